What follows belongs to an exercise in optimizing a design on an open flow for small area; a production flow would make more cautious choices. RTL that was checked went through simulation tests only; none was proved equivalent to the original. Order is by start time. A run may have started before the one above it ended, and the first run may already hold edits. Some runs may be left out. An edit can pass the tests and still lose a function that they never use. Function not checked in runs 5 to 9 and 19: the RTL went through the layout flow alone. Power is estimated from default activity; no workload was simulated.

File: flow/design.v
module carrier_mixer (
  input  logic       if_sign,
  input  logic       if_mag,
  input  logic       carrier_sign,
  input  logic       carrier_mag,
  output logic       mix_sign,
  output logic [2:0] mix_mag
);
  assign mix_mag[0] = ~carrier_mag;
  assign mix_mag[1] =  if_mag | carrier_mag;
  assign mix_mag[2] =  if_mag & carrier_mag;
  assign mix_sign = ~(if_sign ^ carrier_sign);
endmodule
module carrier_nco (
  input  logic        clk,
  input  logic        rstn,
  input  logic        tic_enable,
  input  logic [28:0] f_control,
  output logic [31:0] carrier_val,
  output logic        i_sign,
  output logic        i_mag,    
  output logic        q_sign,
  output logic        q_mag     
);
  logic [29:0] accum_reg;
  logic [21:0] cycle_count_reg;
  logic [3:0]  phase_key;
  logic [30:0] accum_sum;
  logic        accum_carry;
  logic [31:0] combined_carr_value;
  always_ff @(posedge clk) begin
    if (!rstn) accum_reg <= '0;
    else       accum_reg <= accum_sum[29:0];
  end
  assign accum_sum   = {1'b0, accum_reg} + {2'b0, f_control};  
  assign accum_carry = accum_sum[30];
  assign phase_key   = accum_sum[29:26];
  assign combined_carr_value[9:0]   = accum_reg[29:20];
  assign combined_carr_value[31:10] = cycle_count_reg;
  always_ff @(posedge clk) begin
    if (!rstn) begin
      cycle_count_reg <= '0;
      carrier_val     <= '0;
    end
    else if (tic_enable) begin
      carrier_val     <= combined_carr_value;  
      cycle_count_reg <= '0;                   
    end
    else if (accum_carry) begin
      cycle_count_reg <= cycle_count_reg + 22'd1;
    end
  end
  always_comb begin
    i_sign = 1'b0;
    i_mag  = 1'b0;
    q_sign = 1'b0;
    q_mag  = 1'b0;
    case (phase_key)
      4'd15, 4'd0: begin
        i_sign = 1'b1; i_mag = 1'b0;
        q_sign = 1'b1; q_mag = 1'b1;
      end
      4'd1, 4'd2: begin
        i_sign = 1'b1; i_mag = 1'b1;
        q_sign = 1'b1; q_mag = 1'b0;
      end
      4'd3, 4'd4: begin
        i_sign = 1'b1; i_mag = 1'b1;
        q_sign = 1'b0; q_mag = 1'b0;
      end
      4'd5, 4'd6: begin
        i_sign = 1'b1; i_mag = 1'b0;
        q_sign = 1'b0; q_mag = 1'b1;
      end
      4'd7, 4'd8: begin
        i_sign = 1'b0; i_mag = 1'b0;
        q_sign = 1'b0; q_mag = 1'b1;
      end
      4'd9, 4'd10: begin
        i_sign = 1'b0; i_mag = 1'b1;
        q_sign = 1'b0; q_mag = 1'b0;
      end
      4'd11, 4'd12: begin
        i_sign = 1'b0; i_mag = 1'b1;
        q_sign = 1'b1; q_mag = 1'b0;
      end
      4'd13, 4'd14: begin
        i_sign = 1'b0; i_mag = 1'b0;
        q_sign = 1'b1; q_mag = 1'b1;
      end
      default: begin
      end
    endcase
  end
endmodule
module code_nco (
  input  logic        clk,
  input  logic        rstn,
  input  logic        tic_enable,
  input  logic [27:0] f_control,
  output logic        hc_enable,
  output logic [9:0]  code_nco_phase
);
  logic [28:0] accum_reg;
  logic [29:0] accum_sum;
  logic        accum_carry;
  always_ff @(posedge clk) begin
    if (!rstn) begin
      accum_reg <= '0;
    end
    else begin
      accum_reg <= accum_sum[28:0];
    end
  end
  assign accum_sum   = accum_reg + {1'b0, f_control};
  assign accum_carry = accum_sum[29];
  always_ff @(posedge clk) begin
    if (!rstn) begin
      code_nco_phase <= '0;
    end
    else if (tic_enable) begin
      code_nco_phase <= accum_reg[28:19];
    end
  end
  always_ff @(posedge clk) begin
    if (!rstn) begin
      hc_enable <= 1'b0;
    end
    else if (accum_carry) begin
      hc_enable <= 1'b1;
    end
    else begin
      hc_enable <= 1'b0;
    end
  end
endmodule
module code_gen (
  input  logic        clk,
  input  logic        rstn,
  input  logic        tic_enable,         
  input  logic        hc_enable,          
  input  logic        prn_key_enable,     
  input  logic [9:0]  prn_key,            
  input  logic [10:0] code_slew,          
  input  logic        slew_enable,        
  output logic        dump_enable,        
  output logic [10:0] code_phase,         
  output logic        fc_enable,          
  output logic        early,
  output logic        prompt,
  output logic        late
);
  logic [9:0] g1, g2;
  logic       g1_q, g2_q;
  logic       ca_code;
  logic [2:0] srq;
  logic [10:0] hc_count1;
  logic [10:0] hc_count3;
  logic [10:0] slew;
  logic [11:0] hc_count2;
  logic [11:0] max_count2;
  logic        slew_flag;
  logic        slew_trigger;
  logic [2:0]  shft_reg;
  always_ff @(posedge clk) begin
    if (prn_key_enable) begin
      g1_q <= 1'b0;
      g1   <= 10'b1111111111;
    end
    else if (fc_enable) begin
      g1_q <= g1[0];
      g1   <= {(g1[7] ^ g1[0]), g1[9:1]};
    end
  end
  always_ff @(posedge clk) begin
    if (prn_key_enable) begin
      g2_q <= 1'b0;
      g2   <= prn_key;
    end
    else if (fc_enable) begin
      g2_q <= g2[0];
      g2   <= {(g2[8] ^ g2[7] ^ g2[4] ^ g2[2] ^ g2[1] ^ g2[0]), g2[9:1]};
    end
  end
  assign ca_code = g1_q ^ g2_q;
  always_ff @(posedge clk) begin
    if (prn_key_enable) begin
      shft_reg <= 3'b000;
    end
    else if (hc_enable) begin
      shft_reg <= {shft_reg[1:0], ca_code};
    end
  end
  assign srq    = shft_reg;
  assign early  = srq[2];
  assign prompt = srq[1];
  assign late   = srq[0];
  always_ff @(posedge clk) begin
    if (prn_key_enable || dump_enable) begin
      hc_count3 <= 11'd0;
    end
    else if (hc_enable) begin
      hc_count3 <= hc_count3 + 11'd1;
    end
  end
  always_ff @(posedge clk) begin
    if (tic_enable) begin
      code_phase <= hc_count3;
    end
  end
  always_ff @(posedge clk) begin
    if (prn_key_enable) begin
      hc_count1 <= 11'd0;
      fc_enable <= 1'b0;
      slew      <= 11'd0;
    end
    else begin
      fc_enable <= 1'b0;
      if (slew_trigger) begin
        slew <= code_slew;
      end
      if (hc_enable) begin
        if (slew == 11'd0) begin
          if (hc_count1 == 11'd1) begin
            hc_count1 <= 11'd0;
            fc_enable <= 1'b1;    
          end
          else begin
            hc_count1 <= hc_count1 + 11'd1;
          end
        end
        else begin
          slew <= slew - 11'd1;
        end
      end
    end
  end
  always_ff @(posedge clk) begin
    if (prn_key_enable) begin
      dump_enable  <= 1'b0;
      hc_count2    <= 12'd0;
      slew_trigger <= 1'b0;
      max_count2   <= 12'd2045;
    end
    else if (hc_enable) begin
      hc_count2 <= hc_count2 + 12'd1;
      if (hc_count2 == 12'd3) begin
        dump_enable <= 1'b1;
      end
      else begin
        dump_enable <= 1'b0;
      end
      if (hc_count2 == max_count2) begin
        hc_count2 <= 12'd0;
      end
      else if (hc_count2 == 12'd1) begin
        if (slew_flag) begin
          slew_trigger <= 1'b1;
          max_count2   <= 12'd2045 + {1'b0, code_slew};  
        end
        else begin
          max_count2 <= 12'd2045;
        end
      end
      else begin
        slew_trigger <= 1'b0;
      end
    end
    else begin
      dump_enable  <= 1'b0;
      slew_trigger <= 1'b0;
    end
  end
  always_ff @(posedge clk) begin
    if (prn_key_enable) begin
      slew_flag <= 1'b0;
    end
    else if (slew_enable) begin
      slew_flag <= 1'b1;
    end
    else if (dump_enable) begin
      slew_flag <= 1'b0;
    end
  end
endmodule
module epoch_counter (
  input  logic        clk,
  input  logic        rstn,
  input  logic        tic_enable,
  input  logic        dump_enable,
  input  logic        epoch_enable,
  input  logic [10:0] epoch_load,
  output logic [10:0] epoch,
  output logic [10:0] epoch_check
);
  logic [4:0] cycle_count;
  logic [5:0] bit_count;
  logic       cycle_count_overflow;
  always_ff @(posedge clk) begin
    if (!rstn) begin
      cycle_count <= 5'd0;
    end
    else if (epoch_enable) begin
      cycle_count <= epoch_load[4:0];
    end
    else if (dump_enable) begin
      if (cycle_count_overflow)
        cycle_count <= 5'd0;
      else
        cycle_count <= cycle_count + 5'd1;
    end
  end
  assign cycle_count_overflow = (cycle_count == 5'd19);
  always_ff @(posedge clk) begin
    if (!rstn) begin
      bit_count <= 6'd0;
    end
    else if (epoch_enable) begin
      bit_count <= epoch_load[10:5];
    end
    else if (cycle_count_overflow && dump_enable) begin
      if (bit_count == 6'd49)
        bit_count <= 6'd0;
      else
        bit_count <= bit_count + 6'd1;
    end
  end
  always_ff @(posedge clk) begin
    if (tic_enable) begin
      epoch[4:0]  <= cycle_count;
      epoch[10:5] <= bit_count;
    end
  end
  always_ff @(posedge clk) begin
    epoch_check[4:0]  <= cycle_count;
    epoch_check[10:5] <= bit_count;
  end
endmodule
module accumulator (
  input  logic        clk,
  input  logic        rstn,
  input  logic        code,
  input  logic        carrier_mix_sign,
  input  logic [2:0]  carrier_mix_mag,
  input  logic        dump_enable,
  output logic signed [15:0] accumulation
);
  logic signed [15:0] accum_i;
  logic signed [15:0] mag_ext;
  assign mag_ext = $signed({13'b0, carrier_mix_mag});
  always_ff @(posedge clk) begin
    if (!rstn) begin
      accumulation <= '0;
      accum_i      <= '0;
    end
    else if (dump_enable) begin
      accumulation <= accum_i;
      if (code == carrier_mix_sign)
        accum_i <= mag_ext;
      else
        accum_i <= -mag_ext;
    end
    else begin
      if (code == carrier_mix_sign)
        accum_i <= accum_i + mag_ext;
      else
        accum_i <= accum_i - mag_ext;
    end
  end
endmodule
module tracking_channel (
  input  logic        clk,
  input  logic        rstn,
  input  logic        if_sign,
  input  logic        if_mag,
  input  logic        pre_tic_enable,
  input  logic        tic_enable,
  input  logic [28:0] carr_nco_fc,
  input  logic [27:0] code_nco_fc,
  input  logic [9:0]  prn_key,
  input  logic        prn_key_enable,
  input  logic [10:0] code_slew,
  input  logic        slew_enable,
  input  logic        epoch_enable,
  input  logic [10:0] epoch_load,
  output logic        dump,
  output logic signed [15:0] i_early,
  output logic signed [15:0] q_early,
  output logic signed [15:0] i_prompt,
  output logic signed [15:0] q_prompt,
  output logic signed [15:0] i_late,
  output logic signed [15:0] q_late,
  output logic [31:0] carrier_val,
  output logic [20:0] code_val,
  output logic [10:0] epoch,
  output logic [10:0] epoch_check,
  output logic        test_point_01,
  output logic        test_point_02,
  output logic        test_point_03
);
  logic        carrier_i_mag,  carrier_q_mag;
  logic        carrier_i_sign, carrier_q_sign;
  logic        hc_enable, fc_enable;
  logic        dump_enable;
  logic        early_code, prompt_code, late_code;
  logic        mix_i_sign, mix_q_sign;
  logic [2:0]  mix_i_mag,  mix_q_mag;
  assign dump = dump_enable;
  carrier_mixer i_cos (
    .if_sign      (if_sign),
    .if_mag       (if_mag),
    .carrier_sign (carrier_i_sign),
    .carrier_mag  (carrier_i_mag),
    .mix_sign     (mix_i_sign),
    .mix_mag      (mix_i_mag)
  );
  carrier_mixer q_sin (
    .if_sign      (if_sign),
    .if_mag       (if_mag),
    .carrier_sign (carrier_q_sign),
    .carrier_mag  (carrier_q_mag),
    .mix_sign     (mix_q_sign),
    .mix_mag      (mix_q_mag)
  );
  carrier_nco carrnco (
    .clk         (clk),
    .rstn        (rstn),
    .tic_enable  (tic_enable),
    .f_control   (carr_nco_fc),
    .carrier_val (carrier_val),
    .i_sign      (carrier_i_sign),
    .i_mag       (carrier_i_mag),
    .q_sign      (carrier_q_sign),
    .q_mag       (carrier_q_mag)
  );
  code_nco codenco (
    .clk           (clk),
    .rstn          (rstn),
    .tic_enable    (pre_tic_enable),
    .f_control     (code_nco_fc),
    .hc_enable     (hc_enable),
    .code_nco_phase(code_val[9:0])
  );
  code_gen codegen (
    .clk            (clk),
    .rstn           (rstn),
    .tic_enable     (tic_enable),
    .hc_enable      (hc_enable),
    .prn_key_enable (prn_key_enable),
    .prn_key        (prn_key),
    .code_slew      (code_slew),
    .slew_enable    (slew_enable),
    .dump_enable    (dump_enable),
    .code_phase     (code_val[20:10]),
    .fc_enable      (fc_enable),
    .early          (early_code),
    .prompt         (prompt_code),
    .late           (late_code)
  );
  epoch_counter epc (
    .clk          (clk),
    .rstn         (rstn),
    .tic_enable   (tic_enable),
    .dump_enable  (dump_enable),
    .epoch_enable (epoch_enable),
    .epoch_load   (epoch_load),
    .epoch        (epoch),
    .epoch_check  (epoch_check)
  );
  accumulator ie (
    .clk             (clk),
    .rstn            (rstn),
    .code            (early_code),
    .carrier_mix_sign(mix_i_sign),
    .carrier_mix_mag (mix_i_mag),
    .dump_enable     (dump_enable),
    .accumulation    (i_early)
  );
  accumulator ip (
    .clk             (clk),
    .rstn            (rstn),
    .code            (prompt_code),
    .carrier_mix_sign(mix_i_sign),
    .carrier_mix_mag (mix_i_mag),
    .dump_enable     (dump_enable),
    .accumulation    (i_prompt)
  );
  accumulator il (
    .clk             (clk),
    .rstn            (rstn),
    .code            (late_code),
    .carrier_mix_sign(mix_i_sign),
    .carrier_mix_mag (mix_i_mag),
    .dump_enable     (dump_enable),
    .accumulation    (i_late)
  );
  accumulator qe (
    .clk             (clk),
    .rstn            (rstn),
    .code            (early_code),
    .carrier_mix_sign(mix_q_sign),
    .carrier_mix_mag (mix_q_mag),
    .dump_enable     (dump_enable),
    .accumulation    (q_early)
  );
  accumulator qp (
    .clk             (clk),
    .rstn            (rstn),
    .code            (prompt_code),
    .carrier_mix_sign(mix_q_sign),
    .carrier_mix_mag (mix_q_mag),
    .dump_enable     (dump_enable),
    .accumulation    (q_prompt)
  );
  accumulator ql (
    .clk             (clk),
    .rstn            (rstn),
    .code            (late_code),
    .carrier_mix_sign(mix_q_sign),
    .carrier_mix_mag (mix_q_mag),
    .dump_enable     (dump_enable),
    .accumulation    (q_late)
  );
  assign test_point_01 = hc_enable;
  assign test_point_02 = fc_enable;
  assign test_point_03 = prompt_code;
endmodule
File: flow/run.sh
#!/bin/bash
# synth_recipe.tcl (not shown) runs the flow's synth.tcl, then flattens the netlist and writes it again
# the make line also repeats each setting of config.mk as NAME=value (left out here)
make -C /OpenROAD-flow-scripts/flow DESIGN_CONFIG=/design/flow/config.mk WORK_HOME=/design/flow/orfs CLKGATE_MAP_FILE= SYNTH_SCRIPT=/design/flow/synth_recipe.tcl finish
File: flow/config.mk
export PLATFORM = sky130hd
export DESIGN_NAME = tracking_channel
export DESIGN_NICKNAME = tracking_channel
export VERILOG_FILES = /design/flow/design.v
export SDC_FILE = /design/flow/constraint.sdc
export NUM_CORES = 4
export LEC_CHECK = 0
export CAP_MARGIN = 20
export CORE_MARGIN = 2
export CORE_UTILIZATION = 40
export SLEW_MARGIN = 20
File: flow/constraint.sdc
create_clock -name core_clock -period 10.0 [get_ports {clk}]
set_input_delay 2.0000 -clock core_clock [delete_from_list [all_inputs] [get_ports {clk}]]
set_output_delay 2.0000 -clock core_clock [all_outputs]
set_load 0.01 [all_outputs]
==> reports/results.tsv, run 1 <==
stage	metric	value	unit
outcome	status	complete, no violations	
floorplan	design.die.area	60100	um2
critical_path	worstPathRequired	10.45	ns
power_and_ir_drop	cell_internal_pwr	6.85	mW
power_and_ir_drop	power_per_cell_area	429	nW/um2
timing	clock-skew-final	0.0134	ns
logic_synthesis	synthCells	2561	
power_and_ir_drop	netSwitchingFraction	43.7	%
timing	setup_viol	0	
floorplan	chipHeight	245	um
critical_path	critical_path.endpoint_type	flip-flop	
floorplan	die_width	245	um
critical_path	cp_max_fo	17	
critical_path	setup.worst_path.start_class	input pin	
critical_path	crit_start	carr_nco_fc[0]	
grt	global_route_wire_length_before_repair	95.6	mm
hold_path	worstHoldPathType	reg2reg	
logic_synthesis	synthArstFlopShare	0	%
power_and_ir_drop	comb_power_share	65.0	%
drt	number_of_optimization_iterations_in_the_first_detailed_route_pass	5	
cts	count_of_instances_resized_after_the_clock_tree_is_built	0	
cts	cts_htree_levels	2	
logic_synthesis	syn-num-nets	2822	
logic_synthesis	post_synth.cell_area_avg	9.09	um2
drt	ant_nets	0	
power_and_ir_drop	share_clk_of_total_power	15.6	%
logic_synthesis	post_synth_main_area_contributors	sky130_fd_sc_hd__dfxtp_1, sky130_fd_sc_hd__ha_1, sky130_fd_sc_hd__mux2i_1	
critical_path	r2r_setup_slack	3.17	ns
floorplan	starting_density	40.4	%
cts	clk-insertion-delay-late	0.59	ns
cts	clk_transition_reported_paths	0.06	ns
power_and_ir_drop	seq_power_share	19.4	%
finish	fin_util	49.2	%
timing	layout_min_cycle_time	8.41	ns
timing	slew_headroom	38.9	%
hold_path	worst_hold_depth	0	
logic_synthesis	synth_enable_flop_cells	32	
timing	max_slew.worst_pin.slew	0.912	ns
floorplan	std_cell_rows	88	
placement	port_buffers	272	
finish	final_net_count	3062	
hold_path	min_delay_worst_endpoint	epc.epoch_check[3]	
floorplan	core-area	57600	um2
drt	drtIter0Drc	1154	
logic_synthesis	yosys.cell_types.count	95	
critical_path	cp_slowest_cell	sky130_fd_sc_hd__a2111oi_0	
timing	final-max-slew-violation-count	0	
placement	place.detailed.instances	3514	
finish	layout.cells.most_common	sky130_fd_sc_hd__dfxtp_1	
finish	n_antenna_cell	0	
finish	drive_above_1_share	5.81	%
placement	placedInstanceArea	26600	um2
timing	number_of_hold_violations_in_the_final_report	0	
logic_synthesis	post_synth_instance_area	23300	um2
critical_path	regToRegStartpoint	carrnco.accum_reg[0]	
grt	gr-usage-all-layers	19.4	%
cts	clock_sink_count	446	
grt	via_count_of_the_first_global_routing_pass	18500	
cts	cts_made_buffers	50	
finish	largest_register_ff_count	32	
placement	final_estimated_routing_congestion_in_global_placement	0.892	
drt	wl_per_cell	16.5	um
timing	fin_crit_sh	84.1	%
cts	cts_setup_buffers	0	
power_and_ir_drop	p_leak	11.3	nW
placement	post-dp-hpwl	42.3	mm
finish	syn2layout_area_growth	21.7	%
cts	clock_tree_from_tritoncts	yes	
floorplan	ports_placed_on_the_boundary	273	
logic_synthesis	ys_seq_elements	446	
finish	layout.cells.most_common_list	sky130_fd_sc_hd__dfxtp_1, sky130_fd_sc_hd__nor2_1, sky130_fd_sc_hd__clkdlybuf4s50_1	
power_and_ir_drop	total_power	12.2	mW
power_and_ir_drop	total_switching_power	5.31	mW
power_and_ir_drop	vdd_ir_drop_max	0.273	mV
logic_synthesis	synth.yosys.seq_area_share	39.7	%
cts	cts_root_buffer	sky130_fd_sc_hd__clkbuf_16	
logic_synthesis	cell_type_with_the_highest_aggregate_area_in_the_netlist	sky130_fd_sc_hd__dfxtp_1	
logic_synthesis	number_of_warnings_printed_during_yosys_synthesis	5	
drt	route.detailed.drc	0	
drt	num_vias	19000	
cts	cts_hold_buffers	0	
grt	antenna_violations_before_repair	2	
critical_path	reg2reg_to	qe.accum_i[14]	
grt	grt_max_degree	75	
critical_path	worst_r2r_path_depth	25	
finish	fin_area	28300	um2
logic_synthesis	dominantRegCellSynth	sky130_fd_sc_hd__dfxtp_1	
timing	fin_setup_tns	0	ns
timing	max_freq	119	MHz
logic_synthesis	synth_top_area_share	35.6	%
critical_path	slowest_delay	0.78	ns
drt	routed_via_density	5.27	
finish	fin_cells	3604	
hold_path	worstHoldStart	epc.cycle_count[3]	
flow_run	drv.max_cap_violation_count	0	
drt	wirelength	59.3	mm
grt	grt.overflow.total	0	
critical_path	timing.critical_path.arrival	8.87	ns
timing	grt_setup_unrepaired	no	
critical_path	timing_worst_setup_path_type	in2reg	
cts	cts_buffer_depth	3	
-- area by class of cell --
| class | count | area [um2] |
|---|---|---|
| Fill cell | 5421 | 29300 |
| Sequential cell | 446 | 9250 |
| Tap cell | 765 | 957 |
| Multi-Input combinational cell | 1948 | 13300 |
| Timing Repair Buffer | 283 | 2790 |
| Inverter | 72 | 278 |
| Clock inverter | 17 | 226 |
| Clock buffer | 73 | 1470 |
-- worst max-delay path by stage --
stage               cells after the start             end
floorplan                              25  qp.accum_i[12]
global placement                       26  qp.accum_i[12]
detailed placement                     26  qe.accum_i[14]
CTS                                    26  qe.accum_i[14]
global route                           26  qp.accum_i[12]
finish                                 26  qe.accum_i[14]
-- synthesized netlist by cell type, drive strengths merged (5+ instances only) --
library cell  number
a2111oi            7
a211o             16
a211oi            22
a21o              46
a21oi            190
a31oi             25
and2              22
and3              25
and4               8
buf               26
clkbuf            67
dfxtp            414
edfxtp            32
fa                 8
ha               155
inv               71
mux2              10
mux2i            162
nand2            181
nand2b            24
nand3             67
nand3b             5
nand4             24
nor2             367
nor2b             23
nor3              52
nor3b              9
nor4               9
o211ai            16
o21a              25
o21ai             98
o21bai            34
o311ai             8
o31a               7
o31ai             13
or2               15
or3               24
or3b               5
xnor2            112
xor2              76
xor3               6
-- metal layers --
metal / GRT usage [%] / share of wire [%] / vias up
li1: - / - / 9560
met1: 24.5 / 44 / 8910
met2: 32.8 / 47 / 421
met3: 4.50 / 6.2 / 93
met4: 5.34 / 2.3 / 4
met5: 0 / 0.039 / -
-- power groups by stage --
stage | Combinational (mW) | Sequential (mW) | Clock (mW)
after floorplan | 6.49 | 2.32 | 0
after global placement | 7.66 | 2.40 | 0
after detailed placement | 7.80 | 2.40 | 0
after CTS | 7.87 | 2.36 | 1.96
after global routing | 8.90 | 2.39 | 2.03
final | 7.90 | 2.36 | 1.90
-- kinds of logic after synthesis --
kind of cell / share of synthesized area (%)
AND/OR/NAND/NOR: 17.3
XOR/XNOR: 8.27
flip-flops: 39.7
AO/OA/AOI/OAI: 15.3
adder cells (fa/ha/maj): 9.02
buffers and inverters: 2.95
multiplexers: 7.45
-- per-stage QoR --
| step | hold WS, ns | setup slack (ns) |
|---|---|---|
| after floorplan | 0.361 | 2.55 |
| after global placement | 0.386 | 1.34 |
| after detailed placement | 0.393 | 1.04 |
| after CTS | 0.402 | 1.65 |
| after global routing | 0.410 | 0.999 |
| final | 0.397 | 1.59 |
-- critical path: cells and delay by family --
family	cells	cell delay, ns
AO/OA/AOI/OAI	14	3.37
XOR/XNOR	3	1.14
adder cells (fa/ha/maj)	3	0.92
buffers and inverters	3	0.85
AND/OR/NAND/NOR	3	0.59
==> inputs of run 2 (changes only) <==
==> flow/design.v (replaced) <==
module carrier_mixer (
  input  logic       if_sign,
  input  logic       if_mag,
  input  logic       carrier_sign,
  input  logic       carrier_mag,
  output logic       mix_sign,
  output logic [2:0] mix_mag
);
  assign mix_mag[0] = ~carrier_mag;
  assign mix_mag[1] =  if_mag | carrier_mag;
  assign mix_mag[2] =  if_mag & carrier_mag;
  assign mix_sign = ~(if_sign ^ carrier_sign);
endmodule
module carrier_nco (
  input  logic        clk,
  input  logic        rstn,
  input  logic        tic_enable,
  input  logic [28:0] f_control,
  output logic [31:0] carrier_val,
  output logic [3:0]  phase_reg       
);
  logic [29:0] accum_reg;
  logic [21:0] cycle_count_reg;
  logic [29:0] sum;
  logic [30:0] c;
  logic [22:0] k;
  logic [21:0] cnt_inc;
  assign c[0] = 1'b0;
  for (genvar i = 0; i < 30; i++) begin : g_add
    if (i < 29) begin : g_fa
      assign sum[i]   = accum_reg[i] ^ f_control[i] ^ c[i];
      assign c[i+1]   = (accum_reg[i] & f_control[i]) | (accum_reg[i] & c[i]) | (f_control[i] & c[i]);
    end else begin : g_ha
      assign sum[i]   = accum_reg[i] ^ c[i];
      assign c[i+1]   = accum_reg[i] & c[i];
    end
  end
  always_ff @(posedge clk) begin
    if (!rstn) accum_reg <= '0;
    else       accum_reg <= sum;
  end
  assign phase_reg = accum_reg[29:26];
  assign k[0] = c[30];
  for (genvar i = 0; i < 22; i++) begin : g_cnt
    assign cnt_inc[i] = cycle_count_reg[i] ^ k[i];
    assign k[i+1]     = cycle_count_reg[i] & k[i];
  end
  always_ff @(posedge clk) begin
    if (!rstn || tic_enable) cycle_count_reg <= '0;
    else                     cycle_count_reg <= cnt_inc;
  end
  always_ff @(posedge clk) begin
    if (!rstn)           carrier_val <= '0;
    else if (tic_enable) carrier_val <= {cycle_count_reg, accum_reg[29:20]};
  end
endmodule
module code_nco (
  input  logic        clk,
  input  logic        rstn,
  input  logic        tic_enable,
  input  logic [27:0] f_control,
  output logic        hc_enable,
  output logic [9:0]  code_nco_phase
);
  logic [28:0] accum_reg;
  logic [28:0] sum;
  logic [29:0] c;
  assign c[0] = 1'b0;
  for (genvar i = 0; i < 29; i++) begin : g_add
    if (i < 28) begin : g_fa
      assign sum[i] = accum_reg[i] ^ f_control[i] ^ c[i];
      assign c[i+1] = (accum_reg[i] & f_control[i]) | (accum_reg[i] & c[i]) | (f_control[i] & c[i]);
    end else begin : g_ha
      assign sum[i] = accum_reg[i] ^ c[i];
      assign c[i+1] = accum_reg[i] & c[i];
    end
  end
  always_ff @(posedge clk) begin
    if (!rstn) accum_reg <= '0;
    else       accum_reg <= sum;
  end
  always_ff @(posedge clk) begin
    if (!rstn)           code_nco_phase <= '0;
    else if (tic_enable) code_nco_phase <= accum_reg[28:19];
  end
  always_ff @(posedge clk) begin
    hc_enable <= rstn & c[29];
  end
endmodule
module code_gen (
  input  logic        clk,
  input  logic        rstn,
  input  logic        tic_enable,
  input  logic        hc_enable,
  input  logic        prn_key_enable,
  input  logic [9:0]  prn_key,
  input  logic [10:0] code_slew,
  input  logic        slew_enable,
  output logic        dump_enable,
  output logic [10:0] code_phase,
  output logic        fc_enable,
  output logic        early,
  output logic        prompt,
  output logic        late
);
  logic [9:0]  g1, g2;
  logic        ca_code;
  logic [2:0]  shft_reg;
  logic [10:0] hc_count3;
  logic        hc_half;
  logic [10:0] slew;
  logic        slew_zero;
  logic [2:0]  hc_pos;
  logic [11:0] remain;
  logic        period_end;
  logic        slew_flag;
  logic        slew_trigger;
  always_ff @(posedge clk) begin
    if (prn_key_enable) begin
      g1      <= 10'b1111111111;
      g2      <= prn_key;
      ca_code <= 1'b0;
    end
    else if (fc_enable) begin
      g1      <= {(g1[7] ^ g1[0]), g1[9:1]};
      g2      <= {(g2[8] ^ g2[7] ^ g2[4] ^ g2[2] ^ g2[1] ^ g2[0]), g2[9:1]};
      ca_code <= g1[0] ^ g2[0];
    end
  end
  always_ff @(posedge clk) begin
    if (prn_key_enable)  shft_reg <= 3'b000;
    else if (hc_enable)  shft_reg <= {shft_reg[1:0], ca_code};
  end
  assign early  = shft_reg[2];
  assign prompt = shft_reg[1];
  assign late   = shft_reg[0];
  logic [11:0] h3k;
  logic [10:0] h3inc;
  assign h3k[0] = hc_enable;
  for (genvar i = 0; i < 11; i++) begin : g_h3
    assign h3inc[i] = hc_count3[i] ^ h3k[i];
    assign h3k[i+1] = hc_count3[i] & h3k[i];
  end
  always_ff @(posedge clk) begin
    if (prn_key_enable || dump_enable) hc_count3 <= 11'd0;
    else                               hc_count3 <= h3inc;
  end
  always_ff @(posedge clk) begin
    if (tic_enable) code_phase <= hc_count3;
  end
  assign slew_zero = ~|slew;
  logic [11:0] sb;
  logic [10:0] slew_dec;
  assign sb[0] = hc_enable & ~slew_zero;
  for (genvar i = 0; i < 11; i++) begin : g_sd
    assign slew_dec[i] = slew[i] ^ sb[i];
    assign sb[i+1]     = ~slew[i] & sb[i];
  end
  always_ff @(posedge clk) begin
    if (prn_key_enable) begin
      hc_half   <= 1'b0;
      fc_enable <= 1'b0;
      slew      <= 11'd0;
    end
    else begin
      fc_enable <= hc_enable & slew_zero & hc_half;
      if (hc_enable & slew_zero) hc_half <= ~hc_half;
      if (slew_trigger) slew <= code_slew;
      else              slew <= slew_dec;
    end
  end
  assign period_end = hc_pos[2] & (remain == 12'd2053);
  logic [12:0] rb;
  logic [11:0] remain_dec;
  assign rb[0] = hc_enable;
  for (genvar i = 0; i < 12; i++) begin : g_rd
    assign remain_dec[i] = remain[i] ^ rb[i];
    assign rb[i+1]       = ~remain[i] & rb[i];
  end
  always_ff @(posedge clk) begin
    if (hc_enable && hc_pos == 3'd1)
      remain <= slew_flag ? {1'b0, code_slew} : 12'd0;
    else
      remain <= remain_dec;
  end
  always_ff @(posedge clk) begin
    if (prn_key_enable) begin
      hc_pos       <= 3'd0;
      dump_enable  <= 1'b0;
      slew_trigger <= 1'b0;
    end
    else begin
      dump_enable  <= hc_enable & (hc_pos == 3'd3);
      slew_trigger <= hc_enable & (hc_pos == 3'd1) & slew_flag;
      if (hc_enable) begin
        if (period_end)        hc_pos <= 3'd0;
        else if (!hc_pos[2])   hc_pos <= hc_pos + 3'd1;
      end
    end
  end
  always_ff @(posedge clk) begin
    if (prn_key_enable)   slew_flag <= 1'b0;
    else if (slew_enable) slew_flag <= 1'b1;
    else if (dump_enable) slew_flag <= 1'b0;
  end
endmodule
module epoch_counter (
  input  logic        clk,
  input  logic        rstn,
  input  logic        tic_enable,
  input  logic        dump_enable,
  input  logic        epoch_enable,
  input  logic [10:0] epoch_load,
  output logic [10:0] epoch,
  output logic [10:0] epoch_check
);
  logic [4:0] cycle_count;
  logic [5:0] bit_count;
  logic       cycle_count_overflow;
  assign cycle_count_overflow = (cycle_count == 5'd19);
  always_ff @(posedge clk) begin
    if (!rstn)
      cycle_count <= 5'd0;
    else if (epoch_enable)
      cycle_count <= epoch_load[4:0];
    else if (dump_enable)
      cycle_count <= cycle_count_overflow ? 5'd0 : cycle_count + 5'd1;
  end
  always_ff @(posedge clk) begin
    if (!rstn)
      bit_count <= 6'd0;
    else if (epoch_enable)
      bit_count <= epoch_load[10:5];
    else if (cycle_count_overflow && dump_enable)
      bit_count <= (bit_count == 6'd49) ? 6'd0 : bit_count + 6'd1;
  end
  always_ff @(posedge clk) begin
    if (tic_enable) epoch <= {bit_count, cycle_count};
  end
  always_ff @(posedge clk) begin
    epoch_check <= {bit_count, cycle_count};
  end
endmodule
module accumulator (
  input  logic        clk,
  input  logic        rstn,
  input  logic        dump_enable,
  input  logic        clear_d,
  input  logic        code_d,
  input  logic        mix_sign_d,
  input  logic [2:0]  mix_mag_d,
  output logic signed [15:0] accumulation
);
  logic [15:0] accum_d;
  logic [15:0] a, b, accum_now;
  logic [16:0] c;
  logic        neg;
  assign neg = code_d ^ mix_sign_d;
  assign a   = accum_d & {16{~clear_d}};
  assign b   = {{13{neg}}, mix_mag_d ^ {3{neg}}};
  assign c[0] = neg;
  for (genvar i = 0; i < 16; i++) begin : g_add
    assign accum_now[i] = a[i] ^ b[i] ^ c[i];
    assign c[i+1]       = (a[i] & b[i]) | (a[i] & c[i]) | (b[i] & c[i]);
  end
  always_ff @(posedge clk) begin
    accum_d <= accum_now;
  end
  always_ff @(posedge clk) begin
    if (!rstn)            accumulation <= '0;
    else if (dump_enable) accumulation <= accum_now;
  end
endmodule
module tracking_channel (
  input  logic        clk,
  input  logic        rstn,
  input  logic        if_sign,
  input  logic        if_mag,
  input  logic        pre_tic_enable,
  input  logic        tic_enable,
  input  logic [28:0] carr_nco_fc,
  input  logic [27:0] code_nco_fc,
  input  logic [9:0]  prn_key,
  input  logic        prn_key_enable,
  input  logic [10:0] code_slew,
  input  logic        slew_enable,
  input  logic        epoch_enable,
  input  logic [10:0] epoch_load,
  output logic        dump,
  output logic signed [15:0] i_early,
  output logic signed [15:0] q_early,
  output logic signed [15:0] i_prompt,
  output logic signed [15:0] q_prompt,
  output logic signed [15:0] i_late,
  output logic signed [15:0] q_late,
  output logic [31:0] carrier_val,
  output logic [20:0] code_val,
  output logic [10:0] epoch,
  output logic [10:0] epoch_check,
  output logic        test_point_01,
  output logic        test_point_02,
  output logic        test_point_03
);
  logic        hc_enable, fc_enable;
  logic        dump_enable;
  logic        early_code, prompt_code, late_code;
  logic [3:0]  phase_reg;
  logic        if_sign_d, if_mag_d;
  logic        rstn_d, dump_d;
  logic        early_d, prompt_d, late_d;
  always_ff @(posedge clk) begin
    if_sign_d <= if_sign;
    if_mag_d  <= if_mag;
    rstn_d    <= rstn;
    dump_d    <= dump_enable;
    early_d   <= early_code;
    prompt_d  <= prompt_code;
    late_d    <= late_code;
  end
  assign dump = dump_enable;
  logic carrier_i_sign, carrier_i_mag, carrier_q_sign, carrier_q_mag;
  always_comb begin
    case (phase_reg)
      4'd15, 4'd0:  {carrier_i_sign, carrier_i_mag, carrier_q_sign, carrier_q_mag} = 4'b1011;
      4'd1,  4'd2:  {carrier_i_sign, carrier_i_mag, carrier_q_sign, carrier_q_mag} = 4'b1110;
      4'd3,  4'd4:  {carrier_i_sign, carrier_i_mag, carrier_q_sign, carrier_q_mag} = 4'b1100;
      4'd5,  4'd6:  {carrier_i_sign, carrier_i_mag, carrier_q_sign, carrier_q_mag} = 4'b1001;
      4'd7,  4'd8:  {carrier_i_sign, carrier_i_mag, carrier_q_sign, carrier_q_mag} = 4'b0001;
      4'd9,  4'd10: {carrier_i_sign, carrier_i_mag, carrier_q_sign, carrier_q_mag} = 4'b0100;
      4'd11, 4'd12: {carrier_i_sign, carrier_i_mag, carrier_q_sign, carrier_q_mag} = 4'b0110;
      default:      {carrier_i_sign, carrier_i_mag, carrier_q_sign, carrier_q_mag} = 4'b0011;
    endcase
  end
  logic        mix_i_sign, mix_q_sign;
  logic [2:0]  mix_i_mag,  mix_q_mag;
  carrier_mixer i_cos (
    .if_sign      (if_sign_d),
    .if_mag       (if_mag_d),
    .carrier_sign (carrier_i_sign),
    .carrier_mag  (carrier_i_mag),
    .mix_sign     (mix_i_sign),
    .mix_mag      (mix_i_mag)
  );
  carrier_mixer q_sin (
    .if_sign      (if_sign_d),
    .if_mag       (if_mag_d),
    .carrier_sign (carrier_q_sign),
    .carrier_mag  (carrier_q_mag),
    .mix_sign     (mix_q_sign),
    .mix_mag      (mix_q_mag)
  );
  logic [2:0] mag_i_g, mag_q_g;
  logic       clear_d;
  assign mag_i_g = mix_i_mag & {3{rstn_d}};
  assign mag_q_g = mix_q_mag & {3{rstn_d}};
  assign clear_d = dump_d | ~rstn_d;
  carrier_nco carrnco (
    .clk         (clk),
    .rstn        (rstn),
    .tic_enable  (tic_enable),
    .f_control   (carr_nco_fc),
    .carrier_val (carrier_val),
    .phase_reg   (phase_reg)
  );
  code_nco codenco (
    .clk           (clk),
    .rstn          (rstn),
    .tic_enable    (pre_tic_enable),
    .f_control     (code_nco_fc),
    .hc_enable     (hc_enable),
    .code_nco_phase(code_val[9:0])
  );
  code_gen codegen (
    .clk            (clk),
    .rstn           (rstn),
    .tic_enable     (tic_enable),
    .hc_enable      (hc_enable),
    .prn_key_enable (prn_key_enable),
    .prn_key        (prn_key),
    .code_slew      (code_slew),
    .slew_enable    (slew_enable),
    .dump_enable    (dump_enable),
    .code_phase     (code_val[20:10]),
    .fc_enable      (fc_enable),
    .early          (early_code),
    .prompt         (prompt_code),
    .late           (late_code)
  );
  epoch_counter epc (
    .clk          (clk),
    .rstn         (rstn),
    .tic_enable   (tic_enable),
    .dump_enable  (dump_enable),
    .epoch_enable (epoch_enable),
    .epoch_load   (epoch_load),
    .epoch        (epoch),
    .epoch_check  (epoch_check)
  );
  accumulator ie (.clk(clk), .rstn(rstn), .dump_enable(dump_enable), .clear_d(clear_d),
                  .code_d(early_d),  .mix_sign_d(mix_i_sign), .mix_mag_d(mag_i_g), .accumulation(i_early));
  accumulator ip (.clk(clk), .rstn(rstn), .dump_enable(dump_enable), .clear_d(clear_d),
                  .code_d(prompt_d), .mix_sign_d(mix_i_sign), .mix_mag_d(mag_i_g), .accumulation(i_prompt));
  accumulator il (.clk(clk), .rstn(rstn), .dump_enable(dump_enable), .clear_d(clear_d),
                  .code_d(late_d),   .mix_sign_d(mix_i_sign), .mix_mag_d(mag_i_g), .accumulation(i_late));
  accumulator qe (.clk(clk), .rstn(rstn), .dump_enable(dump_enable), .clear_d(clear_d),
                  .code_d(early_d),  .mix_sign_d(mix_q_sign), .mix_mag_d(mag_q_g), .accumulation(q_early));
  accumulator qp (.clk(clk), .rstn(rstn), .dump_enable(dump_enable), .clear_d(clear_d),
                  .code_d(prompt_d), .mix_sign_d(mix_q_sign), .mix_mag_d(mag_q_g), .accumulation(q_prompt));
  accumulator ql (.clk(clk), .rstn(rstn), .dump_enable(dump_enable), .clear_d(clear_d),
                  .code_d(late_d),   .mix_sign_d(mix_q_sign), .mix_mag_d(mag_q_g), .accumulation(q_late));
  assign test_point_01 = hc_enable;
  assign test_point_02 = fc_enable;
  assign test_point_03 = prompt_code;
endmodule
==> reports/results.tsv, run 2 <==
stage	metric	value	unit
outcome	status	finished with violations	
outcome	violated_checks	setup timing	
cts	cts_root_buffer	sky130_fd_sc_hd__clkbuf_16	
logic_synthesis	number_of_warnings_printed_during_yosys_synthesis	6	
finish	final_net_count	2127	
hold_path	worstHoldStart	codegen.shft_reg[2]	
power_and_ir_drop	power_per_cell_area	253	nW/um2
drt	num_vias	11400	
timing	final-max-slew-violation-count	0	
timing	setup_viol	40	
logic_synthesis	synth.yosys.seq_area_share	49.6	%
cts	cts_htree_levels	2	
drt	number_of_optimization_iterations_in_the_first_detailed_route_pass	4	
drt	wirelength	38.2	mm
finish	largest_register_ff_count	32	
drt	ant_nets	0	
logic_synthesis	syn-num-nets	1875	
timing	slew_headroom	30.9	%
timing	layout_min_cycle_time	14.82	ns
critical_path	timing_worst_setup_path_type	in2reg	
grt	global_route_wire_length_before_repair	63.7	mm
logic_synthesis	post_synth_main_area_contributors	sky130_fd_sc_hd__dfxtp_1, sky130_fd_sc_hd__fa_1, sky130_fd_sc_hd__edfxtp_1	
logic_synthesis	synth_top_cells_by_count	sky130_fd_sc_hd__dfxtp_1, sky130_fd_sc_hd__nand2_1, sky130_fd_sc_hd__fa_1, sky130_fd_sc_hd__inv_1, sky130_fd_sc_hd__and2_1	
cts	clk_transition_reported_paths	0.06	ns
logic_synthesis	synth_enable_flop_cells	32	
floorplan	ports_placed_on_the_boundary	273	
power_and_ir_drop	p_leak	9.92	nW
critical_path	reg2reg_to	carrnco.cycle_count_reg[21]	
floorplan	core-area	45200	um2
timing	final_critical_path_setup_slack	-4.82	ns
placement	final_estimated_routing_congestion_in_global_placement	0.755	
grt	met3_use_gr	5.19	%
drt	wl_per_cell	15.5	um
critical_path	slowest_delay	0.38	ns
floorplan	std_cell_rows	78	
timing	fin_setup_tns	-92.74	ns
cts	clk-insertion-delay-late	0.56	ns
floorplan	die_width	218	um
grt	gr-max-usage-layer	met2	
timing	number_of_hold_violations_in_the_final_report	0	
drt	routed_via_density	4.61	
critical_path	crit_start	carr_nco_fc[0]	
logic_synthesis	yosys.cell_types.count	56	
critical_path	setup.worst_path.start_class	input pin	
logic_synthesis	cell_type_with_the_highest_aggregate_area_in_the_netlist	sky130_fd_sc_hd__dfxtp_1	
critical_path	critical_path.endpoint_type	flip-flop	
hold_path	worst_hold_depth	0	
logic_synthesis	post_synth_instance_area	18300	um2
logic_synthesis	synth_top_area_share	44.4	%
timing	fin_crit_sh	148	%
finish	drive_above_1_share	10.6	%
critical_path	r2r_setup_slack	-3.61	ns
grt	antenna_violations_before_repair	1	
finish	n_fill_cell	4023	
timing	max_freq	67.5	MHz
critical_path	cp_max_fo	1	
critical_path	timing.critical_path.arrival	15.28	ns
placement	post-dp-hpwl	26.9	mm
finish	syn2layout_area_growth	29.1	%
floorplan	chipHeight	218	um
drt	drtIter0Drc	370	
cts	clock_sink_count	437	
critical_path	crit_top_cell	sky130_fd_sc_hd__fa_2	
floorplan	starting_density	40.4	%
critical_path	worstPathRequired	10.45	ns
finish	layout.cells.most_common	sky130_fd_sc_hd__dfxtp_1	
critical_path	regToRegStartpoint	carrnco.accum_reg[0]	
logic_synthesis	post_synth.cell_area_avg	11.6	um2
logic_synthesis	synthCells	1577	
logic_synthesis	library_cell_with_the_highest_instance_count_after_synthesis	sky130_fd_sc_hd__dfxtp_1	
finish	fin_cells	2468	
timing	max_slew.worst_pin.slew	1.04	ns
power_and_ir_drop	total_power	5.98	mW
cts	clock_tree_from_tritoncts	yes	
power_and_ir_drop	vdd_ir_drop_max	0.132	mV
critical_path	cp_slowest_cell	sky130_fd_sc_hd__fa_2	
cts	cts_buffer_depth	3	
logic_synthesis	ys_seq_elements	437	
floorplan	design.die.area	47400	um2
logic_synthesis	dominantRegCellSynth	sky130_fd_sc_hd__dfxtp_1	
drt	route.detailed.drc	0	
grt	gr_layer_usage_met1	21.9	%
cts	cts_made_buffers	48	
timing	grt_setup_unrepaired	yes	
grt	gr-usage-all-layers	16.8	%
grt	grt.overflow.total	0	
grt	met2_track_demand_over_resource	27.0	%
timing	clock-skew-final	0.0105	ns
critical_path	worst_r2r_path_depth	55	
flow_run	drv.max_cap_violation_count	0	
placement	port_buffers	272	
placement	place.detailed.instances	2378	
finish	layout.cells.most_common_list	sky130_fd_sc_hd__dfxtp_1, sky130_fd_sc_hd__clkdlybuf4s50_1, sky130_fd_sc_hd__nand2_1	
grt	grt_max_degree	96	
logic_synthesis	synthArstFlopShare	0	%
grt	via_count_of_the_first_global_routing_pass	12100	
hold_path	min_delay_worst_endpoint	early_d	
hold_path	worstHoldPathType	reg2reg	
run 2: cell types whose count changed after synthesis, sizes merged, moves of 78 or more:
cell / previous run / this run
o21ai: 98 / 20
o211a: 4 / 85
ha: 155 / 61
mux2i: 162 / 61
nor2: 367 / 40
a21oi: 190 / 42
fa: 8 / 139
xnor2: 112 / 31
run 2: worst max path at each step:
stage	endpoint	slack, ns	cells past startpoint
after CTS	carrnco.cycle_count_reg[21]	-4.85	56
after global routing	carrnco.cycle_count_reg[21]	-5.15	56
after detailed placement	carrnco.cycle_count_reg[21]	-6.53	56
final	carrnco.cycle_count_reg[21]	-4.82	56
after floorplan	carrnco.cycle_count_reg[21]	-5.69	55
after global placement	carrnco.cycle_count_reg[21]	-6.44	56
run 2: timing repair:
| action | 4_1_cts | 5_1_grt |
|---|---|---|
| hold buffers | 0 | 0 |
| buffers inserted | 0 | 1 |
| gates resized for setup | 14 | 12 |
| pin swaps | 59 | 0 |
| endpoints found under the setup margin | 44 | 40 |
run 2: cell families (layout without fill, tap and decap cells):
kind of cell               after synthesis  count (layout)  share of synthesized area, %
muxes                                   71              71                          3.96
adders and majority gates              200             200                          19.4
xor gates and xnor gates                46              46                          3.21
AOI/OAI and AO/OA                      169             169                          7.30
and+or+nand+nor                        450             450                          12.2
buffers and inverters                  204             494                          4.32
other                                    0               1                             0
DFF                                    437             437                          49.6
run 2: area by class of cell:
type,count,area [um2],area share [%]
repair buffers,284,2810,11.9
clock buffers,78,1430,6.04
inverters,122,460,1.95
clock inverters,10,150,0.637
diodes,1,2.50,0.0106
well taps,600,751,3.18
flip-flops and latches,437,9070,38.5
multi-input cells,936,8910,37.8
run 2: worst max-delay path, delay by kind of cell:
family,cells,cell delay (ns)
adder cells (fa/ha/maj),51,12.76
XOR/XNOR,1,0.12
buffers and inverters,3,0.20
AND/OR/NAND/NOR,1,0.14
run 2: per-layer routing:
layer | vias to the layer above | wire, um
met3 | 48 | 2760
met2 | 210 | 17900
met1 | 5510 | 16900
met5 | - | 0
li1 | 5621 | -
met4 | 0 | 686
run 2: per-stage QoR:
stage                     setup slack, ns  hold WS [ns]  cell area (um2)  utilization, %
final                               -4.82         0.373            23600            52.2
after global routing                -5.15         0.371            23600            52.2
after CTS                           -4.85         0.373            23500            52.1
after detailed placement            -6.53         0.365            21900            48.6
after global placement              -6.44         0.366            21900            48.6
after floorplan                     -5.69         0.330            18700               -
run 2: report_power, final:
| part | total, mW | switching, mW | internal, mW |
|---|---|---|---|
| clock network | 1.76 | 0.690 | 1.07 |
| registers | 2.34 | 0.168 | 2.18 |
| logic | 1.87 | 0.961 | 0.908 |
==> inputs of run 3 (changes only) <==
--- a/flow/design.v
+++ b/flow/design.v
@@ -24,15 +24,8 @@
   logic [29:0] sum;
-  logic [30:0] c;
+  logic        carry;
   logic [22:0] k;
   logic [21:0] cnt_inc;
-  assign c[0] = 1'b0;
-  for (genvar i = 0; i < 30; i++) begin : g_add
-    if (i < 29) begin : g_fa
-      assign sum[i]   = accum_reg[i] ^ f_control[i] ^ c[i];
-      assign c[i+1]   = (accum_reg[i] & f_control[i]) | (accum_reg[i] & c[i]) | (f_control[i] & c[i]);
-    end else begin : g_ha
-      assign sum[i]   = accum_reg[i] ^ c[i];
-      assign c[i+1]   = accum_reg[i] & c[i];
-    end
-  end
+  nco_adder #(.W(30), .B1(10), .B2(20)) add (
+    .a(accum_reg), .b({1'b0, f_control}), .s(sum), .co(carry)
+  );
   always_ff @(posedge clk) begin
@@ -42,3 +35,3 @@
   assign phase_reg = accum_reg[29:26];
-  assign k[0] = c[30];
+  assign k[0] = carry;
   for (genvar i = 0; i < 22; i++) begin : g_cnt
@@ -66,13 +59,6 @@
   logic [28:0] sum;
-  logic [29:0] c;
-  assign c[0] = 1'b0;
-  for (genvar i = 0; i < 29; i++) begin : g_add
-    if (i < 28) begin : g_fa
-      assign sum[i] = accum_reg[i] ^ f_control[i] ^ c[i];
-      assign c[i+1] = (accum_reg[i] & f_control[i]) | (accum_reg[i] & c[i]) | (f_control[i] & c[i]);
-    end else begin : g_ha
-      assign sum[i] = accum_reg[i] ^ c[i];
-      assign c[i+1] = accum_reg[i] & c[i];
-    end
-  end
+  logic        carry;
+  nco_adder #(.W(29), .B1(10), .B2(20)) add (
+    .a(accum_reg), .b({1'b0, f_control}), .s(sum), .co(carry)
+  );
   always_ff @(posedge clk) begin
@@ -86,4 +72,43 @@
   always_ff @(posedge clk) begin
-    hc_enable <= rstn & c[29];
+    hc_enable <= rstn & carry;
+  end
+endmodule
+module nco_adder #(
+  parameter int W  = 30,
+  parameter int B1 = 10,
+  parameter int B2 = 20
+) (
+  input  logic [W-1:0] a,
+  input  logic [W-1:0] b,
+  output logic [W-1:0] s,
+  output logic         co
+);
+  logic [W:0]   c0;    
+  logic [W-1:0] s0;    
+  logic [W:0]   t1, t2;  
+  logic         cb1, cb2;
+  for (genvar i = 0; i < W; i++) begin : g_rc
+    logic cin;
+    if (i == 0 || i == B1 || i == B2) begin : g_z
+      assign cin = 1'b0;
+    end else begin : g_c
+      assign cin = c0[i];
+    end
+    assign s0[i]   = a[i] ^ b[i] ^ cin;
+    assign c0[i+1] = (a[i] & b[i]) | (a[i] & cin) | (b[i] & cin);
+  end
+  assign s[B1-1:0] = s0[B1-1:0];
+  assign cb1 = c0[B1];
+  assign t1[B1] = cb1;
+  for (genvar i = B1; i < B2; i++) begin : g_i1
+    assign s[i]    = s0[i] ^ t1[i];
+    assign t1[i+1] = s0[i] & t1[i];
+  end
+  assign cb2 = c0[B2] | (cb1 & (&s0[B2-1:B1]));
+  assign t2[B2] = cb2;
+  for (genvar i = B2; i < W; i++) begin : g_i2
+    assign s[i]    = s0[i] ^ t2[i];
+    assign t2[i+1] = s0[i] & t2[i];
   end
+  assign co = c0[W] | (cb2 & (&s0[W-1:B2]));
 endmodule
==> reports/results.tsv, run 3 <==
stage	metric	value	unit
outcome	status	complete, no violations	
timing	grt_setup_unrepaired	no	
timing	number_of_hold_violations_in_the_final_report	0	
timing	slew_headroom	30.7	%
cts	clock_sink_count	437	
finish	largest_register_ff_count	32	
logic_synthesis	syn-num-nets	2055	
logic_synthesis	ys_seq_elements	437	
critical_path	worstPathRequired	10.42	ns
finish	fin_util	51.1	%
logic_synthesis	synth.yosys.seq_area_share	48.2	%
timing	clock-skew-final	0.0151	ns
timing	fin_hold_ws	0.355	ns
floorplan	core-area	46500	um2
logic_synthesis	synthSimpleGateAreaFrac	11.3	%
floorplan	ports_placed_on_the_boundary	273	
critical_path	crit_top_cell	sky130_fd_sc_hd__ha_2	
timing	max_freq	102	MHz
logic_synthesis	post_synth_instance_area	18800	um2
logic_synthesis	dominantRegCellSynth	sky130_fd_sc_hd__dfxtp_1	
power_and_ir_drop	netSwitchingFraction	32.5	%
logic_synthesis	synth_enable_flop_cells	32	
critical_path	cp_max_fo	2	
power_and_ir_drop	p_leak	9.73	nW
cts	cts_buffer_depth	3	
logic_synthesis	synthArstFlopShare	0	%
logic_synthesis	synth-xor-area-share	3.40	%
placement	place.detailed.instances	2529	
hold_path	worst_hold_depth	0	
drt	routed_via_density	4.64	
placement	pre_cts_slack	-0.890	ns
critical_path	timing.critical_path.arrival	10.19	ns
finish	drive_above_1_share	8.01	%
finish	final_net_count	2306	
cts	cts_setup_buffers	0	
timing	layout_min_cycle_time	9.78	ns
logic_synthesis	area_fraction_in_compound_gates_after_synthesis	6.06	%
placement	final_estimated_routing_congestion_in_global_placement	0.797	
finish	layout.cells.most_common_list	sky130_fd_sc_hd__dfxtp_1, sky130_fd_sc_hd__clkdlybuf4s50_1, sky130_fd_sc_hd__inv_1	
drt	drtIter0Drc	386	
cts	clock_tree_from_tritoncts	yes	
critical_path	critical_path.endpoint_type	flip-flop	
critical_path	worst_r2r_path_depth	38	
finish	layout.cells.most_common	sky130_fd_sc_hd__dfxtp_1	
floorplan	design.die.area	48700	um2
critical_path	timing_worst_setup_path_type	in2reg	
timing	final-max-slew-violation-count	0	
critical_path	slowest_delay	0.53	ns
grt	antenna_violations_before_repair	8	
power_and_ir_drop	power_per_cell_area	262	nW/um2
drt	wl_per_cell	15.4	um
power_and_ir_drop	seq_power_share	37.2	%
logic_synthesis	cell_type_with_the_highest_aggregate_area_in_the_netlist	sky130_fd_sc_hd__dfxtp_1	
grt	grt.overflow.total	0	
floorplan	die_width	221	um
grt	grt_max_degree	112	
power_and_ir_drop	cell_internal_pwr	4.20	mW
cts	cts_made_buffers	49	
logic_synthesis	synthCells	1722	
cts	cts_root_buffer	sky130_fd_sc_hd__clkbuf_16	
floorplan	starting_density	40.5	%
flow_run	drv.max_cap_violation_count	0	
logic_synthesis	number_of_warnings_printed_during_yosys_synthesis	6	
cts	cts_htree_levels	2	
critical_path	cp_slowest_cell	sky130_fd_sc_hd__fa_1	
logic_synthesis	synth_top_family_by_area	adder cells	
drt	route.detailed.drc	0	
finish	syn2layout_area_growth	26.4	%
drt	num_vias	12200	
placement	post-dp-hpwl	28.5	mm
floorplan	std_cell_rows	79	
drt	wirelength	40.3	mm
logic_synthesis	post_synth.cell_area_avg	10.9	um2
logic_synthesis	library_cell_with_the_highest_instance_count_after_synthesis	sky130_fd_sc_hd__dfxtp_1	
logic_synthesis	muxShareOfSynthArea	3.85	%
cts	clk_transition_reported_paths	0.06	ns
floorplan	chipHeight	221	um
power_and_ir_drop	comb_power_share	35.2	%
critical_path	setup.worst_path.start_class	input pin	
power_and_ir_drop	total_power	6.23	mW
logic_synthesis	synth_top_area_share	43.1	%
cts	clk-insertion-delay-late	0.57	ns
grt	gr-usage-all-layers	17.1	%
grt	via_count_of_the_first_global_routing_pass	12500	
logic_synthesis	synth_top_cells_by_count	sky130_fd_sc_hd__dfxtp_1, sky130_fd_sc_hd__inv_1, sky130_fd_sc_hd__nor2_1, sky130_fd_sc_hd__fa_1, sky130_fd_sc_hd__nand2_1	
drt	ant_nets	0	
placement	port_buffers	272	
grt	global_route_wire_length_before_repair	65.5	mm
power_and_ir_drop	vdd_ir_drop_max	0.147	mV
power_and_ir_drop	share_clk_of_total_power	27.6	%
drt	number_of_optimization_iterations_in_the_first_detailed_route_pass	4	
timing	setup_viol	0	
timing	final_critical_path_setup_slack	0.224	ns
timing	max_slew.worst_pin.slew	1.04	ns
logic_synthesis	yosys.cell_types.count	52	
hold_path	worstHoldPathType	reg2reg	
logic_synthesis	post_synth_main_area_contributors	sky130_fd_sc_hd__dfxtp_1, sky130_fd_sc_hd__fa_1, sky130_fd_sc_hd__ha_1	
power_and_ir_drop	total_switching_power	2.03	mW
logic_synthesis	synth_adder_area_share	21.0	%
finish	fin_cells	2621	
timing	fin_crit_sh	97.8	%
## run 3: changes by cell type in the layout (fill, tap and decap cells not counted), moves of 42 or more
cell / before / now
sky130_fd_sc_hd__nor2b_1: 57 / 11
sky130_fd_sc_hd__o211a_1: 85 / 0
sky130_fd_sc_hd__a211oi_1: 1 / 87
sky130_fd_sc_hd__ha_1: 36 / 78
sky130_fd_sc_hd__nor2_1: 40 / 187
sky130_fd_sc_hd__nand2_1: 201 / 110
sky130_fd_sc_hd__inv_1: 116 / 211
## run 3: stage by stage
stage / setup TNS (ns) / area, um2
2_1_floorplan: 0 / 18900
3_3_place_gp: -2.84 / 22100
3_5_place_dp: -3.23 / 22100
4_1_cts: 0 / 23700
5_1_grt: 0 / 23800
6_report: 0 / 23800
## run 3: logic make-up after synthesis
| family | Yosys count |
|---|---|
| and+or+nand+nor | 459 |
| DFF | 437 |
| adders and majority gates | 235 |
| AOI/OAI and AO/OA | 172 |
| xor gates and xnor gates | 51 |
| buffers and inverters | 297 |
| muxes | 71 |
## run 3: per-layer routing
layer | GRT usage (%) | routed length [um] | vias up
li1 | - | - | 6064
met1 | 21.2 | 17600 | 5794
met2 | 28.1 | 18800 | 227
met3 | 5.81 | 3050 | 66
met4 | 5.42 | 894 | 8
met5 | 0 | 45 | -
## run 3: worst paths after layout
path	start	to	slack, ns
worst min-delay path	codegen.shft_reg[2]	early_d	0.35
worst max register to register	carrnco.accum_reg[10]	carrnco.cycle_count_reg[21]	1.79
worst min register to register	codegen.shft_reg[2]	early_d	0.35
worst max-delay path	carr_nco_fc[10]	carrnco.cycle_count_reg[21]	0.22
## run 3: layout make-up
class	instances	area [um2]
diodes	3	7.51
clock buffers	68	1370
clock inverters	21	163
fillers	4263	22700
inverters	215	810
multi-input cells	988	8790
flip-flops and latches	437	9070
well taps	607	759
repair buffers	282	2790
## run 3: timing repair
action / CTS / global route
hold buffers: 0 / 0
setup endpoints to repair: 3 / 2
pin swaps: 16 / 6
resized for setup: 30 / 0
## run 3: worst max-delay path, delay by kind of cell
family / cells / cell delay [ns]
adder cells (fa/ha/maj): 31 / 7.01
buffers and inverters: 2 / 0.50
XOR/XNOR: 1 / 0.14
AND/OR/NAND/NOR: 4 / 0.27
AO/OA/AOI/OAI: 1 / 0.25
## run 3: power groups by stage
stage	clock (mW)	combinational [mW]	sequential, mW
5_1_grt	1.85	2.59	2.35
2_1_floorplan	0	1.63	2.32
6_report	1.72	2.19	2.32
4_1_cts	1.78	2.25	2.32
3_3_place_gp	0	2.13	2.35
3_5_place_dp	0	2.22	2.35
==> inputs of run 4 (changes only) <==
--- a/flow/design.v
+++ b/flow/design.v
@@ -27,3 +27,3 @@
   logic [21:0] cnt_inc;
-  nco_adder #(.W(30), .B1(10), .B2(20)) add (
+  nco_adder #(.W(30), .B1(10), .B2(20), .BT(29)) add (
     .a(accum_reg), .b({1'b0, f_control}), .s(sum), .co(carry)
@@ -37,4 +37,3 @@
   for (genvar i = 0; i < 22; i++) begin : g_cnt
-    assign cnt_inc[i] = cycle_count_reg[i] ^ k[i];
-    assign k[i+1]     = cycle_count_reg[i] & k[i];
+    ha_cell u_ha (.a(cycle_count_reg[i]), .b(k[i]), .s(cnt_inc[i]), .co(k[i+1]));
   end
@@ -60,3 +59,3 @@
   logic        carry;
-  nco_adder #(.W(29), .B1(10), .B2(20)) add (
+  nco_adder #(.W(29), .B1(10), .B2(20), .BT(28)) add (
     .a(accum_reg), .b({1'b0, f_control}), .s(sum), .co(carry)
@@ -78,6 +77,7 @@
   parameter int B1 = 10,
-  parameter int B2 = 20
+  parameter int B2 = 20,
+  parameter int BT = 29
 ) (
   input  logic [W-1:0] a,
-  input  logic [W-1:0] b,
+  input  logic [W-1:0] b,      
   output logic [W-1:0] s,
@@ -90,10 +90,9 @@
   for (genvar i = 0; i < W; i++) begin : g_rc
-    logic cin;
     if (i == 0 || i == B1 || i == B2) begin : g_z
-      assign cin = 1'b0;
+      ha_cell u_ha (.a(a[i]), .b(b[i]), .s(s0[i]), .co(c0[i+1]));
+    end else if (i >= BT) begin : g_t
+      ha_cell u_ha (.a(a[i]), .b(c0[i]), .s(s0[i]), .co(c0[i+1]));
     end else begin : g_c
-      assign cin = c0[i];
+      fa_cell u_fa (.a(a[i]), .b(b[i]), .ci(c0[i]), .s(s0[i]), .co(c0[i+1]));
     end
-    assign s0[i]   = a[i] ^ b[i] ^ cin;
-    assign c0[i+1] = (a[i] & b[i]) | (a[i] & cin) | (b[i] & cin);
   end
@@ -103,4 +102,3 @@
   for (genvar i = B1; i < B2; i++) begin : g_i1
-    assign s[i]    = s0[i] ^ t1[i];
-    assign t1[i+1] = s0[i] & t1[i];
+    ha_cell u_ha (.a(s0[i]), .b(t1[i]), .s(s[i]), .co(t1[i+1]));
   end
@@ -109,4 +107,3 @@
   for (genvar i = B2; i < W; i++) begin : g_i2
-    assign s[i]    = s0[i] ^ t2[i];
-    assign t2[i+1] = s0[i] & t2[i];
+    ha_cell u_ha (.a(s0[i]), .b(t2[i]), .s(s[i]), .co(t2[i+1]));
   end
@@ -165,4 +162,3 @@
   for (genvar i = 0; i < 11; i++) begin : g_h3
-    assign h3inc[i] = hc_count3[i] ^ h3k[i];
-    assign h3k[i+1] = hc_count3[i] & h3k[i];
+    ha_cell u_ha (.a(hc_count3[i]), .b(h3k[i]), .s(h3inc[i]), .co(h3k[i+1]));
   end
@@ -287,4 +283,3 @@
   for (genvar i = 0; i < 16; i++) begin : g_add
-    assign accum_now[i] = a[i] ^ b[i] ^ c[i];
-    assign c[i+1]       = (a[i] & b[i]) | (a[i] & c[i]) | (b[i] & c[i]);
+    fa_cell u_fa (.a(a[i]), .b(b[i]), .ci(c[i]), .s(accum_now[i]), .co(c[i+1]));
   end
@@ -298,2 +293,21 @@
 endmodule
+module fa_cell (
+  input  logic a,
+  input  logic b,
+  input  logic ci,
+  output logic s,
+  output logic co
+);
+  assign s  = a ^ b ^ ci;
+  assign co = (a & b) | (a & ci) | (b & ci);
+endmodule
+module ha_cell (
+  input  logic a,
+  input  logic b,
+  output logic s,
+  output logic co
+);
+  assign s  = a ^ b;
+  assign co = a & b;
+endmodule
 module tracking_channel (
--- a/flow/config.mk
+++ b/flow/config.mk
@@ -11 +11,2 @@
 export SLEW_MARGIN = 20
+export SYNTH_HIERARCHICAL = 1
==> reports/results.tsv, run 4 <==
stage	metric	value	unit
outcome	status	complete, no violations	
cts	clk_transition_reported_paths	0.06	ns
finish	fin_util	50.1	%
finish	n_fill_cell	4252	
timing	setup_viol	0	
cts	cts_htree_levels	2	
critical_path	crit_top_cell	sky130_fd_sc_hd__ha_2	
critical_path	cp_slowest_cell	sky130_fd_sc_hd__clkdlybuf4s50_1	
cts	clock_sink_count	433	
drt	wl_per_cell	15.6	um
drt	route.detailed.drc	0	
critical_path	path_depth	37	
hold_path	worst_hold_depth	0	
floorplan	die_width	223	um
critical_path	timing.critical_path.arrival	10.21	ns
floorplan	ports_placed_on_the_boundary	273	
critical_path	slowest_delay	0.42	ns
timing	max_freq	103	MHz
cts	cts_hold_buffers	0	
critical_path	reg2reg_to	qp.accumulation[15]	
timing	clock-skew-final	0.0198	ns
power_and_ir_drop	cell_internal_pwr	4.48	mW
floorplan	core-area	47600	um2
hold_path	min_delay_worst_endpoint	early_d	
power_and_ir_drop	power_per_cell_area	282	nW/um2
power_and_ir_drop	share_clk_of_total_power	25.5	%
timing	max_slew.worst_pin.slew	0.921	ns
grt	global_route_wire_length_before_repair	62.2	mm
timing	fin_crit_sh	97.5	%
drt	num_vias	11200	
logic_synthesis	syn-num-nets	1879	
critical_path	crit_family	adder cells	
cts	clock_tree_from_tritoncts	yes	
timing	grt_setup_unrepaired	no	
power_and_ir_drop	p_leak	9.30	nW
cts	cts_made_buffers	48	
critical_path	timing_worst_setup_path_type	in2reg	
finish	layout.cells.most_common_list	sky130_fd_sc_hd__dfxtp_1, sky130_fd_sc_hd__clkdlybuf4s50_1, sky130_fd_sc_hd__nor2b_1	
power_and_ir_drop	total_power	6.72	mW
floorplan	starting_density	40.4	%
placement	final_estimated_routing_congestion_in_global_placement	0.757	
cts	clk-insertion-delay-late	0.58	ns
hold_path	worstHoldStart	codegen.shft_reg[2]	
critical_path	r2r_setup_slack	1.02	ns
drt	wirelength	38.0	mm
power_and_ir_drop	netSwitchingFraction	33.4	%
power_and_ir_drop	seq_power_share	35.0	%
critical_path	worst_r2r_path_depth	23	
critical_path	setup.worst_path.start_class	input pin	
drt	drtIter0Drc	438	
drt	number_of_optimization_iterations_in_the_first_detailed_route_pass	4	
critical_path	critical_path.endpoint_type	flip-flop	
critical_path	timing.critical_path.buf_inv	1	
finish	layout.cells.most_common	sky130_fd_sc_hd__dfxtp_1	
critical_path	worstPathRequired	10.46	ns
grt	antenna_violations_before_repair	3	
critical_path	regToRegStartpoint	carrnco.accum_reg[26]	
hold_path	worstHoldPathType	reg2reg	
logic_synthesis	number_of_warnings_printed_during_yosys_synthesis	12	
placement	post-dp-hpwl	26.8	mm
finish	largest_register_ff_count	32	
floorplan	std_cell_rows	80	
timing	slew_headroom	38.6	%
power_and_ir_drop	comb_power_share	39.5	%
drt	routed_via_density	4.59	
grt	grt.overflow.total	0	
cts	cts_root_buffer	sky130_fd_sc_hd__clkbuf_16	
timing	layout_min_cycle_time	9.75	ns
finish	final_net_count	2133	
logic_synthesis	post_synth.cell_area_avg	12.6	um2
timing	final-max-slew-violation-count	0	
floorplan	design.die.area	49900	um2
floorplan	chipHeight	223	um
drt	ant_nets	0	
logic_synthesis	synthCells	1528	
timing	number_of_hold_violations_in_the_final_report	0	
finish	drive_above_1_share	9.17	%
power_and_ir_drop	vdd_ir_drop_max	0.134	mV
placement	port_buffers	272	
logic_synthesis	post_synth_instance_area	19200	um2
flow_run	drv.max_cap_violation_count	0	
power_and_ir_drop	total_switching_power	2.24	mW
critical_path	cp_max_fo	2	
grt	grt_max_degree	93	
finish	syn2layout_area_growth	23.9	%
grt	via_count_of_the_first_global_routing_pass	11700	
grt	gr-usage-all-layers	15.6	%
cts	cts_buffer_depth	3	
-- run 4: repair_timing --
action	CTS	global route
gates resized for setup	15	21
cloned	0	0
pin swaps	3	13
endpoints found under the setup margin	2	2
setup buffers	0	1
-- run 4: cell type report --
class                   count  area (um2)  area share (%)
diodes                      1        2.50          0.0105
clock buffers              67        1360            5.71
clock inverters            22         181           0.761
inverters                  39         146           0.614
multi-input cells         972        9560            40.1
flip-flops and latches    433        8990            37.7
well taps                 615         769            3.23
repair buffers            288        2840            11.9
-- run 4: per-layer routing --
metal	vias up	wire length, um	GRT usage (%)
met5	-	26	0
met4	4	873	4.45
met3	64	2290	4.75
met2	219	17600	25.0
met1	5375	17300	20.5
li1	5520	-	-
-- run 4: through the flow --
stage               setup TNS, ns  hold slack [ns]  setup WS, ns  instances  cell area (um2)
floorplan                       0            0.330       0.00551       1528            19300
global placement            -2.45            0.350        -0.846       2346            22200
detailed placement          -3.01            0.335        -0.946       2346            22200
CTS                             0            0.349       0.00728       2435            23800
global route                    0            0.359      0.000901       2436            23900
finish                          0            0.349         0.253       2437            23900
-- run 4: how the worst max path moves through the flow --
stage / startpoint / to / slack, ns
after floorplan: carr_nco_fc[0] / carrnco.cycle_count_reg[21] / 0.006
after global placement: carr_nco_fc[0] / carrnco.cycle_count_reg[21] / -0.85
after detailed placement: carr_nco_fc[0] / carrnco.cycle_count_reg[21] / -0.95
after CTS: carr_nco_fc[10] / carrnco.cycle_count_reg[21] / 0.007
after global routing: carr_nco_fc[10] / carrnco.cycle_count_reg[21] / 0.0009
final: carr_nco_fc[0] / carrnco.cycle_count_reg[21] / 0.25
-- run 4: power groups by stage --
stage	Clock (mW)	Sequential, mW	Combinational, mW
3_5_place_dp	0	2.39	2.65
3_3_place_gp	0	2.38	2.56
4_1_cts	1.77	2.36	2.69
6_report	1.72	2.35	2.66
5_1_grt	1.85	2.40	3.08
2_1_floorplan	0	2.35	1.97
==> inputs of run 5 (changes only) <==
--- a/flow/design.v
+++ b/flow/design.v
@@ -43,5 +43,17 @@
   end
+  logic        lat_load, lat_hold;
+  logic [31:0] cv_next;
+  assign lat_load = tic_enable & rstn;
+  assign lat_hold = ~tic_enable & rstn;
+  for (genvar i = 0; i < 32; i++) begin : g_cv
+    logic nv;
+    if (i < 10) begin : g_ph
+      assign nv = accum_reg[20+i];
+    end else begin : g_cc
+      assign nv = cycle_count_reg[i-10];
+    end
+    sel_cell u_sel (.s1(lat_load), .x(nv), .s0(lat_hold), .y(carrier_val[i]), .z(cv_next[i]));
+  end
   always_ff @(posedge clk) begin
-    if (!rstn)           carrier_val <= '0;
-    else if (tic_enable) carrier_val <= {cycle_count_reg, accum_reg[29:20]};
+    carrier_val <= cv_next;
   end
@@ -66,5 +78,11 @@
   end
+  logic       lat_load, lat_hold;
+  logic [9:0] ph_next;
+  assign lat_load = tic_enable & rstn;
+  assign lat_hold = ~tic_enable & rstn;
+  for (genvar i = 0; i < 10; i++) begin : g_ph
+    sel_cell u_sel (.s1(lat_load), .x(accum_reg[19+i]), .s0(lat_hold), .y(code_nco_phase[i]), .z(ph_next[i]));
+  end
   always_ff @(posedge clk) begin
-    if (!rstn)           code_nco_phase <= '0;
-    else if (tic_enable) code_nco_phase <= accum_reg[28:19];
+    code_nco_phase <= ph_next;
   end
@@ -266,4 +284,4 @@
   input  logic        clk,
-  input  logic        rstn,
-  input  logic        dump_enable,
+  input  logic        load,           
+  input  logic        hold,           
   input  logic        clear_d,
@@ -288,5 +306,8 @@
   end
+  logic [15:0] acc_next;
+  for (genvar i = 0; i < 16; i++) begin : g_out
+    sel_cell u_sel (.s1(load), .x(accum_now[i]), .s0(hold), .y(accumulation[i]), .z(acc_next[i]));
+  end
   always_ff @(posedge clk) begin
-    if (!rstn)            accumulation <= '0;
-    else if (dump_enable) accumulation <= accum_now;
+    accumulation <= acc_next;
   end
@@ -312,2 +333,11 @@
 endmodule
+module sel_cell (
+  input  logic s1,
+  input  logic x,
+  input  logic s0,
+  input  logic y,
+  output logic z
+);
+  assign z = (s1 & x) | (s0 & y);
+endmodule
 module tracking_channel (
@@ -395,2 +425,5 @@
   assign clear_d = dump_d | ~rstn_d;
+  logic acc_load, acc_hold;
+  assign acc_load = dump_enable & rstn;
+  assign acc_hold = ~dump_enable & rstn;
   carrier_nco carrnco (
@@ -437,13 +470,13 @@
   );
-  accumulator ie (.clk(clk), .rstn(rstn), .dump_enable(dump_enable), .clear_d(clear_d),
+  accumulator ie (.clk(clk), .load(acc_load), .hold(acc_hold), .clear_d(clear_d),
                   .code_d(early_d),  .mix_sign_d(mix_i_sign), .mix_mag_d(mag_i_g), .accumulation(i_early));
-  accumulator ip (.clk(clk), .rstn(rstn), .dump_enable(dump_enable), .clear_d(clear_d),
+  accumulator ip (.clk(clk), .load(acc_load), .hold(acc_hold), .clear_d(clear_d),
                   .code_d(prompt_d), .mix_sign_d(mix_i_sign), .mix_mag_d(mag_i_g), .accumulation(i_prompt));
-  accumulator il (.clk(clk), .rstn(rstn), .dump_enable(dump_enable), .clear_d(clear_d),
+  accumulator il (.clk(clk), .load(acc_load), .hold(acc_hold), .clear_d(clear_d),
                   .code_d(late_d),   .mix_sign_d(mix_i_sign), .mix_mag_d(mag_i_g), .accumulation(i_late));
-  accumulator qe (.clk(clk), .rstn(rstn), .dump_enable(dump_enable), .clear_d(clear_d),
+  accumulator qe (.clk(clk), .load(acc_load), .hold(acc_hold), .clear_d(clear_d),
                   .code_d(early_d),  .mix_sign_d(mix_q_sign), .mix_mag_d(mag_q_g), .accumulation(q_early));
-  accumulator qp (.clk(clk), .rstn(rstn), .dump_enable(dump_enable), .clear_d(clear_d),
+  accumulator qp (.clk(clk), .load(acc_load), .hold(acc_hold), .clear_d(clear_d),
                   .code_d(prompt_d), .mix_sign_d(mix_q_sign), .mix_mag_d(mag_q_g), .accumulation(q_prompt));
-  accumulator ql (.clk(clk), .rstn(rstn), .dump_enable(dump_enable), .clear_d(clear_d),
+  accumulator ql (.clk(clk), .load(acc_load), .hold(acc_hold), .clear_d(clear_d),
                   .code_d(late_d),   .mix_sign_d(mix_q_sign), .mix_mag_d(mag_q_g), .accumulation(q_late));
==> flow/flow/run.sh (new file) <==
#!/bin/bash
# Layout flow: the standard ORFS flow (standard.sh, unchanged synthesis),
# with two settings changed:
#  - every input and output port still gets its own buffer, but a small
#    buf_1 instead of the default delay buffer (repair may resize it);
#  - clock tree: no dummy loads, smaller clock buffers.
# Each tool's full output is kept in orfs/logs; make's output in standard.log.
set -euo pipefail
export BUFFER_PORTS_ARGS="-buffer_cell sky130_fd_sc_hd__buf_1"
export CTS_ARGS="-sink_clustering_enable -repair_clock_nets -dont_use_dummy_load -buf_list {sky130_fd_sc_hd__clkbuf_4 sky130_fd_sc_hd__clkbuf_8}"
bash standard.sh > standard.log 2>&1
==> flow/standard.sh (new file) <==
#!/bin/bash
# synth_recipe.tcl (not shown) runs the flow's synth.tcl, then flattens the netlist and writes it again
# the make line also repeats each setting of config.mk as NAME=value (left out here)
make -C /OpenROAD-flow-scripts/flow DESIGN_CONFIG=/design/flow/config.mk WORK_HOME=/design/flow/orfs CLKGATE_MAP_FILE= SYNTH_SCRIPT=/design/flow/synth_recipe.tcl "${@:-finish}"
removed: flow/run.sh
==> reports/results.tsv, run 5 <==
stage	metric	value	unit
cts	clk-insertion-delay-late	0.64	ns
placement	final_estimated_routing_congestion_in_global_placement	0.777	
critical_path	timing.critical_path.buf_inv	1	
drt	route.detailed.drc	0	
critical_path	cp_max_fo	2	
timing	layout_min_cycle_time	9.80	ns
drt	dr_wl_met3	2.48	mm
critical_path	worstPathRequired	10.49	ns
drt	ant_nets	0	
power_and_ir_drop	vdd_ir_drop_max	0.160	mV
floorplan	chipHeight	218	um
outcome	status	complete, no violations	
cts	clk_transition_reported_paths	0.05	ns
drt	routed_via_density	4.84	
timing	slew_headroom	31.3	%
logic_synthesis	post_synth_instance_area	18400	um2
drt	wirelength	37.8	mm
power_and_ir_drop	netSwitchingFraction	33.7	%
timing	clock-skew-final	0.0643	ns
timing	final-max-slew-violation-count	0	
drt	drtIter0Drc	491	
power_and_ir_drop	total_switching_power	2.14	mW
cts	clock_sink_count	433	
timing	setup_viol	0	
finish	final_net_count	2025	
logic_synthesis	number_of_warnings_printed_during_yosys_synthesis	12	
logic_synthesis	post_synth.cell_area_avg	13.5	um2
critical_path	cp_slowest_cell	sky130_fd_sc_hd__fa_1	
finish	layout.cells.most_common_list	sky130_fd_sc_hd__dfxtp_1, sky130_fd_sc_hd__buf_1, sky130_fd_sc_hd__a22o_1	
grt	grt_max_degree	101	
drt	num_vias	11000	
timing	fin_setup_tns	0	ns
grt	antenna_violations_before_repair	0	
cts	cts_htree_levels	3	
critical_path	setup.worst_path.start_class	input pin	
critical_path	timing.critical_path.arrival	10.29	ns
drt	post_route_met1_wirelength	16.9	mm
power_and_ir_drop	share_clk_of_total_power	20.4	%
cts	cts_root_buffer	sky130_fd_sc_hd__clkbuf_8	
power_and_ir_drop	total_power	6.35	mW
floorplan	ports_placed_on_the_boundary	273	
drt	metal2_wl	17.8	mm
power_and_ir_drop	power_per_cell_area	299	nW/um2
timing	fin_crit_sh	98.0	%
power_and_ir_drop	seq_power_share	37.0	%
power_and_ir_drop	cell_internal_pwr	4.21	mW
finish	fin_cells	2273	
finish	layout.cells.most_common	sky130_fd_sc_hd__dfxtp_1	
finish	largest_register_ff_count	32	
grt	grt.overflow.total	0	
critical_path	slowest_delay	0.51	ns
drt	wl_per_cell	16.6	um
drt	top_layer	met4	
critical_path	crit_family	adder cells	
logic_synthesis	synthCells	1363	
grt	gr-usage-all-layers	16.3	%
grt	via_count_of_the_first_global_routing_pass	11500	
finish	drive_above_1_share	13.6	%
power_and_ir_drop	comb_power_share	42.6	%
floorplan	die_width	218	um
critical_path	critical_path.endpoint_type	flip-flop	
timing	max_freq	102	MHz
cts	cts_made_buffers	76	
placement	post-dp-hpwl	26.2	mm
critical_path	timing_worst_setup_path_type	in2reg	
logic_synthesis	syn-num-nets	1714	
floorplan	std_cell_rows	78	
floorplan	core-area	45400	um2
critical_path	crit_top_cell	sky130_fd_sc_hd__ha_2	
hold_path	worstHoldPathType	reg2reg	
cts	clock_tree_from_tritoncts	yes	
floorplan	starting_density	40.5	%
placement	port_buffers	272	
timing	max_slew.worst_pin.slew	1.02	ns
critical_path	r2r_setup_slack	1.05	ns
cts	cts_buffer_depth	3	
timing	number_of_hold_violations_in_the_final_report	0	
floorplan	design.die.area	47600	um2
grt	global_route_wire_length_before_repair	61.3	mm
placement	place.detailed.instances	2194	
power_and_ir_drop	p_leak	8.90	nW
drt	number_of_optimization_iterations_in_the_first_detailed_route_pass	4	
finish	syn2layout_area_growth	15.6	%
flow_run	drv.max_cap_violation_count	0	
==> run 5: area by class of cell <==
type / instances / area [um2]
multi-input cells: 839 / 9130
well taps: 600 / 751
fillers: 4176 / 24100
inverters: 33 / 124
clock buffers: 76 / 1050
diodes: 1 / 2.50
flip-flops and latches: 433 / 8990
repair buffers: 291 / 1190
==> run 5: what timing repair did <==
| action | 4_1_cts | 5_1_grt |
|---|---|---|
| setup buffers | 0 | 1 |
| resized for setup | 0 | 33 |
| endpoints found under the setup margin | 0 | 1 |
| hold buffers | 0 | 0 |
==> run 5: power groups by stage <==
stage | sequential, mW | combinational, mW | clock (mW)
2_1_floorplan | 2.35 | 2.06 | 0
3_3_place_gp | 2.38 | 2.62 | 0
3_5_place_dp | 2.39 | 2.71 | 0
4_1_cts | 2.36 | 2.75 | 1.36
5_1_grt | 2.39 | 3.15 | 1.43
6_report | 2.35 | 2.71 | 1.29
==> run 5: final timing paths <==
kind / start / to / cells after the start
worst max-delay path: carr_nco_fc[10] / carrnco.cycle_count_reg[21] / 37
worst min-delay path: codegen.shft_reg[2] / early_d / 0
worst max register to register: carrnco.accum_reg[28] / ie.accumulation[15] / 23
worst min register to register: codegen.shft_reg[2] / early_d / 0
==> run 5: layer usage <==
metal | vias to the layer above | GRT usage (%)
li1 | 5302 | -
met1 | 5424 | 21.1
met2 | 232 | 25.6
met3 | 45 | 5.12
met4 | 0 | 5.90
met5 | - | 0
==> run 5: metrics by stage <==
| step | hold WS (ns) | setup WS (ns) | utilization [%] | area (um2) |
|---|---|---|---|---|
| 2_1_floorplan | 0.330 | 0.0158 | - | 18400 |
| 3_3_place_gp | 0.351 | -0.342 | 44.1 | 20000 |
| 3_5_place_dp | 0.355 | -0.522 | 44.1 | 20000 |
| 4_1_cts | 0.365 | 0.150 | 46.4 | 21100 |
| 5_1_grt | 0.371 | -0.0215 | 46.8 | 21200 |
| 6_report | 0.372 | 0.195 | 46.8 | 21200 |
==> inputs of run 6 (changes only) <==
==> flow/run.sh (new file) <==
#!/bin/bash
# synth_recipe.tcl (not shown) runs the flow's synth.tcl, then flattens the netlist and writes it again
# the make line also repeats each setting of config.mk as NAME=value (left out here)
make -C /OpenROAD-flow-scripts/flow DESIGN_CONFIG=/design/flow/config.mk WORK_HOME=/design/flow/orfs CLKGATE_MAP_FILE= SYNTH_SCRIPT=/design/flow/synth_recipe.tcl finish
removed: flow/flow/run.sh
removed: flow/standard.sh
==> reports/results.tsv, run 6 <==
stage	metric	value	unit
outcome	status	complete, no violations	
cts	cts_hold_buffers	0	
cts	clock_sink_count	433	
drt	ant_nets	0	
critical_path	path_depth	37	
finish	layout.cells.most_common_list	sky130_fd_sc_hd__dfxtp_1, sky130_fd_sc_hd__clkdlybuf4s50_1, sky130_fd_sc_hd__a22o_1	
grt	gr-usage-all-layers	16.8	%
drt	wirelength	38.4	mm
finish	final_net_count	2000	
grt	via_count_of_the_first_global_routing_pass	11700	
floorplan	std_cell_rows	78	
timing	fin_crit_sh	96.6	%
finish	largest_register_ff_count	32	
critical_path	crit_top_cell	sky130_fd_sc_hd__ha_2	
logic_synthesis	post_synth_instance_area	18400	um2
hold_path	worstHoldPathType	reg2reg	
timing	layout_min_cycle_time	9.66	ns
flow_run	drv.max_cap_violation_count	0	
power_and_ir_drop	total_power	6.74	mW
drt	number_of_optimization_iterations_in_the_first_detailed_route_pass	4	
timing	clock-skew-final	0.0222	ns
grt	gr-max-usage-layer	met2	
floorplan	chipHeight	218	um
critical_path	timing_worst_setup_path_type	in2reg	
finish	n_fill_cell	3921	
critical_path	setup.worst_path.start_class	input pin	
timing	fin_setup_tns	0	ns
power_and_ir_drop	p_leak	9.73	nW
power_and_ir_drop	power_per_cell_area	289	nW/um2
critical_path	timing.critical_path.buf_inv	1	
grt	met3_use_gr	5.21	%
finish	syn2layout_area_growth	27.1	%
timing	max_freq	103	MHz
timing	final-max-slew-violation-count	0	
critical_path	r2r_setup_slack	1.14	ns
finish	layout.cells.most_common	sky130_fd_sc_hd__dfxtp_1	
grt	met2_track_demand_over_resource	26.8	%
critical_path	crit_start	carr_nco_fc[10]	
timing	grt_setup_unrepaired	no	
timing	setup_viol	0	
finish	fin_util	51.4	%
critical_path	worst_r2r_path_depth	21	
critical_path	cp_slowest_cell	sky130_fd_sc_hd__fa_1	
critical_path	worstPathRequired	10.46	ns
logic_synthesis	number_of_warnings_printed_during_yosys_synthesis	12	
critical_path	timing.critical_path.arrival	10.12	ns
critical_path	reg2reg_to	il.accumulation[15]	
drt	wl_per_cell	16.8	um
grt	gr_layer_usage_met1	22.1	%
drt	drtIter0Drc	383	
cts	cts_made_buffers	48	
floorplan	design.die.area	47600	um2
critical_path	slowest_delay	0.47	ns
floorplan	core-area	45400	um2
grt	antenna_violations_before_repair	0	
placement	pre_cts_slack	-0.842	ns
grt	grt_max_degree	101	
drt	route.detailed.drc	0	
drt	num_vias	11000	
cts	clock_tree_from_tritoncts	yes	
cts	clk-insertion-delay-late	0.58	ns
timing	final_critical_path_setup_slack	0.336	ns
floorplan	ports_placed_on_the_boundary	273	
logic_synthesis	synthCells	1363	
power_and_ir_drop	vdd_ir_drop_max	0.162	mV
cts	cts_root_buffer	sky130_fd_sc_hd__clkbuf_16	
floorplan	starting_density	40.5	%
drt	routed_via_density	4.80	
finish	area_of_the_multi_input_gates	9130	um2
finish	layout.area.seq	8990	um2
floorplan	die_width	218	um
finish	drive_above_1_share	13.5	%
critical_path	critical_path.endpoint_type	flip-flop	
placement	final_estimated_routing_congestion_in_global_placement	0.758	
timing	number_of_hold_violations_in_the_final_report	0	
critical_path	regToRegStartpoint	carrnco.accum_reg[28]	
cts	cts_htree_levels	2	
cts	cts_buffer_depth	3	
placement	port_buffers	272	
critical_path	crit_end	carrnco.cycle_count_reg[21]	
cts	clk_transition_reported_paths	0.06	ns
finish	n_antenna_cell	0	
logic_synthesis	syn-num-nets	1714	
timing	slew_headroom	40.7	%
placement	post-dp-hpwl	27.0	mm
critical_path	crit_family	adder cells	
timing	max_slew.worst_pin.slew	0.884	ns
cts	cts_setup_buffers	0	
grt	grt.overflow.total	0	
critical_path	cp_max_fo	2	
logic_synthesis	post_synth.cell_area_avg	13.5	um2
grt	global_route_wire_length_before_repair	63.4	mm
[run 6: how the worst min path moves through the flow]
stage	depth (start not counted)	slack, ns	start	endpoint
2_1_floorplan	0	0.33	codegen.shft_reg[2]	early_d
3_3_place_gp	0	0.37	codegen.shft_reg[2]	early_d
3_5_place_dp	0	0.38	codegen.shft_reg[2]	early_d
4_1_cts	0	0.39	codegen.shft_reg[2]	early_d
5_1_grt	0	0.40	codegen.shft_reg[2]	early_d
6_report	0	0.38	codegen.shft_reg[2]	early_d
[run 6: routing by layer]
layer | share of wire, % | up-vias
met1 | 44 | 5392
met5 | 0 | -
met4 | 2.1 | 0
met2 | 47 | 221
met3 | 6.8 | 61
li1 | - | 5289
[run 6: report_power, final]
part / switching (mW) / total [mW] / internal (mW)
clock: 0.702 / 1.65 / 0.952
combinational: 1.34 / 2.74 / 1.39
sequential: 0.160 / 2.35 / 2.19
total: 2.21 / 6.74 / 4.54
[run 6: worst reg2reg max path, stage by stage (launching register included)]
cell	delay [ns]
sky130_fd_sc_hd__dfxtp_1	0.52
sky130_fd_sc_hd__nand3_2	0.11
sky130_fd_sc_hd__xor2_1	0.19
sky130_fd_sc_hd__xnor2_2	0.72
sky130_fd_sc_hd__xor3_4	0.58
sky130_fd_sc_hd__fa_1	0.42
sky130_fd_sc_hd__fa_1	0.39
sky130_fd_sc_hd__fa_1	0.41
sky130_fd_sc_hd__fa_1	0.41
sky130_fd_sc_hd__fa_1	0.41
sky130_fd_sc_hd__fa_1	0.41
sky130_fd_sc_hd__fa_1	0.42
sky130_fd_sc_hd__fa_1	0.39
sky130_fd_sc_hd__fa_1	0.38
sky130_fd_sc_hd__fa_1	0.39
sky130_fd_sc_hd__fa_1	0.39
sky130_fd_sc_hd__fa_1	0.39
sky130_fd_sc_hd__fa_1	0.38
sky130_fd_sc_hd__fa_1	0.39
sky130_fd_sc_hd__fa_1	0.39
sky130_fd_sc_hd__fa_1	0.47
sky130_fd_sc_hd__a22o_1	0.22
[run 6: repair_timing]
item | 4_1_cts | 5_1_grt
endpoints found under the setup margin | 2 | 2
pin swaps | 13 | 9
gates resized for setup | 36 | 1
[run 6: cell type report]
| cell class | count | area share [%] |
|---|---|---|
| clock buffer | 69 | 5.70 |
| clock inverter | 18 | 0.595 |
| inverter | 33 | 0.531 |
| multi-input combinational | 839 | 39.1 |
| sequential | 433 | 38.5 |
| tap | 600 | 3.22 |
| timing repair buffer | 294 | 12.4 |
[run 6: metrics by stage]
stage,std cells,hold slack (ns),area [um2]
after CTS,2285,0.385,23300
after global routing,2286,0.397,23300
after floorplan,1363,0.330,18400
final,2286,0.378,23300
after global placement,2198,0.372,21700
after detailed placement,2198,0.378,21700
==> inputs of run 7 (changes only) <==
==> flow/flow/run.sh (new file) <==
#!/bin/bash
# Layout flow: the standard ORFS flow (standard.sh, unchanged synthesis),
# with two settings changed:
#  - every input and output port still gets its own buffer, but a small
#    buf_1 instead of the default delay buffer (repair may resize it);
#  - clock tree: no dummy loads, smaller clock buffers.
# Each tool's full output is kept in orfs/logs; make's output in standard.log.
set -euo pipefail
export BUFFER_PORTS_ARGS="-buffer_cell sky130_fd_sc_hd__buf_1"
export CTS_ARGS="-sink_clustering_enable -repair_clock_nets -dont_use_dummy_load -buf_list sky130_fd_sc_hd__clkbuf_8 -sink_clustering_size 20 -sink_clustering_max_diameter 80"
bash standard.sh > standard.log 2>&1
==> flow/standard.sh (new file) <==
#!/bin/bash
# synth_recipe.tcl (not shown) runs the flow's synth.tcl, then flattens the netlist and writes it again
# the make line also repeats each setting of config.mk as NAME=value (left out here)
make -C /OpenROAD-flow-scripts/flow DESIGN_CONFIG=/design/flow/config.mk WORK_HOME=/design/flow/orfs CLKGATE_MAP_FILE= SYNTH_SCRIPT=/design/flow/synth_recipe.tcl "${@:-finish}"
removed: flow/run.sh
==> reports/results.tsv, run 7 <==
stage	metric	value	unit
timing	fin_crit_sh	97.2	%
floorplan	die_width	218	um
cts	cts_hold_buffers	0	
placement	port_buffers	272	
critical_path	timing.critical_path.arrival	10.25	ns
drt	drtIter0Drc	491	
finish	fin_util	45.1	%
grt	antenna_violations_before_repair	0	
floorplan	chipHeight	218	um
flow_run	drv.max_cap_violation_count	0	
grt	grt.overflow.total	0	
cts	clock_sink_count	433	
critical_path	cp_max_fo	2	
finish	largest_register_ff_count	32	
drt	routed_via_density	4.82	
placement	place.detailed.instances	2194	
timing	clock-skew-final	0.0592	ns
drt	wirelength	36.8	mm
finish	syn2layout_area_growth	11.4	%
floorplan	ports_placed_on_the_boundary	273	
logic_synthesis	number_of_warnings_printed_during_yosys_synthesis	12	
timing	number_of_hold_violations_in_the_final_report	0	
cts	cts_htree_levels	1	
cts	clk-insertion-delay-late	0.64	ns
finish	fin_cells	2224	
drt	route.detailed.drc	0	
finish	layout.cells.most_common	sky130_fd_sc_hd__dfxtp_1	
grt	global_route_wire_length_before_repair	60.0	mm
critical_path	slowest_delay	0.40	ns
floorplan	core-area	45400	um2
logic_synthesis	syn-num-nets	1714	
power_and_ir_drop	power_per_cell_area	284	nW/um2
logic_synthesis	post_synth_instance_area	18400	um2
drt	ant_nets	0	
critical_path	worstPathRequired	10.53	ns
timing	fin_setup_tns	0	ns
power_and_ir_drop	vdd_ir_drop_max	0.159	mV
timing	max_freq	103	MHz
timing	grt_setup_unrepaired	no	
drt	wl_per_cell	16.6	um
critical_path	crit_family	adder cells	
critical_path	timing_worst_setup_path_type	in2reg	
floorplan	starting_density	40.5	%
timing	final-max-slew-violation-count	0	
placement	pre_cts_slack	-0.522	ns
cts	cts_root_buffer	sky130_fd_sc_hd__clkbuf_8	
timing	max_slew.worst_pin.slew	1.01	ns
timing	setup_viol	0	
cts	cts_buffer_depth	3	
hold_path	worstHoldPathType	reg2reg	
drt	number_of_optimization_iterations_in_the_first_detailed_route_pass	4	
finish	drive_above_1_share	9.61	%
grt	via_count_of_the_first_global_routing_pass	11100	
floorplan	std_cell_rows	78	
critical_path	cp_slowest_cell	sky130_fd_sc_hd__fa_1	
grt	grt_max_degree	101	
drt	num_vias	10700	
logic_synthesis	post_synth.cell_area_avg	13.5	um2
grt	gr-usage-all-layers	15.6	%
critical_path	crit_top_cell	sky130_fd_sc_hd__ha_1	
timing	layout_min_cycle_time	9.72	ns
power_and_ir_drop	total_power	5.81	mW
finish	final_net_count	1976	
finish	layout.cells.most_common_list	sky130_fd_sc_hd__dfxtp_1, sky130_fd_sc_hd__buf_1, sky130_fd_sc_hd__a22o_1	
timing	final_critical_path_setup_slack	0.280	ns
logic_synthesis	synthCells	1363	
critical_path	critical_path.endpoint_type	flip-flop	
cts	count_of_instances_resized_after_the_clock_tree_is_built	0	
power_and_ir_drop	p_leak	8.61	nW
finish	n_fill_cell	4225	
critical_path	setup.worst_path.start_class	input pin	
timing	slew_headroom	32.0	%
cts	clk_transition_reported_paths	0.11	ns
critical_path	timing.critical_path.buf_inv	1	
floorplan	design.die.area	47600	um2
cts	cts_setup_buffers	0	
finish	layout.area.seq	8990	um2
cts	cts_made_buffers	28	
cts	clock_tree_from_tritoncts	yes	
finish	area_of_the_multi_input_gates	9020	um2
placement	post-dp-hpwl	26.2	mm
outcome	status	complete, no violations	
placement	final_estimated_routing_congestion_in_global_placement	0.777	
run 7: where the power goes:
group,total [mW],internal (mW),switching [mW],leakage [nW]
clock network,0.780,0.251,0.529,0.201
logic,2.68,1.34,1.35,4.79
registers,2.35,2.19,0.157,3.62
total,5.81,3.78,2.03,8.61
run 7: worst reg2reg max path: stages (launching register included):
cell and delay [ns]:
sky130_fd_sc_hd__dfxtp_1 0.50, sky130_fd_sc_hd__a21oi_2 0.10, sky130_fd_sc_hd__xor2_1 0.18, sky130_fd_sc_hd__xnor2_2 0.82, sky130_fd_sc_hd__xor3_4 0.58, sky130_fd_sc_hd__fa_1 0.41, sky130_fd_sc_hd__fa_1 0.39, sky130_fd_sc_hd__fa_1 0.41
sky130_fd_sc_hd__fa_1 0.40, sky130_fd_sc_hd__fa_1 0.42, sky130_fd_sc_hd__fa_1 0.40, sky130_fd_sc_hd__fa_1 0.40, sky130_fd_sc_hd__fa_1 0.40, sky130_fd_sc_hd__fa_1 0.40, sky130_fd_sc_hd__fa_1 0.39, sky130_fd_sc_hd__fa_1 0.39
sky130_fd_sc_hd__fa_1 0.39, sky130_fd_sc_hd__fa_1 0.39, sky130_fd_sc_hd__fa_1 0.39, sky130_fd_sc_hd__fa_1 0.39, sky130_fd_sc_hd__fa_1 0.46, sky130_fd_sc_hd__a22o_1 0.22
run 7: worst paths after layout:
check / startpoint / to / slack, ns / depth (start not counted)
max reg2reg: carrnco.accum_reg[27] / qe.accumulation[15] / 1.08 / 21
max: carr_nco_fc[0] / carrnco.cycle_count_reg[21] / 0.28 / 37
min: codegen.shft_reg[2] / early_d / 0.38 / 0
min reg2reg: codegen.shft_reg[2] / early_d / 0.38 / 0
run 7: final cells by class:
type	count	share of cell area [%]
inverters	33	0.606
well taps	600	3.67
diodes	1	0.0122
flip-flops and latches	433	44.0
clock buffers	28	1.88
repair buffers	290	5.77
multi-input cells	839	44.1
run 7: per-stage QoR:
stage | area (um2) | hold slack (ns)
finish | 20400 | 0.376
global route | 20400 | 0.382
CTS | 20400 | 0.376
detailed placement | 20000 | 0.355
global placement | 20000 | 0.351
floorplan | 18400 | 0.330
run 7: per-layer routing:
layer / vias up / GRT usage, % / part of all wire, %
met5: - / 0 / 0
met1: 5309 / 21.2 / 46
met4: 0 / 3.49 / 2.2
met2: 171 / 25.2 / 47
li1: 5205 / - / -
met3: 39 / 3.87 / 5.4
==> inputs of run 8 (changes only) <==
--- a/flow/flow/run.sh
+++ b/flow/flow/run.sh
@@ -9,3 +9,3 @@
 export BUFFER_PORTS_ARGS="-buffer_cell sky130_fd_sc_hd__buf_1"
-export CTS_ARGS="-sink_clustering_enable -repair_clock_nets -dont_use_dummy_load -buf_list sky130_fd_sc_hd__clkbuf_8 -sink_clustering_size 20 -sink_clustering_max_diameter 80"
+export CTS_ARGS="-sink_clustering_enable -repair_clock_nets -dont_use_dummy_load -buf_list sky130_fd_sc_hd__clkbuf_8 -sink_clustering_size 20 -sink_clustering_max_diameter 50"
 bash standard.sh > standard.log 2>&1
==> reports/results.tsv, run 8 <==
stage	metric	value	unit
critical_path	crit_top_cell	sky130_fd_sc_hd__ha_2	
finish	layout.cells.most_common_list	sky130_fd_sc_hd__dfxtp_1, sky130_fd_sc_hd__buf_1, sky130_fd_sc_hd__a22o_1	
cts	cts_made_buffers	46	
critical_path	cp_slowest_cell	sky130_fd_sc_hd__fa_1	
cts	cts_root_buffer	sky130_fd_sc_hd__clkbuf_8	
critical_path	crit_end	carrnco.cycle_count_reg[21]	
timing	fin_hold_ws	0.371	ns
critical_path	timing.critical_path.arrival	10.26	ns
timing	final_critical_path_setup_slack	0.206	ns
placement	port_buffers	272	
grt	grt_max_degree	101	
drt	number_of_optimization_iterations_in_the_first_detailed_route_pass	4	
logic_synthesis	syn-num-nets	1714	
cts	clock_sink_count	433	
critical_path	reg2reg_to	ie.accumulation[15]	
grt	global_route_wire_length_before_repair	60.4	mm
timing	clock-skew-final	0.0768	ns
critical_path	setup.worst_path.start_class	input pin	
floorplan	die_width	218	um
power_and_ir_drop	power_per_cell_area	289	nW/um2
drt	num_vias	10900	
drt	routed_via_density	4.84	
critical_path	worstPathRequired	10.47	ns
timing	slew_headroom	32.0	%
timing	max_slew.worst_pin.slew	1.02	ns
hold_path	worst_hold_depth	0	
logic_synthesis	post_synth.cell_area_avg	13.5	um2
cts	cts_buffer_depth	3	
finish	layout.cells.most_common	sky130_fd_sc_hd__dfxtp_1	
power_and_ir_drop	total_power	6.02	mW
critical_path	r2r_setup_slack	1.08	ns
floorplan	design.die.area	47600	um2
grt	gr-usage-all-layers	15.9	%
critical_path	critical_path.endpoint_type	flip-flop	
hold_path	worstHoldStart	codegen.shft_reg[2]	
timing	fin_crit_sh	97.9	%
cts	clk_transition_reported_paths	0.08	ns
cts	clk-insertion-delay-late	0.63	ns
critical_path	worst_r2r_path_depth	23	
finish	final_net_count	1995	
floorplan	ports_placed_on_the_boundary	273	
finish	fin_util	45.9	%
finish	syn2layout_area_growth	13.4	%
critical_path	cp_max_fo	2	
drt	ant_nets	0	
floorplan	chipHeight	218	um
drt	drtIter0Drc	527	
critical_path	crit_start	carr_nco_fc[10]	
timing	layout_min_cycle_time	9.79	ns
placement	post-dp-hpwl	26.2	mm
cts	clock_tree_from_tritoncts	yes	
power_and_ir_drop	vdd_ir_drop_max	0.183	mV
placement	pre_cts_slack	-0.522	ns
grt	grt.overflow.total	0	
logic_synthesis	number_of_warnings_printed_during_yosys_synthesis	12	
critical_path	regToRegStartpoint	carrnco.accum_reg[28]	
floorplan	core-area	45400	um2
power_and_ir_drop	p_leak	8.69	nW
grt	antenna_violations_before_repair	0	
timing	final-max-slew-violation-count	0	
critical_path	slowest_delay	0.51	ns
timing	fin_setup_tns	0	ns
timing	max_freq	102	MHz
drt	wirelength	37.2	mm
cts	cts_htree_levels	2	
logic_synthesis	synthCells	1363	
drt	route.detailed.drc	0	
flow_run	drv.max_cap_violation_count	0	
placement	final_estimated_routing_congestion_in_global_placement	0.777	
critical_path	timing_worst_setup_path_type	in2reg	
finish	drive_above_1_share	12.0	%
finish	largest_register_ff_count	32	
floorplan	starting_density	40.5	%
logic_synthesis	post_synth_instance_area	18400	um2
floorplan	std_cell_rows	78	
outcome	status	complete, no violations	
drt	wl_per_cell	16.6	um
timing	number_of_hold_violations_in_the_final_report	0	
hold_path	worstHoldPathType	reg2reg	
timing	setup_viol	0	
grt	via_count_of_the_first_global_routing_pass	11300	
-- run 8: layout make-up --
class                      count  area, um2
tap                          600        751
clock buffer                  46        633
antenna                        1       2.50
inverter                      33        124
fill                        4197      24600
timing repair buffer         291       1190
sequential                   433       8990
multi-input combinational    839       9140
-- run 8: metrics by stage --
stage / std cells / cell area (um2)
floorplan: 1363 / 18400
global placement: 2194 / 20000
detailed placement: 2194 / 20000
CTS: 2240 / 20700
global route: 2242 / 20800
finish: 2243 / 20800
-- run 8: what timing repair did --
action                     4_1_cts  5_1_grt
setup buffers                    0        1
resized for setup                0       34
hold buffers                     0        0
setup endpoints to repair        0        1
-- run 8: worst min path at each step --
stage	endpoint	slack, ns
2_1_floorplan	early_d	0.33
5_1_grt	early_d	0.38
3_5_place_dp	early_d	0.36
6_report	early_d	0.37
3_3_place_gp	early_d	0.35
4_1_cts	early_d	0.37
-- run 8: where the power goes --
part	internal, mW	switching, mW	total (mW)
registers	2.19	0.154	2.34
clock network	0.409	0.565	0.974
logic	1.34	1.36	2.70
-- run 8: worst max-delay path: cells and delay by family --
family,cells,cell delay [ns]
buffers and inverters,1,0.08
AO/OA/AOI/OAI,2,0.28
adder cells (fa/ha/maj),32,7.53
AND/OR/NAND/NOR,2,0.30
-- run 8: metal layers --
metal	part of all wire [%]	up-vias	GRT usage (%)	wire, um
met5	0	-	0	0
met4	1.9	0	4.15	691
met3	6.4	50	4.91	2380
met2	47	191	25.1	17400
met1	45	5376	21.2	16700
li1	-	5240	-	-
==> inputs of run 9 (changes only) <==
--- a/flow/flow/run.sh
+++ b/flow/flow/run.sh
@@ -9,3 +9,3 @@
 export BUFFER_PORTS_ARGS="-buffer_cell sky130_fd_sc_hd__buf_1"
-export CTS_ARGS="-sink_clustering_enable -repair_clock_nets -dont_use_dummy_load -buf_list sky130_fd_sc_hd__clkbuf_8 -sink_clustering_size 20 -sink_clustering_max_diameter 50"
+export CTS_ARGS="-sink_clustering_enable -repair_clock_nets -dont_use_dummy_load -buf_list sky130_fd_sc_hd__clkbuf_16 -sink_clustering_size 40 -sink_clustering_max_diameter 80"
 bash standard.sh > standard.log 2>&1
==> reports/results.tsv, run 9 <==
stage	metric	value	unit
floorplan	chipHeight	218	um
grt	gr-max-usage-layer	met2	
power_and_ir_drop	p_leak	8.69	nW
timing	final-max-slew-violation-count	0	
timing	layout_min_cycle_time	9.77	ns
logic_synthesis	post_synth.cell_area_avg	13.5	um2
placement	post-dp-hpwl	26.2	mm
floorplan	std_cell_rows	78	
critical_path	slowest_delay	0.51	ns
cts	cts_hold_buffers	0	
timing	number_of_hold_violations_in_the_final_report	0	
finish	layout.cells.most_common_list	sky130_fd_sc_hd__dfxtp_1, sky130_fd_sc_hd__buf_1, sky130_fd_sc_hd__a22o_1	
critical_path	timing.critical_path.buf_inv	1	
grt	grt.overflow.total	0	
drt	wl_per_cell	16.6	um
critical_path	critical_path.endpoint_type	flip-flop	
hold_path	worst_hold_depth	0	
critical_path	worstPathRequired	10.44	ns
timing	grt_setup_unrepaired	no	
cts	clk_transition_reported_paths	0.07	ns
finish	drive_above_1_share	11.0	%
drt	number_of_optimization_iterations_in_the_first_detailed_route_pass	4	
finish	largest_register_ff_count	32	
placement	port_buffers	272	
timing	max_slew.worst_pin.slew	1.01	ns
grt	global_route_wire_length_before_repair	59.9	mm
outcome	status	complete, no violations	
floorplan	design.die.area	47600	um2
drt	routed_via_density	4.84	
cts	clock_tree_from_tritoncts	yes	
floorplan	core-area	45400	um2
finish	layout.cells.most_common	sky130_fd_sc_hd__dfxtp_1	
hold_path	worstHoldPathType	reg2reg	
drt	wirelength	36.9	mm
cts	cts_made_buffers	27	
logic_synthesis	post_synth_instance_area	18400	um2
grt	met2_track_demand_over_resource	25.2	%
critical_path	crit_top_cell	sky130_fd_sc_hd__ha_4	
placement	final_estimated_routing_congestion_in_global_placement	0.777	
timing	fin_crit_sh	97.7	%
grt	gr_layer_usage_met1	21.2	%
critical_path	cp_max_fo	2	
placement	place.detailed.instances	2194	
critical_path	cp_slowest_cell	sky130_fd_sc_hd__fa_1	
drt	drtIter0Drc	446	
logic_synthesis	number_of_warnings_printed_during_yosys_synthesis	12	
grt	antenna_violations_before_repair	0	
critical_path	timing.critical_path.arrival	10.21	ns
grt	gr-usage-all-layers	15.6	%
finish	n_fill_cell	4176	
power_and_ir_drop	power_per_cell_area	290	nW/um2
floorplan	die_width	218	um
logic_synthesis	synthCells	1363	
critical_path	timing_worst_setup_path_type	in2reg	
cts	cts_buffer_depth	3	
timing	fin_setup_tns	0	ns
grt	grt_max_degree	101	
floorplan	starting_density	40.5	%
cts	cts_root_buffer	sky130_fd_sc_hd__clkbuf_16	
cts	clock_sink_count	433	
power_and_ir_drop	vdd_ir_drop_max	0.160	mV
finish	syn2layout_area_growth	14.0	%
critical_path	crit_family	adder cells	
drt	num_vias	10800	
flow_run	drv.max_cap_violation_count	0	
timing	setup_viol	0	
drt	ant_nets	0	
finish	fin_cells	2224	
grt	met3_use_gr	3.63	%
timing	clock-skew-final	0.0636	ns
floorplan	ports_placed_on_the_boundary	273	
logic_synthesis	syn-num-nets	1714	
power_and_ir_drop	total_power	6.08	mW
critical_path	worst_r2r_path_depth	23	
critical_path	setup.worst_path.start_class	input pin	
finish	fin_util	46.1	%
grt	via_count_of_the_first_global_routing_pass	11100	
drt	route.detailed.drc	0	
critical_path	path_depth	37	
finish	final_net_count	1976	
timing	max_freq	102	MHz
timing	slew_headroom	32.1	%
cts	cts_htree_levels	1	
cts	clk-insertion-delay-late	0.60	ns
## run 9: path summary, 6_finish.rpt
kind,startpoint,end,slack (ns)
setup / recovery,carr_nco_fc[10],carrnco.cycle_count_reg[21],0.23
hold / removal,codegen.shft_reg[2],early_d,0.37
setup reg to reg,carrnco.accum_reg[28],ie.accumulation[15],1.07
hold reg to reg,codegen.shft_reg[2],early_d,0.37
## run 9: final cells by class
type | instances | area (um2) | area share (%)
antenna | 1 | 2.50 | 0.0120
clock buffer | 27 | 676 | 3.23
timing repair buffer | 291 | 1190 | 5.67
multi-input combinational | 839 | 9200 | 44.0
tap | 600 | 751 | 3.59
sequential | 433 | 8990 | 42.9
inverter | 33 | 124 | 0.592
## run 9: what timing repair did
| item | 4_1_cts | 5_1_grt |
|---|---|---|
| buffers inserted | 0 | 1 |
| resized for setup | 0 | 40 |
| endpoints found under the setup margin | 0 | 2 |
## run 9: per-layer routing
metal | wire (um) | share of wire (%) | vias up
met1 | 16700 | 45 | 5332
met2 | 17500 | 47 | 181
li1 | - | - | 5216
met5 | 0 | 0 | -
met4 | 648 | 1.8 | 0
met3 | 2130 | 5.8 | 45
## run 9: through the flow
step	instance area, um2	hold slack (ns)	setup WS (ns)
after floorplan	18400	0.330	0.0158
after global placement	20000	0.351	-0.342
after detailed placement	20000	0.355	-0.522
after CTS	20700	0.367	0.0955
after global routing	20900	0.374	0.00350
final	20900	0.370	0.233
## run 9: where the power goes
part	internal, mW	leakage [nW]	switching, mW
Clock	0.477	0.333	0.554
Sequential	2.19	3.62	0.154
Combinational	1.35	4.73	1.36
==> inputs of run 10 (changes only) <==
--- a/flow/design.v
+++ b/flow/design.v
@@ -153,3 +153,2 @@
   logic [2:0]  hc_pos;
-  logic [11:0] remain;
   logic        period_end;
@@ -157,18 +156,28 @@
   logic        slew_trigger;
-  always_ff @(posedge clk) begin
-    if (prn_key_enable) begin
-      g1      <= 10'b1111111111;
-      g2      <= prn_key;
-      ca_code <= 1'b0;
-    end
-    else if (fc_enable) begin
-      g1      <= {(g1[7] ^ g1[0]), g1[9:1]};
-      g2      <= {(g2[8] ^ g2[7] ^ g2[4] ^ g2[2] ^ g2[1] ^ g2[0]), g2[9:1]};
-      ca_code <= g1[0] ^ g2[0];
-    end
-  end
-  always_ff @(posedge clk) begin
-    if (prn_key_enable)  shft_reg <= 3'b000;
-    else if (hc_enable)  shft_reg <= {shft_reg[1:0], ca_code};
+  logic np, fc_go, fc_stay, hc_go, hc_stay;
+  assign np      = ~prn_key_enable;
+  assign fc_go   =  fc_enable & np;
+  assign fc_stay = ~fc_enable & np;
+  assign hc_go   =  hc_enable & np;
+  assign hc_stay = ~hc_enable & np;
+  logic [9:0] g1_sh, g2_sh, g1_next, g2_next;
+  logic       ca_next;
+  assign g1_sh = {(g1[7] ^ g1[0]), g1[9:1]};
+  assign g2_sh = {(g2[8] ^ g2[7] ^ g2[4] ^ g2[2] ^ g2[1] ^ g2[0]), g2[9:1]};
+  for (genvar i = 0; i < 10; i++) begin : g_g
+    selor_cell u_g1 (.s1(fc_go), .x(g1_sh[i]), .s0(fc_stay), .y(g1[i]), .c(prn_key_enable), .z(g1_next[i]));
+    sel3_cell  u_g2 (.s2(prn_key_enable), .w(prn_key[i]), .s1(fc_go), .x(g2_sh[i]), .s0(fc_stay), .y(g2[i]), .z(g2_next[i]));
+  end
+  sel_cell u_ca (.s1(fc_go), .x(g1[0] ^ g2[0]), .s0(fc_stay), .y(ca_code), .z(ca_next));
+  always_ff @(posedge clk) begin
+    g1      <= g1_next;
+    g2      <= g2_next;
+    ca_code <= ca_next;
+  end
+  logic [2:0] sr_in, sr_next;
+  assign sr_in = {shft_reg[1:0], ca_code};
+  for (genvar i = 0; i < 3; i++) begin : g_sr
+    sel_cell u_sel (.s1(hc_go), .x(sr_in[i]), .s0(hc_stay), .y(shft_reg[i]), .z(sr_next[i]));
   end
+  always_ff @(posedge clk) shft_reg <= sr_next;
   assign early  = shft_reg[2];
@@ -178,3 +187,5 @@
   logic [10:0] h3inc;
-  assign h3k[0] = hc_enable;
+  logic        h3_keep;
+  assign h3k[0]  = hc_enable;
+  assign h3_keep = ~(prn_key_enable | dump_enable);
   for (genvar i = 0; i < 11; i++) begin : g_h3
@@ -182,44 +193,44 @@
   end
-  always_ff @(posedge clk) begin
-    if (prn_key_enable || dump_enable) hc_count3 <= 11'd0;
-    else                               hc_count3 <= h3inc;
-  end
-  always_ff @(posedge clk) begin
-    if (tic_enable) code_phase <= hc_count3;
-  end
-  assign slew_zero = ~|slew;
+  always_ff @(posedge clk) hc_count3 <= h3inc & {11{h3_keep}};
+  logic [10:0] cp_next;
+  for (genvar i = 0; i < 11; i++) begin : g_cp
+    sel_cell u_sel (.s1(tic_enable), .x(hc_count3[i]), .s0(~tic_enable), .y(code_phase[i]), .z(cp_next[i]));
+  end
+  always_ff @(posedge clk) code_phase <= cp_next;
+  logic [10:0] slew_n;
+  assign slew      = ~slew_n;
+  assign slew_zero = &slew_n;
   logic [11:0] sb;
-  logic [10:0] slew_dec;
-  assign sb[0] = hc_enable & ~slew_zero;
+  logic [10:0] slew_hs, slew_n_next;
+  logic        sl_load, sl_keep_n;
+  assign sb[0]     = hc_enable & ~slew_zero;
+  assign sl_load   = slew_trigger & np;
+  assign sl_keep_n = slew_trigger | prn_key_enable;
   for (genvar i = 0; i < 11; i++) begin : g_sd
-    assign slew_dec[i] = slew[i] ^ sb[i];
-    assign sb[i+1]     = ~slew[i] & sb[i];
+    ha_cell u_ha (.a(slew_n[i]), .b(sb[i]), .s(slew_hs[i]), .co(sb[i+1]));
+    seln_cell u_sel (.s1(sl_load), .x(code_slew[i]), .s0_n(sl_keep_n), .y_n(slew_hs[i]), .z_n(slew_n_next[i]));
   end
   always_ff @(posedge clk) begin
-    if (prn_key_enable) begin
-      hc_half   <= 1'b0;
-      fc_enable <= 1'b0;
-      slew      <= 11'd0;
-    end
-    else begin
-      fc_enable <= hc_enable & slew_zero & hc_half;
-      if (hc_enable & slew_zero) hc_half <= ~hc_half;
-      if (slew_trigger) slew <= code_slew;
-      else              slew <= slew_dec;
-    end
+    slew_n    <= slew_n_next;
+    fc_enable <= np & hc_enable & slew_zero & hc_half;
+    hc_half   <= np & (hc_half ^ (hc_enable & slew_zero));
   end
-  assign period_end = hc_pos[2] & (remain == 12'd2053);
+  logic [11:0] remain_n;
+  assign period_end = hc_pos[2] & (remain_n == ~12'd2053);
   logic [12:0] rb;
-  logic [11:0] remain_dec;
-  assign rb[0] = hc_enable;
+  logic [11:0] remain_hs, remain_n_next;
+  logic        rm_load, rm_slew, rm_keep_n;
+  assign rb[0]     = hc_enable;
+  assign rm_load   = hc_enable & (hc_pos == 3'd1);
+  assign rm_slew   = rm_load & slew_flag;
+  assign rm_keep_n = rm_load;
   for (genvar i = 0; i < 12; i++) begin : g_rd
-    assign remain_dec[i] = remain[i] ^ rb[i];
-    assign rb[i+1]       = ~remain[i] & rb[i];
-  end
-  always_ff @(posedge clk) begin
-    if (hc_enable && hc_pos == 3'd1)
-      remain <= slew_flag ? {1'b0, code_slew} : 12'd0;
-    else
-      remain <= remain_dec;
+    ha_cell u_ha (.a(remain_n[i]), .b(rb[i]), .s(remain_hs[i]), .co(rb[i+1]));
+    if (i < 11) begin : g_l
+      seln_cell u_sel (.s1(rm_slew), .x(code_slew[i]), .s0_n(rm_keep_n), .y_n(remain_hs[i]), .z_n(remain_n_next[i]));
+    end else begin : g_t
+      assign remain_n_next[i] = rm_keep_n | remain_hs[i];
+    end
   end
+  always_ff @(posedge clk) remain_n <= remain_n_next;
   always_ff @(posedge clk) begin
@@ -240,7 +251,35 @@
   always_ff @(posedge clk) begin
-    if (prn_key_enable)   slew_flag <= 1'b0;
-    else if (slew_enable) slew_flag <= 1'b1;
-    else if (dump_enable) slew_flag <= 1'b0;
+    slew_flag <= np & (slew_enable | (slew_flag & ~dump_enable));
   end
 endmodule
+module selor_cell (
+  input  logic s1,
+  input  logic x,
+  input  logic s0,
+  input  logic y,
+  input  logic c,
+  output logic z
+);
+  assign z = (s1 & x) | (s0 & y) | c;
+endmodule
+module sel3_cell (
+  input  logic s2,
+  input  logic w,
+  input  logic s1,
+  input  logic x,
+  input  logic s0,
+  input  logic y,
+  output logic z
+);
+  assign z = (s2 & w) | (s1 & x) | (s0 & y);
+endmodule
+module seln_cell (
+  input  logic s1,
+  input  logic x,
+  input  logic s0_n,
+  input  logic y_n,
+  output logic z_n
+);
+  assign z_n = ~((s1 & x) | (~s0_n & ~y_n));
+endmodule
 module epoch_counter (
@@ -258,24 +297,41 @@
   logic       cycle_count_overflow;
+  logic       bit_count_overflow;
   assign cycle_count_overflow = (cycle_count == 5'd19);
-  always_ff @(posedge clk) begin
-    if (!rstn)
-      cycle_count <= 5'd0;
-    else if (epoch_enable)
-      cycle_count <= epoch_load[4:0];
-    else if (dump_enable)
-      cycle_count <= cycle_count_overflow ? 5'd0 : cycle_count + 5'd1;
-  end
-  always_ff @(posedge clk) begin
-    if (!rstn)
-      bit_count <= 6'd0;
-    else if (epoch_enable)
-      bit_count <= epoch_load[10:5];
-    else if (cycle_count_overflow && dump_enable)
-      bit_count <= (bit_count == 6'd49) ? 6'd0 : bit_count + 6'd1;
-  end
-  always_ff @(posedge clk) begin
-    if (tic_enable) epoch <= {bit_count, cycle_count};
+  assign bit_count_overflow   = (bit_count == 6'd49);
+  logic [5:0] ck;
+  logic [6:0] bk;
+  logic [4:0] c_inc;
+  logic [5:0] b_inc;
+  assign ck[0] = dump_enable;
+  assign bk[0] = dump_enable & cycle_count_overflow;
+  for (genvar i = 0; i < 5; i++) begin : g_ci
+    ha_cell u_ha (.a(cycle_count[i]), .b(ck[i]), .s(c_inc[i]), .co(ck[i+1]));
+  end
+  for (genvar i = 0; i < 6; i++) begin : g_bi
+    ha_cell u_ha (.a(bit_count[i]), .b(bk[i]), .s(b_inc[i]), .co(bk[i+1]));
+  end
+  logic ld, c_keep, b_keep;
+  assign ld     = rstn & epoch_enable;
+  assign c_keep = rstn & ~epoch_enable & ~(dump_enable & cycle_count_overflow);
+  assign b_keep = rstn & ~epoch_enable & ~(bk[0] & bit_count_overflow);
+  logic [10:0] cnt_next;
+  for (genvar i = 0; i < 5; i++) begin : g_cn
+    sel_cell u_sel (.s1(ld), .x(epoch_load[i]), .s0(c_keep), .y(c_inc[i]), .z(cnt_next[i]));
+  end
+  for (genvar i = 0; i < 6; i++) begin : g_bn
+    sel_cell u_sel (.s1(ld), .x(epoch_load[5+i]), .s0(b_keep), .y(b_inc[i]), .z(cnt_next[5+i]));
+  end
+  always_ff @(posedge clk) begin
+    cycle_count <= cnt_next[4:0];
+    bit_count   <= cnt_next[10:5];
+  end
+  logic [10:0] ep_next;
+  for (genvar i = 0; i < 11; i++) begin : g_ep
+    sel_cell u_sel (.s1(tic_enable), .x(epoch_check_d[i]), .s0(~tic_enable), .y(epoch[i]), .z(ep_next[i]));
   end
+  logic [10:0] epoch_check_d;
+  assign epoch_check_d = {bit_count, cycle_count};
   always_ff @(posedge clk) begin
-    epoch_check <= {bit_count, cycle_count};
+    epoch       <= ep_next;
+    epoch_check <= epoch_check_d;
   end
@@ -286,6 +342,6 @@
   input  logic        hold,           
-  input  logic        clear_d,
+  input  logic        keep_d,         
   input  logic        code_d,
   input  logic        mix_sign_d,
-  input  logic [2:0]  mix_mag_d,
+  input  logic [2:0]  mix_p_d,        
   output logic signed [15:0] accumulation
@@ -297,4 +353,4 @@
   assign neg = code_d ^ mix_sign_d;
-  assign a   = accum_d & {16{~clear_d}};
-  assign b   = {{13{neg}}, mix_mag_d ^ {3{neg}}};
+  assign a   = accum_d & {16{keep_d}};
+  assign b   = {{13{neg}}, mix_p_d ^ {3{code_d}}};
   assign c[0] = neg;
@@ -420,7 +476,9 @@
   );
-  logic [2:0] mag_i_g, mag_q_g;
-  logic       clear_d;
+  logic [2:0] mag_i_g, mag_q_g, p_i, p_q;
+  logic       keep_d;
   assign mag_i_g = mix_i_mag & {3{rstn_d}};
   assign mag_q_g = mix_q_mag & {3{rstn_d}};
-  assign clear_d = dump_d | ~rstn_d;
+  assign p_i     = mag_i_g ^ {3{mix_i_sign}};
+  assign p_q     = mag_q_g ^ {3{mix_q_sign}};
+  assign keep_d  = ~dump_d & rstn_d;
   logic acc_load, acc_hold;
@@ -470,14 +528,14 @@
   );
-  accumulator ie (.clk(clk), .load(acc_load), .hold(acc_hold), .clear_d(clear_d),
-                  .code_d(early_d),  .mix_sign_d(mix_i_sign), .mix_mag_d(mag_i_g), .accumulation(i_early));
-  accumulator ip (.clk(clk), .load(acc_load), .hold(acc_hold), .clear_d(clear_d),
-                  .code_d(prompt_d), .mix_sign_d(mix_i_sign), .mix_mag_d(mag_i_g), .accumulation(i_prompt));
-  accumulator il (.clk(clk), .load(acc_load), .hold(acc_hold), .clear_d(clear_d),
-                  .code_d(late_d),   .mix_sign_d(mix_i_sign), .mix_mag_d(mag_i_g), .accumulation(i_late));
-  accumulator qe (.clk(clk), .load(acc_load), .hold(acc_hold), .clear_d(clear_d),
-                  .code_d(early_d),  .mix_sign_d(mix_q_sign), .mix_mag_d(mag_q_g), .accumulation(q_early));
-  accumulator qp (.clk(clk), .load(acc_load), .hold(acc_hold), .clear_d(clear_d),
-                  .code_d(prompt_d), .mix_sign_d(mix_q_sign), .mix_mag_d(mag_q_g), .accumulation(q_prompt));
-  accumulator ql (.clk(clk), .load(acc_load), .hold(acc_hold), .clear_d(clear_d),
-                  .code_d(late_d),   .mix_sign_d(mix_q_sign), .mix_mag_d(mag_q_g), .accumulation(q_late));
+  accumulator ie (.clk(clk), .load(acc_load), .hold(acc_hold), .keep_d(keep_d),
+                  .code_d(early_d),  .mix_sign_d(mix_i_sign), .mix_p_d(p_i), .accumulation(i_early));
+  accumulator ip (.clk(clk), .load(acc_load), .hold(acc_hold), .keep_d(keep_d),
+                  .code_d(prompt_d), .mix_sign_d(mix_i_sign), .mix_p_d(p_i), .accumulation(i_prompt));
+  accumulator il (.clk(clk), .load(acc_load), .hold(acc_hold), .keep_d(keep_d),
+                  .code_d(late_d),   .mix_sign_d(mix_i_sign), .mix_p_d(p_i), .accumulation(i_late));
+  accumulator qe (.clk(clk), .load(acc_load), .hold(acc_hold), .keep_d(keep_d),
+                  .code_d(early_d),  .mix_sign_d(mix_q_sign), .mix_p_d(p_q), .accumulation(q_early));
+  accumulator qp (.clk(clk), .load(acc_load), .hold(acc_hold), .keep_d(keep_d),
+                  .code_d(prompt_d), .mix_sign_d(mix_q_sign), .mix_p_d(p_q), .accumulation(q_prompt));
+  accumulator ql (.clk(clk), .load(acc_load), .hold(acc_hold), .keep_d(keep_d),
+                  .code_d(late_d),   .mix_sign_d(mix_q_sign), .mix_p_d(p_q), .accumulation(q_late));
   assign test_point_01 = hc_enable;
--- a/flow/flow/run.sh
+++ b/flow/flow/run.sh
@@ -9,3 +9,3 @@
 export BUFFER_PORTS_ARGS="-buffer_cell sky130_fd_sc_hd__buf_1"
-export CTS_ARGS="-sink_clustering_enable -repair_clock_nets -dont_use_dummy_load -buf_list sky130_fd_sc_hd__clkbuf_16 -sink_clustering_size 40 -sink_clustering_max_diameter 80"
+export CTS_ARGS="-sink_clustering_enable -repair_clock_nets -dont_use_dummy_load -buf_list sky130_fd_sc_hd__clkbuf_8 -sink_clustering_size 20 -sink_clustering_max_diameter 80"
 bash standard.sh > standard.log 2>&1
==> reports/results.tsv, run 10 <==
stage	metric	value	unit
outcome	status	complete, no violations	
timing	setup_viol	0	
finish	syn2layout_area_growth	12.2	%
drt	num_vias	10500	
finish	fin_cells	2156	
critical_path	worstPathRequired	10.54	ns
power_and_ir_drop	p_leak	8.44	nW
hold_path	worst_hold_depth	0	
critical_path	cp_max_fo	2	
finish	area_of_the_multi_input_gates	8710	um2
placement	placedInstanceArea	19400	um2
drt	routed_via_density	4.89	
cts	cts_htree_levels	1	
finish	layout.area.seq	8670	um2
finish	fin_area	19800	um2
timing	max_slew.worst_pin.slew	1.03	ns
timing	grt_setup_unrepaired	no	
cts	cts_hold_buffers	0	
power_and_ir_drop	total_power	5.60	mW
drt	wirelength	35.9	mm
placement	post-dp-hpwl	26.0	mm
grt	global_route_wire_length_before_repair	59.8	mm
critical_path	regToRegStartpoint	carrnco.accum_reg[28]	
logic_synthesis	number_of_warnings_printed_during_yosys_synthesis	12	
floorplan	die_width	214	um
floorplan	starting_density	40.8	%
timing	clock-skew-final	0.0674	ns
grt	grt.overflow.total	0	
critical_path	reg2reg_to	il.accumulation[15]	
flow_run	drv.max_cap_violation_count	0	
cts	clock_tree_from_tritoncts	yes	
logic_synthesis	post_synth_instance_area	17600	um2
floorplan	ports_placed_on_the_boundary	273	
floorplan	std_cell_rows	76	
drt	ant_nets	0	
timing	layout_min_cycle_time	9.70	ns
floorplan	design.die.area	45800	um2
floorplan	core-area	43300	um2
finish	final_net_count	1934	
timing	fin_setup_tns	0	ns
cts	clock_sink_count	433	
grt	grt_max_degree	97	
drt	drtIter0Drc	528	
finish	layout.cells.most_common	sky130_fd_sc_hd__dfxtp_1	
logic_synthesis	synthCells	1290	
drt	route.detailed.drc	0	
critical_path	critical_path.endpoint_type	flip-flop	
timing	max_freq	103	MHz
critical_path	r2r_setup_slack	0.95	ns
hold_path	worstHoldStart	epc.bit_count[3]	
hold_path	min_delay_worst_endpoint	epc.epoch_check[8]	
logic_synthesis	post_synth.cell_area_avg	13.7	um2
finish	largest_register_ff_count	32	
finish	layout.cells.most_common_list	sky130_fd_sc_hd__dfxtp_1, sky130_fd_sc_hd__buf_1, sky130_fd_sc_hd__a22o_1	
critical_path	slowest_delay	0.40	ns
logic_synthesis	syn-num-nets	1651	
grt	via_count_of_the_first_global_routing_pass	11000	
critical_path	timing_worst_setup_path_type	in2reg	
placement	place.detailed.instances	2126	
critical_path	cp_slowest_cell	sky130_fd_sc_hd__fa_1	
timing	fin_crit_sh	97.0	%
critical_path	crit_top_cell	sky130_fd_sc_hd__ha_1	
timing	final-max-slew-violation-count	0	
grt	gr-usage-all-layers	15.8	%
floorplan	chipHeight	214	um
critical_path	setup.worst_path.start_class	input pin	
finish	n_fill_cell	3966	
finish	n_antenna_cell	0	
grt	antenna_violations_before_repair	1	
critical_path	timing.critical_path.arrival	10.25	ns
timing	slew_headroom	30.6	%
placement	port_buffers	272	
cts	cts_made_buffers	28	
cts	clk_transition_reported_paths	0.11	ns
critical_path	worst_r2r_path_depth	22	
power_and_ir_drop	power_per_cell_area	283	nW/um2
hold_path	worstHoldPathType	reg2reg	
cts	cts_buffer_depth	3	
drt	wl_per_cell	16.7	um
cts	clk-insertion-delay-late	0.64	ns
timing	number_of_hold_violations_in_the_final_report	0	
cts	cts_root_buffer	sky130_fd_sc_hd__clkbuf_8	
drt	number_of_optimization_iterations_in_the_first_detailed_route_pass	4	
placement	final_estimated_routing_congestion_in_global_placement	0.820	
power_and_ir_drop	vdd_ir_drop_max	0.143	mV
finish	drive_above_1_share	7.26	%
[run 10: changes by cell type in the layout (fill, tap and decap cells not counted), sizes merged, moves of 11 or more]
cell,change
a2bb2oi,+22
and2,+92
dfxtp,+32
xor2,+17
a22o,+37
xor3,-18
edfxtp,-32
inv,-14
a21oi,-43
a211o,-11
and2b,-73
nor2,-27
nor2b,-26
[run 10: worst max-delay path by stage]
stage	start	end	depth (start not counted)
after floorplan	carr_nco_fc[0]	carrnco.cycle_count_reg[21]	36
after global placement	carr_nco_fc[0]	carrnco.cycle_count_reg[21]	37
after detailed placement	carr_nco_fc[0]	carrnco.cycle_count_reg[21]	37
after CTS	carr_nco_fc[0]	carrnco.cycle_count_reg[21]	37
after global routing	carr_nco_fc[10]	carrnco.cycle_count_reg[21]	37
final	carr_nco_fc[0]	carrnco.cycle_count_reg[21]	37
[run 10: final cells by class]
cell class	instances	share of cell area (%)
repair buffers	295	6.24
well taps	585	3.70
multi-input cells	796	44.0
clock buffers	28	1.95
inverters	19	0.360
flip-flops and latches	433	43.8
[run 10: stage by stage]
stage          hold slack, ns  setup slack, ns  utilization [%]
2_1_floorplan           0.332           0.0158                -
3_3_place_gp            0.359           -0.348             44.7
5_1_grt                 0.368         0.000422             45.8
3_5_place_dp            0.357           -0.444             44.7
6_report                0.342            0.299             45.8
4_1_cts                 0.345            0.277             45.6
[run 10: what timing repair did]
item | 4_1_cts | 5_1_grt
endpoints found under the hold margin | 0 | 0
resized for setup | 0 | 3
buffers inserted | 0 | 0
setup endpoints to repair | 0 | 1
[run 10: metal layers]
layer  track usage (%)  routed length (um)  vias up
li1                  -                   -     5083
met1              21.6               16600     5235
met2              26.2               17100      176
met3              2.54                1420       48
met4              3.73                 850        2
met5                 0                  12        -
[run 10: power breakdown]
group	switching, mW	leakage (nW)	internal, mW
Sequential	0.152	3.56	2.16
Combinational	1.35	4.68	1.16
Clock	0.525	0.201	0.251
Total	2.03	8.44	3.57
[run 10: worst max-delay path: cells and delay by family]
family | cells | cell delay (ns)
AOI/OAI and AO/OA | 2 | 0.26
adders and majority gates | 32 | 7.62
buffers and inverters | 1 | 0.07
and+or+nand+nor | 2 | 0.31
==> inputs of run 11 (changes only) <==
--- a/flow/flow/run.sh
+++ b/flow/flow/run.sh
@@ -9,3 +9,3 @@
 export BUFFER_PORTS_ARGS="-buffer_cell sky130_fd_sc_hd__buf_1"
-export CTS_ARGS="-sink_clustering_enable -repair_clock_nets -dont_use_dummy_load -buf_list sky130_fd_sc_hd__clkbuf_8 -sink_clustering_size 20 -sink_clustering_max_diameter 80"
+export CTS_ARGS="-sink_clustering_enable -repair_clock_nets -dont_use_dummy_load -buf_list sky130_fd_sc_hd__clkbuf_8 -sink_clustering_size 16 -sink_clustering_max_diameter 60"
 bash standard.sh > standard.log 2>&1
--- a/flow/config.mk
+++ b/flow/config.mk
@@ -9,3 +9,3 @@
 export CORE_MARGIN = 2
-export CORE_UTILIZATION = 40
+export CORE_UTILIZATION = 55
 export SLEW_MARGIN = 20
==> reports/results.tsv, run 11 <==
stage	metric	value	unit
power_and_ir_drop	comb_power_share	44.2	%
drt	ant_nets	0	
drt	drtIter0Drc	408	
cts	clock_sink_count	433	
finish	layout.cells.most_common_list	sky130_fd_sc_hd__dfxtp_1, sky130_fd_sc_hd__buf_1, sky130_fd_sc_hd__a22o_1	
timing	slew_headroom	28.4	%
grt	via_count_of_the_first_global_routing_pass	11000	
finish	area_of_the_multi_input_gates	8830	um2
cts	cts_buffer_depth	3	
outcome	status	complete, no violations	
grt	antenna_violations_before_repair	0	
cts	cts_root_buffer	sky130_fd_sc_hd__clkbuf_8	
floorplan	std_cell_rows	65	
critical_path	timing_worst_setup_path_type	in2reg	
floorplan	die_width	183	um
cts	count_of_instances_resized_after_the_clock_tree_is_built	0	
critical_path	timing.critical_path.arrival	10.21	ns
logic_synthesis	number_of_warnings_printed_during_yosys_synthesis	12	
critical_path	cp_slowest_cell	sky130_fd_sc_hd__fa_1	
timing	final_critical_path_setup_slack	0.221	ns
timing	max_freq	102	MHz
logic_synthesis	synthCells	1290	
floorplan	core-area	31600	um2
finish	final_net_count	1941	
finish	drive_above_1_share	9.25	%
placement	final_estimated_routing_congestion_in_global_placement	0.782	
placement	port_buffers	272	
power_and_ir_drop	seq_power_share	40.8	%
power_and_ir_drop	netSwitchingFraction	35.4	%
floorplan	ports_placed_on_the_boundary	273	
critical_path	r2r_setup_slack	1.10	ns
drt	wirelength	33.6	mm
cts	clk-insertion-delay-late	0.55	ns
logic_synthesis	post_synth.cell_area_avg	13.7	um2
grt	grt.overflow.total	0	
critical_path	reg2reg_to	ie.accumulation[15]	
power_and_ir_drop	p_leak	8.41	nW
critical_path	worstPathRequired	10.43	ns
timing	final-max-slew-violation-count	0	
drt	route.detailed.drc	0	
finish	largest_register_ff_count	32	
cts	cts_made_buffers	36	
critical_path	setup.worst_path.start_class	input pin	
flow_run	drv.max_cap_violation_count	0	
power_and_ir_drop	vdd_ir_drop_max	0.169	mV
power_and_ir_drop	share_clk_of_total_power	15.0	%
drt	wl_per_cell	17.0	um
timing	number_of_hold_violations_in_the_final_report	0	
timing	layout_min_cycle_time	9.78	ns
grt	global_route_wire_length_before_repair	56.0	mm
critical_path	critical_path.endpoint_type	flip-flop	
finish	fin_area	19800	um2
critical_path	worst_r2r_path_depth	22	
cts	cts_hold_buffers	0	
floorplan	starting_density	55.9	%
timing	setup_viol	0	
cts	clock_tree_from_tritoncts	yes	
power_and_ir_drop	power_per_cell_area	286	nW/um2
hold_path	worst_hold_depth	0	
critical_path	regToRegStartpoint	carrnco.accum_reg[28]	
placement	placedInstanceArea	19100	um2
cts	clk_transition_reported_paths	0.10	ns
drt	number_of_optimization_iterations_in_the_first_detailed_route_pass	5	
hold_path	min_delay_worst_endpoint	early_d	
finish	syn2layout_area_growth	12.0	%
critical_path	crit_family	adder cells	
logic_synthesis	post_synth_instance_area	17600	um2
power_and_ir_drop	total_switching_power	2.00	mW
timing	clock-skew-final	0.0432	ns
critical_path	slowest_delay	0.51	ns
critical_path	timing.critical_path.buf_inv	1	
power_and_ir_drop	cell_internal_pwr	3.65	mW
floorplan	chipHeight	183	um
drt	num_vias	10400	
floorplan	design.die.area	33500	um2
finish	n_antenna_cell	0	
finish	layout.area.seq	8670	um2
drt	routed_via_density	5.26	
cts	cts_setup_buffers	0	
logic_synthesis	syn-num-nets	1651	
placement	post-dp-hpwl	23.6	mm
finish	n_fill_cell	2605	
finish	layout.cells.most_common	sky130_fd_sc_hd__dfxtp_1	
placement	pre_cts_slack	-0.437	ns
critical_path	crit_top_cell	sky130_fd_sc_hd__ha_2	
critical_path	cp_max_fo	2	
cts	cts_htree_levels	2	
timing	max_slew.worst_pin.slew	1.07	ns
power_and_ir_drop	total_power	5.65	mW
grt	grt_max_degree	97	
timing	fin_setup_tns	0	ns
hold_path	worstHoldPathType	reg2reg	
hold_path	worstHoldStart	codegen.shft_reg[2]	
grt	gr-usage-all-layers	20.6	%
timing	fin_crit_sh	97.8	%
run 11: how the worst max path moves through the flow:
stage,depth (start not counted),end,slack (ns),from
after CTS,37,carrnco.cycle_count_reg[21],0.14,carr_nco_fc[0]
after global routing,37,carrnco.cycle_count_reg[21],-0.02,carr_nco_fc[10]
after global placement,37,carrnco.cycle_count_reg[21],-0.34,carr_nco_fc[0]
final,37,carrnco.cycle_count_reg[21],0.22,carr_nco_fc[10]
after detailed placement,37,carrnco.cycle_count_reg[21],-0.44,carr_nco_fc[10]
after floorplan,36,carrnco.cycle_count_reg[21],0.02,carr_nco_fc[0]
run 11: routing by layer:
metal  wire [um]  vias up  global-route usage (%)
li1            -     5077                       -
met1       15300     5080                    28.1
met2       15900      210                    34.1
met3        1690       46                    4.17
met4         684        0                    4.99
met5           0        -                       0
run 11: power groups by stage:
stage                     Clock (mW)  Sequential, mW  Combinational (mW)
after floorplan                    0            2.31                1.89
after global placement             0            2.34                2.43
after detailed placement           0            2.35                2.50
after CTS                      0.885            2.31                2.54
after global routing           0.953            2.35                2.93
final                          0.846            2.30                2.50
run 11: layout make-up:
type / instances / share of cell area (%)
Timing Repair Buffer: 294 / 6.03
Tap cell: 402 / 2.54
Multi-Input combinational cell: 796 / 44.7
Clock buffer: 36 / 2.51
Inverter: 19 / 0.361
Sequential cell: 433 / 43.9
run 11: stage by stage:
stage | utilization [%] | hold WS (ns) | instances
2_1_floorplan | - | 0.332 | 1290
3_3_place_gp | 60.6 | 0.353 | 1944
3_5_place_dp | 60.6 | 0.355 | 1944
4_1_cts | 62.2 | 0.400 | 1980
5_1_grt | 62.6 | 0.402 | 1980
6_report | 62.6 | 0.393 | 1980
==> inputs of run 12 (changes only) <==
--- a/flow/design.v
+++ b/flow/design.v
@@ -35,5 +35,10 @@
   assign phase_reg = accum_reg[29:26];
-  assign k[0] = carry;
+  assign k[0]  = carry;
+  assign k[11] = carry & (&cycle_count_reg[10:0]);
   for (genvar i = 0; i < 22; i++) begin : g_cnt
-    ha_cell u_ha (.a(cycle_count_reg[i]), .b(k[i]), .s(cnt_inc[i]), .co(k[i+1]));
+    if (i == 10 || i == 21) begin : g_x
+      hx_cell u_hx (.a(cycle_count_reg[i]), .b(k[i]), .s(cnt_inc[i]));
+    end else begin : g_h
+      ha_cell u_ha (.a(cycle_count_reg[i]), .b(k[i]), .s(cnt_inc[i]), .co(k[i+1]));
+    end
   end
@@ -120,3 +125,7 @@
   for (genvar i = B1; i < B2; i++) begin : g_i1
-    ha_cell u_ha (.a(s0[i]), .b(t1[i]), .s(s[i]), .co(t1[i+1]));
+    if (i == B2 - 1) begin : g_x
+      hx_cell u_hx (.a(s0[i]), .b(t1[i]), .s(s[i]));
+    end else begin : g_h
+      ha_cell u_ha (.a(s0[i]), .b(t1[i]), .s(s[i]), .co(t1[i+1]));
+    end
   end
@@ -125,3 +134,7 @@
   for (genvar i = B2; i < W; i++) begin : g_i2
-    ha_cell u_ha (.a(s0[i]), .b(t2[i]), .s(s[i]), .co(t2[i+1]));
+    if (i == W - 1) begin : g_x
+      hx_cell u_hx (.a(s0[i]), .b(t2[i]), .s(s[i]));
+    end else begin : g_h
+      ha_cell u_ha (.a(s0[i]), .b(t2[i]), .s(s[i]), .co(t2[i+1]));
+    end
   end
@@ -191,3 +204,7 @@
   for (genvar i = 0; i < 11; i++) begin : g_h3
-    ha_cell u_ha (.a(hc_count3[i]), .b(h3k[i]), .s(h3inc[i]), .co(h3k[i+1]));
+    if (i == 10) begin : g_x
+      hx_cell u_hx (.a(hc_count3[i]), .b(h3k[i]), .s(h3inc[i]));
+    end else begin : g_h
+      ha_cell u_ha (.a(hc_count3[i]), .b(h3k[i]), .s(h3inc[i]), .co(h3k[i+1]));
+    end
   end
@@ -209,3 +226,7 @@
   for (genvar i = 0; i < 11; i++) begin : g_sd
-    ha_cell u_ha (.a(slew_n[i]), .b(sb[i]), .s(slew_hs[i]), .co(sb[i+1]));
+    if (i == 10) begin : g_x
+      hx_cell u_hx (.a(slew_n[i]), .b(sb[i]), .s(slew_hs[i]));
+    end else begin : g_h
+      ha_cell u_ha (.a(slew_n[i]), .b(sb[i]), .s(slew_hs[i]), .co(sb[i+1]));
+    end
     seln_cell u_sel (.s1(sl_load), .x(code_slew[i]), .s0_n(sl_keep_n), .y_n(slew_hs[i]), .z_n(slew_n_next[i]));
@@ -227,3 +248,7 @@
   for (genvar i = 0; i < 12; i++) begin : g_rd
-    ha_cell u_ha (.a(remain_n[i]), .b(rb[i]), .s(remain_hs[i]), .co(rb[i+1]));
+    if (i == 11) begin : g_x
+      hx_cell u_hx (.a(remain_n[i]), .b(rb[i]), .s(remain_hs[i]));
+    end else begin : g_h
+      ha_cell u_ha (.a(remain_n[i]), .b(rb[i]), .s(remain_hs[i]), .co(rb[i+1]));
+    end
     if (i < 11) begin : g_l
@@ -307,6 +332,14 @@
   for (genvar i = 0; i < 5; i++) begin : g_ci
-    ha_cell u_ha (.a(cycle_count[i]), .b(ck[i]), .s(c_inc[i]), .co(ck[i+1]));
+    if (i == 4) begin : g_x
+      hx_cell u_hx (.a(cycle_count[i]), .b(ck[i]), .s(c_inc[i]));
+    end else begin : g_h
+      ha_cell u_ha (.a(cycle_count[i]), .b(ck[i]), .s(c_inc[i]), .co(ck[i+1]));
+    end
   end
   for (genvar i = 0; i < 6; i++) begin : g_bi
-    ha_cell u_ha (.a(bit_count[i]), .b(bk[i]), .s(b_inc[i]), .co(bk[i+1]));
+    if (i == 5) begin : g_x
+      hx_cell u_hx (.a(bit_count[i]), .b(bk[i]), .s(b_inc[i]));
+    end else begin : g_h
+      ha_cell u_ha (.a(bit_count[i]), .b(bk[i]), .s(b_inc[i]), .co(bk[i+1]));
+    end
   end
@@ -327,2 +360,4 @@
   end
+  logic [10:0] epoch_check_d;
+  assign epoch_check_d = {bit_count, cycle_count};
   logic [10:0] ep_next;
@@ -331,4 +366,2 @@
   end
-  logic [10:0] epoch_check_d;
-  assign epoch_check_d = {bit_count, cycle_count};
   always_ff @(posedge clk) begin
@@ -398,2 +431,9 @@
 endmodule
+module hx_cell (
+  input  logic a,
+  input  logic b,
+  output logic s
+);
+  assign s = a ^ b;
+endmodule
 module tracking_channel (
--- a/flow/flow/run.sh
+++ b/flow/flow/run.sh
@@ -9,3 +9,3 @@
 export BUFFER_PORTS_ARGS="-buffer_cell sky130_fd_sc_hd__buf_1"
-export CTS_ARGS="-sink_clustering_enable -repair_clock_nets -dont_use_dummy_load -buf_list sky130_fd_sc_hd__clkbuf_8 -sink_clustering_size 16 -sink_clustering_max_diameter 60"
+export CTS_ARGS="-sink_clustering_enable -repair_clock_nets -dont_use_dummy_load -buf_list sky130_fd_sc_hd__clkbuf_4 -sink_clustering_size 8 -sink_clustering_max_diameter 40"
 bash standard.sh > standard.log 2>&1
==> reports/results.tsv, run 12 <==
stage	metric	value	unit
drt	wl_per_cell	17.2	um
timing	setup_viol	0	
outcome	status	complete, no violations	
floorplan	std_cell_rows	65	
critical_path	timing_worst_setup_path_type	reg2reg	
cts	clock_tree_from_tritoncts	yes	
critical_path	worstPathRequired	10.56	ns
critical_path	cp_max_fo	6	
finish	fin_cells	2012	
critical_path	crit_path_cell_trace	a21oi_1 -> xor2_1 -> xnor2_1 -> xnor2_1 -> xor2_1 -> fa_1 -> fa_1 -> fa_1 -> fa_1 -> fa_1 -> fa_1 -> fa_1 -> fa_1 -> fa_1 -> fa_1 -> fa_1 -> fa_1 -> fa_1 -> fa_1 -> fa_1 -> fa_1 -> a22o_1	
timing	final-max-slew-violation-count	0	
drt	ant_nets	0	
floorplan	core-area	31600	um2
hold_path	worstHoldPathType	reg2reg	
drt	num_vias	10600	
finish	largest_register_ff_count	32	
placement	place.detailed.instances	1942	
logic_synthesis	post_synth.cell_area_avg	13.6	um2
placement	post-dp-hpwl	24.2	mm
finish	fin_area	19500	um2
timing	number_of_hold_violations_in_the_final_report	0	
drt	wirelength	34.6	mm
floorplan	chipHeight	183	um
floorplan	starting_density	55.7	%
timing	layout_min_cycle_time	8.97	ns
timing	clock-skew-final	0.0519	ns
timing	fin_setup_tns	0	ns
cts	cts_buffer_depth	3	
floorplan	die_width	183	um
drt	routed_via_density	5.27	
logic_synthesis	post_synth_instance_area	17600	um2
cts	cts_made_buffers	68	
critical_path	crit_family	adder cells	
cts	cts_hold_buffers	0	
cts	cts_htree_levels	3	
finish	final_net_count	1961	
placement	placedInstanceArea	19000	um2
drt	route.detailed.drc	0	
floorplan	ports_placed_on_the_boundary	273	
grt	global_route_wire_length_before_repair	57.2	mm
cts	count_of_instances_resized_after_the_clock_tree_is_built	0	
cts	cts_setup_buffers	0	
finish	syn2layout_area_growth	11.1	%
grt	antenna_violations_before_repair	2	
floorplan	design.die.area	33400	um2
grt	gr-usage-all-layers	21.4	%
timing	max_freq	111	MHz
cts	clk_transition_reported_paths	0.09	ns
logic_synthesis	number_of_warnings_printed_during_yosys_synthesis	12	
logic_synthesis	synthCells	1292	
grt	via_count_of_the_first_global_routing_pass	11000	
power_and_ir_drop	vdd_ir_drop_max	0.144	mV
logic_synthesis	syn-num-nets	1642	
drt	drtIter0Drc	454	
critical_path	setup.worst_path.start_class	flip-flop	
critical_path	slowest_delay	0.83	ns
timing	max_slew.worst_pin.slew	1.09	ns
drt	number_of_optimization_iterations_in_the_first_detailed_route_pass	4	
timing	fin_crit_sh	89.7	%
grt	grt.overflow.total	0	
critical_path	cp_slowest_cell	sky130_fd_sc_hd__xnor2_1	
cts	clock_sink_count	433	
grt	grt_max_degree	97	
placement	final_estimated_routing_congestion_in_global_placement	0.758	
timing	slew_headroom	27.1	%
finish	layout.cells.most_common	sky130_fd_sc_hd__dfxtp_1	
critical_path	crit_top_cell	sky130_fd_sc_hd__fa_1	
flow_run	drv.max_cap_violation_count	0	
power_and_ir_drop	power_per_cell_area	290	nW/um2
cts	clk-insertion-delay-late	0.69	ns
critical_path	critical_path.endpoint_type	flip-flop	
critical_path	timing.critical_path.buf_inv	0	
cts	cts_root_buffer	sky130_fd_sc_hd__clkbuf_4	
power_and_ir_drop	p_leak	8.41	nW
finish	layout.cells.most_common_list	sky130_fd_sc_hd__dfxtp_1, sky130_fd_sc_hd__buf_1, sky130_fd_sc_hd__and2_1	
finish	n_fill_cell	2632	
timing	grt_setup_unrepaired	no	
placement	port_buffers	272	
finish	drive_above_1_share	8.83	%
critical_path	timing.critical_path.arrival	9.53	ns
==> run 12: worst reg2reg max path: stages (launching register included) <==
cell and delay [ns]:
sky130_fd_sc_hd__dfxtp_1 0.48, sky130_fd_sc_hd__a21oi_1 0.09, sky130_fd_sc_hd__xor2_1 0.16, sky130_fd_sc_hd__xnor2_1 0.83, sky130_fd_sc_hd__xnor2_1 0.34, sky130_fd_sc_hd__xor2_1 0.24
sky130_fd_sc_hd__fa_1 0.43, sky130_fd_sc_hd__fa_1 0.38, sky130_fd_sc_hd__fa_1 0.43, sky130_fd_sc_hd__fa_1 0.42, sky130_fd_sc_hd__fa_1 0.40, sky130_fd_sc_hd__fa_1 0.39
sky130_fd_sc_hd__fa_1 0.41, sky130_fd_sc_hd__fa_1 0.40, sky130_fd_sc_hd__fa_1 0.39, sky130_fd_sc_hd__fa_1 0.39, sky130_fd_sc_hd__fa_1 0.40, sky130_fd_sc_hd__fa_1 0.40
sky130_fd_sc_hd__fa_1 0.39, sky130_fd_sc_hd__fa_1 0.39, sky130_fd_sc_hd__fa_1 0.38, sky130_fd_sc_hd__fa_1 0.46, sky130_fd_sc_hd__a22o_1 0.22
==> run 12: where the power goes <==
| part | internal [mW] | total (mW) | leakage (nW) | switching [mW] |
|---|---|---|---|---|
| clock network | 0.314 | 0.875 | 0.313 | 0.561 |
| registers | 2.16 | 2.31 | 3.56 | 0.147 |
| logic | 1.14 | 2.50 | 4.54 | 1.35 |
==> run 12: final timing paths <==
| path | from | to | slack, ns | cells after the start |
|---|---|---|---|---|
| worst min-delay path | codegen.shft_reg[2] | early_d | 0.36 | 0 |
| worst max-delay path | carrnco.accum_reg[28] | qp.accumulation[15] | 1.03 | 22 |
| worst min register to register | codegen.shft_reg[2] | early_d | 0.36 | 0 |
| worst max register to register | carrnco.accum_reg[28] | qp.accumulation[15] | 1.03 | 22 |
==> run 12: through the flow <==
stage | util [%] | setup slack (ns) | hold WS [ns] | power, mW
finish | 61.9 | 1.03 | 0.360 | 5.68
CTS | 61.9 | 0.976 | 0.364 | 5.77
global route | 61.9 | 0.562 | 0.373 | 6.25
detailed placement | 60.2 | 1.04 | 0.352 | 4.84
global placement | 60.2 | 1.24 | 0.351 | 4.79
floorplan | - | 1.48 | 0.332 | 4.20
==> run 12: cell type report <==
| class | instances | area (um2) | share of cell area [%] |
|---|---|---|---|
| Inverter | 19 | 71.3 | 0.365 |
| Tap cell | 402 | 503 | 2.57 |
| Multi-Input combinational cell | 800 | 8620 | 44.1 |
| Sequential cell | 433 | 8670 | 44.4 |
| Antenna cell | 1 | 2.50 | 0.0128 |
| Timing Repair Buffer | 289 | 1160 | 5.95 |
| Clock buffer | 68 | 510 | 2.61 |
==> run 12: routing by layer <==
layer,up-vias,GRT usage [%],wire length (um)
met3,85,6.06,2190
met2,250,34.2,15800
met5,-,0,13
met1,5112,27.9,15500
li1,5148,-,-
met4,2,8.03,1090
==> inputs of run 13 (changes only) <==
--- a/flow/flow/run.sh
+++ b/flow/flow/run.sh
@@ -9,3 +9,3 @@
 export BUFFER_PORTS_ARGS="-buffer_cell sky130_fd_sc_hd__buf_1"
-export CTS_ARGS="-sink_clustering_enable -repair_clock_nets -dont_use_dummy_load -buf_list sky130_fd_sc_hd__clkbuf_4 -sink_clustering_size 8 -sink_clustering_max_diameter 40"
+export CTS_ARGS="-sink_clustering_enable -repair_clock_nets -dont_use_dummy_load -buf_list sky130_fd_sc_hd__clkbuf_8 -sink_clustering_size 16 -sink_clustering_max_diameter 60"
 bash standard.sh > standard.log 2>&1
==> reports/results.tsv, run 13 <==
stage	metric	value	unit
finish	syn2layout_area_growth	11.1	%
timing	max_freq	113	MHz
cts	clock_sink_count	433	
timing	fin_setup_tns	0	ns
critical_path	critical_path.endpoint_type	flip-flop	
grt	gr_layer_usage_met1	28.0	%
cts	clk_transition_reported_paths	0.08	ns
placement	placedInstanceArea	19000	um2
power_and_ir_drop	power_per_cell_area	290	nW/um2
grt	grt_max_degree	97	
drt	num_vias	10400	
placement	place.detailed.instances	1942	
timing	layout_min_cycle_time	8.89	ns
drt	route.detailed.drc	0	
placement	pre_cts_slack	1.04	ns
timing	setup_viol	0	
timing	number_of_hold_violations_in_the_final_report	0	
critical_path	worstPathRequired	10.43	ns
flow_run	drv.max_cap_violation_count	0	
cts	count_of_instances_resized_after_the_clock_tree_is_built	0	
grt	antenna_violations_before_repair	1	
placement	post-dp-hpwl	24.2	mm
placement	port_buffers	272	
logic_synthesis	post_synth.cell_area_avg	13.6	um2
cts	cts_hold_buffers	0	
finish	n_antenna_cell	0	
placement	final_estimated_routing_congestion_in_global_placement	0.758	
critical_path	setup.worst_path.start_class	flip-flop	
cts	cts_setup_buffers	0	
power_and_ir_drop	p_leak	8.36	nW
outcome	status	complete, no violations	
grt	gr-max-usage-layer	met2	
logic_synthesis	post_synth_instance_area	17600	um2
power_and_ir_drop	vdd_ir_drop_max	0.142	mV
timing	final-max-slew-violation-count	0	
grt	global_route_wire_length_before_repair	56.4	mm
finish	fin_area	19500	um2
logic_synthesis	syn-num-nets	1642	
floorplan	core-area	31600	um2
finish	final_net_count	1930	
timing	clock-skew-final	0.0483	ns
floorplan	die_width	183	um
grt	via_count_of_the_first_global_routing_pass	10700	
cts	clk-insertion-delay-late	0.56	ns
grt	met3_use_gr	5.40	%
drt	drtIter0Drc	487	
grt	gr-usage-all-layers	21.0	%
finish	layout.cells.most_common	sky130_fd_sc_hd__dfxtp_1	
cts	cts_made_buffers	37	
timing	final_critical_path_setup_slack	1.11	ns
finish	layout.cells.most_common_list	sky130_fd_sc_hd__dfxtp_1, sky130_fd_sc_hd__buf_1, sky130_fd_sc_hd__and2_1	
timing	slew_headroom	27.0	%
floorplan	ports_placed_on_the_boundary	273	
finish	fin_cells	1980	
drt	number_of_optimization_iterations_in_the_first_detailed_route_pass	5	
hold_path	worstHoldPathType	reg2reg	
drt	wl_per_cell	17.2	um
timing	fin_hold_ws	0.360	ns
critical_path	timing.critical_path.arrival	9.32	ns
grt	met2_track_demand_over_resource	34.2	%
critical_path	timing_worst_setup_path_type	reg2reg	
grt	grt.overflow.total	0	
finish	largest_register_ff_count	32	
floorplan	design.die.area	33400	um2
floorplan	chipHeight	183	um
floorplan	starting_density	55.7	%
critical_path	cp_max_fo	6	
cts	cts_root_buffer	sky130_fd_sc_hd__clkbuf_8	
logic_synthesis	synthCells	1292	
finish	fin_util	61.9	%
cts	clock_tree_from_tritoncts	yes	
timing	max_slew.worst_pin.slew	1.09	ns
logic_synthesis	number_of_warnings_printed_during_yosys_synthesis	12	
timing	fin_crit_sh	88.9	%
floorplan	std_cell_rows	65	
cts	cts_htree_levels	2	
drt	wirelength	34.0	mm
power_and_ir_drop	total_power	5.66	mW
drt	routed_via_density	5.26	
finish	drive_above_1_share	7.03	%
drt	ant_nets	0	
cts	cts_buffer_depth	3	
timing	grt_setup_unrepaired	no	
==> run 13: worst max-delay path: stages, from the launching register on <==
cell and delay [ns]:
sky130_fd_sc_hd__dfxtp_1 0.47, sky130_fd_sc_hd__a21oi_1 0.09, sky130_fd_sc_hd__xor2_1 0.16, sky130_fd_sc_hd__xnor2_1 0.83, sky130_fd_sc_hd__xnor2_1 0.34, sky130_fd_sc_hd__xor2_1 0.24
sky130_fd_sc_hd__fa_1 0.43, sky130_fd_sc_hd__fa_1 0.38, sky130_fd_sc_hd__fa_1 0.43, sky130_fd_sc_hd__fa_1 0.42, sky130_fd_sc_hd__fa_1 0.40, sky130_fd_sc_hd__fa_1 0.39
sky130_fd_sc_hd__fa_1 0.40, sky130_fd_sc_hd__fa_1 0.39, sky130_fd_sc_hd__fa_1 0.39, sky130_fd_sc_hd__fa_1 0.39, sky130_fd_sc_hd__fa_1 0.40, sky130_fd_sc_hd__fa_1 0.40
sky130_fd_sc_hd__fa_1 0.39, sky130_fd_sc_hd__fa_1 0.39, sky130_fd_sc_hd__fa_1 0.38, sky130_fd_sc_hd__fa_1 0.46, sky130_fd_sc_hd__a22o_1 0.22
==> run 13: area by class of cell <==
class / count / area (um2)
Fill cell: 2616 / 12000
Sequential cell: 433 / 8670
Multi-Input combinational cell: 800 / 8620
Timing Repair Buffer: 289 / 1160
Clock buffer: 37 / 509
Tap cell: 402 / 503
Inverter: 19 / 71.3
==> run 13: report_power, final <==
group	internal [mW]	switching, mW	leakage (nW)	total [mW]
clock network	0.333	0.536	0.266	0.869
logic	1.14	1.34	4.54	2.49
registers	2.16	0.146	3.56	2.30
==> run 13: layer usage <==
metal	share of wire, %	up-vias
met5	0.038	-
met4	2.2	2
met3	6.6	53
met2	47	237
met1	45	5052
li1	-	5066
==> run 13: worst paths after layout <==
check / start / endpoint / slack [ns] / cells after the start
min: codegen.shft_reg[2] / early_d / 0.36 / 0
max: carrnco.accum_reg[28] / qp.accumulation[15] / 1.11 / 22
max reg2reg: carrnco.accum_reg[28] / qp.accumulation[15] / 1.11 / 22
min reg2reg: codegen.shft_reg[2] / early_d / 0.36 / 0
==> inputs of run 14 (changes only) <==
--- a/flow/flow/run.sh
+++ b/flow/flow/run.sh
@@ -9,3 +9,3 @@
 export BUFFER_PORTS_ARGS="-buffer_cell sky130_fd_sc_hd__buf_1"
-export CTS_ARGS="-sink_clustering_enable -repair_clock_nets -dont_use_dummy_load -buf_list sky130_fd_sc_hd__clkbuf_8 -sink_clustering_size 16 -sink_clustering_max_diameter 60"
+export CTS_ARGS="-sink_clustering_enable -repair_clock_nets -dont_use_dummy_load -buf_list sky130_fd_sc_hd__clkbuf_16 -sink_clustering_size 30 -sink_clustering_max_diameter 50"
 bash standard.sh > standard.log 2>&1
==> reports/results.tsv, run 14 <==
stage	metric	value	unit
outcome	status	complete, no violations	
timing	number_of_hold_violations_in_the_final_report	0	
critical_path	timing_worst_setup_path_type	reg2reg	
finish	layout.cells.most_common_list	sky130_fd_sc_hd__dfxtp_1, sky130_fd_sc_hd__buf_1, sky130_fd_sc_hd__and2_1	
finish	n_antenna_cell	0	
critical_path	timing.critical_path.buf_inv	0	
critical_path	worstPathRequired	10.39	ns
cts	cts_made_buffers	39	
finish	largest_register_ff_count	32	
grt	global_route_wire_length_before_repair	57.0	mm
timing	max_freq	112	MHz
timing	max_slew.worst_pin.slew	1.10	ns
cts	count_of_instances_resized_after_the_clock_tree_is_built	0	
logic_synthesis	syn-num-nets	1642	
finish	n_fill_cell	2568	
critical_path	crit_family	adder cells	
power_and_ir_drop	vdd_ir_drop_max	0.166	mV
cts	cts_hold_buffers	0	
critical_path	crit_path_cell_trace	nand3_1 -> xor2_1 -> xnor2_1 -> xnor2_1 -> xor2_1 -> fa_1 -> fa_1 -> fa_1 -> fa_1 -> fa_1 -> fa_1 -> fa_1 -> fa_1 -> fa_1 -> fa_1 -> fa_1 -> fa_1 -> fa_1 -> fa_1 -> fa_1 -> fa_1 -> a22o_1	
critical_path	slowest_delay	0.81	ns
drt	drtIter0Drc	521	
timing	clock-skew-final	0.0349	ns
logic_synthesis	synthCells	1292	
finish	layout.cells.most_common	sky130_fd_sc_hd__dfxtp_1	
floorplan	core-area	31600	um2
floorplan	design.die.area	33400	um2
power_and_ir_drop	power_per_cell_area	303	nW/um2
critical_path	timing.critical_path.arrival	9.32	ns
logic_synthesis	post_synth.cell_area_avg	13.6	um2
finish	syn2layout_area_growth	13.8	%
timing	fin_setup_tns	0	ns
drt	num_vias	10400	
floorplan	starting_density	55.7	%
floorplan	ports_placed_on_the_boundary	273	
grt	met2_track_demand_over_resource	34.7	%
cts	clk-insertion-delay-late	0.52	ns
critical_path	setup.worst_path.start_class	flip-flop	
grt	grt_max_degree	97	
grt	gr_layer_usage_met1	28.1	%
placement	post-dp-hpwl	24.2	mm
critical_path	cp_max_fo	6	
drt	wl_per_cell	17.3	um
grt	met3_use_gr	4.92	%
critical_path	crit_top_cell	sky130_fd_sc_hd__fa_1	
critical_path	cp_slowest_cell	sky130_fd_sc_hd__xnor2_1	
timing	grt_setup_unrepaired	no	
critical_path	critical_path.endpoint_type	flip-flop	
timing	slew_headroom	26.4	%
timing	fin_crit_sh	89.3	%
timing	final-max-slew-violation-count	0	
grt	gr-max-usage-layer	met2	
timing	setup_viol	0	
drt	number_of_optimization_iterations_in_the_first_detailed_route_pass	5	
drt	routed_via_density	5.27	
drt	wirelength	34.3	mm
grt	antenna_violations_before_repair	1	
finish	drive_above_1_share	7.15	%
floorplan	std_cell_rows	65	
power_and_ir_drop	p_leak	8.58	nW
finish	fin_area	20000	um2
placement	placedInstanceArea	19000	um2
drt	ant_nets	0	
logic_synthesis	number_of_warnings_printed_during_yosys_synthesis	12	
cts	clock_tree_from_tritoncts	yes	
logic_synthesis	post_synth_instance_area	17600	um2
cts	cts_htree_levels	2	
finish	final_net_count	1932	
cts	cts_root_buffer	sky130_fd_sc_hd__clkbuf_16	
placement	final_estimated_routing_congestion_in_global_placement	0.758	
cts	clock_sink_count	433	
hold_path	worstHoldPathType	reg2reg	
grt	gr-usage-all-layers	21.2	%
cts	cts_buffer_depth	3	
floorplan	die_width	183	um
timing	layout_min_cycle_time	8.93	ns
floorplan	chipHeight	183	um
grt	via_count_of_the_first_global_routing_pass	10900	
placement	port_buffers	272	
cts	clk_transition_reported_paths	0.06	ns
cts	cts_setup_buffers	0	
flow_run	drv.max_cap_violation_count	0	
grt	grt.overflow.total	0	
drt	route.detailed.drc	0	
==> run 14: cell count changes in the layout (fill, tap and decap cells not counted), sizes merged <==
cell | previous run | this run
clkbuf | 38 | 40
==> run 14: layer usage <==
| layer | share of wire (%) | up-vias |
|---|---|---|
| li1 | - | 5075 |
| met1 | 45 | 5082 |
| met2 | 47 | 224 |
| met3 | 5.7 | 63 |
| met4 | 2.9 | 2 |
| met5 | 0.038 | - |
==> run 14: layout make-up <==
cell class	count	area [um2]	share of cell area, %
inverters	19	71.3	0.356
repair buffers	289	1160	5.81
multi-input cells	800	8620	43.1
clock buffers	39	976	4.88
well taps	402	503	2.51
flip-flops and latches	433	8670	43.3
==> run 14: worst paths after layout <==
| check | endpoint | cells past startpoint | startpoint | slack, ns |
|---|---|---|---|---|
| worst max-delay path | il.accumulation[15] | 22 | carrnco.accum_reg[28] | 1.07 |
| worst min-delay path | early_d | 0 | codegen.shft_reg[2] | 0.36 |
| worst max register to register | il.accumulation[15] | 22 | carrnco.accum_reg[28] | 1.07 |
| worst min register to register | early_d | 0 | codegen.shft_reg[2] | 0.36 |
==> run 14: where the power goes <==
group          switching, mW  internal (mW)  total, mW
clock network          0.581          0.686       1.27
registers              0.146           2.16       2.31
logic                   1.35           1.14       2.50
total                   2.08           3.99       6.07
==> run 14: per-stage QoR <==
stage	power, mW	cells	utilization (%)	worst slack, ns	hold slack [ns]
floorplan	4.20	1292	-	1.48	0.332
global placement	4.79	1942	60.2	1.24	0.351
detailed placement	4.84	1942	60.2	1.04	0.352
CTS	6.17	1981	63.3	1.01	0.361
global route	6.65	1982	63.4	0.612	0.369
finish	6.07	1982	63.4	1.07	0.357
==> run 14: worst register-to-register path: stages (launching register included) <==
cell and delay (ns):
sky130_fd_sc_hd__dfxtp_1 0.46, sky130_fd_sc_hd__nand3_1 0.13, sky130_fd_sc_hd__xor2_1 0.18, sky130_fd_sc_hd__xnor2_1 0.81, sky130_fd_sc_hd__xnor2_1 0.33, sky130_fd_sc_hd__xor2_1 0.23, sky130_fd_sc_hd__fa_1 0.43, sky130_fd_sc_hd__fa_1 0.40
sky130_fd_sc_hd__fa_1 0.39, sky130_fd_sc_hd__fa_1 0.39, sky130_fd_sc_hd__fa_1 0.40, sky130_fd_sc_hd__fa_1 0.41, sky130_fd_sc_hd__fa_1 0.41, sky130_fd_sc_hd__fa_1 0.39, sky130_fd_sc_hd__fa_1 0.40, sky130_fd_sc_hd__fa_1 0.39
sky130_fd_sc_hd__fa_1 0.38, sky130_fd_sc_hd__fa_1 0.40, sky130_fd_sc_hd__fa_1 0.40, sky130_fd_sc_hd__fa_1 0.39, sky130_fd_sc_hd__fa_1 0.39, sky130_fd_sc_hd__fa_1 0.45, sky130_fd_sc_hd__a22o_1 0.21
==> inputs of run 15 (changes only) <==
--- a/flow/flow/run.sh
+++ b/flow/flow/run.sh
@@ -9,3 +9,3 @@
 export BUFFER_PORTS_ARGS="-buffer_cell sky130_fd_sc_hd__buf_1"
-export CTS_ARGS="-sink_clustering_enable -repair_clock_nets -dont_use_dummy_load -buf_list sky130_fd_sc_hd__clkbuf_16 -sink_clustering_size 30 -sink_clustering_max_diameter 50"
+export CTS_ARGS="-sink_clustering_enable -repair_clock_nets -dont_use_dummy_load -buf_list sky130_fd_sc_hd__clkbuf_8 -sink_clustering_size 24 -sink_clustering_max_diameter 45"
 bash standard.sh > standard.log 2>&1
==> reports/results.tsv, run 15 <==
stage	metric	value	unit
cts	count_of_instances_resized_after_the_clock_tree_is_built	0	
timing	slew_headroom	26.1	%
finish	layout.cells.most_common	sky130_fd_sc_hd__dfxtp_1	
timing	grt_setup_unrepaired	no	
logic_synthesis	post_synth.cell_area_avg	13.6	um2
critical_path	timing_worst_setup_path_type	reg2reg	
grt	met2_track_demand_over_resource	34.1	%
flow_run	drv.max_cap_violation_count	0	
critical_path	timing.critical_path.arrival	9.40	ns
grt	gr-max-usage-layer	met2	
drt	num_vias	10500	
cts	clk-insertion-delay-late	0.58	ns
cts	clock_sink_count	433	
timing	fin_crit_sh	89.7	%
floorplan	core-area	31600	um2
timing	layout_min_cycle_time	8.97	ns
hold_path	worstHoldPathType	reg2reg	
grt	gr-usage-all-layers	21.1	%
logic_synthesis	number_of_warnings_printed_during_yosys_synthesis	12	
logic_synthesis	syn-num-nets	1642	
placement	placedInstanceArea	19000	um2
critical_path	setup.worst_path.start_class	flip-flop	
placement	post-dp-hpwl	24.2	mm
finish	fin_util	62.2	%
finish	syn2layout_area_growth	11.7	%
floorplan	starting_density	55.7	%
floorplan	design.die.area	33400	um2
grt	grt_max_degree	97	
cts	clk_transition_reported_paths	0.08	ns
timing	final_critical_path_setup_slack	1.03	ns
cts	cts_setup_buffers	0	
drt	number_of_optimization_iterations_in_the_first_detailed_route_pass	5	
drt	wl_per_cell	17.3	um
power_and_ir_drop	total_power	5.74	mW
placement	final_estimated_routing_congestion_in_global_placement	0.758	
timing	number_of_hold_violations_in_the_final_report	0	
drt	drtIter0Drc	510	
finish	fin_area	19600	um2
placement	place.detailed.instances	1942	
finish	largest_register_ff_count	32	
finish	fin_cells	1987	
grt	global_route_wire_length_before_repair	56.8	mm
timing	clock-skew-final	0.0526	ns
finish	drive_above_1_share	7.44	%
timing	max_freq	111	MHz
timing	fin_setup_tns	0	ns
power_and_ir_drop	vdd_ir_drop_max	0.163	mV
timing	fin_hold_ws	0.361	ns
floorplan	die_width	183	um
finish	final_net_count	1937	
cts	cts_buffer_depth	3	
timing	setup_viol	0	
placement	port_buffers	272	
drt	routed_via_density	5.26	
grt	gr_layer_usage_met1	28.3	%
floorplan	std_cell_rows	65	
cts	cts_htree_levels	2	
grt	grt.overflow.total	0	
floorplan	ports_placed_on_the_boundary	273	
outcome	status	complete, no violations	
cts	clock_tree_from_tritoncts	yes	
timing	max_slew.worst_pin.slew	1.11	ns
finish	layout.cells.most_common_list	sky130_fd_sc_hd__dfxtp_1, sky130_fd_sc_hd__buf_1, sky130_fd_sc_hd__and2_1	
drt	wirelength	34.3	mm
critical_path	r2r_setup_slack	1.03	ns
grt	met3_use_gr	5.46	%
power_and_ir_drop	power_per_cell_area	292	nW/um2
placement	pre_cts_slack	1.04	ns
cts	cts_hold_buffers	0	
floorplan	chipHeight	183	um
grt	via_count_of_the_first_global_routing_pass	10800	
grt	antenna_violations_before_repair	1	
cts	cts_root_buffer	sky130_fd_sc_hd__clkbuf_8	
logic_synthesis	post_synth_instance_area	17600	um2
drt	ant_nets	0	
critical_path	critical_path.endpoint_type	flip-flop	
drt	route.detailed.drc	0	
finish	n_fill_cell	2608	
power_and_ir_drop	p_leak	8.41	nW
timing	final-max-slew-violation-count	0	
finish	n_antenna_cell	0	
logic_synthesis	synthCells	1292	
critical_path	worstPathRequired	10.43	ns
critical_path	cp_max_fo	6	
cts	cts_made_buffers	44	
==> run 15: critical path, cell delays in order (launching register included) <==
cell and delay (ns):
sky130_fd_sc_hd__dfxtp_1 0.47, sky130_fd_sc_hd__a21oi_1 0.09, sky130_fd_sc_hd__xor2_1 0.16, sky130_fd_sc_hd__xnor2_1 0.85, sky130_fd_sc_hd__xnor2_1 0.34, sky130_fd_sc_hd__xor2_1 0.24, sky130_fd_sc_hd__fa_1 0.43, sky130_fd_sc_hd__fa_1 0.38
sky130_fd_sc_hd__fa_1 0.43, sky130_fd_sc_hd__fa_1 0.42, sky130_fd_sc_hd__fa_1 0.40, sky130_fd_sc_hd__fa_1 0.39, sky130_fd_sc_hd__fa_1 0.41, sky130_fd_sc_hd__fa_1 0.40, sky130_fd_sc_hd__fa_1 0.39, sky130_fd_sc_hd__fa_1 0.39
sky130_fd_sc_hd__fa_1 0.40, sky130_fd_sc_hd__fa_1 0.40, sky130_fd_sc_hd__fa_1 0.39, sky130_fd_sc_hd__fa_1 0.39, sky130_fd_sc_hd__fa_1 0.38, sky130_fd_sc_hd__fa_1 0.46, sky130_fd_sc_hd__a22o_1 0.22
==> run 15: cell type report <==
cell class | count | area [um2] | share of cell area (%)
Sequential cell | 433 | 8670 | 44.1
Multi-Input combinational cell | 800 | 8620 | 43.9
Timing Repair Buffer | 289 | 1160 | 5.92
Clock buffer | 44 | 606 | 3.08
Tap cell | 402 | 503 | 2.56
Inverter | 19 | 71.3 | 0.363
==> run 15: path summary, 6_finish.rpt <==
path                               from                   to  depth (start not counted)
setup / recovery  carrnco.accum_reg[28]  qp.accumulation[15]                         22
hold / removal      codegen.shft_reg[2]              early_d                          0
setup reg to reg  carrnco.accum_reg[28]  qp.accumulation[15]                         22
hold reg to reg     codegen.shft_reg[2]              early_d                          0
==> run 15: routing by layer <==
layer,routed length (um),vias to the layer above
met5,13,-
met4,873,2
met1,15700,5080
met3,2010,66
met2,15700,226
li1,-,5085
==> run 15: where the power goes <==
part | total (mW) | switching [mW] | internal, mW
clock network | 0.943 | 0.551 | 0.392
registers | 2.31 | 0.146 | 2.16
logic | 2.49 | 1.35 | 1.14
total | 5.74 | 2.04 | 3.70
==> inputs of run 16 (changes only) <==
--- a/flow/design.v
+++ b/flow/design.v
@@ -28,3 +28,3 @@
   nco_adder #(.W(30), .B1(10), .B2(20), .BT(29)) add (
-    .a(accum_reg), .b({1'b0, f_control}), .s(sum), .co(carry)
+    .a(accum_reg), .b(f_control), .s(sum), .co(carry)
   );
@@ -77,3 +77,3 @@
   nco_adder #(.W(29), .B1(10), .B2(20), .BT(28)) add (
-    .a(accum_reg), .b({1'b0, f_control}), .s(sum), .co(carry)
+    .a(accum_reg), .b(f_control), .s(sum), .co(carry)
   );
@@ -104,3 +104,3 @@
   input  logic [W-1:0] a,
-  input  logic [W-1:0] b,      
+  input  logic [BT-1:0] b,     
   output logic [W-1:0] s,
@@ -221,6 +221,6 @@
   logic [10:0] slew_hs, slew_n_next;
-  logic        sl_load, sl_keep_n;
-  assign sb[0]     = hc_enable & ~slew_zero;
-  assign sl_load   = slew_trigger & np;
-  assign sl_keep_n = slew_trigger | prn_key_enable;
+  logic        sl_load, sl_keep;
+  assign sb[0]   = hc_enable & ~slew_zero;
+  assign sl_load =  slew_trigger & np;
+  assign sl_keep = ~slew_trigger & np;
   for (genvar i = 0; i < 11; i++) begin : g_sd
@@ -231,3 +231,4 @@
     end
-    seln_cell u_sel (.s1(sl_load), .x(code_slew[i]), .s0_n(sl_keep_n), .y_n(slew_hs[i]), .z_n(slew_n_next[i]));
+    selor_cell u_sel (.s1(sl_load), .x(~code_slew[i]), .s0(sl_keep), .y(slew_hs[i]),
+                      .c(prn_key_enable), .z(slew_n_next[i]));
   end
@@ -242,7 +243,6 @@
   logic [11:0] remain_hs, remain_n_next;
-  logic        rm_load, rm_slew, rm_keep_n;
-  assign rb[0]     = hc_enable;
-  assign rm_load   = hc_enable & (hc_pos == 3'd1);
-  assign rm_slew   = rm_load & slew_flag;
-  assign rm_keep_n = rm_load;
+  logic        rm_load, rm_keep;
+  assign rb[0]   = hc_enable;
+  assign rm_load = hc_enable & (hc_pos == 3'd1);
+  assign rm_keep = ~rm_load;
   for (genvar i = 0; i < 12; i++) begin : g_rd
@@ -254,5 +254,5 @@
     if (i < 11) begin : g_l
-      seln_cell u_sel (.s1(rm_slew), .x(code_slew[i]), .s0_n(rm_keep_n), .y_n(remain_hs[i]), .z_n(remain_n_next[i]));
+      sel_cell u_sel (.s1(rm_load), .x(~(slew_flag & code_slew[i])), .s0(rm_keep), .y(remain_hs[i]), .z(remain_n_next[i]));
     end else begin : g_t
-      assign remain_n_next[i] = rm_keep_n | remain_hs[i];
+      assign remain_n_next[i] = rm_load | remain_hs[i];
     end
@@ -300,11 +300,2 @@
 endmodule
-module seln_cell (
-  input  logic s1,
-  input  logic x,
-  input  logic s0_n,
-  input  logic y_n,
-  output logic z_n
-);
-  assign z_n = ~((s1 & x) | (~s0_n & ~y_n));
-endmodule
 module epoch_counter (
--- a/flow/flow/run.sh
+++ b/flow/flow/run.sh
@@ -9,3 +9,3 @@
 export BUFFER_PORTS_ARGS="-buffer_cell sky130_fd_sc_hd__buf_1"
-export CTS_ARGS="-sink_clustering_enable -repair_clock_nets -dont_use_dummy_load -buf_list sky130_fd_sc_hd__clkbuf_8 -sink_clustering_size 24 -sink_clustering_max_diameter 45"
+export CTS_ARGS="-sink_clustering_enable -repair_clock_nets -dont_use_dummy_load -buf_list sky130_fd_sc_hd__clkbuf_8 -sink_clustering_size 16 -sink_clustering_max_diameter 60"
 bash standard.sh > standard.log 2>&1
==> reports/results.tsv, run 16 <==
stage	metric	value	unit
grt	global_route_wire_length_before_repair	56.2	mm
logic_synthesis	synth_top_cells_by_count	sky130_fd_sc_hd__dfxtp_1, sky130_fd_sc_hd__a22o_1, sky130_fd_sc_hd__and2_1, sky130_fd_sc_hd__fa_1, sky130_fd_sc_hd__ha_1	
cts	clock_tree_from_tritoncts	yes	
finish	area_of_the_multi_input_gates	8510	um2
timing	max_freq	112	MHz
critical_path	slowest_delay	0.83	ns
cts	cts_root_buffer	sky130_fd_sc_hd__clkbuf_8	
outcome	status	complete, no violations	
critical_path	crit_family	adder cells	
timing	grt_setup_unrepaired	no	
power_and_ir_drop	power_per_cell_area	289	nW/um2
finish	layout.cells.most_common_list	sky130_fd_sc_hd__dfxtp_1, sky130_fd_sc_hd__buf_1, sky130_fd_sc_hd__a22o_1	
timing	max_slew.worst_pin.slew	1.06	ns
logic_synthesis	yosys.cell_types.count	41	
power_and_ir_drop	p_leak	8.41	nW
logic_synthesis	dominantRegCellSynth	sky130_fd_sc_hd__dfxtp_1	
logic_synthesis	library_cell_with_the_highest_instance_count_after_synthesis	sky130_fd_sc_hd__dfxtp_1	
floorplan	core-area	31500	um2
critical_path	timing.critical_path.arrival	9.34	ns
drt	route.detailed.drc	0	
critical_path	timing.critical_path.buf_inv	0	
timing	clock-skew-final	0.0476	ns
timing	number_of_hold_violations_in_the_final_report	0	
grt	antenna_violations_before_repair	5	
critical_path	setup.worst_path.start_class	flip-flop	
finish	syn2layout_area_growth	11.2	%
critical_path	cp_max_fo	6	
floorplan	chipHeight	182	um
drt	wl_per_cell	16.8	um
timing	fin_crit_sh	88.9	%
critical_path	crit_path_cell_trace	nand3_1 -> xor2_1 -> xnor2_1 -> xnor2_1 -> xor2_1 -> fa_1 -> fa_1 -> fa_1 -> fa_1 -> fa_1 -> fa_1 -> fa_1 -> fa_1 -> fa_1 -> fa_1 -> fa_1 -> fa_1 -> fa_1 -> fa_1 -> fa_1 -> fa_1 -> a22o_1	
critical_path	critical_path.endpoint_type	flip-flop	
critical_path	crit_top_cell	sky130_fd_sc_hd__fa_1	
grt	grt.overflow.total	0	
placement	post-dp-hpwl	23.7	mm
timing	slew_headroom	29.1	%
cts	cts_buffer_depth	3	
finish	final_net_count	1950	
drt	ant_nets	0	
critical_path	cp_slowest_cell	sky130_fd_sc_hd__xnor2_1	
logic_synthesis	post_synth.cell_area_avg	13.3	um2
power_and_ir_drop	total_power	5.64	mW
grt	met3_use_gr	5.55	%
drt	routed_via_density	5.26	
finish	drive_above_1_share	5.26	%
floorplan	std_cell_rows	65	
logic_synthesis	synthArstFlopShare	0	%
critical_path	timing_worst_setup_path_type	reg2reg	
logic_synthesis	syn-num-nets	1665	
cts	cts_made_buffers	37	
grt	gr_layer_usage_met1	28.2	%
cts	cts_hold_buffers	0	
cts	clk-insertion-delay-late	0.55	ns
placement	port_buffers	272	
logic_synthesis	cell_type_with_the_highest_aggregate_area_in_the_netlist	sky130_fd_sc_hd__dfxtp_1	
floorplan	starting_density	55.7	%
cts	clk_transition_reported_paths	0.09	ns
grt	grt_max_degree	97	
cts	clock_sink_count	433	
finish	largest_register_ff_count	32	
logic_synthesis	post_synth_main_area_contributors	sky130_fd_sc_hd__dfxtp_1, sky130_fd_sc_hd__fa_1, sky130_fd_sc_hd__a22o_1	
power_and_ir_drop	vdd_ir_drop_max	0.161	mV
hold_path	worstHoldPathType	reg2reg	
logic_synthesis	post_synth_instance_area	17500	um2
cts	cts_htree_levels	2	
finish	n_fill_cell	2617	
floorplan	ports_placed_on_the_boundary	273	
floorplan	die_width	182	um
timing	final-max-slew-violation-count	0	
logic_synthesis	ys_seq_elements	433	
logic_synthesis	number_of_warnings_printed_during_yosys_synthesis	12	
logic_synthesis	synth.yosys.seq_area_share	49.5	%
drt	wirelength	33.6	mm
grt	met2_track_demand_over_resource	33.1	%
placement	final_estimated_routing_congestion_in_global_placement	0.787	
logic_synthesis	synthCells	1315	
grt	gr-usage-all-layers	20.9	%
flow_run	drv.max_cap_violation_count	0	
drt	num_vias	10500	
drt	number_of_optimization_iterations_in_the_first_detailed_route_pass	4	
finish	layout.cells.most_common	sky130_fd_sc_hd__dfxtp_1	
floorplan	design.die.area	33300	um2
drt	drtIter0Drc	473	
timing	fin_setup_tns	0	ns
timing	layout_min_cycle_time	8.89	ns
logic_synthesis	synth_enable_flop_cells	0	
timing	setup_viol	0	
cts	cts_setup_buffers	0	
cts	count_of_instances_resized_after_the_clock_tree_is_built	0	
logic_synthesis	synth_top_area_share	49.5	%
critical_path	worstPathRequired	10.45	ns
grt	via_count_of_the_first_global_routing_pass	10900	
finish	layout.area.seq	8670	um2
grt	gr-max-usage-layer	met2	
run 16: metal layers:
layer  vias to the layer above  share of wire, %
li1                       5137                 -
met1                      5072                45
met2                       236                45
met3                        66               6.5
met4                         8               3.0
met5                         -              0.16
run 16: through the flow:
stage	cell area (um2)	setup slack [ns]	utilization, %	cells	hold slack [ns]
CTS	19400	1.08	61.7	1998	0.370
floorplan	17500	1.48	-	1315	0.332
finish	19500	1.11	61.9	2001	0.370
detailed placement	18900	1.09	60.1	1961	0.359
global route	19500	0.685	61.9	2001	0.380
global placement	18900	1.17	60.1	1961	0.349
run 16: worst paths after layout:
check,start,end,slack [ns],depth (start not counted)
worst max-delay path,carrnco.accum_reg[28],ie.accumulation[15],1.11,22
worst min-delay path,codegen.shft_reg[2],early_d,0.37,0
worst min register to register,codegen.shft_reg[2],early_d,0.37,0
worst max register to register,carrnco.accum_reg[28],ie.accumulation[15],1.11,22
run 16: layout make-up:
type | count | share of cell area (%)
multi-input combinational | 810 | 43.7
timing repair buffer | 287 | 6.04
tap | 402 | 2.58
clock buffer | 37 | 2.61
sequential | 433 | 44.5
antenna | 1 | 0.0128
inverter | 31 | 0.597
run 16: Yosys stat by module (local to each module, per instance), a selection:
module	cells	cell area [um2]	flip-flops and latches	copies in the design
sel3_cell	2	13.8	0	10
ha_cell	1	12.5	0	103
carrier_nco	151	2130	84	1
fa_cell	1	20.0	0	147
code_nco	75	1020	40	1
tracking_channel	29	285	7	1
selor_cell	1	10.0	0	21
carrier_mixer	4	26.3	0	2
hx_cell	1	8.76	0	11
sel_cell	1	8.76	0	186
epoch_counter	41	714	33	1
accumulator	53	783	32	6
code_gen	165	2040	77	1
run 16: cell families after synthesis:
group	Yosys count	share of synthesized area, %
AOI/OAI and AO/OA	232	11.7
xor gates and xnor gates	54	2.70
adders and majority gates	252	24.3
buffers and inverters	72	2.29
DFF	433	49.5
and+or+nand+nor	272	9.54
run 16: power by group:
group / leakage, nW / internal, mW / switching (mW)
registers: 3.56 / 2.16 / 0.147
logic: 4.58 / 1.13 / 1.33
clock network: 0.266 / 0.333 / 0.533
run 16: worst reg2reg max path, cell delays in order, from the launching register on:
cell	delay (ns)
sky130_fd_sc_hd__dfxtp_1	0.48
sky130_fd_sc_hd__nand3_1	0.13
sky130_fd_sc_hd__xor2_1	0.16
sky130_fd_sc_hd__xnor2_1	0.83
sky130_fd_sc_hd__xnor2_1	0.32
sky130_fd_sc_hd__xor2_1	0.23
sky130_fd_sc_hd__fa_1	0.42
sky130_fd_sc_hd__fa_1	0.39
sky130_fd_sc_hd__fa_1	0.41
sky130_fd_sc_hd__fa_1	0.40
sky130_fd_sc_hd__fa_1	0.39
sky130_fd_sc_hd__fa_1	0.41
sky130_fd_sc_hd__fa_1	0.41
sky130_fd_sc_hd__fa_1	0.40
sky130_fd_sc_hd__fa_1	0.39
sky130_fd_sc_hd__fa_1	0.39
sky130_fd_sc_hd__fa_1	0.40
sky130_fd_sc_hd__fa_1	0.40
sky130_fd_sc_hd__fa_1	0.39
sky130_fd_sc_hd__fa_1	0.39
sky130_fd_sc_hd__fa_1	0.39
sky130_fd_sc_hd__fa_1	0.45
sky130_fd_sc_hd__a22o_1	0.21
==> inputs of run 17 (changes only) <==
--- a/flow/config.mk
+++ b/flow/config.mk
@@ -7,6 +7,6 @@
 export LEC_CHECK = 0
-export CAP_MARGIN = 20
+export CAP_MARGIN = 0
 export CORE_MARGIN = 2
 export CORE_UTILIZATION = 55
-export SLEW_MARGIN = 20
+export SLEW_MARGIN = 0
 export SYNTH_HIERARCHICAL = 1
==> reports/results.tsv, run 17 <==
stage	metric	value	unit
outcome	status	complete, no violations	
logic_synthesis	synthArstFlopShare	0	%
grt	grt_max_degree	97	
logic_synthesis	library_cell_with_the_highest_instance_count_after_synthesis	sky130_fd_sc_hd__dfxtp_1	
cts	count_of_instances_resized_after_the_clock_tree_is_built	0	
grt	via_count_of_the_first_global_routing_pass	10900	
critical_path	setup.worst_path.start_class	flip-flop	
finish	layout.cells.most_common_list	sky130_fd_sc_hd__dfxtp_1, sky130_fd_sc_hd__buf_1, sky130_fd_sc_hd__a22o_1	
critical_path	critical_path.endpoint_type	flip-flop	
finish	layout.cells.most_common	sky130_fd_sc_hd__dfxtp_1	
critical_path	worstPathRequired	10.43	ns
logic_synthesis	area_fraction_in_compound_gates_after_synthesis	11.7	%
cts	cts_setup_buffers	0	
critical_path	regToRegStartpoint	carrnco.accum_reg[26]	
timing	clock-skew-final	0.0509	ns
logic_synthesis	post_synth.cell_area_avg	13.3	um2
hold_path	worstHoldStart	codegen.shft_reg[2]	
cts	cts_root_buffer	sky130_fd_sc_hd__clkbuf_8	
cts	cts_hold_buffers	0	
timing	fin_crit_sh	88.8	%
floorplan	std_cell_rows	65	
logic_synthesis	post_synth_instance_area	17500	um2
logic_synthesis	synth_top_cells_by_count	sky130_fd_sc_hd__dfxtp_1, sky130_fd_sc_hd__a22o_1, sky130_fd_sc_hd__and2_1, sky130_fd_sc_hd__fa_1, sky130_fd_sc_hd__ha_1	
finish	layout.area.seq	8670	um2
timing	fin_hold_ws	0.371	ns
logic_synthesis	synthCells	1315	
timing	setup_viol	0	
logic_synthesis	synthSimpleGateAreaFrac	9.54	%
grt	grt.overflow.total	0	
logic_synthesis	synth-xor-area-share	2.70	%
logic_synthesis	dominantRegCellSynth	sky130_fd_sc_hd__dfxtp_1	
floorplan	ports_placed_on_the_boundary	273	
flow_run	drv.max_cap_violation_count	0	
finish	drive_above_1_share	5.14	%
logic_synthesis	synth_top_family_by_area	adder cells	
cts	cts_htree_levels	2	
finish	final_net_count	1948	
drt	route.detailed.drc	0	
timing	grt_setup_unrepaired	no	
logic_synthesis	cell_type_with_the_highest_aggregate_area_in_the_netlist	sky130_fd_sc_hd__dfxtp_1	
critical_path	timing.critical_path.arrival	9.31	ns
floorplan	chipHeight	182	um
power_and_ir_drop	p_leak	8.38	nW
floorplan	core-area	31500	um2
hold_path	min_delay_worst_endpoint	early_d	
cts	clock_sink_count	433	
cts	cts_buffer_depth	3	
critical_path	worst_r2r_path_depth	22	
hold_path	worstHoldPathType	reg2reg	
critical_path	r2r_setup_slack	1.12	ns
logic_synthesis	syn-num-nets	1665	
logic_synthesis	synth_enable_flop_cells	0	
cts	clk_transition_reported_paths	0.09	ns
floorplan	die_width	182	um
cts	cts_made_buffers	37	
drt	wirelength	33.6	mm
logic_synthesis	post_synth_main_area_contributors	sky130_fd_sc_hd__dfxtp_1, sky130_fd_sc_hd__fa_1, sky130_fd_sc_hd__a22o_1	
timing	number_of_hold_violations_in_the_final_report	0	
drt	wl_per_cell	16.8	um
hold_path	worst_hold_depth	0	
drt	routed_via_density	5.27	
floorplan	design.die.area	33300	um2
critical_path	timing_worst_setup_path_type	reg2reg	
power_and_ir_drop	vdd_ir_drop_max	0.161	mV
grt	global_route_wire_length_before_repair	56.2	mm
timing	max_freq	113	MHz
timing	slew_headroom	26.0	%
placement	final_estimated_routing_congestion_in_global_placement	0.787	
grt	antenna_violations_before_repair	5	
finish	area_of_the_multi_input_gates	8510	um2
finish	syn2layout_area_growth	10.9	%
drt	ant_nets	0	
logic_synthesis	synth_top_area_share	49.5	%
drt	num_vias	10500	
critical_path	reg2reg_to	qp.accumulation[15]	
cts	clock_tree_from_tritoncts	yes	
logic_synthesis	ys_seq_elements	433	
cts	clk-insertion-delay-late	0.55	ns
logic_synthesis	number_of_warnings_printed_during_yosys_synthesis	12	
timing	layout_min_cycle_time	8.88	ns
timing	max_slew.worst_pin.slew	1.11	ns
power_and_ir_drop	power_per_cell_area	290	nW/um2
logic_synthesis	muxShareOfSynthArea	0	%
placement	post-dp-hpwl	23.7	mm
grt	gr-usage-all-layers	20.9	%
finish	n_fill_cell	2618	
critical_path	cp_max_fo	6	
floorplan	starting_density	55.7	%
timing	fin_setup_tns	0	ns
drt	number_of_optimization_iterations_in_the_first_detailed_route_pass	4	
drt	drtIter0Drc	494	
timing	final-max-slew-violation-count	0	
logic_synthesis	yosys.cell_types.count	41	
finish	largest_register_ff_count	32	
logic_synthesis	synth.yosys.seq_area_share	49.5	%
logic_synthesis	synth_adder_area_share	24.3	%
placement	port_buffers	272	
## run 17: cell counts after synthesis
No cell type changed its count.
## run 17: power by group
group	leakage, nW	total, mW	internal, mW	switching (mW)
logic	4.55	2.46	1.13	1.33
registers	3.56	2.31	2.16	0.147
clock network	0.266	0.866	0.333	0.534
## run 17: layout make-up
type                    count  area share (%)
multi-input cells         810            43.8
flip-flops and latches    433            44.6
repair buffers            285            5.77
clock buffers              37            2.62
inverters                  31           0.599
diodes                      1          0.0129
well taps                 402            2.59
## run 17: logic make-up after synthesis
group / Yosys count
flip-flops: 433
adder cells (fa/ha/maj): 252
XOR/XNOR: 54
buffers and inverters: 72
AO/OA/AOI/OAI: 232
AND/OR/NAND/NOR: 272
## run 17: worst max path at each step
stage | startpoint | end
5_1_grt | carrnco.accum_reg[26] | qp.accumulation[15]
4_1_cts | carrnco.accum_reg[26] | qp.accumulation[15]
2_1_floorplan | carrnco.accum_reg[28] | ie.accumulation[15]
3_3_place_gp | carrnco.accum_reg[28] | ie.accumulation[15]
3_5_place_dp | carrnco.accum_reg[28] | ie.accumulation[15]
6_report | carrnco.accum_reg[26] | qp.accumulation[15]
## run 17: stage by stage
stage	cell area [um2]	utilization [%]	std cells	setup WS [ns]	power, mW
3_3_place_gp	18900	60.1	1961	1.17	4.77
4_1_cts	19400	61.7	1998	1.08	5.72
3_5_place_dp	18900	60.1	1961	1.09	4.81
5_1_grt	19400	61.7	1999	0.685	6.22
2_1_floorplan	17500	-	1315	1.48	4.20
6_report	19400	61.7	1999	1.12	5.64
## run 17: metal layers
layer / up-vias / global-route usage (%) / part of all wire (%) / wire, um
li1: 5131 / - / - / -
met1: 5085 / 28.2 / 45 / 15100
met2: 238 / 33.1 / 45 / 15200
met3: 66 / 5.55 / 6.5 / 2200
met4: 8 / 6.42 / 3.0 / 992
met5: - / 0 / 0.15 / 50
## run 17: worst max-delay path, cell delays in order, from the launching register on
cell                      delay, ns
sky130_fd_sc_hd__dfxtp_1       0.45
sky130_fd_sc_hd__a21oi_1       0.12
sky130_fd_sc_hd__xor2_1        0.16
sky130_fd_sc_hd__xnor2_1       0.82
sky130_fd_sc_hd__xnor2_1       0.34
sky130_fd_sc_hd__xor2_1        0.23
sky130_fd_sc_hd__fa_1          0.43
sky130_fd_sc_hd__fa_1          0.39
sky130_fd_sc_hd__fa_1          0.43
sky130_fd_sc_hd__fa_1          0.41
sky130_fd_sc_hd__fa_1          0.39
sky130_fd_sc_hd__fa_1          0.40
sky130_fd_sc_hd__fa_1          0.40
sky130_fd_sc_hd__fa_1          0.39
sky130_fd_sc_hd__fa_1          0.40
sky130_fd_sc_hd__fa_1          0.40
sky130_fd_sc_hd__fa_1          0.39
sky130_fd_sc_hd__fa_1          0.38
sky130_fd_sc_hd__fa_1          0.38
sky130_fd_sc_hd__fa_1          0.39
sky130_fd_sc_hd__fa_1          0.38
sky130_fd_sc_hd__fa_1          0.46
sky130_fd_sc_hd__a22o_1        0.22
## run 17: per-module statistics from Yosys (local to each module, per instance), a selection
module / area (um2) / cells / copies in the design
carrier_nco: 2130 / 151 / 1
code_gen: 2040 / 165 / 1
code_nco: 1020 / 75 / 1
accumulator: 783 / 53 / 6
epoch_counter: 714 / 41 / 1
tracking_channel: 285 / 29 / 1
carrier_mixer: 26.3 / 4 / 2
fa_cell: 20.0 / 1 / 147
sel3_cell: 13.8 / 2 / 10
ha_cell: 12.5 / 1 / 103
selor_cell: 10.0 / 1 / 21
hx_cell: 8.76 / 1 / 11
sel_cell: 8.76 / 1 / 186
==> inputs of run 18 (changes only) <==
--- a/flow/config.mk
+++ b/flow/config.mk
@@ -9,3 +9,3 @@
 export CORE_MARGIN = 2
-export CORE_UTILIZATION = 55
+export CORE_UTILIZATION = 70
 export SLEW_MARGIN = 0
==> reports/results.tsv, run 18 <==
stage	metric	value	unit
outcome	status	complete, no violations	
finish	syn2layout_area_growth	10.2	%
cts	clk_transition_reported_paths	0.10	ns
cts	cts_root_buffer	sky130_fd_sc_hd__clkbuf_8	
finish	layout.cells.most_common	sky130_fd_sc_hd__dfxtp_1	
power_and_ir_drop	power_per_cell_area	294	nW/um2
grt	global_route_wire_length_before_repair	57.2	mm
logic_synthesis	library_cell_with_the_highest_instance_count_after_synthesis	sky130_fd_sc_hd__dfxtp_1	
logic_synthesis	cell_type_with_the_highest_aggregate_area_in_the_netlist	sky130_fd_sc_hd__dfxtp_1	
finish	n_fill_cell	1597	
logic_synthesis	post_synth.cell_area_avg	13.3	um2
floorplan	core-area	24500	um2
drt	number_of_optimization_iterations_in_the_first_detailed_route_pass	5	
critical_path	r2r_setup_slack	1.04	ns
logic_synthesis	dominantRegCellSynth	sky130_fd_sc_hd__dfxtp_1	
timing	max_slew.worst_pin.slew	1.26	ns
finish	largest_register_ff_count	32	
cts	cts_made_buffers	35	
cts	cts_hold_buffers	0	
critical_path	cp_max_fo	6	
critical_path	crit_family	adder cells	
timing	max_freq	112	MHz
finish	drive_above_1_share	4.96	%
finish	layout.cells.most_common_list	sky130_fd_sc_hd__dfxtp_1, sky130_fd_sc_hd__buf_1, sky130_fd_sc_hd__a22o_1	
logic_synthesis	post_synth_instance_area	17500	um2
logic_synthesis	synthArstFlopShare	0	%
timing	fin_hold_ws	0.393	ns
finish	fin_area	19300	um2
floorplan	std_cell_rows	57	
timing	setup_viol	0	
drt	ant_nets	0	
grt	antenna_violations_before_repair	4	
drt	routed_via_density	5.57	
drt	wl_per_cell	17.8	um
drt	drtIter0Drc	654	
cts	cts_htree_levels	2	
logic_synthesis	post_synth_main_area_contributors	sky130_fd_sc_hd__dfxtp_1, sky130_fd_sc_hd__fa_1, sky130_fd_sc_hd__a22o_1	
cts	clock_tree_from_tritoncts	yes	
cts	clock_sink_count	433	
placement	post-dp-hpwl	24.3	mm
logic_synthesis	syn-num-nets	1665	
critical_path	worstPathRequired	10.44	ns
floorplan	design.die.area	26300	um2
floorplan	ports_placed_on_the_boundary	273	
cts	clk-insertion-delay-late	0.54	ns
grt	via_count_of_the_first_global_routing_pass	11300	
logic_synthesis	synth_top_cells_by_count	sky130_fd_sc_hd__dfxtp_1, sky130_fd_sc_hd__a22o_1, sky130_fd_sc_hd__and2_1, sky130_fd_sc_hd__fa_1, sky130_fd_sc_hd__ha_1	
critical_path	timing.critical_path.arrival	9.40	ns
critical_path	crit_path_cell_trace	nand3_1 -> xor2_1 -> xnor2_1 -> xnor2_1 -> xor2_1 -> fa_1 -> fa_1 -> fa_1 -> fa_1 -> fa_1 -> fa_1 -> fa_1 -> fa_1 -> fa_1 -> fa_1 -> fa_1 -> fa_1 -> fa_1 -> fa_1 -> fa_1 -> fa_1 -> a22o_1	
logic_synthesis	synth.yosys.seq_area_share	49.5	%
cts	count_of_instances_resized_after_the_clock_tree_is_built	0	
power_and_ir_drop	vdd_ir_drop_max	0.229	mV
placement	placedInstanceArea	18800	um2
floorplan	starting_density	71.6	%
power_and_ir_drop	p_leak	8.36	nW
logic_synthesis	yosys.cell_types.count	41	
critical_path	critical_path.endpoint_type	flip-flop	
grt	grt_max_degree	97	
critical_path	cp_slowest_cell	sky130_fd_sc_hd__xnor2_1	
timing	fin_crit_sh	89.6	%
flow_run	drv.max_cap_violation_count	0	
cts	cts_setup_buffers	0	
critical_path	timing.critical_path.buf_inv	0	
timing	slew_headroom	16.1	%
critical_path	timing_worst_setup_path_type	reg2reg	
drt	route.detailed.drc	0	
logic_synthesis	synth_top_area_share	49.5	%
placement	final_estimated_routing_congestion_in_global_placement	0.824	
hold_path	worstHoldPathType	reg2reg	
timing	final-max-slew-violation-count	0	
logic_synthesis	synth_enable_flop_cells	0	
timing	fin_setup_tns	0	ns
placement	port_buffers	272	
drt	wirelength	34.2	mm
timing	grt_setup_unrepaired	no	
finish	final_net_count	1945	
timing	clock-skew-final	0.0893	ns
floorplan	chipHeight	162	um
grt	grt.overflow.total	0	
cts	cts_buffer_depth	3	
timing	number_of_hold_violations_in_the_final_report	0	
drt	num_vias	10700	
logic_synthesis	number_of_warnings_printed_during_yosys_synthesis	12	
timing	layout_min_cycle_time	8.96	ns
grt	gr-usage-all-layers	27.0	%
logic_synthesis	synthCells	1315	
critical_path	crit_top_cell	sky130_fd_sc_hd__fa_1	
floorplan	die_width	162	um
critical_path	slowest_delay	0.80	ns
critical_path	setup.worst_path.start_class	flip-flop	
logic_synthesis	ys_seq_elements	433	
[run 18: cell counts after synthesis]
Identical to the previous run, type by type.
[run 18: final cells by class]
class | instances | area (um2) | area share [%]
Tap cell | 324 | 405 | 2.10
Multi-Input combinational cell | 810 | 8510 | 44.1
Inverter | 31 | 116 | 0.603
Timing Repair Buffer | 284 | 1110 | 5.77
Antenna cell | 3 | 7.51 | 0.0389
Sequential cell | 433 | 8670 | 44.9
Clock buffer | 35 | 482 | 2.50
[run 18: path summary, 6_finish.rpt]
check	start	end	cells after the start
min reg2reg	codegen.shft_reg[2]	early_d	0
min	codegen.shft_reg[2]	early_d	0
max	carrnco.accum_reg[28]	ip.accumulation[15]	22
max reg2reg	carrnco.accum_reg[28]	ip.accumulation[15]	22
[run 18: worst reg2reg max path, cell delays in order (launching register included)]
cell	delay, ns
sky130_fd_sc_hd__dfxtp_1	0.49
sky130_fd_sc_hd__nand3_1	0.15
sky130_fd_sc_hd__xor2_1	0.17
sky130_fd_sc_hd__xnor2_1	0.80
sky130_fd_sc_hd__xnor2_1	0.33
sky130_fd_sc_hd__xor2_1	0.23
sky130_fd_sc_hd__fa_1	0.43
sky130_fd_sc_hd__fa_1	0.40
sky130_fd_sc_hd__fa_1	0.40
sky130_fd_sc_hd__fa_1	0.40
sky130_fd_sc_hd__fa_1	0.42
sky130_fd_sc_hd__fa_1	0.39
sky130_fd_sc_hd__fa_1	0.42
sky130_fd_sc_hd__fa_1	0.40
sky130_fd_sc_hd__fa_1	0.39
sky130_fd_sc_hd__fa_1	0.39
sky130_fd_sc_hd__fa_1	0.41
sky130_fd_sc_hd__fa_1	0.39
sky130_fd_sc_hd__fa_1	0.40
sky130_fd_sc_hd__fa_1	0.40
sky130_fd_sc_hd__fa_1	0.39
sky130_fd_sc_hd__fa_1	0.46
sky130_fd_sc_hd__a22o_1	0.22
[run 18: cells by family after synthesis]
family / synth area share [%]
buf+inv: 2.29
compound gates: 11.7
xor+xnor: 2.70
fa+ha+maj: 24.3
simple gates: 9.54
flops: 49.5
[run 18: stage by stage]
step / utilization, % / total power [mW] / worst slack, ns / instances
finish: 78.9 / 5.68 / 1.04 / 1920
global route: 78.9 / 6.20 / 0.634 / 1918
CTS: 78.9 / 5.72 / 1.01 / 1917
detailed placement: 76.9 / 4.84 / 1.07 / 1882
global placement: 76.9 / 4.70 / 1.21 / 1882
floorplan: - / 4.20 / 1.48 / 1315
[run 18: layer usage]
layer / vias up / part of all wire (%) / wire length (um) / global-route usage (%)
li1: 5119 / - / - / -
met1: 5278 / 43 / 14700 / 35.9
met2: 244 / 49 / 16600 / 45.1
met3: 49 / 6.2 / 2120 / 6.46
met4: 4 / 2.1 / 732 / 6.92
met5: - / 0.056 / 19 / 0
[run 18: modules after synthesis, one instance, submodules excluded, a selection]
module	area, um2	flops+latches	cells inside
selor_cell	10.0	0	1
sel3_cell	13.8	0	2
carrier_mixer	26.3	0	4
sel_cell	8.76	0	1
tracking_channel	285	7	29
ha_cell	12.5	0	1
code_gen	2040	77	165
accumulator	783	32	53
hx_cell	8.76	0	1
epoch_counter	714	33	41
carrier_nco	2130	84	151
fa_cell	20.0	0	1
code_nco	1020	40	75
[run 18: power by group]
part | total (mW) | internal, mW | switching, mW
logic | 2.53 | 1.15 | 1.38
clock network | 0.832 | 0.315 | 0.516
registers | 2.32 | 2.16 | 0.155
total | 5.68 | 3.63 | 2.05
==> inputs of run 19 (changes only) <==
--- a/flow/design.v
+++ b/flow/design.v
@@ -27,3 +27,3 @@
   logic [21:0] cnt_inc;
-  nco_adder #(.W(30), .B1(10), .B2(20), .BT(29)) add (
+  nco_adder2 #(.W(30), .B1(15), .BT(29)) add (
     .a(accum_reg), .b(f_control), .s(sum), .co(carry)
@@ -76,3 +76,3 @@
   logic        carry;
-  nco_adder #(.W(29), .B1(10), .B2(20), .BT(28)) add (
+  nco_adder2 #(.W(29), .B1(15), .BT(28)) add (
     .a(accum_reg), .b(f_control), .s(sum), .co(carry)
@@ -142,2 +142,37 @@
 endmodule
+module nco_adder2 #(
+  parameter int W  = 30,
+  parameter int B1 = 15,
+  parameter int BT = 29
+) (
+  input  logic [W-1:0]  a,
+  input  logic [BT-1:0] b,     
+  output logic [W-1:0]  s,
+  output logic          co
+);
+  logic [W:0]   c0;    
+  logic [W-1:0] s0;    
+  logic [W:0]   t1;    
+  logic         cb1;
+  for (genvar i = 0; i < W; i++) begin : g_rc
+    if (i == 0 || i == B1) begin : g_z
+      ha_cell u_ha (.a(a[i]), .b(b[i]), .s(s0[i]), .co(c0[i+1]));
+    end else if (i >= BT) begin : g_t
+      ha_cell u_ha (.a(a[i]), .b(c0[i]), .s(s0[i]), .co(c0[i+1]));
+    end else begin : g_c
+      fa_cell u_fa (.a(a[i]), .b(b[i]), .ci(c0[i]), .s(s0[i]), .co(c0[i+1]));
+    end
+  end
+  assign s[B1-1:0] = s0[B1-1:0];
+  assign cb1 = c0[B1];
+  assign t1[B1] = cb1;
+  for (genvar i = B1; i < W; i++) begin : g_i1
+    if (i == W - 1) begin : g_x
+      hx_cell u_hx (.a(s0[i]), .b(t1[i]), .s(s[i]));
+    end else begin : g_h
+      ha_cell u_ha (.a(s0[i]), .b(t1[i]), .s(s[i]), .co(t1[i+1]));
+    end
+  end
+  assign co = c0[W] | (cb1 & (&s0[W-1:B1]));
+endmodule
 module code_gen (
--- a/flow/config.mk
+++ b/flow/config.mk
@@ -9,3 +9,3 @@
 export CORE_MARGIN = 2
-export CORE_UTILIZATION = 70
+export CORE_UTILIZATION = 55
 export SLEW_MARGIN = 0
==> reports/results.tsv, run 19 <==
stage	metric	value	unit
outcome	status	complete, no violations	
placement	post-dp-hpwl	24.2	mm
timing	final_critical_path_setup_slack	0.310	ns
critical_path	crit_top_cell	sky130_fd_sc_hd__ha_1	
floorplan	std_cell_rows	65	
placement	placedInstanceArea	18900	um2
drt	ant_nets	0	
grt	antenna_violations_before_repair	5	
critical_path	crit_start	code_nco_fc[0]	
timing	max_freq	103	MHz
finish	drive_above_1_share	6.94	%
timing	layout_min_cycle_time	9.69	ns
power_and_ir_drop	cell_internal_pwr	3.62	mW
grt	gr-usage-all-layers	21.1	%
grt	grt_max_degree	93	
floorplan	design.die.area	33200	um2
critical_path	slowest_delay	0.39	ns
logic_synthesis	library_cell_with_the_highest_instance_count_after_synthesis	sky130_fd_sc_hd__dfxtp_1	
hold_path	worstHoldPathType	reg2reg	
critical_path	crit_family	adder cells	
finish	n_fill_cell	2650	
logic_synthesis	synthArstFlopShare	0	%
grt	via_count_of_the_first_global_routing_pass	10800	
drt	routed_via_density	5.28	
logic_synthesis	synthCells	1307	
critical_path	r2r_setup_slack	0.93	ns
placement	port_buffers	272	
power_and_ir_drop	total_power	5.62	mW
floorplan	ports_placed_on_the_boundary	273	
timing	grt_setup_unrepaired	no	
timing	clock-skew-final	0.0512	ns
timing	fin_setup_tns	0	ns
logic_synthesis	synth_top_area_share	49.7	%
power_and_ir_drop	seq_power_share	41.3	%
floorplan	starting_density	55.6	%
logic_synthesis	dominantRegCellSynth	sky130_fd_sc_hd__dfxtp_1	
critical_path	regToRegStartpoint	carrnco.accum_reg[28]	
timing	number_of_hold_violations_in_the_final_report	0	
cts	cts_htree_levels	2	
critical_path	worst_r2r_path_depth	22	
logic_synthesis	post_synth_instance_area	17500	um2
cts	cts_root_buffer	sky130_fd_sc_hd__clkbuf_8	
critical_path	timing.critical_path.arrival	10.12	ns
timing	final-max-slew-violation-count	0	
floorplan	die_width	182	um
critical_path	crit_end	codenco.accum_reg[28]	
grt	grt.overflow.total	0	
finish	fin_area	19400	um2
logic_synthesis	number_of_warnings_printed_during_yosys_synthesis	12	
critical_path	cp_slowest_cell	sky130_fd_sc_hd__fa_1	
logic_synthesis	syn-num-nets	1649	
floorplan	chipHeight	182	um
drt	drtIter0Drc	443	
timing	setup_viol	0	
finish	final_net_count	1928	
finish	layout.cells.most_common	sky130_fd_sc_hd__dfxtp_1	
cts	cts_made_buffers	37	
logic_synthesis	cell_type_with_the_highest_aggregate_area_in_the_netlist	sky130_fd_sc_hd__dfxtp_1	
finish	layout.cells.most_common_list	sky130_fd_sc_hd__dfxtp_1, sky130_fd_sc_hd__buf_1, sky130_fd_sc_hd__a22o_1	
critical_path	worstPathRequired	10.43	ns
logic_synthesis	post_synth.cell_area_avg	13.4	um2
power_and_ir_drop	p_leak	8.31	nW
cts	clock_tree_from_tritoncts	yes	
finish	syn2layout_area_growth	11.2	%
critical_path	reg2reg_to	qp.accumulation[15]	
finish	largest_register_ff_count	32	
power_and_ir_drop	comb_power_share	43.4	%
drt	route.detailed.drc	0	
power_and_ir_drop	vdd_ir_drop_max	0.161	mV
logic_synthesis	synth_top_cells_by_count	sky130_fd_sc_hd__dfxtp_1, sky130_fd_sc_hd__a22o_1, sky130_fd_sc_hd__and2_1, sky130_fd_sc_hd__fa_1, sky130_fd_sc_hd__ha_1	
critical_path	timing_worst_setup_path_type	in2reg	
power_and_ir_drop	netSwitchingFraction	35.6	%
placement	final_estimated_routing_congestion_in_global_placement	0.787	
placement	place.detailed.instances	1949	
power_and_ir_drop	share_clk_of_total_power	15.3	%
placement	pre_cts_slack	-0.576	ns
cts	clk-insertion-delay-late	0.55	ns
critical_path	cp_max_fo	2	
power_and_ir_drop	power_per_cell_area	290	nW/um2
finish	fin_util	61.8	%
drt	number_of_optimization_iterations_in_the_first_detailed_route_pass	5	
cts	clk_transition_reported_paths	0.10	ns
cts	cts_setup_buffers	0	
cts	clock_sink_count	433	
drt	wirelength	34.4	mm
timing	fin_hold_ws	0.373	ns
drt	num_vias	10500	
logic_synthesis	yosys.cell_types.count	40	
timing	slew_headroom	30.5	%
cts	cts_hold_buffers	0	
logic_synthesis	ys_seq_elements	433	
critical_path	timing.critical_path.buf_inv	1	
cts	cts_buffer_depth	3	
drt	wl_per_cell	17.3	um
timing	fin_crit_sh	96.9	%
finish	fin_cells	1990	
timing	max_slew.worst_pin.slew	1.04	ns
critical_path	critical_path.endpoint_type	flip-flop	
logic_synthesis	post_synth_main_area_contributors	sky130_fd_sc_hd__dfxtp_1, sky130_fd_sc_hd__fa_1, sky130_fd_sc_hd__a22o_1	
logic_synthesis	synth.yosys.seq_area_share	49.7	%
flow_run	drv.max_cap_violation_count	0	
floorplan	core-area	31400	um2
power_and_ir_drop	total_switching_power	2.01	mW
grt	global_route_wire_length_before_repair	56.9	mm
critical_path	setup.worst_path.start_class	input pin	
critical_path	path_depth	31	
logic_synthesis	synth_enable_flop_cells	0	
==> run 19: area by class of cell <==
type	count	area [um2]	share of cell area [%]
sequential	433	8670	44.6
multi-input combinational	792	8440	43.5
timing repair buffer	291	1170	6.01
inverter	31	116	0.599
clock buffer	37	509	2.62
tap	402	503	2.59
antenna	4	10.0	0.0516
==> run 19: how the worst min path moves through the flow <==
stage                              from                  to  cells past startpoint
CTS                 codegen.shft_reg[2]             early_d                      0
global placement    codegen.shft_reg[2]             early_d                      0
finish                 epc.bit_count[1]  epc.epoch_check[6]                      0
floorplan           codegen.shft_reg[2]             early_d                      0
global route        codegen.shft_reg[2]             early_d                      0
detailed placement  codegen.shft_reg[2]             early_d                      0
==> run 19: per-layer routing <==
metal / vias up / global-route usage (%) / wire length (um)
met5: - / 0 / 13
met4: 2 / 6.71 / 976
met3: 60 / 5.81 / 2110
met2: 225 / 32.2 / 15600
met1: 5152 / 29.5 / 15700
li1: 5078 / - / -
==> run 19: cell families after synthesis <==
group                    Yosys count  share of synthesized area, %
AO/OA/AOI/OAI                    230                          11.7
XOR/XNOR                          52                          2.61
adder cells (fa/ha/maj)          244                          23.9
buffers and inverters             82                          2.73
flip-flops                       433                          49.7
AND/OR/NAND/NOR                  266                          9.42
==> run 19: worst reg2reg max path: stages (launching register included) <==
cell,delay (ns)
sky130_fd_sc_hd__dfxtp_1,0.53
sky130_fd_sc_hd__a21oi_1,0.09
sky130_fd_sc_hd__xor2_1,0.17
sky130_fd_sc_hd__xnor2_1,0.81
sky130_fd_sc_hd__xnor2_1,0.35
sky130_fd_sc_hd__xor2_1,0.24
sky130_fd_sc_hd__fa_1,0.43
sky130_fd_sc_hd__fa_1,0.42
sky130_fd_sc_hd__fa_1,0.42
sky130_fd_sc_hd__fa_1,0.40
sky130_fd_sc_hd__fa_1,0.40
sky130_fd_sc_hd__fa_1,0.41
sky130_fd_sc_hd__fa_1,0.42
sky130_fd_sc_hd__fa_1,0.43
sky130_fd_sc_hd__fa_1,0.41
sky130_fd_sc_hd__fa_1,0.40
sky130_fd_sc_hd__fa_1,0.39
sky130_fd_sc_hd__fa_1,0.40
sky130_fd_sc_hd__fa_1,0.39
sky130_fd_sc_hd__fa_1,0.39
sky130_fd_sc_hd__fa_1,0.39
sky130_fd_sc_hd__fa_1,0.46
sky130_fd_sc_hd__a22o_1,0.22
==> run 19: power by group through the flow <==
| stage | combinational (mW) | sequential [mW] | clock, mW |
|---|---|---|---|
| floorplan | 1.91 | 2.32 | 0 |
| global placement | 2.38 | 2.35 | 0 |
| detailed placement | 2.43 | 2.36 | 0 |
| CTS | 2.47 | 2.32 | 0.902 |
| global route | 2.86 | 2.36 | 0.972 |
| finish | 2.44 | 2.32 | 0.862 |
==> run 19: repair_timing <==
item                                   in CTS  in global routing
setup endpoints to repair                   0                  6
endpoints found under the hold margin       0                  0
gates resized for setup                     0                 10
==> run 19: modules after synthesis, one instance, submodules excluded, a selection <==
module	cells inside	cell area, um2	flip-flops and latches	copies in the design
carrier_nco	151	2130	84	1
hx_cell	1	8.76	0	9
code_gen	165	2040	77	1
accumulator	53	783	32	6
code_nco	75	1020	40	1
ha_cell	1	12.5	0	93
==> inputs of run 20 (changes only) <==
--- a/flow/design.v
+++ b/flow/design.v
@@ -27,3 +27,3 @@
   logic [21:0] cnt_inc;
-  nco_adder2 #(.W(30), .B1(15), .BT(29)) add (
+  nco_adder #(.W(30), .B1(10), .B2(20), .BT(29)) add (
     .a(accum_reg), .b(f_control), .s(sum), .co(carry)
@@ -76,3 +76,3 @@
   logic        carry;
-  nco_adder2 #(.W(29), .B1(15), .BT(28)) add (
+  nco_adder #(.W(29), .B1(10), .B2(20), .BT(28)) add (
     .a(accum_reg), .b(f_control), .s(sum), .co(carry)
@@ -142,37 +142,2 @@
 endmodule
-module nco_adder2 #(
-  parameter int W  = 30,
-  parameter int B1 = 15,
-  parameter int BT = 29
-) (
-  input  logic [W-1:0]  a,
-  input  logic [BT-1:0] b,     
-  output logic [W-1:0]  s,
-  output logic          co
-);
-  logic [W:0]   c0;    
-  logic [W-1:0] s0;    
-  logic [W:0]   t1;    
-  logic         cb1;
-  for (genvar i = 0; i < W; i++) begin : g_rc
-    if (i == 0 || i == B1) begin : g_z
-      ha_cell u_ha (.a(a[i]), .b(b[i]), .s(s0[i]), .co(c0[i+1]));
-    end else if (i >= BT) begin : g_t
-      ha_cell u_ha (.a(a[i]), .b(c0[i]), .s(s0[i]), .co(c0[i+1]));
-    end else begin : g_c
-      fa_cell u_fa (.a(a[i]), .b(b[i]), .ci(c0[i]), .s(s0[i]), .co(c0[i+1]));
-    end
-  end
-  assign s[B1-1:0] = s0[B1-1:0];
-  assign cb1 = c0[B1];
-  assign t1[B1] = cb1;
-  for (genvar i = B1; i < W; i++) begin : g_i1
-    if (i == W - 1) begin : g_x
-      hx_cell u_hx (.a(s0[i]), .b(t1[i]), .s(s[i]));
-    end else begin : g_h
-      ha_cell u_ha (.a(s0[i]), .b(t1[i]), .s(s[i]), .co(t1[i+1]));
-    end
-  end
-  assign co = c0[W] | (cb1 & (&s0[W-1:B1]));
-endmodule
 module code_gen (
--- a/flow/config.mk
+++ b/flow/config.mk
@@ -10,2 +10,3 @@
 export CORE_UTILIZATION = 55
+export PLACE_DENSITY = 0.75
 export SLEW_MARGIN = 0
==> reports/results.tsv, run 20 <==
stage	metric	value	unit
logic_synthesis	synth_top_area_share	49.5	%
finish	layout.cells.most_common	sky130_fd_sc_hd__dfxtp_1	
grt	via_count_of_the_first_global_routing_pass	11200	
cts	clk-insertion-delay-late	0.56	ns
drt	route.detailed.drc	0	
logic_synthesis	synth_enable_flop_cells	0	
grt	gr-usage-all-layers	21.4	%
floorplan	core-area	31500	um2
logic_synthesis	synthArstFlopShare	0	%
power_and_ir_drop	power_per_cell_area	292	nW/um2
critical_path	timing.critical_path.arrival	9.38	ns
timing	max_freq	112	MHz
logic_synthesis	synth_top_cells_by_count	sky130_fd_sc_hd__dfxtp_1, sky130_fd_sc_hd__a22o_1, sky130_fd_sc_hd__and2_1, sky130_fd_sc_hd__fa_1, sky130_fd_sc_hd__ha_1	
finish	layout.cells.most_common_list	sky130_fd_sc_hd__dfxtp_1, sky130_fd_sc_hd__buf_1, sky130_fd_sc_hd__a22o_1	
logic_synthesis	post_synth_main_area_contributors	sky130_fd_sc_hd__dfxtp_1, sky130_fd_sc_hd__fa_1, sky130_fd_sc_hd__a22o_1	
drt	num_vias	10700	
critical_path	critical_path.endpoint_type	flip-flop	
grt	global_route_wire_length_before_repair	57.7	mm
logic_synthesis	number_of_warnings_printed_during_yosys_synthesis	12	
drt	drtIter0Drc	539	
cts	clock_sink_count	433	
finish	syn2layout_area_growth	10.9	%
cts	cts_htree_levels	2	
timing	slew_headroom	18.8	%
timing	fin_crit_sh	89.4	%
logic_synthesis	yosys.cell_types.count	41	
floorplan	starting_density	55.7	%
timing	setup_viol	0	
timing	final-max-slew-violation-count	0	
drt	wirelength	34.2	mm
drt	number_of_optimization_iterations_in_the_first_detailed_route_pass	5	
timing	number_of_hold_violations_in_the_final_report	0	
critical_path	regToRegStartpoint	carrnco.accum_reg[28]	
logic_synthesis	cell_type_with_the_highest_aggregate_area_in_the_netlist	sky130_fd_sc_hd__dfxtp_1	
floorplan	die_width	182	um
grt	antenna_violations_before_repair	6	
critical_path	timing_worst_setup_path_type	reg2reg	
grt	grt.overflow.total	0	
logic_synthesis	synthCells	1315	
critical_path	reg2reg_to	qp.accumulation[15]	
logic_synthesis	ys_seq_elements	433	
logic_synthesis	synth.yosys.seq_area_share	49.5	%
hold_path	worst_hold_depth	0	
cts	clock_tree_from_tritoncts	yes	
critical_path	setup.worst_path.start_class	flip-flop	
timing	grt_setup_unrepaired	no	
placement	port_buffers	272	
cts	cts_setup_buffers	0	
placement	post-dp-hpwl	24.4	mm
finish	drive_above_1_share	5.14	%
critical_path	worst_r2r_path_depth	22	
cts	count_of_instances_resized_after_the_clock_tree_is_built	0	
critical_path	crit_end	qp.accumulation[15]	
finish	largest_register_ff_count	32	
cts	clk_transition_reported_paths	0.10	ns
logic_synthesis	syn-num-nets	1665	
drt	ant_nets	0	
finish	fin_cells	2000	
drt	wl_per_cell	17.1	um
power_and_ir_drop	p_leak	8.38	nW
floorplan	design.die.area	33300	um2
flow_run	drv.max_cap_violation_count	0	
finish	final_net_count	1948	
logic_synthesis	post_synth.cell_area_avg	13.3	um2
floorplan	chipHeight	182	um
critical_path	cp_max_fo	6	
outcome	status	complete, no violations	
cts	cts_made_buffers	35	
critical_path	crit_start	carrnco.accum_reg[28]	
cts	cts_root_buffer	sky130_fd_sc_hd__clkbuf_8	
finish	n_fill_cell	2509	
placement	place.detailed.instances	1963	
cts	cts_buffer_depth	3	
logic_synthesis	post_synth_instance_area	17500	um2
floorplan	ports_placed_on_the_boundary	273	
cts	cts_hold_buffers	0	
timing	clock-skew-final	0.0439	ns
timing	max_slew.worst_pin.slew	1.22	ns
placement	final_estimated_routing_congestion_in_global_placement	0.815	
hold_path	worstHoldPathType	reg2reg	
grt	grt_max_degree	97	
logic_synthesis	library_cell_with_the_highest_instance_count_after_synthesis	sky130_fd_sc_hd__dfxtp_1	
critical_path	r2r_setup_slack	1.06	ns
timing	fin_setup_tns	0	ns
floorplan	std_cell_rows	65	
power_and_ir_drop	vdd_ir_drop_max	0.184	mV
drt	routed_via_density	5.37	
timing	layout_min_cycle_time	8.94	ns
logic_synthesis	dominantRegCellSynth	sky130_fd_sc_hd__dfxtp_1	
critical_path	worstPathRequired	10.44	ns
[run 20: worst max-delay path: stages (launching register included)]
cell	delay, ns
sky130_fd_sc_hd__dfxtp_1	0.47
sky130_fd_sc_hd__a21oi_1	0.10
sky130_fd_sc_hd__xor2_1	0.16
sky130_fd_sc_hd__xnor2_1	0.84
sky130_fd_sc_hd__xnor2_1	0.33
sky130_fd_sc_hd__xor2_1	0.23
sky130_fd_sc_hd__fa_1	0.43
sky130_fd_sc_hd__fa_1	0.39
sky130_fd_sc_hd__fa_1	0.41
sky130_fd_sc_hd__fa_1	0.43
sky130_fd_sc_hd__fa_1	0.43
sky130_fd_sc_hd__fa_1	0.44
sky130_fd_sc_hd__fa_1	0.40
sky130_fd_sc_hd__fa_1	0.38
sky130_fd_sc_hd__fa_1	0.40
sky130_fd_sc_hd__fa_1	0.40
sky130_fd_sc_hd__fa_1	0.39
sky130_fd_sc_hd__fa_1	0.38
sky130_fd_sc_hd__fa_1	0.38
sky130_fd_sc_hd__fa_1	0.38
sky130_fd_sc_hd__fa_1	0.38
sky130_fd_sc_hd__fa_1	0.46
sky130_fd_sc_hd__a22o_1	0.22
[run 20: cells by family (layout without fill, tap and decap cells)]
logic type / count (synthesis) / in the layout / synth area share (%)
buf+inv: 72 / 353 / 2.29
flops: 433 / 433 / 49.5
xor+xnor: 54 / 54 / 2.70
other cells: 0 / 2 / 0
simple gates: 272 / 272 / 9.54
compound gates: 232 / 232 / 11.7
fa+ha+maj: 252 / 252 / 24.3
[run 20: final cells by class]
type                            count  area (um2)  share of cell area [%]
Antenna cell                        2        5.00                  0.0258
Clock buffer                       35         482                    2.48
Inverter                           31         116                   0.599
Multi-Input combinational cell    810        8510                    43.8
Sequential cell                   433        8670                    44.6
Tap cell                          402         503                    2.59
Timing Repair Buffer              287        1140                    5.85
[run 20: layer usage]
layer | wire length [um] | up-vias | global-route usage, % | share of wire (%)
li1 | - | 5148 | - | -
met1 | 15000 | 5250 | 28.2 | 44
met2 | 16000 | 268 | 34.8 | 47
met3 | 2460 | 57 | 6.05 | 7.2
met4 | 751 | 10 | 5.55 | 2.2
met5 | 60 | - | 0 | 0.18
[run 20: worst min-delay path by stage]
stage / start / end / slack [ns]
after floorplan: codegen.shft_reg[2] / early_d / 0.33
final: codegen.shft_reg[2] / early_d / 0.38
after detailed placement: codegen.shft_reg[2] / early_d / 0.37
after CTS: epc.bit_count[4] / epc.epoch_check[9] / 0.38
after global placement: codegen.shft_reg[2] / early_d / 0.37
after global routing: epc.bit_count[4] / epc.epoch_check[9] / 0.39
[run 20: power by group]
part           internal [mW]  switching, mW
Clock                  0.316          0.528
Combinational           1.15           1.37
Sequential              2.16          0.150
Total                   3.62           2.05
[run 20: stage by stage]
| step | utilization, % | instance area, um2 | hold WS [ns] | worst slack (ns) | power [mW] |
|---|---|---|---|---|---|
| after global routing | 61.7 | 19400 | 0.388 | 0.691 | 6.21 |
| after global placement | 60.2 | 18900 | 0.368 | 1.23 | 4.74 |
| after floorplan | - | 17500 | 0.332 | 1.48 | 4.20 |
| after CTS | 61.7 | 19400 | 0.380 | 1.02 | 5.75 |
| final | 61.7 | 19400 | 0.379 | 1.06 | 5.67 |
| after detailed placement | 60.2 | 18900 | 0.369 | 1.12 | 4.87 |
[run 20: per-module statistics from Yosys, one instance, submodules excluded, excerpt]
module | cells inside | cell area (um2)
carrier_nco | 151 | 2130
code_gen | 165 | 2040
code_nco | 75 | 1020
accumulator | 53 | 783
epoch_counter | 41 | 714
tracking_channel | 29 | 285
carrier_mixer | 4 | 26.3
fa_cell | 1 | 20.0
sel3_cell | 2 | 13.8
ha_cell | 1 | 12.5
selor_cell | 1 | 10.0
hx_cell | 1 | 8.76
sel_cell | 1 | 8.76
==> inputs of run 21 (changes only) <==
--- a/flow/flow/run.sh
+++ b/flow/flow/run.sh
@@ -9,3 +9,3 @@
 export BUFFER_PORTS_ARGS="-buffer_cell sky130_fd_sc_hd__buf_1"
-export CTS_ARGS="-sink_clustering_enable -repair_clock_nets -dont_use_dummy_load -buf_list sky130_fd_sc_hd__clkbuf_8 -sink_clustering_size 16 -sink_clustering_max_diameter 60"
+export CTS_ARGS="-sink_clustering_enable -repair_clock_nets -dont_use_dummy_load -buf_list sky130_fd_sc_hd__clkbuf_8 -sink_clustering_size 18 -sink_clustering_max_diameter 55"
 bash standard.sh > standard.log 2>&1
--- a/flow/config.mk
+++ b/flow/config.mk
@@ -10,3 +10,2 @@
 export CORE_UTILIZATION = 55
-export PLACE_DENSITY = 0.75
 export SLEW_MARGIN = 0
==> reports/results.tsv, run 21 <==
stage	metric	value	unit
grt	antenna_violations_before_repair	5	
drt	wirelength	33.6	mm
power_and_ir_drop	power_per_cell_area	290	nW/um2
drt	num_vias	10500	
cts	cts_made_buffers	37	
finish	drive_above_1_share	5.14	%
critical_path	timing.critical_path.arrival	9.33	ns
logic_synthesis	post_synth_instance_area	17500	um2
finish	final_net_count	1948	
power_and_ir_drop	netSwitchingFraction	35.7	%
critical_path	crit_top_cell	sky130_fd_sc_hd__fa_1	
placement	port_buffers	272	
grt	grt_max_degree	97	
floorplan	design.die.area	33300	um2
critical_path	worstPathRequired	10.43	ns
timing	number_of_hold_violations_in_the_final_report	0	
finish	layout.cells.most_common	sky130_fd_sc_hd__dfxtp_1	
timing	max_freq	112	MHz
placement	final_estimated_routing_congestion_in_global_placement	0.787	
timing	fin_crit_sh	88.9	%
hold_path	worstHoldPathType	reg2reg	
grt	grt.overflow.total	0	
timing	final-max-slew-violation-count	0	
logic_synthesis	syn-num-nets	1665	
cts	cts_hold_buffers	0	
grt	global_route_wire_length_before_repair	56.2	mm
logic_synthesis	dominantRegCellSynth	sky130_fd_sc_hd__dfxtp_1	
finish	area_of_the_multi_input_gates	8510	um2
critical_path	slowest_delay	0.82	ns
placement	placedInstanceArea	18900	um2
drt	number_of_optimization_iterations_in_the_first_detailed_route_pass	5	
cts	clock_sink_count	433	
critical_path	timing_worst_setup_path_type	reg2reg	
power_and_ir_drop	comb_power_share	43.7	%
drt	drtIter0Drc	502	
finish	layout.area.seq	8670	um2
finish	largest_register_ff_count	32	
critical_path	cp_slowest_cell	sky130_fd_sc_hd__xnor2_1	
power_and_ir_drop	p_leak	8.38	nW
critical_path	cp_max_fo	6	
finish	n_fill_cell	2620	
timing	setup_viol	0	
logic_synthesis	cell_type_with_the_highest_aggregate_area_in_the_netlist	sky130_fd_sc_hd__dfxtp_1	
logic_synthesis	post_synth.cell_area_avg	13.3	um2
power_and_ir_drop	seq_power_share	41.0	%
power_and_ir_drop	cell_internal_pwr	3.62	mW
cts	clk-insertion-delay-late	0.57	ns
logic_synthesis	synthCells	1315	
critical_path	setup.worst_path.start_class	flip-flop	
logic_synthesis	library_cell_with_the_highest_instance_count_after_synthesis	sky130_fd_sc_hd__dfxtp_1	
timing	max_slew.worst_pin.slew	1.10	ns
logic_synthesis	yosys.cell_types.count	41	
grt	via_count_of_the_first_global_routing_pass	10900	
power_and_ir_drop	share_clk_of_total_power	15.3	%
timing	final_critical_path_setup_slack	1.11	ns
logic_synthesis	post_synth_main_area_contributors	sky130_fd_sc_hd__dfxtp_1, sky130_fd_sc_hd__fa_1, sky130_fd_sc_hd__a22o_1	
cts	cts_buffer_depth	3	
finish	syn2layout_area_growth	10.9	%
cts	cts_setup_buffers	0	
logic_synthesis	synthArstFlopShare	0	%
logic_synthesis	number_of_warnings_printed_during_yosys_synthesis	12	
timing	slew_headroom	26.6	%
drt	ant_nets	0	
cts	count_of_instances_resized_after_the_clock_tree_is_built	0	
floorplan	core-area	31500	um2
floorplan	std_cell_rows	65	
critical_path	crit_path_cell_trace	a21oi_1 -> xor2_1 -> xnor2_1 -> xnor2_1 -> xor2_1 -> fa_1 -> fa_1 -> fa_1 -> fa_1 -> fa_1 -> fa_1 -> fa_1 -> fa_1 -> fa_1 -> fa_1 -> fa_1 -> fa_1 -> fa_1 -> fa_1 -> fa_1 -> fa_1 -> a22o_1	
logic_synthesis	ys_seq_elements	433	
timing	layout_min_cycle_time	8.89	ns
floorplan	starting_density	55.7	%
timing	grt_setup_unrepaired	no	
power_and_ir_drop	total_switching_power	2.01	mW
cts	cts_root_buffer	sky130_fd_sc_hd__clkbuf_8	
finish	fin_cells	1999	
flow_run	drv.max_cap_violation_count	0	
cts	clk_transition_reported_paths	0.08	ns
placement	place.detailed.instances	1961	
floorplan	die_width	182	um
finish	fin_area	19400	um2
critical_path	critical_path.endpoint_type	flip-flop	
logic_synthesis	synth_top_cells_by_count	sky130_fd_sc_hd__dfxtp_1, sky130_fd_sc_hd__a22o_1, sky130_fd_sc_hd__and2_1, sky130_fd_sc_hd__fa_1, sky130_fd_sc_hd__ha_1	
floorplan	ports_placed_on_the_boundary	273	
timing	fin_setup_tns	0	ns
timing	clock-skew-final	0.0425	ns
logic_synthesis	synth_top_area_share	49.5	%
power_and_ir_drop	vdd_ir_drop_max	0.160	mV
outcome	status	complete, no violations	
cts	cts_htree_levels	2	
drt	route.detailed.drc	0	
drt	wl_per_cell	16.8	um
drt	routed_via_density	5.27	
finish	layout.cells.most_common_list	sky130_fd_sc_hd__dfxtp_1, sky130_fd_sc_hd__buf_1, sky130_fd_sc_hd__a22o_1	
floorplan	chipHeight	182	um
cts	clock_tree_from_tritoncts	yes	
placement	post-dp-hpwl	23.7	mm
logic_synthesis	synth.yosys.seq_area_share	49.5	%
placement	pre_cts_slack	1.09	ns
logic_synthesis	synth_enable_flop_cells	0	
grt	gr-usage-all-layers	20.9	%
## run 21: worst paths after layout
path | slack [ns] | cells after the start | startpoint | end
max | 1.11 | 22 | carrnco.accum_reg[26] | qp.accumulation[15]
min | 0.37 | 0 | codegen.shft_reg[2] | early_d
max reg2reg | 1.11 | 22 | carrnco.accum_reg[26] | qp.accumulation[15]
min reg2reg | 0.37 | 0 | codegen.shft_reg[2] | early_d
## run 21: through the flow
| step | util (%) | hold slack, ns | power, mW |
|---|---|---|---|
| floorplan | - | 0.332 | 4.20 |
| global placement | 60.1 | 0.349 | 4.77 |
| detailed placement | 60.1 | 0.359 | 4.81 |
| CTS | 61.7 | 0.371 | 5.72 |
| global route | 61.7 | 0.381 | 6.22 |
| finish | 61.7 | 0.367 | 5.63 |
## run 21: power by group through the flow
stage               Sequential, mW  Clock, mW  Combinational [mW]
floorplan                     2.32          0                1.88
global placement              2.34          0                2.42
detailed placement            2.35          0                2.46
CTS                           2.31      0.903                2.50
global route                  2.35      0.964                2.91
finish                        2.31      0.862                2.46
## run 21: metal layers
layer	share of wire, %	track usage, %	up-vias
li1	-	-	5128
met1	45	28.1	5085
met2	46	33.2	241
met3	6.6	5.59	68
met4	2.8	6.55	8
met5	0.16	0	-
## run 21: cells by family (layout without fill, tap and decap cells)
family	after synthesis	in the layout	synth area share, %
and+or+nand+nor	272	272	9.54
buffers and inverters	72	353	2.29
AOI/OAI and AO/OA	232	232	11.7
xor gates and xnor gates	54	54	2.70
DFF	433	433	49.5
other	0	1	0
adders and majority gates	252	252	24.3
## run 21: modules after synthesis (local to each module, per instance), excerpt
module / copies in the design / cells inside / cell area [um2]
hx_cell: 11 / 1 / 8.76
tracking_channel: 1 / 29 / 285
carrier_mixer: 2 / 4 / 26.3
sel3_cell: 10 / 2 / 13.8
carrier_nco: 1 / 151 / 2130
selor_cell: 21 / 1 / 10.0
accumulator: 6 / 53 / 783
sel_cell: 186 / 1 / 8.76
code_nco: 1 / 75 / 1020
fa_cell: 147 / 1 / 20.0
epoch_counter: 1 / 41 / 714
code_gen: 1 / 165 / 2040
ha_cell: 103 / 1 / 12.5
## run 21: worst max-delay path, delay by kind of cell (launching register included)
kind,cells,cell delay (ns)
flip-flops,1,0.45
adder cells (fa/ha/maj),16,6.41
AO/OA/AOI/OAI,2,0.34
XOR/XNOR,4,1.55
## run 21: cell type report
type	instances	share of cell area, %
Antenna cell	1	0.0129
Multi-Input combinational cell	810	43.8
Sequential cell	433	44.6
Tap cell	402	2.59
Clock buffer	37	2.62
Timing Repair Buffer	285	5.77
Inverter	31	0.599
==> inputs of run 22 (changes only) <==
--- a/flow/flow/run.sh
+++ b/flow/flow/run.sh
@@ -9,3 +9,3 @@
 export BUFFER_PORTS_ARGS="-buffer_cell sky130_fd_sc_hd__buf_1"
-export CTS_ARGS="-sink_clustering_enable -repair_clock_nets -dont_use_dummy_load -buf_list sky130_fd_sc_hd__clkbuf_8 -sink_clustering_size 18 -sink_clustering_max_diameter 55"
+export CTS_ARGS="-sink_clustering_enable -repair_clock_nets -dont_use_dummy_load -buf_list sky130_fd_sc_hd__clkbuf_8 -sink_clustering_size 20 -sink_clustering_max_diameter 60"
 bash standard.sh > standard.log 2>&1
--- a/flow/config.mk
+++ b/flow/config.mk
@@ -9,3 +9,3 @@
 export CORE_MARGIN = 2
-export CORE_UTILIZATION = 55
+export CORE_UTILIZATION = 70
 export SLEW_MARGIN = 0
==> reports/results.tsv, run 22 <==
stage	metric	value	unit
timing	fin_hold_ws	0.358	ns
logic_synthesis	synthArstFlopShare	0	%
timing	layout_min_cycle_time	8.95	ns
drt	routed_via_density	5.58	
grt	antenna_violations_before_repair	4	
drt	number_of_optimization_iterations_in_the_first_detailed_route_pass	8	
placement	pre_cts_slack	1.07	ns
critical_path	timing.critical_path.arrival	9.43	ns
timing	clock-skew-final	0.0596	ns
logic_synthesis	dominantRegCellSynth	sky130_fd_sc_hd__dfxtp_1	
logic_synthesis	synthCells	1315	
finish	syn2layout_area_growth	9.80	%
critical_path	regToRegStartpoint	carrnco.accum_reg[26]	
logic_synthesis	synth_top_area_share	49.5	%
cts	cts_buffer_depth	3	
outcome	status	complete, no violations	
power_and_ir_drop	cell_internal_pwr	3.58	mW
logic_synthesis	ys_seq_elements	433	
grt	gr-usage-all-layers	26.6	%
logic_synthesis	post_synth_instance_area	17500	um2
floorplan	chipHeight	162	um
hold_path	worstHoldPathType	reg2reg	
placement	port_buffers	272	
floorplan	design.die.area	26300	um2
timing	max_freq	112	MHz
critical_path	worst_r2r_path_depth	22	
critical_path	crit_top_cell	sky130_fd_sc_hd__fa_1	
drt	route.detailed.drc	0	
floorplan	die_width	162	um
drt	dr_wl_met3	1.98	mm
critical_path	reg2reg_to	qp.accumulation[15]	
flow_run	drv.max_cap_violation_count	0	
timing	final-max-slew-violation-count	0	
placement	post-dp-hpwl	24.3	mm
timing	grt_setup_unrepaired	no	
cts	cts_htree_levels	1	
cts	cts_hold_buffers	0	
drt	wirelength	33.8	mm
logic_synthesis	number_of_warnings_printed_during_yosys_synthesis	12	
critical_path	timing.critical_path.buf_inv	0	
floorplan	core-area	24500	um2
logic_synthesis	synth.yosys.seq_area_share	49.5	%
drt	top_layer	met5	
critical_path	worstPathRequired	10.48	ns
placement	final_estimated_routing_congestion_in_global_placement	0.824	
timing	fin_crit_sh	89.5	%
finish	final_net_count	1940	
grt	grt.overflow.total	0	
drt	metal2_wl	16.4	mm
power_and_ir_drop	vdd_ir_drop_max	0.200	mV
cts	clk-insertion-delay-late	0.60	ns
cts	clock_sink_count	433	
timing	final_critical_path_setup_slack	1.05	ns
critical_path	crit_path_cell_trace	a21oi_1 -> xor2_1 -> xnor2_1 -> xnor2_1 -> xor2_1 -> fa_1 -> fa_1 -> fa_1 -> fa_1 -> fa_1 -> fa_1 -> fa_1 -> fa_1 -> fa_1 -> fa_1 -> fa_1 -> fa_1 -> fa_1 -> fa_1 -> fa_1 -> fa_1 -> a22o_1	
floorplan	starting_density	71.6	%
timing	number_of_hold_violations_in_the_final_report	0	
logic_synthesis	post_synth.cell_area_avg	13.3	um2
power_and_ir_drop	total_switching_power	2.03	mW
timing	max_slew.worst_pin.slew	1.24	ns
critical_path	crit_start	carrnco.accum_reg[26]	
finish	drive_above_1_share	4.66	%
logic_synthesis	library_cell_with_the_highest_instance_count_after_synthesis	sky130_fd_sc_hd__dfxtp_1	
logic_synthesis	post_synth_main_area_contributors	sky130_fd_sc_hd__dfxtp_1, sky130_fd_sc_hd__fa_1, sky130_fd_sc_hd__a22o_1	
power_and_ir_drop	power_per_cell_area	291	nW/um2
grt	global_route_wire_length_before_repair	56.7	mm
critical_path	crit_family	adder cells	
grt	via_count_of_the_first_global_routing_pass	11200	
timing	fin_setup_tns	0	ns
critical_path	setup.worst_path.start_class	flip-flop	
grt	grt_max_degree	97	
floorplan	ports_placed_on_the_boundary	273	
power_and_ir_drop	p_leak	8.33	nW
cts	cts_made_buffers	30	
finish	layout.cells.most_common	sky130_fd_sc_hd__dfxtp_1	
power_and_ir_drop	seq_power_share	41.3	%
cts	clock_tree_from_tritoncts	yes	
drt	drtIter0Drc	750	
critical_path	slowest_delay	0.85	ns
power_and_ir_drop	comb_power_share	44.9	%
floorplan	std_cell_rows	57	
critical_path	r2r_setup_slack	1.05	ns
logic_synthesis	synth_top_cells_by_count	sky130_fd_sc_hd__dfxtp_1, sky130_fd_sc_hd__a22o_1, sky130_fd_sc_hd__and2_1, sky130_fd_sc_hd__fa_1, sky130_fd_sc_hd__ha_1	
critical_path	timing_worst_setup_path_type	reg2reg	
logic_synthesis	yosys.cell_types.count	41	
cts	clk_transition_reported_paths	0.11	ns
drt	ant_nets	0	
cts	cts_root_buffer	sky130_fd_sc_hd__clkbuf_8	
logic_synthesis	cell_type_with_the_highest_aggregate_area_in_the_netlist	sky130_fd_sc_hd__dfxtp_1	
timing	slew_headroom	17.1	%
logic_synthesis	syn-num-nets	1665	
drt	wl_per_cell	17.6	um
drt	num_vias	10700	
power_and_ir_drop	share_clk_of_total_power	13.8	%
critical_path	cp_slowest_cell	sky130_fd_sc_hd__xnor2_1	
cts	count_of_instances_resized_after_the_clock_tree_is_built	0	
finish	largest_register_ff_count	32	
power_and_ir_drop	netSwitchingFraction	36.2	%
cts	cts_setup_buffers	0	
drt	post_route_met1_wirelength	14.7	mm
critical_path	critical_path.endpoint_type	flip-flop	
timing	setup_viol	0	
critical_path	crit_end	qp.accumulation[15]	
critical_path	path_depth	22	
finish	layout.cells.most_common_list	sky130_fd_sc_hd__dfxtp_1, sky130_fd_sc_hd__buf_1, sky130_fd_sc_hd__a22o_1	
logic_synthesis	synth_enable_flop_cells	0	
critical_path	cp_max_fo	6	
==> run 22: stage by stage <==
stage / power (mW) / cell area [um2] / utilization (%) / instances
floorplan: 4.20 / 17500 / - / 1315
global placement: 4.70 / 18800 / 76.9 / 1882
detailed placement: 4.84 / 18800 / 76.9 / 1882
CTS: 5.64 / 19200 / 78.6 / 1912
global route: 6.13 / 19200 / 78.6 / 1914
finish: 5.60 / 19200 / 78.6 / 1915
==> run 22: layout make-up <==
cell class	count	area [um2]
Tap cell	324	405
Fill cell	1609	5230
Clock buffer	30	413
Multi-Input combinational cell	810	8510
Sequential cell	433	8670
Antenna cell	3	7.51
Timing Repair Buffer	284	1110
Inverter	31	116
==> run 22: per-layer routing <==
layer / vias to the layer above / GRT usage, %
met5: - / 0
met4: 4 / 6.36
met3: 46 / 5.49
met2: 254 / 44.5
met1: 5275 / 36.1
li1: 5114 / -
==> run 22: cell families after synthesis <==
| kind of cell | count (synthesis) | share of synthesized area (%) |
|---|---|---|
| AO/OA/AOI/OAI | 232 | 11.7 |
| buffers and inverters | 72 | 2.29 |
| XOR/XNOR | 54 | 2.70 |
| AND/OR/NAND/NOR | 272 | 9.54 |
| flip-flops | 433 | 49.5 |
| adder cells (fa/ha/maj) | 252 | 24.3 |
==> run 22: worst min-delay path by stage <==
stage,from,endpoint,slack [ns],cells past startpoint
after floorplan,codegen.shft_reg[2],early_d,0.33,0
after global placement,codegen.shft_reg[2],early_d,0.36,0
after detailed placement,codegen.shft_reg[2],early_d,0.36,0
after CTS,epc.bit_count[2],epc.epoch_check[7],0.36,0
after global routing,epc.bit_count[2],epc.epoch_check[7],0.36,0
final,epc.bit_count[2],epc.epoch_check[7],0.36,0
==> run 22: per-module statistics from Yosys, one instance, submodules excluded, a selection <==
module            times used  area (um2)  flip-flops and latches
code_gen                   1        2040                      77
carrier_mixer              2        26.3                       0
ha_cell                  103        12.5                       0
selor_cell                21        10.0                       0
carrier_nco                1        2130                      84
sel_cell                 186        8.76                       0
code_nco                   1        1020                      40
tracking_channel           1         285                       7
accumulator                6         783                      32
hx_cell                   11        8.76                       0
sel3_cell                 10        13.8                       0
fa_cell                  147        20.0                       0
==> run 22: power groups by stage <==
stage	logic (mW)	clock network, mW	registers [mW]
finish	2.51	0.775	2.31
global route	2.91	0.855	2.36
CTS	2.53	0.790	2.32
detailed placement	2.49	0	2.35
global placement	2.36	0	2.34
floorplan	1.88	0	2.32
==> inputs of run 23 (changes only) <==
--- a/flow/design.v
+++ b/flow/design.v
@@ -27,3 +27,3 @@
   logic [21:0] cnt_inc;
-  nco_adder #(.W(30), .B1(10), .B2(20), .BT(29)) add (
+  nco_adder #(.W(30), .B1(13), .B2(22), .BT(29)) add (
     .a(accum_reg), .b(f_control), .s(sum), .co(carry)
@@ -76,3 +76,3 @@
   logic        carry;
-  nco_adder #(.W(29), .B1(10), .B2(20), .BT(28)) add (
+  nco_adder #(.W(29), .B1(13), .B2(21), .BT(28)) add (
     .a(accum_reg), .b(f_control), .s(sum), .co(carry)
--- a/flow/flow/run.sh
+++ b/flow/flow/run.sh
@@ -9,3 +9,3 @@
 export BUFFER_PORTS_ARGS="-buffer_cell sky130_fd_sc_hd__buf_1"
-export CTS_ARGS="-sink_clustering_enable -repair_clock_nets -dont_use_dummy_load -buf_list sky130_fd_sc_hd__clkbuf_8 -sink_clustering_size 20 -sink_clustering_max_diameter 60"
+export CTS_ARGS="-sink_clustering_enable -repair_clock_nets -dont_use_dummy_load -buf_list sky130_fd_sc_hd__clkbuf_8 -sink_clustering_size 16 -sink_clustering_max_diameter 60"
 bash standard.sh > standard.log 2>&1
==> reports/results.tsv, run 23 <==
stage	metric	value	unit
timing	layout_min_cycle_time	9.18	ns
grt	via_count_of_the_first_global_routing_pass	11100	
logic_synthesis	syn-num-nets	1655	
floorplan	core-area	24400	um2
critical_path	setup.worst_path.start_class	flip-flop	
hold_path	worst_hold_depth	0	
power_and_ir_drop	netSwitchingFraction	35.6	%
cts	cts_root_buffer	sky130_fd_sc_hd__clkbuf_8	
logic_synthesis	synth_enable_flop_cells	0	
critical_path	slowest_delay	0.90	ns
timing	grt_setup_unrepaired	no	
finish	layout.cells.most_common	sky130_fd_sc_hd__dfxtp_1	
floorplan	die_width	162	um
logic_synthesis	ys_seq_elements	433	
drt	number_of_optimization_iterations_in_the_first_detailed_route_pass	6	
finish	final_net_count	1930	
timing	fin_setup_tns	0	ns
timing	clock-skew-final	0.0505	ns
timing	max_slew.worst_pin.slew	1.12	ns
placement	final_estimated_routing_congestion_in_global_placement	0.852	
grt	grt_max_degree	97	
critical_path	cp_max_fo	6	
drt	route.detailed.drc	0	
finish	n_antenna_cell	0	
timing	max_freq	109	MHz
drt	routed_via_density	5.61	
logic_synthesis	yosys.cell_types.count	43	
critical_path	timing_worst_setup_path_type	reg2reg	
cts	cts_htree_levels	2	
logic_synthesis	synth.yosys.seq_area_share	49.6	%
cts	cts_setup_buffers	0	
placement	post-dp-hpwl	23.6	mm
timing	setup_viol	0	
timing	number_of_hold_violations_in_the_final_report	0	
grt	gr-usage-all-layers	26.6	%
grt	grt.overflow.total	0	
cts	clk_transition_reported_paths	0.10	ns
critical_path	crit_top_cell	sky130_fd_sc_hd__fa_1	
logic_synthesis	synth_top_cells_by_count	sky130_fd_sc_hd__dfxtp_1, sky130_fd_sc_hd__a22o_1, sky130_fd_sc_hd__and2_1, sky130_fd_sc_hd__fa_1, sky130_fd_sc_hd__ha_1	
floorplan	starting_density	71.6	%
cts	cts_buffer_depth	3	
placement	place.detailed.instances	1874	
logic_synthesis	library_cell_with_the_highest_instance_count_after_synthesis	sky130_fd_sc_hd__dfxtp_1	
power_and_ir_drop	total_switching_power	1.97	mW
floorplan	design.die.area	26200	um2
drt	wirelength	33.8	mm
logic_synthesis	number_of_warnings_printed_during_yosys_synthesis	12	
timing	slew_headroom	24.7	%
finish	layout.cells.most_common_list	sky130_fd_sc_hd__dfxtp_1, sky130_fd_sc_hd__buf_1, sky130_fd_sc_hd__a22o_1	
floorplan	ports_placed_on_the_boundary	273	
logic_synthesis	post_synth_instance_area	17500	um2
power_and_ir_drop	share_clk_of_total_power	15.0	%
timing	fin_crit_sh	91.8	%
logic_synthesis	post_synth_main_area_contributors	sky130_fd_sc_hd__dfxtp_1, sky130_fd_sc_hd__fa_1, sky130_fd_sc_hd__a22o_1	
power_and_ir_drop	vdd_ir_drop_max	0.216	mV
power_and_ir_drop	power_per_cell_area	287	nW/um2
floorplan	std_cell_rows	57	
finish	fin_util	78.7	%
critical_path	cp_slowest_cell	sky130_fd_sc_hd__xnor2_1	
power_and_ir_drop	comb_power_share	43.1	%
drt	num_vias	10700	
finish	drive_above_1_share	4.99	%
logic_synthesis	synthCells	1311	
critical_path	crit_path_cell_trace	nand3_1 -> xor2_1 -> xnor2_1 -> xnor2_1 -> xor2_1 -> fa_1 -> fa_1 -> fa_1 -> fa_1 -> fa_1 -> fa_1 -> fa_1 -> fa_1 -> fa_1 -> fa_1 -> fa_1 -> fa_1 -> fa_1 -> fa_1 -> fa_1 -> fa_1 -> a22o_1	
timing	final-max-slew-violation-count	0	
logic_synthesis	dominantRegCellSynth	sky130_fd_sc_hd__dfxtp_1	
cts	clock_tree_from_tritoncts	yes	
finish	fin_cells	1908	
drt	wl_per_cell	17.7	um
cts	clk-insertion-delay-late	0.56	ns
flow_run	drv.max_cap_violation_count	0	
critical_path	crit_start	carrnco.accum_reg[28]	
power_and_ir_drop	cell_internal_pwr	3.55	mW
cts	cts_made_buffers	34	
critical_path	r2r_setup_slack	0.82	ns
placement	port_buffers	272	
critical_path	timing.critical_path.arrival	9.61	ns
cts	clock_sink_count	433	
power_and_ir_drop	total_power	5.52	mW
logic_synthesis	synthArstFlopShare	0	%
grt	global_route_wire_length_before_repair	56.5	mm
logic_synthesis	post_synth.cell_area_avg	13.3	um2
logic_synthesis	cell_type_with_the_highest_aggregate_area_in_the_netlist	sky130_fd_sc_hd__dfxtp_1	
hold_path	worstHoldStart	codegen.shft_reg[0]	
power_and_ir_drop	seq_power_share	41.9	%
critical_path	critical_path.endpoint_type	flip-flop	
power_and_ir_drop	p_leak	8.32	nW
drt	drtIter0Drc	681	
critical_path	reg2reg_to	ip.accumulation[15]	
finish	syn2layout_area_growth	9.93	%
cts	cts_hold_buffers	0	
logic_synthesis	synth_top_area_share	49.6	%
outcome	status	complete, no violations	
floorplan	chipHeight	162	um
critical_path	worstPathRequired	10.43	ns
cts	count_of_instances_resized_after_the_clock_tree_is_built	0	
finish	n_fill_cell	1581	
critical_path	timing.critical_path.buf_inv	0	
finish	largest_register_ff_count	32	
hold_path	min_delay_worst_endpoint	late_d	
grt	antenna_violations_before_repair	1	
critical_path	crit_family	adder cells	
drt	ant_nets	0	
critical_path	worst_r2r_path_depth	22	
hold_path	worstHoldPathType	reg2reg	
critical_path	regToRegStartpoint	carrnco.accum_reg[28]	
==> run 23: changes by cell type after synthesis, sizes merged, moves of 2 or more <==
cell	before	now
nor2	9	11
nand3	5	2
nor3	6	4
buf	32	38
ha	105	99
==> run 23: layer usage <==
metal | share of wire [%] | global-route usage [%]
met5 | 0.038 | 0
met4 | 2.8 | 7.80
met3 | 6.6 | 6.36
met2 | 47 | 42.9
met1 | 43 | 36.3
==> run 23: worst register-to-register path: stages (launching register included) <==
cell and delay (ns):
sky130_fd_sc_hd__dfxtp_1 0.51, sky130_fd_sc_hd__nand3_1 0.14, sky130_fd_sc_hd__xor2_1 0.17, sky130_fd_sc_hd__xnor2_1 0.90, sky130_fd_sc_hd__xnor2_1 0.33, sky130_fd_sc_hd__xor2_1 0.24, sky130_fd_sc_hd__fa_1 0.43, sky130_fd_sc_hd__fa_1 0.40
sky130_fd_sc_hd__fa_1 0.41, sky130_fd_sc_hd__fa_1 0.43, sky130_fd_sc_hd__fa_1 0.42, sky130_fd_sc_hd__fa_1 0.42, sky130_fd_sc_hd__fa_1 0.43, sky130_fd_sc_hd__fa_1 0.42, sky130_fd_sc_hd__fa_1 0.39, sky130_fd_sc_hd__fa_1 0.40
sky130_fd_sc_hd__fa_1 0.39, sky130_fd_sc_hd__fa_1 0.39, sky130_fd_sc_hd__fa_1 0.39, sky130_fd_sc_hd__fa_1 0.41, sky130_fd_sc_hd__fa_1 0.39, sky130_fd_sc_hd__fa_1 0.46, sky130_fd_sc_hd__a22o_1 0.21
==> run 23: per-module statistics from Yosys (local to each module, per instance), a selection <==
module	cells	area, um2
tracking_channel	29	285
carrier_mixer	4	26.3
selor_cell	1	10.0
code_nco	75	1020
code_gen	165	2040
carrier_nco	151	2130
hx_cell	1	8.76
sel3_cell	2	13.8
epoch_counter	41	714
ha_cell	1	12.5
accumulator	53	783
fa_cell	1	20.0
sel_cell	1	8.76
==> run 23: final cells by class <==
class / count / area, um2 / area share [%]
tap: 324 / 405 / 2.11
multi-input combinational: 801 / 8420 / 43.8
clock buffer: 34 / 468 / 2.44
inverter: 30 / 113 / 0.586
sequential: 433 / 8670 / 45.1
timing repair buffer: 286 / 1130 / 5.88
==> run 23: how the worst max path moves through the flow <==
stage	endpoint	slack (ns)	depth (start not counted)
final	ip.accumulation[15]	0.82	22
after floorplan	carrnco.cycle_count_reg[21]	0.69	30
after global placement	carrnco.cycle_count_reg[21]	0.38	31
after detailed placement	carrnco.cycle_count_reg[21]	0.24	31
after CTS	carrnco.cycle_count_reg[21]	0.81	31
after global routing	carrnco.cycle_count_reg[21]	0.42	31
==> run 23: cell families (layout without fill, tap and decap cells) <==
| group | Yosys count | after routing | synth area share, % |
|---|---|---|---|
| fa+ha+maj | 246 | 246 | 23.9 |
| xor+xnor | 54 | 54 | 2.71 |
| flops | 433 | 433 | 49.6 |
| simple gates | 269 | 269 | 9.50 |
| compound gates | 232 | 232 | 11.7 |
| buf+inv | 77 | 350 | 2.54 |
==> run 23: per-stage QoR <==
step / instance area, um2 / worst slack [ns] / hold WS (ns)
3_5_place_dp: 18700 / 0.238 / 0.358
3_3_place_gp: 18700 / 0.383 / 0.346
6_report: 19200 / 0.823 / 0.346
5_1_grt: 19200 / 0.424 / 0.363
4_1_cts: 19200 / 0.811 / 0.343
2_1_floorplan: 17500 / 0.687 / 0.332
==> run 23: power groups by stage <==
stage	combinational, mW	clock (mW)	sequential [mW]
4_1_cts	2.39	0.848	2.32
6_report	2.38	0.829	2.31
5_1_grt	2.75	0.921	2.36
2_1_floorplan	1.82	0	2.31
3_5_place_dp	2.33	0	2.35
3_3_place_gp	2.20	0	2.34

## static timing again, ports no longer ideal
The results above use ideal ports. As a check the final layouts listed here were re-extracted and re-timed, cells and wires unchanged.
Step 1, drivers: a clkbuf_16 drives clk and a buf_2 each remaining input, both assumed.
Step 2 adds t to the input delays and takes it off the output delays; t is the mean of the earliest and latest rising clock arrival at the registers after step 1. Input paths then give back, and output paths get back, about the clock's delay inside the block.
a / b / c = no drivers / after step 1 / after step 2; a / b = the first two.
run	shift t [ns]	setup slack, ns	worst register clock-pin slew, ns
run 1	0.643	1.586 / 1.623 / 0.979	0.06 / 0.06
run 2	0.613	-4.823 / -4.801 / -5.414	0.06 / 0.06
run 3	0.617	0.224 / 0.252 / -0.365	0.06 / 0.06
run 4	0.622	0.253 / 0.257 / -0.365	0.06 / 0.06
run 5	0.658	0.195 / 0.221 / -0.437	0.06 / 0.06
run 6	0.625	0.336 / 0.358 / -0.267	0.06 / 0.06
run 7	0.665	0.280 / 0.314 / -0.352	0.12 / 0.12
run 8	0.642	0.206 / 0.232 / -0.410	0.09 / 0.09
run 9	0.617	0.233 / 0.264 / -0.353	0.11 / 0.11
run 10	0.653	0.299 / 0.325 / -0.328	0.12 / 0.12
run 11	0.576	0.221 / 0.242 / -0.334	0.10 / 0.10
run 12	0.713	1.026 / 1.026 / 1.026	0.09 / 0.09
run 13	0.586	1.113 / 1.113 / 1.113	0.10 / 0.10
run 14	0.559	1.070 / 1.070 / 1.070	0.08 / 0.08
run 15	0.603	1.029 / 1.029 / 1.029	0.11 / 0.11
run 16	0.575	1.109 / 1.109 / 1.109	0.10 / 0.10
run 17	0.574	1.117 / 1.117 / 1.117	0.10 / 0.10
run 18	0.548	1.035 / 1.035 / 1.035	0.10 / 0.10
run 19	0.572	0.310 / 0.323 / -0.249	0.10 / 0.10
run 20	0.581	1.059 / 1.059 / 1.059	0.10 / 0.10
run 21	0.589	1.106 / 1.106 / 1.106	0.11 / 0.11
run 22	0.617	1.048 / 1.048 / 1.048	0.12 / 0.12
run 23	0.577	0.823 / 0.823 / 0.283	0.10 / 0.10
With both steps, setup timing fails in 10 of these runs, where it was met with ideal ports.
